From an optimization exercise on the open Yosys and OpenROAD flow, aimed at small area; shortcuts taken in it are not production practice. Only simulation tests tie the RTL to the original design; equivalence was not proved. Order is by start time. A run may have started before the one above it ended, and the first run may already hold edits. Some runs may be left out. An edit can pass the tests and still lose a function that they never use. In runs 6 to 14 the design's own scripts or RTL, not TritonCTS, make the clock network. The flow treats the clock pin as an ideal source. Dropping or thinning the clock tree relies on that and would not hold on a real chip. Power figures rest on the tool's default switching activity, not on a simulated workload.

==> design/flow/design.v <==
`timescale 1ns/1ps
module alu
#(
    parameter NB_DATA = 8,                                   
    parameter NB_OP = 6                                      
)
(
    input wire signed [NB_DATA-1 : 0] i_data_a,              
    input wire signed [NB_DATA-1 : 0] i_data_b,              
    input wire [NB_OP-1 : 0] i_op,                           
    output reg signed [NB_DATA-1 : 0] o_alu_result           
);
    localparam OP_ADD = 6'b100000;                           
    localparam OP_SUB = 6'b100010;                           
    localparam OP_AND = 6'b100100;                           
    localparam OP_OR  = 6'b100101;                           
    localparam OP_XOR = 6'b100110;                           
    localparam OP_SRA = 6'b000011;                           
    localparam OP_SRL = 6'b000010;                           
    localparam OP_NOR = 6'b100111;                           
    always @(*)
    begin
        case (i_op)
            OP_ADD: o_alu_result = i_data_a + i_data_b;            
            OP_SUB: o_alu_result = i_data_a - i_data_b;            
            OP_AND: o_alu_result = i_data_a & i_data_b;
            OP_OR:  o_alu_result = i_data_a | i_data_b;
            OP_XOR: o_alu_result = i_data_a ^ i_data_b;
            OP_SRA: o_alu_result = i_data_a >>> i_data_b;
            OP_SRL: o_alu_result = i_data_a >> i_data_b;
            OP_NOR: o_alu_result = ~(i_data_a | i_data_b);
            default: o_alu_result = 0;
        endcase
    end
endmodule
`timescale 1ns/1ps
module alu_uart_interface #(
    parameter NB_DATA = 8,                               
    parameter NB_OPCODE = 6                              
)
(
    input wire i_clk,                                    
    input wire i_reset,                                  
    input wire [NB_DATA-1:0] i_alu_result,               
    input wire [NB_DATA-1:0] i_data_to_read,             
    input wire i_fifo_rx_empty,                          
    input wire i_fifo_tx_full,                           
    output wire o_fifo_rx_read,                          
    output wire o_fifo_tx_write,                         
    output wire [NB_DATA-1:0] o_data_to_write,           
    output wire [NB_OPCODE-1:0] o_alu_opcode,            
    output wire [NB_DATA-1:0] o_alu_op_A,                
    output wire [NB_DATA-1:0] o_alu_op_B                
);
localparam [3:0] IDLE = 4'b0000;                         
localparam [3:0] OPCODE = 4'b0001;                       
localparam [3:0] OPERAND_A = 4'b0010;                    
localparam [3:0] OPERAND_B = 4'b0011;                    
localparam [3:0] RESULT = 4'b0100;                       
localparam [3:0] WAIT = 4'b1000;                         
reg [3:0] state, state_next;                             
reg fifo_rx_read, fifo_rx_read_next;                     
reg fifo_tx_write, fifo_tx_write_next;                   
reg [NB_OPCODE-1:0] opcode_sel, opcode_sel_next;         
reg [NB_DATA-1:0] operand_a_sel, operand_a_sel_next;     
reg [NB_DATA-1:0] operand_b_sel, operand_b_sel_next;     
reg [NB_DATA-1:0] result, result_next;                   
reg [3:0] wait_reg, wait_next;                           
always @(posedge i_clk) begin
    if(i_reset) begin
        state           <= IDLE;
        fifo_rx_read    <= 1'b0;
        fifo_tx_write   <= 1'b0;
        opcode_sel      <= {NB_OPCODE{1'b0}};
        operand_a_sel   <= {NB_DATA{1'b0}};
        operand_b_sel   <= {NB_DATA{1'b0}};
        result          <= {NB_DATA{1'b0}};
        wait_reg        <= 4'b0000;
    end
    else begin
        state           <= state_next;
        fifo_rx_read    <= fifo_rx_read_next;
        fifo_tx_write   <= fifo_tx_write_next;
        opcode_sel      <= opcode_sel_next;
        operand_a_sel   <= operand_a_sel_next;
        operand_b_sel   <= operand_b_sel_next;
        result          <= result_next;
        wait_reg        <= wait_next;
    end
end
always @(*) begin
    state_next          = state;
    fifo_rx_read_next   = fifo_rx_read;
    fifo_tx_write_next  = fifo_tx_write;
    opcode_sel_next     = opcode_sel;
    operand_a_sel_next  = operand_a_sel;
    operand_b_sel_next  = operand_b_sel;
    result_next         = result;
    wait_next           = wait_reg;
    case (state)
        IDLE: begin
            fifo_tx_write_next = 1'b0;    
            if (~i_fifo_rx_empty) begin
                state_next          = OPCODE;
                fifo_rx_read_next   = 1'b1;
            end
        end
        WAIT: begin
            if (~i_fifo_rx_empty) begin
                state_next          = wait_reg;      
                fifo_rx_read_next   = 1'b1;
            end
        end
        OPCODE: begin
            if (i_fifo_rx_empty) begin
                fifo_rx_read_next   = 1'b0;
                state_next          = WAIT;
                wait_next           = OPCODE;        
            end
            else begin
                state_next          = OPERAND_A;
                opcode_sel_next     = i_data_to_read[NB_OPCODE-1:0];
                fifo_rx_read_next   = 1'b1;          
            end
        end 
        OPERAND_A: begin
            if (i_fifo_rx_empty) begin
                fifo_rx_read_next   = 1'b0;
                state_next          = WAIT;
                wait_next           = OPERAND_A;     
            end
            else begin
                state_next          = OPERAND_B;
                operand_a_sel_next  = i_data_to_read;
                fifo_rx_read_next   = 1'b1;          
            end
        end
        OPERAND_B: begin
            if (i_fifo_rx_empty) begin
                fifo_rx_read_next   = 1'b0;
                state_next          = WAIT;
                wait_next           = OPERAND_B;     
            end
            else begin
                state_next          = RESULT;
                operand_b_sel_next  = i_data_to_read;
                fifo_rx_read_next   = 1'b0;          
            end
        end
        RESULT: begin
            if (~i_fifo_tx_full) begin
                state_next          = IDLE;          
                result_next         = i_alu_result;  
                fifo_tx_write_next  = 1'b1;          
            end
        end
        default: begin
            state_next          = IDLE;      
            fifo_rx_read_next   = 1'b0;      
            fifo_tx_write_next  = 1'b0;      
        end
    endcase
end
assign o_alu_op_A       = operand_a_sel;      
assign o_alu_op_B       = operand_b_sel;      
assign o_alu_opcode     = opcode_sel;         
assign o_data_to_write  = result;             
assign o_fifo_tx_write  = fifo_tx_write;      
assign o_fifo_rx_read   = fifo_rx_read;       
endmodule
`timescale 1ns/1ps
module baud_rate #
(
    parameter NB_COUNTER = 9,         
    parameter COUNTER_LIMIT = 326      
)
(
    input wire i_clk,
    input wire i_reset,
    output wire o_tick
);
reg [NB_COUNTER-1 : 0] counter;
wire [NB_COUNTER-1 : 0] counter_next;
always @(posedge i_clk) begin
    if (i_reset) begin
        counter <= 0;
    end
    else begin
        counter <= counter_next;
    end
end
assign counter_next = (counter == (COUNTER_LIMIT-1)) ? 0 : counter + 1;
assign o_tick = (counter == (COUNTER_LIMIT-1)) ? 1'b1 : 1'b0;
endmodule
`timescale 1ns/1ps
module fifo #
(
    parameter NB_DATA = 8,                       
    parameter PTR_LEN = 4                        
)
(
    input wire i_clk,                            
    input wire i_reset,                          
    input wire i_read_fifo,                      
    input wire i_write_fifo,                     
    input wire [NB_DATA-1 : 0] i_data_to_write,  
    output wire o_fifo_is_empty,                 
    output wire o_fifo_is_full,                  
    output wire [NB_DATA-1 : 0] o_data_to_read   
);
localparam READ         = 2'b01;
localparam WRITE        = 2'b10;
localparam READWRITE    = 2'b11;
reg [NB_DATA-1 : 0] array [(2**PTR_LEN)-1 : 0];
reg [PTR_LEN-1 : 0] write_ptr, write_ptr_next, write_ptr_ok;
reg [PTR_LEN-1 : 0] read_ptr, read_ptr_next, read_ptr_ok;
reg full, full_next;
reg empty, empty_next;
wire write_enable;
always @(posedge i_clk) begin
    if (write_enable) begin
        array[write_ptr] <= i_data_to_write;
    end
end
assign o_data_to_read = array[read_ptr];
assign write_enable = i_write_fifo & ~full;
always @(posedge i_clk) begin
    if (i_reset) begin
        write_ptr   <= 0;
        read_ptr    <= 0;
        full        <= 0;
        empty       <= 1;
    end
    else begin
        write_ptr   <= write_ptr_next;
        read_ptr    <= read_ptr_next;
        full        <= full_next;
        empty       <= empty_next;
    end
end
always @(*) begin
    write_ptr_ok    = write_ptr + 1;
    read_ptr_ok     = read_ptr + 1;
    write_ptr_next  = write_ptr;
    read_ptr_next   = read_ptr;
    full_next       = full;
    empty_next      = empty;
    case ({i_write_fifo, i_read_fifo})
        READ:   
            if (~empty) begin
                read_ptr_next = read_ptr_ok;     
                full_next = 1'b0;                
                if (read_ptr_ok == write_ptr) begin
                    empty_next = 1'b1;           
                end
            end
        WRITE:   
            if (~full) begin
                write_ptr_next  = write_ptr_ok;          
                empty_next      = 1'b0;                  
                if (write_ptr_ok == read_ptr) begin
                    full_next = 1'b1;                    
                end
            end
        READWRITE:   
            begin
                write_ptr_next  = write_ptr_ok;   
                read_ptr_next   = read_ptr_ok;
            end
        default:   
            begin
                write_ptr_next  = write_ptr_next;
                read_ptr_next   = read_ptr_next;
            end
    endcase
end
assign o_fifo_is_full   = full;
assign o_fifo_is_empty  = empty;
endmodule
`timescale 1ns / 1ps
module uart_rx #(
    parameter NB_DATA = 8,   
    parameter N_TICKS = 16   
)
(
    input wire i_clk,                      
    input wire i_reset,                    
    input wire i_rx,                       
    input wire i_tick,                     
    output reg o_rx_done,                  
    output wire [NB_DATA-1:0] o_dout       
);
localparam [1:0] IDLE = 2'b00, START = 2'b01, DATA = 2'b10, STOP = 2'b11;
reg [1:0] state, state_next;                 
reg [3:0] s, s_next;                         
reg [2:0] n, n_next;                         
reg [NB_DATA-1:0] received_byte, received_byte_next;  
always @(posedge i_clk) begin
    if (i_reset) begin
        state           <= IDLE;
        s               <= 0;
        n               <= 0;
        received_byte   <= 0;
    end
    else begin
        state           <= state_next;
        s               <= s_next;
        n               <= n_next;
        received_byte   <= received_byte_next;
    end
end
always @(*) begin
    state_next          = state;
    o_rx_done           = 1'b0;  
    s_next              = s;
    n_next              = n;
    received_byte_next  = received_byte;
    case (state)
        IDLE: begin
            if (~i_rx) begin
                state_next  = START;
                s_next      = 0;  
            end
        end
        START: begin
            if (i_tick) begin
                if (s == 7) begin
                    state_next  = DATA;
                    s_next      = 0;  
                    n_next      = 0;  
                end
                else begin
                    s_next      = s + 1;  
                end
            end
        end
        DATA: begin
            if (i_tick) begin
                if (s == 15) begin
                    s_next = 0;  
                    received_byte_next = {i_rx, received_byte[NB_DATA-1:1]};  
                    if (n == (NB_DATA - 1)) begin
                        state_next = STOP;
                    end
                    else begin
                        n_next = n + 1;  
                    end
                end
                else begin
                    s_next = s + 1;  
                end
            end
        end
        STOP: begin
            if (i_tick) begin
                if (s == (N_TICKS - 1)) begin
                    state_next = IDLE;
                    if (i_rx) begin
                        o_rx_done = 1'b1;  
                    end
                end
                else begin
                    s_next = s + 1;  
                end
            end
        end
        default: begin
            state_next = IDLE;  
        end
    endcase
end
assign o_dout = received_byte;
endmodule
`timescale 1ns/1ps
module uart_tx #
(
    parameter NB_DATA = 8,   
    parameter N_TICKS = 16   
)
(
    input wire i_clk,                     
    input wire i_reset,                   
    input wire i_tx_ready,                
    input wire i_tick,                    
    input wire [NB_DATA-1 : 0] i_din,     
    output reg o_tx_done,                 
    output wire o_tx                      
);
localparam [1:0] IDLE = 2'b00, START = 2'b01, DATA = 2'b10, STOP = 2'b11;
reg [1:0] state, state_next;                     
reg [3:0] s, s_next;                             
reg [2:0] n, n_next;                             
reg [NB_DATA-1:0] send_byte, send_byte_next;     
reg tx, tx_next;                                 
always @(posedge i_clk) begin
    if (i_reset) begin
        state <= IDLE;
        s <= 0;
        n <= 0;
        send_byte <= 0;
        tx <= 1'b1;                              
    end
    else begin
        state <= state_next;
        s <= s_next;
        n <= n_next;
        send_byte <= send_byte_next;
        tx <= tx_next;
    end
end
always @(*) begin
    state_next = state;
    o_tx_done = 1'b0;
    s_next = s;
    n_next = n;
    send_byte_next = send_byte;
    tx_next = tx;
    case (state)
        IDLE: begin
            tx_next = 1'b1;                              
            if (i_tx_ready) begin
                state_next      = START;
                s_next          = 0;                     
                send_byte_next  = i_din;                 
            end
        end
        START: begin
            tx_next = 1'b0;                              
            if (i_tick) begin
                if (s == 15) begin
                    state_next  = DATA;
                    s_next      = 0;                     
                    n_next      = 0;                     
                end
                else begin
                    s_next      = s + 1;                 
                end
            end
        end
        DATA: begin
            tx_next = send_byte[0];
            if (i_tick) begin
                if (s == 15) begin
                    s_next          = 0;                 
                    send_byte_next  = send_byte >> 1;    
                    if (n == (NB_DATA - 1)) begin
                        state_next  = STOP;
                    end
                    else begin
                        n_next      = n + 1;             
                    end
                end
                else begin
                    s_next = s + 1;                      
                end
            end
        end
        STOP: begin
            tx_next = 1'b1;                  
            if (i_tick) begin
                if (s == (N_TICKS - 1)) begin
                    state_next  = IDLE;
                    o_tx_done   = 1'b1;      
                end
                else begin
                    s_next      = s + 1;     
                end
            end
        end
        default: begin
            state_next = IDLE;               
        end
    endcase
end
assign o_tx = tx;
endmodule
`timescale 1ns/1ps
module uart_interface#
(
    parameter NB_DATA = 8,
    parameter N_TICKS = 16,
    parameter COUNTER_LIMIT = 326,
    parameter NB_COUNTER = 9,
    parameter PTR_LEN = 2        
)
(
    input wire i_clk,
    input wire i_reset,
    input wire i_read_uart,
    input wire i_write_uart,
    input wire i_rx,
    input wire [NB_DATA-1 : 0] i_data_to_write,
    output wire o_tx_full,
    output wire o_rx_empty,
    output wire o_tx,
    output wire [NB_DATA-1 : 0] o_data_to_read
);
wire tick;
wire tx_done;
wire tx_empty;
wire tx_not_empty;
wire rx_done;
wire [NB_DATA-1 : 0] tx_fifo_out;
wire [NB_DATA-1 : 0] rx_data_out;
/*verilator lint_off UNUSED*/
wire rx_fifo_full_unused;
/*verilator lint_on UNUSED*/
baud_rate#
(
    .COUNTER_LIMIT(COUNTER_LIMIT),
    .NB_COUNTER(NB_COUNTER)
) baud_rateUnit
(
    .i_clk(i_clk),
    .i_reset(i_reset),
    .o_tick(tick)
);
uart_rx #
(
    .NB_DATA(NB_DATA),
    .N_TICKS(N_TICKS)
) uartRxUnit
(
    .i_clk(i_clk),
    .i_reset(i_reset),
    .i_rx(i_rx),
    .i_tick(tick),
    .o_rx_done(rx_done),
    .o_dout(rx_data_out)
);
fifo #
(
    .NB_DATA(NB_DATA),
    .PTR_LEN(PTR_LEN)
) fifoRX
(
    .i_clk(i_clk),
    .i_reset(i_reset),
    .i_read_fifo(i_read_uart),
    .i_write_fifo(rx_done),
    .i_data_to_write(rx_data_out),
    .o_fifo_is_empty(o_rx_empty),
    .o_fifo_is_full(rx_fifo_full_unused),  
    .o_data_to_read(o_data_to_read)
);
fifo #
(
    .NB_DATA(NB_DATA),
    .PTR_LEN(PTR_LEN)
) fifoTX
(
    .i_clk(i_clk),
    .i_reset(i_reset),
    .i_read_fifo(tx_done),
    .i_write_fifo(i_write_uart),
    .i_data_to_write(i_data_to_write),
    .o_fifo_is_empty(tx_empty),
    .o_fifo_is_full(o_tx_full),
    .o_data_to_read(tx_fifo_out)
);
uart_tx #
(
    .NB_DATA(NB_DATA),
    .N_TICKS(N_TICKS)
) uartTxUnit
(
    .i_clk(i_clk),
    .i_reset(i_reset),
    .i_tx_ready(tx_not_empty),
    .i_tick(tick),
    .i_din(tx_fifo_out),
    .o_tx_done(tx_done),
    .o_tx(o_tx)
);
assign tx_not_empty = ~tx_empty;
endmodule
`timescale 1ns/1ps
module top#
(
    parameter NB_DATA = 8,
    parameter N_TICKS = 16,
    parameter COUNTER_LIMIT = 20,
    parameter NB_COUNTER = 5,
    parameter PTR_LEN = 2,
    parameter NB_OPCODE = 6     
)
( 
    input wire i_clk,
    input wire i_reset,
    input wire i_uartRx,
    output wire o_uartTx
);
wire tx_full;
wire rx_empty;
wire [NB_DATA-1:0] data_to_read;
wire rx_read;
wire tx_write;
wire [NB_DATA-1:0] data_to_write;
wire [NB_OPCODE-1:0] alu_opcode;
wire [NB_DATA-1:0] alu_op_A;
wire [NB_DATA-1:0] alu_op_B;
wire [NB_DATA-1:0] alu_result;
uart_interface#
(
    .NB_DATA(NB_DATA),
    .N_TICKS(N_TICKS),
    .COUNTER_LIMIT(COUNTER_LIMIT),
    .NB_COUNTER(NB_COUNTER),
    .PTR_LEN(PTR_LEN)        
) uartUnit
(
    .i_clk(i_clk),
    .i_reset(i_reset),
    .i_read_uart(rx_read),
    .i_write_uart(tx_write),
    .i_rx(i_uartRx),
    .i_data_to_write(data_to_write),
    .o_tx_full(tx_full),
    .o_rx_empty(rx_empty),
    .o_tx(o_uartTx),
    .o_data_to_read(data_to_read)
);
alu_uart_interface#
(
    .NB_DATA(NB_DATA),
    .NB_OPCODE(NB_OPCODE)     
) alu_uart_interfaceUnit
(
    .i_clk(i_clk),
    .i_reset(i_reset),
    .i_alu_result(alu_result),
    .i_data_to_read(data_to_read),
    .i_fifo_rx_empty(rx_empty),
    .i_fifo_tx_full(tx_full),
    .o_fifo_rx_read(rx_read),
    .o_fifo_tx_write(tx_write),
    .o_data_to_write(data_to_write),
    .o_alu_opcode(alu_opcode),
    .o_alu_op_A(alu_op_A),
    .o_alu_op_B(alu_op_B)
);
alu#
(
    .NB_DATA(NB_DATA),
    .NB_OP(NB_OPCODE)
) aluUnit
( 
    .i_data_a(alu_op_A),
    .i_data_b(alu_op_B),
    .i_op(alu_opcode),
    .o_alu_result(alu_result)
); 
endmodule
==> design/flow/run.sh <==
#!/bin/bash
# synth_recipe.tcl (not shown) runs the flow's synth.tcl, then flattens the netlist and writes it again
# the make line also repeats each setting of config.mk as NAME=value (left out here)
make -C /OpenROAD-flow-scripts/flow DESIGN_CONFIG=/design/flow/config.mk WORK_HOME=/design/flow/orfs CLKGATE_MAP_FILE= SYNTH_SCRIPT=/design/flow/synth_recipe.tcl finish
==> design/flow/config.mk <==
export PLATFORM = sky130hd
export DESIGN_NAME = top
export DESIGN_NICKNAME = top
export VERILOG_FILES = /design/flow/design.v
export SDC_FILE = /design/flow/constraint.sdc
export NUM_CORES = 4
export LEC_CHECK = 0
export CAP_MARGIN = 20
export CORE_MARGIN = 2
export CORE_UTILIZATION = 40
export SLEW_MARGIN = 20
==> design/flow/constraint.sdc <==
create_clock -name core_clock -period 10.0 [get_ports {i_clk}]
set_input_delay 2.0000 -clock core_clock [delete_from_list [all_inputs] [get_ports {i_clk}]]
set_output_delay 2.0000 -clock core_clock [all_outputs]
set_load 0.01 [all_outputs]
==> metrics.yaml, run 1 <==
setup_path:
  critPathBufInv: 0
  slowest_delay_ns: 0.59
  critPathKind: "flop to flop"
  path_delay_family: "simple AND/OR/NAND/NOR gates"
  crit_path_top_delay_cell: "or3b_2"
  start_kind: "flop"
  crit_chain: "or3b_2 > nor2_1 > mux2_2 > fa_1 > nor2b_1 > o31a_1 > a211oi_1 > a311o_1 > a21oi_1 > o21ai_0"
  critPathArrivalTime_ns: 3.74
  required_ns: 10.30
  end_kind: "flop"
  critPathMaxFanout: 24
sta:
  relSlewSlack: 0.389
  period_needed_ns: 3.44
  rsz0062_at_grt: "false"
  timing.setup.tns_ns: 0
  report.final.slew_viol_count: 0
  finalClockSkew_ns: 0.00664
  max_slew.worst_pin.slew_ns: 0.917
  hold_viol: 0
  timing.final.crit_share: 0.344
  setup_violations: 0
  fmax_ghz: 0.291
die:
  die-area_mm2: 0.0217
  io-pin-count: 4
  coreArea_mm2: 0.0202
  die_h_um: 147
  num_rows: 52
  initial_utilization: 0.407
  die_w_um: 147
global_routing:
  first_global_vias: 5461
  grt_max_degree: 87
  gr-total-overflow: 0
  antenna_found_initial: 0
  grt_pass1_wl_um: 27700
  grtUsageTotal: 0.159
cells_and_area:
  regArea_mm2: 0.00380
  area_growth_pct: 10.8
  num-fill-cells: 1891
  drive_gt1_frac: 0.0955
  multi_input_area_mm2: 0.00413
  final_nets: 826
  n_antenna_cell: 0
  reg.largest.list: "uartUnit.fifoRX.array (32), uartUnit.fifoTX.array (32)"
synthesis:
  yosysWarningCount: 6
  synth_top_area_frac: 0.234
  synthCells: 782
  yosys.area.top_type: "edfxtp_1"
  synth.area.top_cells: "edfxtp_1 (23%), dfxtp_1 (23%), ha_1 (7.6%)"
  ys_seq_area_frac: 0.463
  synth_ff_type: "dfxtp_1"
  syn-cell-area_mm2: 0.00821
  synth.distinct_cells: 74
  synth_nets: 836
  synth_edf_count: 64
  synthArstFlopShare: 0
  synth-seq-cells: 158
  syn_avg_cell_area_um2: 10.5
hold_path:
  hp-class: "flop to flop"
routing:
  postRouteAntennaNets: 0
  wl_per_cell_um: 15.6
  vias: 5613
  vias_per_cell: 5.32
  drc_errors: 0
  drt_wl_total_um: 16500
  drt_iter0_drc: 392
  drt_pass1_iterations: 5
placement:
  io_buffers: 3
  gp_congestion: 0.934
  hpwl_um: 11500
power_and_ir_drop:
  power_density_mw_per_mm2: 176
  peakVddDrop_v: 0.000109
  p_total_mw: 1.60
  p_leak_nw: 3.20
clock_tree:
  hold_buffers: 0
  cts.sinks: 158
  root_buffer: "clkbuf_16"
  post-cts-setup-buffer-count: 0
  clkTransAtPathRegs_ns: 0.06
  cts_resized: 0
  cts_made_buffers: 17
  clockBufferDepth: 2
  tritoncts: "done"
  cts_max_level: 4
  clk_latency_ns: 0.42
status:
  status: "complete, no violations"
flow_run:
  maxCapViolCount: 0
==> kinds of logic (layout without fill, tap and decap cells) <==
| kind of cell | after synthesis | in the layout | share of synthesized area |
|---|---|---|---|
| buffers and inverters | 71 | 74 | 0.0332 |
| AO/OA/AOI/OAI | 155 | 155 | 0.125 |
| AND/OR/NAND/NOR | 244 | 244 | 0.153 |
| adder cells (fa/ha/maj) | 51 | 51 | 0.0787 |
| flip-flops | 158 | 158 | 0.463 |
| multiplexers | 68 | 68 | 0.109 |
| XOR/XNOR | 35 | 35 | 0.0374 |
==> stage by stage <==
stage	utilization	cells	cell area, um2	setup WS (ns)	hold slack (ns)
2_1_floorplan	-	782	8210	7.00	0.433
6_report	0.451	1055	9090	6.56	0.454
3_5_place_dp	0.420	1023	8460	6.17	0.448
3_3_place_gp	0.420	1023	8460	6.22	0.452
4_1_cts	0.451	1055	9090	6.55	0.457
5_1_grt	0.451	1055	9090	6.29	0.496
==> metal layers <==
| layer | up-vias | global-route usage | part of all wire |
|---|---|---|---|
| li1 | 2837 | - | - |
| met1 | 2640 | 0.211 | 0.48 |
| met2 | 108 | 0.255 | 0.46 |
| met3 | 28 | 0.0348 | 0.035 |
| met4 | 0 | 0.0620 | 0.023 |
| met5 | - | 0 | 0 |
==> Yosys cell counts, types with 3 or more instances <==
master    number
ha_1          50
xor2_1        12
buf_2          5
nand2b_1       9
and3_1         3
nand4_1        7
dfxtp_1       94
and2_1        10
a21oi_1       50
nor4_4         3
nor4_1         3
a211oi_1      12
o22ai_1        3
mux2i_1       48
or3b_2         3
a31oi_1        8
xnor2_1       23
nand4b_1       3
clkbuf_1      29
mux4_2        17
o221ai_1       3
o21ai_0       27
mux2_2         3
nor2b_1       11
or2_2          3
nor3_1        21
edfxtp_1      64
inv_1         33
o31a_1         4
a21boi_0       3
o21a_1         5
nor2_1        89
buf_1          3
a221oi_1       9
nand3_1       21
nand2_1       41
==> power breakdown <==
group          internal (mW)  switching (mW)
clock                  0.425           0.255
combinational         0.0822           0.119
sequential             0.694          0.0221
total                   1.20           0.397
==> final timing paths <==
path | from | endpoint | slack, ns | cells after the start
max | alu_uart_interfaceUnit.opcode_sel[0] | alu_uart_interfaceUnit.result[4] | 6.56 | 10
min | uartUnit.uartRxUnit.n[1] | uartUnit.uartRxUnit.n[1] | 0.45 | 2
max reg2reg | alu_uart_interfaceUnit.opcode_sel[0] | alu_uart_interfaceUnit.result[4] | 6.56 | 10
min reg2reg | uartUnit.uartRxUnit.n[1] | uartUnit.uartRxUnit.n[1] | 0.45 | 2
==> worst register-to-register path, stage by stage, from the launching register on <==
cell	delay, ns
dfxtp_1	0.58
or3b_2	0.60
nor2_1	0.33
mux2_2	0.42
fa_1	0.46
nor2b_1	0.17
o31a_1	0.17
a211oi_1	0.07
a311o_1	0.28
a21oi_1	0.15
o21ai_0	0.10
==> placed cells by master, fill, tap and decap left out, drive strengths merged, types with 11 or more instances in the layout <==
cell type and count:
nand2 42, dfxtp 94, ha 50, nand3 21
nor2b 11, edfxtp 64, o21ai 30, mux4 17
a211oi 12, xnor2 23, nor3 21, xor2 12
mux2i 48, a21oi 50, inv 34, clkbuf 19
nor2 89
==> area by class of cell <==
class	count	share of cell area
multi-input cells	553	0.454
flip-flops and latches	158	0.418
clock inverters	13	0.0208
clock buffers	19	0.0487
inverters	34	0.0140
well taps	270	0.0371
repair buffers	8	0.00688
==> run 2, diff against run 1 <==
==> design/flow/design.v (replaced) <==
`timescale 1ns/1ps
module top
(
    input  wire i_clk,
    input  wire i_reset,
    input  wire i_uartRx,
    output wire o_uartTx
);
reg  [4:0] cnt;
wire       tick = (cnt == 5'd19);
wire       cnt0 = (cnt == 5'd0);
always @(posedge i_clk)
    if (i_reset | tick) cnt <= 5'd0;
    else                cnt <= cnt + 5'd1;
reg  [3:0] rm;
reg  [3:0] rs;
wire       r_idle = (rm == 4'd1);
wire       r_bnd  = tick & (rs == 4'd15);
wire       sample = r_bnd & rm[3];
wire       done   = r_bnd & (rm == 4'd0) & i_uartRx;
always @(posedge i_clk) begin
    if (i_reset)
        rm <= 4'd1;
    else if (r_idle) begin
        if (~i_uartRx) rm <= 4'd7;
    end
    else if (r_bnd)
        rm <= rm + 4'd1;
    if (r_idle)     rs <= 4'd8;
    else if (tick)  rs <= rs + 4'd1;
end
reg  [1:0] ph;
reg  [3:0] st;           
reg  [7:0] A;            
reg  [7:0] R;            
reg  [3:0] cls;          
reg        X;            
reg        cy;           
wire ph3   = (ph == 2'd3);
wire txsh  = cnt0 & (st == 4'd0) & ((ph == 2'd0) | (ph3 & ~X));
wire comp  = ph3 & st[3];
wire SH    = cls[3];
wire a = A[0];
wire b = R[0];
reg  f;
always @(*) begin
    case (cls[2:0])
        3'b000, 3'b010: f = a ^ b ^ cy;
        3'b100:         f = a & b;
        3'b101:         f = a | b;
        3'b110:         f = a ^ b;
        3'b111:         f = ~(a | b);
        default:        f = 1'b0;
    endcase
end
wire ai   = a ^ cls[1];
wire cout = (ai & b) | (ai & cy) | (b & cy);
wire [2:0] j = st[2:0];
wire shwin = j[2] | (j[1] & j[0]) |
             (j == 3'd2 & cnt[4:2] == 3'd0) |
             (j == 3'd1 & cnt[4:1] == 4'd0) |
             (j == 3'd0 & cnt0);
wire [5:0] op = R[5:0];
wire op_sh = (op[5:1] == 5'b00001);
wire op_ar = op[5] & ~op[4] & ~op[3] & ~(~op[2] & op[0]);
wire op_ok = op_sh | op_ar;
always @(posedge i_clk) begin
    if (i_reset) begin
        ph <= 2'd0;
        st <= 4'd0;
        A  <= 8'hff;
        X  <= 1'b1;
    end
    else begin
        if (done)
            ph <= ph + 2'd1;
        else if (txsh & ph3)
            ph <= 2'd0;
        if (done & (ph == 2'd2)) st <= 4'd0;
        else if (tick)           st <= st + 4'd1;
        if (sample & (ph == 2'd1))
            A <= {i_uartRx, A[7:1]};
        else if (txsh)
            A <= {1'b1, A[7:1]};
        else if (comp & ~SH & tick)
            A <= {f, A[7:1]};
        else if (comp & SH & b & shwin)
            A <= {cls[0] & A[7], A[7:1]};
        if (ph3 & X & (cnt == 5'd5))
            X <= 1'b0;
        else if (txsh)
            X <= A[0];
    end
    if (sample | (comp & tick))
        R <= {i_uartRx, R[7:1]};
    cy <= comp & (tick ? cout : cy);
    if (done & (ph == 2'd0))
        cls <= {op_sh, op[2] & op_ok, op[1] & op_ok, op[0] | ~op_ok};
end
assign o_uartTx = X;
endmodule
==> run 2 against run 1 <==
Still clean on timing, DRC and antenna. Die area down 73%. Non-clock buffer count down 4. Combinational power down 81%. Fmax up 5.5%. Sequential share of layout area down 0.64 points. Worst hold slack worse by 0.030 ns. Clock skew about the same.
==> metrics.yaml, run 2 <==
status:
  status: "complete, no violations"
global_routing:
  gr-total-overflow: 0  # unchanged
  grt_use_met3: 0.0367  # +0.00195
  grtUsageTotal: 0.147  # -0.0127
  first_global_vias: 1472  # -73%
  use_met1: 0.202  # -0.00964
  grt_pass1_wl_um: 6830  # -75%
  grt_max_degree: 14  # -84%
  top_usage_layer: "met2"
  antenna_found_initial: 0  # unchanged
  grt_use_met2: 0.223  # -0.0321
sta:
  period_needed_ns: 3.26  # -0.180 ns
  hold_viol: 0  # unchanged
  setup_ws_ns: 6.74  # +0.180 ns
  relSlewSlack: 0.457  # +0.0682
  fmax_ghz: 0.307  # +5.5%
  finalClockSkew_ns: 0.00636  # -0.000282 ns
  timing.final.crit_share: 0.326  # -0.0180
  max_slew.worst_pin.slew_ns: 0.815  # -0.102 ns
  setup_violations: 0  # unchanged
  timing.setup.tns_ns: 0  # unchanged
  report.final.slew_viol_count: 0  # unchanged
  rsz0062_at_grt: "false"
setup_path:
  r2r-start: "cnt[0]"
  required_ns: 8.00  # -2.30 ns
  crit_chain: "clkdlybuf4s50_1"
  crit_path_top_delay_cell: "clkdlybuf4s50_1"
  critical_path_depth: 1  # -9
  rrSetupSlack_ns: 7.52  # +0.96 ns
  end_kind: "output pin"
  r2r_cells: 4  # -6
  critPathArrivalTime_ns: 1.26  # -2.48 ns
  crit_path_end: "o_uartTx"
  critPathMaxFanout: 4  # -83%
  slowest_delay_ns: 0.57  # -0.02 ns
  start_kind: "flop"
  crit_path_start: "X"
  critPathBufInv: 1  # +1
  critPathKind: "flop to output pin"
  path_delay_family: "buffers and inverters"
  r2r-end: "R[3]"
die:
  die_w_um: 76.4  # -48%
  die-area_mm2: 0.00583  # -73%
  coreArea_mm2: 0.00507  # -75%
  initial_utilization: 0.413  # +0.00584
  die_h_um: 76.4  # -48%
  io-pin-count: 4  # unchanged
  num_rows: 26  # -50%
routing:
  drt_wl_total_um: 3820  # -77%
  drc_errors: 0  # unchanged
  wl_per_cell_um: 13.1  # -16%
  drt_iter0_drc: 58  # -85%
  vias_per_cell: 5.03  # -5.5%
  drt_pass1_iterations: 4  # -1
  vias: 1468  # -74%
  postRouteAntennaNets: 0  # unchanged
cells_and_area:
  postLayoutCoreUtil: 0.450  # -0.000671
  drive_gt1_frac: 0.0631  # -0.0325
  layout_commonest_cell: "dfxtp_1"
  area_growth_pct: 9.08
  n_antenna_cell: 0  # unchanged
  final_cell_mix: "dfxtp_1 (29), nand3_1 (19), ha_1 (18)"
  num-fill-cells: 524  # -72%
  multi_input_area_mm2: 0.00106  # -74%
  reg.largest.list: "A (8), R (8), cnt (5)"
  final_nets: 242  # -71%
  regArea_um2: 941  # -75%
power_and_ir_drop:
  p_seq_frac: 0.560  # +0.112
  peakVddDrop_v: 0.0000760  # -30%
  internal_power_mw: 0.243  # -80%
  p_sw_mw: 0.0820  # -79%
  p_sw_frac: 0.252  # +0.00400
  pwr-share-comb: 0.114  # -0.012
  p_leak_nw: 0.837  # -74%
  clkPwrFrac: 0.325  # -0.101
  power_density_mw_per_mm2: 142  # -19%
  p_total_mw: 0.325  # -80%
synthesis:
  ys_seq_area_frac: 0.449  # -0.0143
  synth_nets: 235  # -72%
  synth.area.top_cells: "dfxtp_1 (28%), edfxtp_1 (17%), ha_1 (11%)"
  yosys-top-cells-count: "dfxtp_1 (29), nand3_1 (19), ha_1 (18)"
  syn_avg_cell_area_um2: 9.79  # -6.7%
  yosys.area.top_type: "dfxtp_1"
  post-synth-top-count-cell: "dfxtp_1"
  synthArstFlopShare: 0  # unchanged
  syn-cell-area_mm2: 0.00209  # -74%
  synth_edf_count: 12  # -81%
  synth_top_area_frac: 0.277  # +0.0430
  yosysWarningCount: 1  # -5
  synthCells: 214  # -73%
  synth.distinct_cells: 44  # -41%
  synth_ff_type: "dfxtp_1"
  synth-seq-cells: 41  # -74%
placement:
  io_buffers: 3  # unchanged
  hpwl_um: 2820  # -75%
  dp_slack_ns: 6.46  # +0.293 ns
  gp_congestion: 0.812  # -13%
clock_tree:
  cts_max_level: 2  # -2
  tritoncts: "done"
  cts_made_buffers: 5  # -12
  clk_latency_ns: 0.29  # -0.13 ns
  clockBufferDepth: 2  # unchanged
  clkTransAtPathRegs_ns: 0.08  # +0.02 ns
  root_buffer: "clkbuf_8"
  cts_resized: 0  # unchanged
  post-cts-setup-buffer-count: 0  # unchanged
  hold_buffers: 0  # unchanged
  cts.sinks: 41  # -74%
hold_path:
  hp-class: "flop to flop"
flow_run:
  maxCapViolCount: 0  # unchanged
==> run 2: cell count changes in the layout (fill, tap and decap cells not counted), moves of 23 or more <==
cell / previous run / this run
nand2_1: 41 / 17
mux2i_1: 48 / 4
nor2_1: 89 / 11
edfxtp_1: 64 / 12
o21ai_0: 27 / 4
a21oi_1: 50 / 12
dfxtp_1: 94 / 29
ha_1: 50 / 18
==> run 2: layer usage <==
metal  part of all wire  routed length, um  vias up
met5                  0                  0        -
met3              0.040                154        2
met2               0.44               1690       19
met1               0.51               1950      671
met4             0.0058                 22        0
li1                   -                  -      776
==> run 2: worst min-delay path by stage <==
stage / from / endpoint / slack [ns] / cells past startpoint
6_report: R[6] / R[5] / 0.42 / 0
5_1_grt: R[6] / R[5] / 0.43 / 0
4_1_cts: R[6] / R[5] / 0.42 / 0
3_5_place_dp: R[6] / R[5] / 0.41 / 0
3_3_place_gp: R[6] / R[5] / 0.40 / 0
2_1_floorplan: R[6] / R[5] / 0.40 / 0
==> run 2: final cells by class <==
class	instances	area share
Clock inverter	2	0.00657
Tap cell	70	0.0383
Timing Repair Buffer	4	0.0164
Clock buffer	6	0.0318
Multi-Input combinational cell	151	0.465
Sequential cell	41	0.412
Inverter	18	0.0296
==> run 2: stage by stage <==
step                      area (um2)  std cells  hold slack [ns]
after floorplan                 2090        214            0.400
after global placement          2200        284            0.402
after detailed placement        2200        284            0.406
after CTS                       2280        292            0.425
after global routing            2280        292            0.434
final                           2280        292            0.424
==> run 2: power by group through the flow <==
| stage | Clock (mW) | Combinational (mW) | Sequential, mW |
|---|---|---|---|
| after floorplan | 0 | 0.0292 | 0.184 |
| after global placement | 0 | 0.0372 | 0.186 |
| after detailed placement | 0 | 0.0372 | 0.186 |
| after CTS | 0.109 | 0.0375 | 0.182 |
| after global routing | 0.117 | 0.0425 | 0.183 |
| final | 0.106 | 0.0372 | 0.182 |
==> run 2: cell families (layout without fill, tap and decap cells) <==
logic type,count (synthesis),count (layout),synth area share
buffers and inverters,22,30,0.0430
xor gates and xnor gates,10,10,0.0418
adders and majority gates,18,18,0.108
muxes,4,4,0.0191
and+or+nand+nor,78,78,0.192
DFF,41,41,0.449
AOI/OAI and AO/OA,41,41,0.147
==> run 3, diff against run 2 <==
==> design/flow/flow/run.sh (new file) <==
#!/bin/bash
# Own flow: the standard layout, with the synthesis step's ABC mapping done by
# an area-oriented script.  Each tool's output goes to a log file here.
set -euo pipefail
W=$(pwd)
export AREA_ABC_SCRIPT=$W/flow/area.script
# synthesis: standard.sh's make command with our synthesis script
sed "s#$W/synth_recipe.tcl#$W/flow/synth.tcl#" standard.sh > synth_step.sh
grep -q "$W/flow/synth.tcl" synth_step.sh
bash synth_step.sh synth > synth.log 2>&1
# the rest of the standard layout (synthesis results are up to date)
bash standard.sh > layout.log 2>&1
==> design/flow/flow/area.script (new file) <==
&get -n
&st
&deepsyn -T 60
&nf -a -R 1000
&put
==> design/flow/flow/synth.tcl (new file) <==
# synth_recipe.tcl (the standard synthesis) with one change: ABC maps the logic
# with an area-oriented script (flow/area.script) instead of ORFS's speed script.
proc synth {args} { yosys synth -nofsm -noshare {*}$args }
proc abc {args} {
  set i [lsearch -exact $args -script]
  if {$i >= 0} { lset args [expr {$i + 1}] $::env(AREA_ABC_SCRIPT) }
  puts "abc (area script): $args"
  yosys abc {*}$args
}
source $::env(SCRIPTS_DIR)/synth.tcl
# left out here: clear keep_hierarchy, flatten, clean up, hide names made inside functions, write 1_2_yosys.v
==> design/flow/standard.sh (new file) <==
#!/bin/bash
# synth_recipe.tcl (not shown) runs the flow's synth.tcl, then flattens the netlist and writes it again
# the make line also repeats each setting of config.mk as NAME=value (left out here)
make -C /OpenROAD-flow-scripts/flow DESIGN_CONFIG=/design/flow/config.mk WORK_HOME=/design/flow/orfs CLKGATE_MAP_FILE= SYNTH_SCRIPT=/design/flow/synth_recipe.tcl "${@:-finish}"
removed: design/flow/run.sh
==> run 3 against run 2 <==
Still clean. Flip-flop and latch count did not move. Sequential share of layout area rose by 3.5 points. Setup slack improved by 0.022 ns. Critical path depth rose by 2. Synthesized cell count fell by 13%. Highest routed layer unchanged.
==> metrics.yaml, run 3 <==
setup_path:
  required_ns: 10.19  # +2.19 ns
  crit_path_top_delay_cell: "clkdlybuf4s50_1"
  path_delay_family: "buffers and inverters"
  slowest_delay_ns: 0.69  # +0.12 ns
  critPathKind: "primary input to flop"
  end_kind: "flop"
  start_kind: "primary input"
  critPathBufInv: 1  # unchanged
  crit_chain: "clkdlybuf4s50_1 > or2_0 > o22a_1"
  critPathArrivalTime_ns: 3.43  # +2.17 ns
  critPathMaxFanout: 16  # +12
synthesis:
  synth.area.top_cells: "dfxtp_1 (31%), edfxtp_1 (19%), ha_1 (12%)"
  synth-seq-cells: 41  # unchanged
  synthCells: 186  # -13%
  yosys-top-cells-count: "dfxtp_1 (29), ha_1 (18), a21oi_1 (15), clkinv_1 (15), nor2_1 (14)"
  synth_top_area_frac: 0.307  # +0.0295
  syn_avg_cell_area_um2: 10.2  # +4.0%
  syn-cell-area_mm2: 0.00189  # -9.6%
  synth_ff_type: "dfxtp_1"
  synth_edf_count: 12  # unchanged
  yosysWarningCount: 1  # unchanged
  synth.distinct_cells: 35  # -20%
  post-synth-top-count-cell: "dfxtp_1"
  yosys.area.top_type: "dfxtp_1"
  synthArstFlopShare: 0  # unchanged
  synth_nets: 207  # -12%
  ys_seq_area_frac: 0.497  # +0.0478
global_routing:
  first_global_vias: 1357  # -7.8%
  grt_use_met3: 0.0483  # +0.0116
  grtUsageTotal: 0.150  # +0.00374
  top_usage_layer: "met2"
  grt_use_met2: 0.242  # +0.0194
  grt_max_degree: 17  # +3
  antenna_found_initial: 0  # unchanged
  use_met1: 0.179  # -0.0222
  gr-total-overflow: 0  # unchanged
  grt_pass1_wl_um: 6040  # -12%
die:
  die-area_mm2: 0.00530  # -9.1%
  coreArea_mm2: 0.00463  # -8.8%
  die_h_um: 72.8  # -4.7%
  num_rows: 25  # -3.8%
  die_w_um: 72.8  # -4.7%
  io-pin-count: 4  # unchanged
  initial_utilization: 0.409  # -0.00380
cells_and_area:
  fin_area_mm2: 0.00211  # -7.8%
  n_antenna_cell: 0  # unchanged
  layout_commonest_cell: "dfxtp_1"
  reg.largest.list: "A (8), R (8), cnt (5)"
  area_growth_pct: 11.2
  num-fill-cells: 460  # -12%
  drive_gt1_frac: 0.0406  # -0.0225
  final_cell_mix: "dfxtp_1 (29), ha_1 (18), clkinv_1 (15), a21oi_1 (15), nor2_1 (14)"
  final_nets: 217  # -10%
power_and_ir_drop:
  power_density_mw_per_mm2: 155  # +8.5%
  p_sw_mw: 0.0729  # -11%
  p_seq_frac: 0.534  # -0.026
  peakVddDrop_v: 0.0000826  # +8.7%
  pwr-share-comb: 0.052  # -0.062
  internal_power_mw: 0.253  # +3.7%
  p_leak_nw: 0.813  # -2.9%
  p_total_mw: 0.325  # about the same
  p_sw_frac: 0.224  # -0.0281
  clkPwrFrac: 0.414  # +0.089
clock_tree:
  post-cts-setup-buffer-count: 0  # unchanged
  clkTransAtPathRegs_ns: 0.08  # about the same
  cts_resized: 0  # unchanged
  root_buffer: "clkbuf_8"
  tritoncts: "done"
  cts_max_level: 2  # unchanged
  clk_latency_ns: 0.30  # about the same
  hold_buffers: 0  # unchanged
  clockBufferDepth: 2  # unchanged
  cts.sinks: 41  # unchanged
  cts_made_buffers: 5  # unchanged
flow_run:
  maxCapViolCount: 0  # unchanged
placement:
  io_buffers: 3  # unchanged
  gp_congestion: 0.799  # -1.6%
  hpwl_um: 2590  # -8.1%
  dpl_cell_area_mm2: 0.00199  # -9.4%
sta:
  relSlewSlack: 0.574  # +0.117
  timing.setup.tns_ns: 0  # unchanged
  hold_viol: 0  # unchanged
  fmax_ghz: 0.309  # +0.68%
  report.final.slew_viol_count: 0  # unchanged
  rsz0062_at_grt: "false"
  timing.final.crit_share: 0.324  # -0.00221
  period_needed_ns: 3.24  # -0.0221 ns
  setup_violations: 0  # unchanged
  finalClockSkew_ns: 0.00616  # -0.000195 ns
  max_slew.worst_pin.slew_ns: 0.633  # -0.182 ns
hold_path:
  hp-class: "flop to flop"
routing:
  drt_pass1_iterations: 4  # unchanged
  drt_wl_total_um: 3460  # -9.6%
  wl_per_cell_um: 13.8  # +5.1%
  drc_errors: 0  # unchanged
  vias: 1348  # -8.2%
  postRouteAntennaNets: 0  # unchanged
  vias_per_cell: 5.37  # +6.8%
  drt_iter0_drc: 60  # +3.4%
status:
  status: "complete, no violations"
run 3: changes by cell type after synthesis, sizes merged, moves of 4 or more:
cell    delta
a211oi     +5
o22a       +7
mux2i      -4
xor2       -4
nand2      -6
clkinv    +14
nand4      -4
inv       -17
nand3     -17
and3       +4
o21ai      -5
run 3: area by class of cell:
cell class	instances	area [um2]	share of cell area
Clock inverter	3	46.3	0.0220
Tap cell	54	67.6	0.0321
Multi-Input combinational cell	130	896	0.425
Clock buffer	5	68.8	0.0327
Inverter	15	56.3	0.0267
Sequential cell	41	941	0.447
Timing Repair Buffer	3	30.0	0.0143
run 3: kinds of logic after synthesis:
family,Yosys count,synth area share
flip-flops,41,0.497
AO/OA/AOI/OAI,47,0.163
multiplexers,2,0.0119
buffers and inverters,15,0.0297
XOR/XNOR,3,0.0139
adder cells (fa/ha/maj),18,0.119
AND/OR/NAND/NOR,60,0.165
run 3: metal layers:
layer	vias up	wire [um]	share of wire
met5	-	0	0
met4	0	59	0.017
met3	6	106	0.031
met2	12	1680	0.49
met1	637	1610	0.46
li1	693	-	-
run 3: path summary, 6_finish.rpt:
check           from   end  slack, ns  cells after the start
max          i_reset  A[5]       6.76                      3
min             R[7]  R[6]       0.43                      0
max reg2reg   cnt[0]  A[5]       7.24                      9
min reg2reg     R[7]  R[6]       0.43                      0
run 3: per-stage QoR:
step / cells / setup WS [ns] / util / hold WS, ns
2_1_floorplan: 186 / 7.22 / - / 0.400
3_3_place_gp: 243 / 6.49 / 0.430 / 0.407
3_5_place_dp: 243 / 6.44 / 0.430 / 0.407
4_1_cts: 251 / 6.76 / 0.455 / 0.430
5_1_grt: 251 / 6.68 / 0.455 / 0.451
6_report: 251 / 6.76 / 0.455 / 0.427
run 3: power by group through the flow:
stage	registers, mW	logic [mW]	clock network (mW)
floorplan	0.177	0.0117	0
global placement	0.177	0.0158	0
detailed placement	0.178	0.0165	0
CTS	0.174	0.0169	0.137
global route	0.174	0.0190	0.147
finish	0.174	0.0169	0.135
run 3: worst reg2reg max path, cell delays in order (launching register included):
cell and delay [ns]:
dfxtp_1 0.37, ha_1 0.27, and3_1 0.31, and3_1 0.27
and2_0 0.22, and3_1 0.24, nor3_1 0.28, nand2_1 0.11
or2_0 0.34, o22a_1 0.26
==> run 4, diff against run 3 <==
--- a/design/flow/flow/run.sh
+++ b/design/flow/flow/run.sh
@@ -5,3 +5,2 @@
 W=$(pwd)
-export AREA_ABC_SCRIPT=$W/flow/area.script
 # synthesis: standard.sh's make command with our synthesis script
==> design/flow/flow/synth.tcl (replaced) <==
# synth_recipe.tcl (the standard synthesis) with one change: ABC maps the logic
# with an area-oriented script (flow/area.script) instead of ORFS's speed script,
# and adders are not pre-mapped to half/full adder cells.
set area_abc_script [file normalize [file join [file dirname [info script]] area.script]]
proc synth {args} { yosys synth -nofsm -noshare {*}$args }
proc abc {args} {
  set i [lsearch -exact $args -script]
  if {$i >= 0} { lset args [expr {$i + 1}] $::area_abc_script }
  puts "abc (area script): $args"
  yosys abc {*}$args
}
# leave adders to ABC as well (no fixed half/full adder cells)
proc extract_fa {args} { puts "extract_fa skipped" }
source $::env(SCRIPTS_DIR)/synth.tcl
# left out here: clear keep_hierarchy, flatten, clean up, hide names made inside functions, write 1_2_yosys.v
--- a/design/flow/config.mk
+++ b/design/flow/config.mk
@@ -10,2 +10,5 @@
 export CORE_UTILIZATION = 40
+export CTS_BUF_LIST = sky130_fd_sc_hd__clkbuf_8
+export CTS_CLUSTER_DIAMETER = 500
+export CTS_CLUSTER_SIZE = 50
 export SLEW_MARGIN = 20
==> run 4 against run 3 <==
Die area fell by 12%. Clock skew rose by 0.0045 ns. Flip-flop and latch count did not move. Global-route usage fell by 0.48 points. Register-to-register slack got worse by 0.28 ns. Power fell by 11%. Fmax fell by 6.5%. Area after synthesis fell by 13%. Clock power fell by 24%. Sequential power barely moved. Design area fell by 13%. Critical path type unchanged. Highest routed layer unchanged.
==> metrics.yaml, run 4 <==
routing:
  wl_per_cell_um: 12.7  # -7.5%
  drt_pass1_iterations: 4  # unchanged
  vias: 1192  # -12%
  drc_errors: 0  # unchanged
  vias_per_cell: 5.32  # -0.91%
  drt_wl_total_um: 2850  # -17%
  drt_iter0_drc: 72  # +20%
  postRouteAntennaNets: 0  # unchanged
sta:
  timing.final.crit_share: 0.346  # +0.0224
  relSlewSlack: 0.643  # +0.0694
  setup_ws_ns: 6.54  # -0.224 ns
  fmax_ghz: 0.289  # -6.5%
  period_needed_ns: 3.46  # +0.224 ns
  setup_violations: 0  # unchanged
  timing.setup.tns_ns: 0  # unchanged
  report.final.slew_viol_count: 0  # unchanged
  max_slew.worst_pin.slew_ns: 0.531  # -0.102 ns
  finalClockSkew_ns: 0.0107  # +0.00455 ns
  hold_viol: 0  # unchanged
  rsz0062_at_grt: "false"
power_and_ir_drop:
  p_leak_nw: 0.653  # -20%
  peakVddDrop_v: 0.0000727  # -12%
  power_density_mw_per_mm2: 158  # +2.6%
clock_tree:
  cts.sinks: 41  # unchanged
  hold_buffers: 0  # unchanged
  post-cts-setup-buffer-count: 0  # unchanged
  cts_max_level: 2  # unchanged
  tritoncts: "done"
  root_buffer: "clkbuf_8"
  cts_made_buffers: 5  # unchanged
  clk_latency_ns: 0.29  # about the same
  cts_resized: 0  # unchanged
  clockBufferDepth: 2  # unchanged
  clkTransAtPathRegs_ns: 0.07  # about the same
setup_path:
  start_kind: "primary input"
  crit_chain: "clkdlybuf4s50_1 > nor2_1 > nand4b_1 > nand2b_1 > o22a_1"
  crit_path_start: "i_reset"
  required_ns: 10.24  # +0.05 ns
  critPathMaxFanout: 14  # -2
  critPathArrivalTime_ns: 3.70  # +0.27 ns
  rrSetupSlack_ns: 6.96  # -0.28 ns
  r2r_cells: 11  # +2
  slowest_delay_ns: 0.65  # -0.04 ns
  critPathKind: "primary input to flop"
  r2r-end: "A[4]"
  r2r-start: "cnt[0]"
  crit_path_top_delay_cell: "clkdlybuf4s50_1"
  end_kind: "flop"
die:
  die_h_um: 68.3  # -6.2%
  die_w_um: 68.3  # -6.2%
  coreArea_mm2: 0.00400  # -14%
  initial_utilization: 0.413  # +0.00397
  num_rows: 23  # -8.0%
  die-area_mm2: 0.00466  # -12%
  io-pin-count: 4  # unchanged
global_routing:
  grt_pass1_wl_um: 4860  # -20%
  grt_max_degree: 15  # -2
  gr-total-overflow: 0  # unchanged
  antenna_found_initial: 0  # unchanged
  grtUsageTotal: 0.145  # -0.00484
  first_global_vias: 1078  # -21%
flow_run:
  maxCapViolCount: 0  # unchanged
placement:
  gp_congestion: 0.837  # +4.8%
  dp_slack_ns: 6.24  # -0.200 ns
  dp.cells: 216  # -11%
  io_buffers: 3  # unchanged
  hpwl_um: 2050  # -21%
cells_and_area:
  layout_commonest_cell: "dfxtp_1"
  drive_gt1_frac: 0.0460  # +0.00537
  final_nets: 176  # -19%
  area_growth_pct: 11.1
  finalNonFillerCells: 224  # -11%
  final_cell_mix: "dfxtp_1 (29), nor2_1 (21), edfxtp_1 (12), a21oi_1 (12), nand2_1 (11)"
  reg.largest.list: "A (8), R (8), cnt (5)"
  n_antenna_cell: 0  # unchanged
synthesis:
  synth_ff_type: "dfxtp_1"
  synth_edf_count: 12  # unchanged
  synth.distinct_cells: 35  # unchanged
  yosysWarningCount: 1  # unchanged
  synth_top_area_frac: 0.352  # +0.0448
  synth-seq-cells: 41  # unchanged
  post-synth-top-count-cell: "dfxtp_1"
  yosys.area.top_type: "dfxtp_1"
  ys_seq_area_frac: 0.570  # +0.0727
  syn_avg_cell_area_um2: 10.2  # +0.17%
  yosys-top-cells-count: "dfxtp_1 (29), nor2_1 (21), a21oi_1 (12), edfxtp_1 (12), nand2_1 (11)"
  synth.area.top_cells: "dfxtp_1 (35%), edfxtp_1 (22%), nor2_1 (4.8%)"
  synth_nets: 165  # -20%
  synthArstFlopShare: 0  # unchanged
  syn-cell-area_mm2: 0.00165  # -13%
  synthCells: 162  # -13%
status:
  status: "complete, no violations"
hold_path:
  hold_start: "R[7]"
  hold_path_depth: 0  # unchanged
  hp-class: "flop to flop"
  holdPathEnd: "R[6]"
-- run 4: cell count changes after synthesis, sizes merged, moves of 4 or more --
cell,delta
nor2,+7
xor2,+4
clkinv,-12
ha,-18
-- run 4: logic make-up after synthesis --
family / Yosys count / synth area share
AND/OR/NAND/NOR: 68 / 0.209
flip-flops: 41 / 0.570
AO/OA/AOI/OAI: 41 / 0.167
buffers and inverters: 3 / 0.00682
XOR/XNOR: 9 / 0.0477
-- run 4: area by class of cell --
| cell class | instances | area (um2) |
|---|---|---|
| inverter | 3 | 11.3 |
| timing repair buffer | 4 | 37.5 |
| tap | 50 | 62.6 |
| sequential | 41 | 941 |
| fill | 383 | 2170 |
| clock inverter | 3 | 13.8 |
| clock buffer | 5 | 68.8 |
| multi-input combinational | 118 | 699 |
-- run 4: worst max-delay path: cells and delay by family --
kind,cells,cell delay [ns]
compound gates,1,0.18
buf+inv,1,0.65
simple gates,3,0.87
-- run 4: power by group --
part	internal, mW	total (mW)	switching, mW
Clock	0.0473	0.102	0.0544
Combinational	0.00609	0.0150	0.00888
Sequential	0.172	0.174	0.00192
-- run 4: layer usage --
metal / up-vias / share of wire / global-route usage
li1: 620 / - / -
met2: 9 / 0.46 / 0.220
met5: - / 0 / 0
met4: 0 / 0.018 / 0.0600
met3: 7 / 0.029 / 0.0543
met1: 556 / 0.49 / 0.187
-- run 4: worst max-delay path by stage --
stage | to
finish | A[4]
global route | A[5]
floorplan | A[0]
detailed placement | A[4]
global placement | A[3]
CTS | A[4]
-- run 4: metrics by stage --
stage	util	cell area (um2)	hold slack [ns]	power, mW
floorplan	-	1650	0.400	0.189
global placement	0.438	1750	0.415	0.192
detailed placement	0.438	1750	0.411	0.193
CTS	0.459	1830	0.428	0.295
global route	0.459	1830	0.444	0.306
finish	0.459	1830	0.425	0.291
==> run 5, diff against run 4 <==
--- a/design/flow/config.mk
+++ b/design/flow/config.mk
@@ -10,5 +10,2 @@
 export CORE_UTILIZATION = 40
-export CTS_BUF_LIST = sky130_fd_sc_hd__clkbuf_8
-export CTS_CLUSTER_DIAMETER = 500
-export CTS_CLUSTER_SIZE = 50
 export SLEW_MARGIN = 20
==> run 5 against run 4 <==
Via count increased by 0.59%. Flip-flop and latch count unchanged. Count of clock-buffer cells in the layout increased by 1. Largest cell class unchanged. Still clean.
==> metrics.yaml, run 5 <==
status:
  status: "complete, no violations"
power_and_ir_drop:
  peakVddDrop_v: 0.0000732  # +0.81%
  p_leak_nw: 0.649  # -0.63%
  power_density_mw_per_mm2: 159  # +0.20%
  p_total_mw: 0.291  # +0.20%
sta:
  hold_viol: 0  # unchanged
  timing.setup.tns_ns: 0  # unchanged
  rsz0062_at_grt: "false"
  period_needed_ns: 3.46  # -0.00255 ns
  setup_ws_ns: 6.54  # +0.00255 ns
  max_slew.worst_pin.slew_ns: 0.521  # -0.00937 ns
  relSlewSlack: 0.650  # +0.00630
  timing.final.crit_share: 0.346  # about the same
  finalClockSkew_ns: 0.00827  # -0.00244 ns
  fmax_ghz: 0.289  # about the same
  setup_violations: 0  # unchanged
  report.final.slew_viol_count: 0  # unchanged
clock_tree:
  root_buffer: "clkbuf_8"
  cts_made_buffers: 5  # unchanged
  cts_max_level: 2  # unchanged
  post-cts-setup-buffer-count: 0  # unchanged
  clkTransAtPathRegs_ns: 0.07  # about the same
  hold_buffers: 0  # unchanged
  tritoncts: "done"
  clk_latency_ns: 0.29  # about the same
  clockBufferDepth: 2  # unchanged
  cts_resized: 0  # unchanged
  cts.sinks: 41  # unchanged
synthesis:
  syn_avg_cell_area_um2: 10.2  # unchanged
  yosys-top-cells-count: "dfxtp_1 (29), nor2_1 (21), a21oi_1 (12), edfxtp_1 (12), nand2_1 (11)"
  synth_nets: 165  # unchanged
  ys_seq_area_frac: 0.570  # unchanged
  synth.area.top_cells: "dfxtp_1 (35%), edfxtp_1 (22%), nor2_1 (4.8%)"
  synth_ff_type: "dfxtp_1"
  synth_top_area_frac: 0.352  # unchanged
  synthCells: 162  # unchanged
  synth.distinct_cells: 35  # unchanged
  synthArstFlopShare: 0  # unchanged
  synth-seq-cells: 41  # unchanged
  synth_edf_count: 12  # unchanged
  yosysWarningCount: 1  # unchanged
  yosys.area.top_type: "dfxtp_1"
  post-synth-top-count-cell: "dfxtp_1"
  syn-cell-area_mm2: 0.00165  # unchanged
global_routing:
  antenna_found_initial: 0  # unchanged
  grt_pass1_wl_um: 4860  # unchanged
  grtUsageTotal: 0.145  # unchanged
  gr-total-overflow: 0  # unchanged
  grt_max_degree: 15  # unchanged
  first_global_vias: 1078  # unchanged
placement:
  io_buffers: 3  # unchanged
  hpwl_um: 2050  # unchanged
  dp_slack_ns: 6.24  # unchanged
  gp_congestion: 0.837  # unchanged
routing:
  drc_errors: 0  # unchanged
  wl_per_cell_um: 12.7  # -0.21%
  drt_iter0_drc: 71  # -1.4%
  vias: 1199  # +0.59%
  drt_pass1_iterations: 4  # unchanged
  drt_wl_total_um: 2850  # -0.21%
  vias_per_cell: 5.35  # +0.59%
  postRouteAntennaNets: 0  # unchanged
setup_path:
  critPathKind: "primary input to flop"
  critPathArrivalTime_ns: 3.69  # about the same
  required_ns: 10.24  # about the same
  critPathMaxFanout: 14  # unchanged
  start_kind: "primary input"
  end_kind: "flop"
die:
  num_rows: 23  # unchanged
  initial_utilization: 0.413  # unchanged
  die_h_um: 68.3  # unchanged
  die_w_um: 68.3  # unchanged
  die-area_mm2: 0.00466  # unchanged
  coreArea_mm2: 0.00400  # unchanged
  io-pin-count: 4  # unchanged
hold_path:
  hp-class: "flop to flop"
cells_and_area:
  final_cell_mix: "dfxtp_1 (29), nor2_1 (21), edfxtp_1 (12), a21oi_1 (12), nand2_1 (11)"
  postLayoutCoreUtil: 0.459  # unchanged
  layout_commonest_cell: "dfxtp_1"
  n_antenna_cell: 0  # unchanged
  area_growth_pct: 11.1  # unchanged
  final_nets: 176  # unchanged
  reg.largest.list: "A (8), R (8), cnt (5)"
  drive_gt1_frac: 0.0460  # unchanged
flow_run:
  maxCapViolCount: 0  # unchanged
==> run 5: cell counts after synthesis <==
Identical to the previous run, type by type.
==> run 5: logic make-up after synthesis <==
kind of cell	count (synthesis)	share of synthesized area
simple gates	68	0.209
buf+inv	3	0.00682
xor+xnor	9	0.0477
compound gates	41	0.167
flops	41	0.570
==> run 5: path summary, 6_finish.rpt <==
path,end,cells after the start,slack (ns),startpoint
worst max-delay path,A[4],5,6.54,i_reset
worst min-delay path,R[6],0,0.42,R[7]
worst max register to register,A[4],11,6.97,cnt[0]
worst min register to register,R[6],0,0.42,R[7]
==> run 5: through the flow <==
stage                     std cells  area (um2)  hold slack (ns)
after floorplan                 162        1650            0.400
after global placement          216        1750            0.415
after detailed placement        216        1750            0.411
after CTS                       224        1830            0.428
after global routing            224        1830            0.444
final                           224        1830            0.425
==> run 5: layer usage <==
| metal | vias up | track usage | routed length, um | part of all wire |
|---|---|---|---|---|
| met5 | - | 0 | 0 | 0 |
| met2 | 11 | 0.220 | 1330 | 0.47 |
| met4 | 0 | 0.0600 | 52 | 0.018 |
| met1 | 561 | 0.187 | 1370 | 0.48 |
| li1 | 620 | - | - | - |
| met3 | 7 | 0.0543 | 91 | 0.032 |
==> run 5: final cells by class <==
| type | count | area, um2 |
|---|---|---|
| fillers | 383 | 2170 |
| flip-flops and latches | 41 | 941 |
| multi-input cells | 118 | 699 |
| clock buffers | 6 | 72.6 |
| well taps | 50 | 62.6 |
| repair buffers | 4 | 37.5 |
| inverters | 3 | 11.3 |
| clock inverters | 2 | 10.0 |
==> run 5: worst max-delay path: stages <==
cell,delay [ns]
clkdlybuf4s50_1,0.65
nor2_1,0.24
nand4b_1,0.31
nand2b_1,0.32
o22a_1,0.18
==> run 5: where the power goes <==
group	switching, mW	internal (mW)	total, mW
registers	0.00191	0.172	0.174
logic	0.00887	0.00609	0.0150
clock network	0.0540	0.0483	0.102
==> run 6, diff against run 5 <==
--- a/design/flow/flow/run.sh
+++ b/design/flow/flow/run.sh
@@ -1,6 +1,13 @@
 #!/bin/bash
-# Own flow: the standard layout, with the synthesis step's ABC mapping done by
-# an area-oriented script.  Each tool's output goes to a log file here.
+# Own flow: the standard layout with two changes.
+#  - synthesis: ABC maps the logic with an area-oriented script (flow/synth.tcl,
+#    flow/area.script); the registers are those of the standard synthesis.
+#  - clock tree: the clock port drives four clock buffers, each driving the
+#    clock pins of one quarter of the registers (flow/pre_cts.tcl).
+# Each tool's output goes to a log file in this folder.
 set -euo pipefail
 W=$(pwd)
+export PRE_CTS_TCL=$W/flow/pre_cts.tcl
+export CLK_LEAF_BUF=sky130_fd_sc_hd__clkbuf_4
+export CLK_LEAF_SPLITS=2
 # synthesis: standard.sh's make command with our synthesis script
==> design/flow/flow/pre_cts.tcl (new file) <==
# Clock tree: the clock port drives a few clock buffers directly, each placed at
# the centre of one group of registers and driving that group's clock pins
# (in place of the tree that clock_tree_synthesis builds).
proc cf_centre {iterms} {
  set sx 0; set sy 0; set n 0
  foreach it $iterms {
    set box [[$it getInst] getBBox]
    set sx [expr {$sx + ([$box xMin] + [$box xMax]) / 2}]
    set sy [expr {$sy + ([$box yMin] + [$box yMax]) / 2}]
    incr n
  }
  return [list [expr {$sx / $n}] [expr {$sy / $n}]]
}
proc cf_sorted {iterms axis} {
  set keyed {}
  foreach it $iterms {
    set box [[$it getInst] getBBox]
    if {$axis eq "x"} { set k [expr {[$box xMin] + [$box xMax]}] } else { set k [expr {[$box yMin] + [$box yMax]}] }
    lappend keyed [list $k $it]
  }
  set out {}
  foreach p [lsort -integer -index 0 $keyed] { lappend out [lindex $p 1] }
  return $out
}
proc cf_split {iterms axis} {
  set s [cf_sorted $iterms $axis]
  set h [expr {[llength $s] / 2}]
  return [list [lrange $s 0 [expr {$h - 1}]] [lrange $s $h end]]
}
proc clock_tree_synthesis {args} {
  set block [ord::get_db_block]
  set master [[ord::get_db] findMaster $::env(CLK_LEAF_BUF)]
  set clknet [$block findNet i_clk]
  set sinks [$clknet getITerms]
  set groups [list $sinks]
  foreach axis [lrange {x y} 0 [expr {$::env(CLK_LEAF_SPLITS) - 1}]] {
    set next {}
    foreach g $groups { foreach h [cf_split $g $axis] { if {[llength $h]} { lappend next $h } } }
    set groups $next
  }
  set k 0
  foreach g $groups {
    set inst [odb::dbInst_create $block $master clkbuf_leaf_$k]
    set bnet [odb::dbNet_create $block clk_leaf_$k]
    $bnet setSigType CLOCK
    lassign [cf_centre $g] x y
    $inst setLocation $x $y
    $inst setPlacementStatus PLACED
    foreach it $g { $it disconnect; $it connect $bnet }
    [$inst findITerm A] connect $clknet
    [$inst findITerm X] connect $bnet
    puts "clock: clkbuf_leaf_$k ([$master getName]) drives [llength $g] register clock pins"
    incr k
  }
}
==> run 6 against run 5 <==
First-iteration DRC count down 31%. Critical path depth unchanged. Sequential share of layout area up 1.5 points. Via count down 2.1%. Flip-flop and latch count unchanged. Utilization down 1.3 points. Worst hold slack better by 0.0083 ns. Cell count down 1.8%. Largest power group unchanged. Combinational power about the same. Global-route usage down 1.6 points. Critical endpoint is now A[3]. Fmax down 3.5%. Power down 15%.
==> metrics.yaml, run 6 <==
status:
  status: "complete, no violations"
global_routing:
  grt_pass1_wl_um: 4760  # -2.0%
  gr-total-overflow: 0  # unchanged
  first_global_vias: 1078  # unchanged
  grtUsageTotal: 0.129  # -0.0160
  antenna_found_initial: 0  # unchanged
  grt_max_degree: 15  # unchanged
cells_and_area:
  reg.largest.list: "A (8), R (8), cnt (5)"
  fin_area_mm2: 0.00178  # -2.9%
  layout_commonest_cell: "dfxtp_1"
  final_nets: 175  # -0.57%
  final_cell_mix: "dfxtp_1 (29), nor2_1 (21), edfxtp_1 (12), a21oi_1 (12), nand2_1 (11)"
  drive_gt1_frac: 0.0294  # -0.0166
  n_antenna_cell: 0  # unchanged
  num-fill-cells: 389  # +1.6%
  area_growth_pct: 7.88
  multi_input_area_um2: 699  # unchanged
  regArea_um2: 941  # unchanged
die:
  die_h_um: 68.3  # unchanged
  initial_utilization: 0.413  # unchanged
  die_w_um: 68.3  # unchanged
  coreArea_mm2: 0.00400  # unchanged
  io-pin-count: 4  # unchanged
  num_rows: 23  # unchanged
  die-area_mm2: 0.00466  # unchanged
sta:
  report.final.slew_viol_count: 0  # unchanged
  rsz0062_at_grt: "false"
  setup_ws_ns: 6.42  # -0.125 ns
  period_needed_ns: 3.58  # +0.125 ns
  hold_viol: 0  # unchanged
  max_slew.worst_pin.slew_ns: 0.522  # +0.000982 ns
  setup_violations: 0  # unchanged
  relSlewSlack: 0.649  # -0.000660
  timing.setup.tns_ns: 0  # unchanged
  timing.final.crit_share: 0.358  # +0.0125
  timing.hold.ws_ns: 0.433  # +0.00825 ns
  finalClockSkew_ns: 0.0165  # +0.00827 ns
  fmax_ghz: 0.279  # -3.5%
synthesis:
  synth_ff_type: "dfxtp_1"
  yosys.area.top_type: "dfxtp_1"
  syn-cell-area_mm2: 0.00165  # unchanged
  synth_nets: 165  # unchanged
  yosys-top-cells-count: "dfxtp_1 (29), nor2_1 (21), a21oi_1 (12), edfxtp_1 (12), nand2_1 (11)"
  post-synth-top-count-cell: "dfxtp_1"
  synth.distinct_cells: 35  # unchanged
  ys_seq_area_frac: 0.570  # unchanged
  synthCells: 162  # unchanged
  synth.area.top_cells: "dfxtp_1 (35%), edfxtp_1 (22%), nor2_1 (4.8%)"
  synth-seq-cells: 41  # unchanged
  synthArstFlopShare: 0  # unchanged
  synth_edf_count: 12  # unchanged
  syn_avg_cell_area_um2: 10.2  # unchanged
  yosysWarningCount: 1  # unchanged
  synth_top_area_frac: 0.352  # unchanged
clock_tree:
  clkTransAtPathRegs_ns: 0.10  # +0.03 ns
  hold_buffers: 0  # unchanged
  post-cts-setup-buffer-count: 0  # unchanged
  cts_resized: 0  # unchanged
  clk_latency_ns: 0.17  # -0.12 ns
hold_path:
  hold_path_depth: 0  # unchanged
  hp-class: "flop to flop"
  holdPathEnd: "R[6]"
  hold_start: "R[7]"
placement:
  hpwl_um: 2050  # unchanged
  gp_congestion: 0.837  # unchanged
  dp_slack_ns: 6.24  # unchanged
  dpl_cell_area_mm2: 0.00175  # unchanged
  io_buffers: 3  # unchanged
setup_path:
  r2r-end: "A[3]"
  crit_chain: "clkdlybuf4s50_1 > nor2_1 > nand4b_1 > nand2b_1 > o22a_1"
  rrSetupSlack_ns: 6.95  # -0.02 ns
  path_delay_family: "simple AND/OR/NAND/NOR gates"
  critPathBufInv: 1  # unchanged
  critPathMaxFanout: 14  # unchanged
  start_kind: "primary input"
  crit_path_top_delay_cell: "clkdlybuf4s50_1"
  end_kind: "flop"
  critPathArrivalTime_ns: 3.69  # about the same
  critPathKind: "primary input to flop"
  slowest_delay_ns: 0.65  # about the same
  r2r_cells: 11  # unchanged
  required_ns: 10.11  # -0.13 ns
  r2r-start: "cnt[0]"
routing:
  drt_iter0_drc: 49  # -31%
  postRouteAntennaNets: 0  # unchanged
  vias: 1174  # -2.1%
  wl_per_cell_um: 12.5  # -1.6%
  drt_pass1_iterations: 4  # unchanged
  vias_per_cell: 5.34  # -0.30%
  drc_errors: 0  # unchanged
  drt_wl_total_um: 2750  # -3.3%
power_and_ir_drop:
  p_seq_frac: 0.703  # +0.106
  p_total_mw: 0.247  # -15%
  internal_power_mw: 0.197  # -13%
  clkPwrFrac: 0.236  # -0.115
  p_leak_nw: 0.623  # -4.1%
  p_sw_mw: 0.0501  # -23%
  pwr-share-comb: 0.060  # +0.009
  power_density_mw_per_mm2: 139  # -13%
  peakVddDrop_v: 0.0000709  # -3.3%
  p_sw_frac: 0.202  # -0.0201
flow_run:
  maxCapViolCount: 0  # unchanged
## run 6: cell counts after synthesis
Identical to the previous run, type by type.
## run 6: final cells by class
class                      instances  share of cell area
inverter                           3             0.00632
buffer                             4              0.0169
timing repair buffer               4              0.0211
tap                               50              0.0351
sequential                        41               0.528
multi-input combinational        118               0.393
## run 6: per-stage QoR
step	utilization	instances
after global placement	0.438	216
after global routing	0.445	220
after detailed placement	0.438	216
after floorplan	-	162
final	0.445	220
after CTS	0.445	220
## run 6: logic make-up after synthesis
logic type | Yosys count | share of synthesized area
compound gates | 41 | 0.167
xor+xnor | 9 | 0.0477
buf+inv | 3 | 0.00682
flops | 41 | 0.570
simple gates | 68 | 0.209
## run 6: per-layer routing
layer | vias up | track usage | part of all wire | wire (um)
li1 | 614 | - | - | -
met5 | - | 0 | 0 | 0
met2 | 15 | 0.216 | 0.46 | 1270
met3 | 5 | 0.0197 | 0.039 | 106
met1 | 540 | 0.182 | 0.48 | 1320
met4 | 0 | 0.0175 | 0.017 | 48
## run 6: worst max-delay path by stage
| stage | start | end | slack [ns] | cells past startpoint |
|---|---|---|---|---|
| 2_1_floorplan | cnt[0] | A[0] | 6.99 | 10 |
| 4_1_cts | i_reset | A[4] | 6.21 | 5 |
| 5_1_grt | i_reset | A[5] | 6.23 | 5 |
| 3_3_place_gp | i_reset | A[3] | 6.33 | 5 |
| 3_5_place_dp | i_reset | A[4] | 6.24 | 5 |
| 6_report | i_reset | A[3] | 6.42 | 5 |
## run 6: worst reg2reg max path, cell delays in order, from the launching register on
cell      delay [ns]
dfxtp_1         0.40
and2_0          0.35
nand2_1         0.10
nor3_1          0.15
buf_4           0.22
and3_1          0.26
and3_1          0.27
nand2_1         0.11
nor3b_1         0.32
nand4b_1        0.33
nand2b_1        0.23
o22a_1          0.22
## run 6: power by group through the flow
stage	sequential [mW]	clock (mW)	combinational (mW)
detailed placement	0.178	0	0.0150
CTS	0.178	0.0439	0.0151
floorplan	0.177	0	0.0112
global route	0.174	0.0681	0.0173
finish	0.174	0.0585	0.0149
global placement	0.178	0	0.0147
==> run 7, diff against run 6 <==
--- a/design/flow/config.mk
+++ b/design/flow/config.mk
@@ -9,3 +9,3 @@
 export CORE_MARGIN = 2
-export CORE_UTILIZATION = 40
+export CORE_UTILIZATION = 65
 export SLEW_MARGIN = 20
==> run 7 against run 6 <==
Still clean. Synthesized cell count unchanged. Cell count fell by 9.1%. Area after synthesis is the same. Critical path type unchanged. Critical endpoint unchanged. Highest routed layer unchanged.
==> metrics.yaml, run 7 <==
routing:
  wl_per_cell_um: 14.8  # +18%
  vias_per_cell: 6.06  # +13%
  drt_pass1_iterations: 4  # unchanged
  drc_errors: 0  # unchanged
  vias: 1211  # +3.2%
  drt_wl_total_um: 2960  # +7.6%
  postRouteAntennaNets: 0  # unchanged
  drt_iter0_drc: 18  # -63%
synthesis:
  syn_avg_cell_area_um2: 10.2  # unchanged
  yosysWarningCount: 1  # unchanged
  yosys-top-cells-count: "dfxtp_1 (29), nor2_1 (21), a21oi_1 (12), edfxtp_1 (12), nand2_1 (11)"
  syn-cell-area_mm2: 0.00165  # unchanged
  synth.area.top_cells: "dfxtp_1 (35%), edfxtp_1 (22%), nor2_1 (4.8%)"
  synth_ff_type: "dfxtp_1"
  post-synth-top-count-cell: "dfxtp_1"
  synth_top_family_by_area: "simple AND/OR/NAND/NOR gates"
  synthArstFlopShare: 0  # unchanged
  synthCells: 162  # unchanged
  muxShareOfSynthArea: 0  # unchanged
  synth_top_area_frac: 0.352  # unchanged
  synth_compound_area_frac: 0.167  # unchanged
  synthSimpleGateAreaFrac: 0.209  # unchanged
  yosys.area.top_type: "dfxtp_1"
  synth-xor-area-share: 0.0477  # unchanged
  synthAdderAreaFrac: 0  # unchanged
  synth.distinct_cells: 35  # unchanged
  synth_nets: 165  # unchanged
  synth_edf_count: 12  # unchanged
  synth-seq-cells: 41  # unchanged
  ys_seq_area_frac: 0.570  # unchanged
sta:
  relSlewSlack: 0.550  # -0.0993
  timing.final.crit_share: 0.364  # +0.00605
  report.final.slew_viol_count: 0  # unchanged
  hold_viol: 0  # unchanged
  timing.hold.ws_ns: 0.435  # +0.00202 ns
  setup_violations: 0  # unchanged
  rsz0062_at_grt: "false"
  fmax_ghz: 0.275  # -1.7%
  max_slew.worst_pin.slew_ns: 0.670  # +0.148 ns
  timing.setup.tns_ns: 0  # unchanged
  period_needed_ns: 3.64  # +0.0605 ns
  finalClockSkew_ns: 0.00882  # -0.00772 ns
setup_path:
  critPathArrivalTime_ns: 3.76  # +0.07 ns
  path_delay_family: "simple AND/OR/NAND/NOR gates"
  r2r-start: "cnt[0]"
  slowest_delay_ns: 0.65  # about the same
  crit_chain: "clkdlybuf4s50_1 > nor2_1 > nand4b_1 > nand2b_1 > o22a_1"
  critical_path_depth: 5  # unchanged
  critPathMaxFanout: 14  # unchanged
  r2r_cells: 11  # unchanged
  crit_path_top_delay_cell: "clkdlybuf4s50_1"
  critPathKind: "primary input to flop"
  critPathBufInv: 1  # unchanged
  crit_path_start: "i_reset"
  end_kind: "flop"
  start_kind: "primary input"
  rrSetupSlack_ns: 6.90  # -0.05 ns
  required_ns: 10.12  # about the same
  r2r-end: "A[3]"
placement:
  dpl_cell_area_mm2: 0.00173  # -1.4%
  dp.cells: 196  # -9.3%
  gp_congestion: 0.728  # -13%
  io_buffers: 3  # unchanged
  hpwl_um: 2210  # +7.8%
global_routing:
  grtUsageTotal: 0.205  # +0.0753
  grt_pass1_wl_um: 4570  # -4.1%
  grt_max_degree: 15  # unchanged
  antenna_found_initial: 0  # unchanged
  first_global_vias: 1080  # +0.19%
  gr-total-overflow: 0  # unchanged
cells_and_area:
  reg.largest.list: "A (8), R (8), cnt (5)"
  drive_gt1_frac: 0.0294  # unchanged
  area_growth_pct: 6.36
  final_cell_mix: "dfxtp_1 (29), nor2_1 (21), edfxtp_1 (12), a21oi_1 (12), nand2_1 (11)"
  layout_commonest_cell: "dfxtp_1"
  n_antenna_cell: 0  # unchanged
  finalNonFillerCells: 200  # -9.1%
  fin_area_mm2: 0.00176  # -1.4%
  final_nets: 175  # unchanged
die:
  io-pin-count: 4  # unchanged
  die_w_um: 54.4  # -20%
  coreArea_mm2: 0.00243  # -39%
  initial_utilization: 0.679  # +0.266
  die-area_mm2: 0.00296  # -36%
  num_rows: 18  # -22%
  die_h_um: 54.4  # -20%
clock_tree:
  clk_latency_ns: 0.16  # about the same
  post-cts-setup-buffer-count: 0  # unchanged
  clkTransAtPathRegs_ns: 0.10  # about the same
  cts_resized: 0  # unchanged
  hold_buffers: 0  # unchanged
power_and_ir_drop:
  p_total_mw: 0.246  # -0.47%
  peakVddDrop_v: 0.000112  # +58%
  p_leak_nw: 0.623  # unchanged
  power_density_mw_per_mm2: 140  # +0.95%
status:
  status: "complete, no violations"
flow_run:
  maxCapViolCount: 0  # unchanged
hold_path:
  holdPathEnd: "R[5]"
  hp-class: "flop to flop"
  hold_start: "R[6]"
  hold_path_depth: 0  # unchanged
## run 7: cell counts after synthesis
Identical to the previous run, type by type.
## run 7: how the worst max path moves through the flow
stage,to,slack (ns)
floorplan,A[0],6.99
global placement,A[2],6.36
detailed placement,A[3],6.22
CTS,A[3],6.21
global route,A[0],6.17
finish,A[3],6.36
## run 7: report_power, final
| group | internal (mW) | total, mW | switching (mW) |
|---|---|---|---|
| combinational | 0.00610 | 0.0154 | 0.00927 |
| sequential | 0.172 | 0.174 | 0.00201 |
| clock | 0.0192 | 0.0569 | 0.0377 |
| total | 0.197 | 0.246 | 0.0489 |
## run 7: cell type report
type                    instances  area [um2]
multi-input cells             118         699
plain buffers                   4        30.0
well taps                      30        37.5
repair buffers                  4        37.5
flip-flops and latches         41         941
fillers                       190         676
inverters                       3        11.3
## run 7: kinds of logic after synthesis
group                  after synthesis
XOR/XNOR                             9
AND/OR/NAND/NOR                     68
buffers and inverters                3
AO/OA/AOI/OAI                       41
flip-flops                          41
## run 7: routing by layer
| metal | wire [um] | share of wire | GRT usage | vias up |
|---|---|---|---|---|
| met3 | 62 | 0.021 | 0.0137 | 4 |
| met4 | 38 | 0.013 | 0.0333 | 0 |
| li1 | - | - | - | 613 |
| met5 | 0 | 0 | 0 | - |
| met1 | 1320 | 0.45 | 0.236 | 575 |
| met2 | 1540 | 0.52 | 0.412 | 19 |
## run 7: stage by stage
step,setup WS (ns),utilization
2_1_floorplan,6.99,-
3_3_place_gp,6.36,0.710
3_5_place_dp,6.22,0.710
4_1_cts,6.21,0.722
5_1_grt,6.17,0.722
6_report,6.36,0.722
==> run 8, diff against run 7 <==
--- a/design/flow/design.v
+++ b/design/flow/design.v
@@ -9,6 +9,6 @@
 reg  [4:0] cnt;
-wire       tick = (cnt == 5'd19);
-wire       cnt0 = (cnt == 5'd0);
+wire       tick = &cnt;
+wire       cnt0 = ~cnt[4] & ~cnt[1] & ~cnt[0];      
 always @(posedge i_clk)
-    if (i_reset | tick) cnt <= 5'd0;
+    if (i_reset | tick) cnt <= 5'd12;
     else                cnt <= cnt + 5'd1;
@@ -35,5 +35,4 @@
 reg  [7:0] R;            
-reg  [3:0] cls;          
+reg  [2:0] cls;          
 reg        X;            
-reg        cy;           
 wire ph3   = (ph == 2'd3);
@@ -41,14 +40,14 @@
 wire comp  = ph3 & st[3];
-wire SH    = cls[3];
+wire SH    = ~cls[2] & cls[0];
 wire a = A[0];
 wire b = R[0];
+wire cy = R[7] & (st[2:0] != 3'd0);
 reg  f;
 always @(*) begin
-    case (cls[2:0])
-        3'b000, 3'b010: f = a ^ b ^ cy;
-        3'b100:         f = a & b;
-        3'b101:         f = a | b;
-        3'b110:         f = a ^ b;
-        3'b111:         f = ~(a | b);
-        default:        f = 1'b0;
+    case (cls)
+        3'b100:  f = a & b;
+        3'b101:  f = a | b;
+        3'b110:  f = a ^ b;
+        3'b111:  f = ~(a | b);
+        default: f = a ^ b ^ cy;     
     endcase
@@ -59,4 +58,4 @@
 wire shwin = j[2] | (j[1] & j[0]) |
-             (j == 3'd2 & cnt[4:2] == 3'd0) |
-             (j == 3'd1 & cnt[4:1] == 4'd0) |
+             (j == 3'd2 & ~cnt[4]) |
+             (j == 3'd1 & ~cnt[4] & ~cnt[1]) |
              (j == 3'd0 & cnt0);
@@ -66,2 +65,3 @@
 wire op_ok = op_sh | op_ar;
+wire [2:0] op_cls = op_ar ? op[2:0] : {~op_sh, op_sh & op[0], op_sh};
 always @(posedge i_clk) begin
@@ -81,3 +81,3 @@
         if (sample & (ph == 2'd1))
-            A <= {i_uartRx, A[7:1]};
+            A <= {i_uartRx & op_ok, A[7:1]};    
         else if (txsh)
@@ -87,4 +87,4 @@
         else if (comp & SH & b & shwin)
-            A <= {cls[0] & A[7], A[7:1]};
-        if (ph3 & X & (cnt == 5'd5))
+            A <= {cls[1] & A[7], A[7:1]};
+        if (ph3 & X & (cnt == 5'd17))
             X <= 1'b0;
@@ -93,7 +93,6 @@
     end
-    if (sample | (comp & tick))
-        R <= {i_uartRx, R[7:1]};
-    cy <= comp & (tick ? cout : cy);
-    if (done & (ph == 2'd0))
-        cls <= {op_sh, op[2] & op_ok, op[1] & op_ok, op[0] | ~op_ok};
+    if ((sample & (ph != 2'd1)) | (comp & tick))
+        R <= {comp ? cout : i_uartRx, R[7:1]};
+    if (done & (ph == 2'd1))
+        cls <= op_cls;
 end
--- a/design/flow/flow/run.sh
+++ b/design/flow/flow/run.sh
@@ -1,7 +1,9 @@
 #!/bin/bash
-# Own flow: the standard layout with two changes.
-#  - synthesis: ABC maps the logic with an area-oriented script (flow/synth.tcl,
-#    flow/area.script); the registers are those of the standard synthesis.
+# Own flow: the standard layout with these changes.
+#  - synthesis: ABC maps the logic with area-oriented scripts and keeps the
+#    smallest mapping (flow/synth.tcl); the registers are those of the
+#    standard synthesis.
 #  - clock tree: the clock port drives four clock buffers, each driving the
 #    clock pins of one quarter of the registers (flow/pre_cts.tcl).
+#  - port buffers: every input and output port gets a buf_1 buffer.
 # Each tool's output goes to a log file in this folder.
@@ -12,2 +14,3 @@
 export CLK_LEAF_SPLITS=2
+export BUFFER_PORTS_ARGS="-buffer_cell sky130_fd_sc_hd__buf_1"
 # synthesis: standard.sh's make command with our synthesis script
==> design/flow/flow/synth.tcl (replaced) <==
# synth_recipe.tcl (the standard synthesis) with two changes, both in how the
# logic between the registers is mapped (the registers are untouched):
#  - ABC maps the logic with area-oriented scripts instead of ORFS's speed
#    script: each script in cf_abc_scripts maps the same netlist, and the
#    mapping with the smallest cell area is kept;
#  - adders are not pre-mapped to half/full adder cells (ABC maps them too).
set cf_abc_scripts {}
foreach seed {0 1 2 3 4 5} {
  lappend cf_abc_scripts "&get -n; &st; &deepsyn -S $seed -T 50; &nf -a -R 1000; &put"
}
foreach seed {6 7} {
  lappend cf_abc_scripts "&get -n; &st; &deepsyn -S $seed -T 50; &dch -f; &nf -a -R 1000; &put"
}
proc synth {args} { yosys synth -nofsm -noshare {*}$args }
proc cf_area {lib file} {
  yosys tee -q -o $file stat -liberty $lib
  set fh [open $file r]; set text [read $fh]; close $fh
  if {![regexp {Chip area for module '\\top': ([0-9.]+)} $text -> area]} { error "no area in $file" }
  return $area
}
proc abc {args} {
  set lib [lindex $args [expr {[lsearch -exact $args -liberty] + 1}]]
  set i [lsearch -exact $args -script]
  yosys design -save cf_before_abc
  set best_area 1e18
  set k 0
  foreach text $::cf_abc_scripts {
    set script $::env(OBJECTS_DIR)/cf_abc_$k.script
    set fh [open $script w]; puts $fh [join [split $text ";"] "\n"]; close $fh
    yosys design -load cf_before_abc
    lset args [expr {$i + 1}] $script
    yosys abc {*}$args
    set area [cf_area $lib $::env(OBJECTS_DIR)/cf_abc_$k.stat]
    puts "abc mapping $k ($text): area $area"
    if {$area < $best_area} { set best_area $area; set best $k; yosys design -save cf_best }
    incr k
  }
  yosys design -load cf_best
  puts "abc: kept mapping $best, area $best_area"
}
proc extract_fa {args} { puts "extract_fa skipped" }
source $::env(SCRIPTS_DIR)/synth.tcl
# left out here: clear keep_hierarchy, flatten, clean up, hide names made inside functions, write 1_2_yosys.v
--- a/design/flow/config.mk
+++ b/design/flow/config.mk
@@ -9,3 +9,4 @@
 export CORE_MARGIN = 2
-export CORE_UTILIZATION = 65
+export CORE_UTILIZATION = 40
+export GPL_TIMING_DRIVEN = 0
 export SLEW_MARGIN = 20
removed: design/flow/flow/area.script
==> run 8 against run 7 <==
Utilization is 27 points lower. Still clean on timing, DRC and antenna. Flip-flop and latch count fell by 2. Critical path type unchanged. Area after synthesis down 3.1%. Via count decreased by 5.1%. Routed wire length is 11% lower. Cell count is 6.0% higher. Setup slack better by 0.49 ns. Worst hold slack better by 0.0082 ns. First-iteration DRC count rose to 2.9 times the previous value. Critical path depth stayed put.
==> metrics.yaml, run 8 <==
status:
  status: "complete, no violations"
placement:
  dp.cells: 208  # +6.1%
  gp_congestion: 0.779  # +7.0%
  io_buffers: 3  # unchanged
  hpwl_um: 2010  # -9.1%
setup_path:
  crit_path_top_delay_cell: "nor3_1"
  r2r-start: "cnt[0]"
  slowest_delay_ns: 0.51  # -0.14 ns
  start_kind: "primary input"
  r2r-end: "ph[1]"
  end_kind: "flop"
  required_ns: 10.07  # -0.05 ns
  critical_path_depth: 5  # unchanged
  r2r_cells: 8  # -3
  rrSetupSlack_ns: 7.17  # +0.27 ns
  critPathArrivalTime_ns: 3.22  # -0.54 ns
  crit_path_start: "i_uartRx"
  crit_path_end: "ph[1]"
  critPathBufInv: 1  # unchanged
  critPathKind: "primary input to flop"
  critPathMaxFanout: 5  # -9
  crit_chain: "buf_1 > nand4b_1 > nor3_1 > nor2_1 > a311oi_1"
  path_delay_family: "simple AND/OR/NAND/NOR gates"
power_and_ir_drop:
  p_leak_nw: 0.581  # -6.6%
  peakVddDrop_v: 0.0000788  # -30%
  power_density_mw_per_mm2: 139  # -0.53%
flow_run:
  maxCapViolCount: 0  # unchanged
synthesis:
  synth_edf_count: 11  # -1
  yosys.area.top_type: "dfxtp_1"
  synth.area.top_cells: "dfxtp_1 (35%), edfxtp_1 (21%), a21oi_1 (4.4%)"
  yosysWarningCount: 1  # unchanged
  synth_top_area_frac: 0.350  # -0.00124
  syn-cell-area_mm2: 0.00160  # -3.1%
  synth.distinct_cells: 35  # unchanged
  syn_avg_cell_area_um2: 10.2  # about the same
  post-synth-top-count-cell: "dfxtp_1"
  synth_nets: 160  # -3.0%
  synth_ff_type: "dfxtp_1"
  synth-seq-cells: 39  # -4.9%
  yosys-top-cells-count: "dfxtp_1 (28), nor2_1 (18), a21oi_1 (14)"
  synthCells: 157  # -3.1%
  ys_seq_area_frac: 0.557  # -0.0130
  synthArstFlopShare: 0  # unchanged
sta:
  hold_viol: 0  # unchanged
  finalClockSkew_ns: 0.00912  # +0.000304 ns
  timing.final.crit_share: 0.315  # -0.0493
  max_slew.worst_pin.slew_ns: 0.710  # +0.0393 ns
  fmax_ghz: 0.317  # +16%
  rsz0062_at_grt: "false"
  timing.setup.tns_ns: 0  # unchanged
  report.final.slew_viol_count: 0  # unchanged
  setup_violations: 0  # unchanged
  period_needed_ns: 3.15  # -0.493 ns
  relSlewSlack: 0.524  # -0.0259
routing:
  postRouteAntennaNets: 0  # unchanged
  drt_pass1_iterations: 4  # unchanged
  drt_iter0_drc: 53  # +35
  wl_per_cell_um: 12.5  # -16%
  vias_per_cell: 5.42  # -10%
  vias: 1149  # -5.1%
  drt_wl_total_um: 2650  # -11%
  drc_errors: 0  # unchanged
cells_and_area:
  final_cell_mix: "dfxtp_1 (28), nor2_1 (18), a21oi_1 (14)"
  drive_gt1_frac: 0.0244  # -0.00502
  final_nets: 169  # -3.4%
  finalNonFillerCells: 212  # +6.0%
  num-fill-cells: 378  # +99%
  reg.largest.list: "A (8), R (8), cnt (5)"
  area_growth_pct: 6.33  # about the same
  layout_commonest_cell: "dfxtp_1"
  n_antenna_cell: 0  # unchanged
global_routing:
  grt_pass1_wl_um: 4760  # +4.2%
  grtUsageTotal: 0.130  # -0.0744
  gr-total-overflow: 0  # unchanged
  grt_max_degree: 17  # +2
  first_global_vias: 1087  # +0.65%
  antenna_found_initial: 0  # unchanged
die:
  die_h_um: 67.3  # +24%
  initial_utilization: 0.427  # -0.252
  coreArea_mm2: 0.00374  # +54%
  num_rows: 22  # +4
  die-area_mm2: 0.00452  # +53%
  io-pin-count: 4  # unchanged
  die_w_um: 67.3  # +24%
clock_tree:
  clk_latency_ns: 0.16  # about the same
  cts_resized: 0  # unchanged
  post-cts-setup-buffer-count: 0  # unchanged
  hold_buffers: 0  # unchanged
  clkTransAtPathRegs_ns: 0.10  # about the same
hold_path:
  hp-class: "flop to flop"
run 8: cell types whose count changed in the layout (fill, tap and decap cells not counted), sizes merged, moves of 3 or more:
cell / before / now
and3: 5 / 8
or2: 1 / 4
clkdlybuf4s50: 3 / 0
o21ai: 5 / 9
nor2: 21 / 18
nand2: 11 / 5
run 8: kinds of logic (layout without fill, tap and decap cells):
logic type	after synthesis	after routing	synth area share
AND/OR/NAND/NOR	61	61	0.202
flip-flops	39	39	0.557
XOR/XNOR	7	7	0.0383
adder cells (fa/ha/maj)	1	1	0.00626
multiplexers	2	2	0.0133
buffers and inverters	4	11	0.00938
AO/OA/AOI/OAI	43	43	0.174
run 8: through the flow:
stage	cell area (um2)	utilization	hold WS, ns	setup slack (ns)	total power, mW
floorplan	1600	-	0.400	7.15	0.181
global placement	1670	0.447	0.408	6.71	0.184
detailed placement	1670	0.447	0.418	6.66	0.185
CTS	1700	0.455	0.423	6.65	0.228
global route	1700	0.455	0.450	6.64	0.250
finish	1700	0.455	0.443	6.85	0.237
run 8: final cells by class:
class | instances | area, um2 | share of cell area
buffer | 4 | 30.0 | 0.0176
timing repair buffer | 3 | 11.3 | 0.00662
sequential | 39 | 891 | 0.524
inverter | 4 | 15.0 | 0.00882
tap | 48 | 60.1 | 0.0353
multi-input combinational | 114 | 694 | 0.408
run 8: worst min-delay path by stage:
stage	startpoint	to	slack, ns	cells after the start
4_1_cts	R[6]	R[5]	0.42	0
2_1_floorplan	R[6]	R[5]	0.40	0
5_1_grt	R[6]	R[5]	0.45	0
3_5_place_dp	R[6]	R[5]	0.42	0
3_3_place_gp	R[6]	R[5]	0.41	0
6_report	R[6]	R[5]	0.44	0
run 8: layer usage:
| metal | GRT usage | routed length [um] |
|---|---|---|
| met1 | 0.174 | 1230 |
| met4 | 0.0255 | 59 |
| met3 | 0.0133 | 91 |
| met5 | 0 | 0 |
| met2 | 0.230 | 1270 |
run 8: power breakdown:
part	total [mW]	switching [mW]	leakage, nW	internal, mW
clock network	0.0561	0.0369	0.0184	0.0192
registers	0.167	0.00265	0.323	0.164
logic	0.0146	0.00872	0.240	0.00591
total	0.237	0.0483	0.581	0.189
==> run 9, diff against run 8 <==
--- a/design/flow/design.v
+++ b/design/flow/design.v
@@ -28,4 +28,4 @@
         rm <= rm + 4'd1;
-    if (r_idle)     rs <= 4'd8;
-    else if (tick)  rs <= rs + 4'd1;
+    if (r_idle & ~i_uartRx) rs <= 4'd8;
+    else if (tick)          rs <= rs + 4'd1;
 end
@@ -37,4 +37,7 @@
 reg        X;            
-wire ph3   = (ph == 2'd3);
-wire txsh  = cnt0 & (st == 4'd0) & ((ph == 2'd0) | (ph3 & ~X));
+wire ph0   = (ph == 2'b00);
+wire ph1   = (ph == 2'b01);
+wire ph2   = (ph == 2'b11);
+wire ph3   = (ph == 2'b10);
+wire txsh  = cnt0 & (st == 4'd0) & (ph0 | (ph3 & ~X));
 wire comp  = ph3 & st[3];
@@ -69,3 +72,2 @@
         ph <= 2'd0;
-        st <= 4'd0;
         A  <= 8'hff;
@@ -75,8 +77,6 @@
         if (done)
-            ph <= ph + 2'd1;
+            ph <= {ph[0], ~ph[1]};
         else if (txsh & ph3)
             ph <= 2'd0;
-        if (done & (ph == 2'd2)) st <= 4'd0;
-        else if (tick)           st <= st + 4'd1;
-        if (sample & (ph == 2'd1))
+        if (sample & ph1)
             A <= {i_uartRx & op_ok, A[7:1]};    
@@ -88,3 +88,3 @@
             A <= {cls[1] & A[7], A[7:1]};
-        if (ph3 & X & (cnt == 5'd17))
+        if (ph3 & (cnt == 5'd17))          
             X <= 1'b0;
@@ -93,5 +93,7 @@
     end
-    if ((sample & (ph != 2'd1)) | (comp & tick))
+    if (done & ph2)  st <= 4'd0;
+    else if (tick)   st <= st + 4'd1;
+    if ((sample & ~ph1) | (comp & tick))
         R <= {comp ? cout : i_uartRx, R[7:1]};
-    if (done & (ph == 2'd1))
+    if (done & ph1)
         cls <= op_cls;
--- a/design/flow/flow/synth.tcl
+++ b/design/flow/flow/synth.tcl
@@ -7,6 +7,6 @@
 set cf_abc_scripts {}
-foreach seed {0 1 2 3 4 5} {
+foreach seed {0 1 2 3 4 5 6 7 8 9} {
   lappend cf_abc_scripts "&get -n; &st; &deepsyn -S $seed -T 50; &nf -a -R 1000; &put"
 }
-foreach seed {6 7} {
+foreach seed {10 11} {
   lappend cf_abc_scripts "&get -n; &st; &deepsyn -S $seed -T 50; &dch -f; &nf -a -R 1000; &put"
==> run 9 against run 8 <==
Combinational power about the same. Largest power group unchanged. Register-to-register slack improved by 0.13 ns. Sequential power increased by 5%.
==> metrics.yaml, run 9 <==
status:
  status: "complete, no violations"
sta:
  report.final.slew_viol_count: 0  # unchanged
  rsz0062_at_grt: "false"
  timing.final.crit_share: 0.311  # -0.00368
  period_needed_ns: 3.11  # -0.0368 ns
  timing.setup.tns_ns: 0  # unchanged
  hold_viol: 0  # unchanged
  fmax_ghz: 0.321  # +1.2%
  setup_ws_ns: 6.89  # +0.0368 ns
  max_slew.worst_pin.slew_ns: 0.748  # +0.0382 ns
  setup_violations: 0  # unchanged
  relSlewSlack: 0.496  # -0.0276
  finalClockSkew_ns: 0.00964  # +0.000513 ns
synthesis:
  synth_nets: 160  # unchanged
  synth_ff_type: "dfxtp_1"
  synthCells: 157  # unchanged
  yosysWarningCount: 1  # unchanged
  synth_top_area_frac: 0.354  # +0.00332
  yosys.area.top_type: "dfxtp_1"
  synth.area.top_cells: "dfxtp_1 (35%), edfxtp_1 (21%), o21ai_0 (4.1%)"
  synth_edf_count: 11  # unchanged
  syn_avg_cell_area_um2: 10.1  # -0.94%
  synth-seq-cells: 39  # unchanged
  synthArstFlopShare: 0  # unchanged
  ys_seq_area_frac: 0.562  # +0.00527
  yosys-top-cells-count: "dfxtp_1 (28), nor2_1 (16), o21ai_0 (13)"
  post-synth-top-count-cell: "dfxtp_1"
  synth.distinct_cells: 35  # unchanged
  syn-cell-area_mm2: 0.00159  # -0.94%
routing:
  postRouteAntennaNets: 0  # unchanged
  wl_per_cell_um: 13.3  # +6.6%
  vias: 1157  # +0.70%
  drt_pass1_iterations: 4  # unchanged
  drc_errors: 0  # unchanged
  vias_per_cell: 5.46  # +0.70%
  drt_iter0_drc: 65  # +23%
  drt_wl_total_um: 2820  # +6.6%
placement:
  io_buffers: 3  # unchanged
  gp_congestion: 0.744  # -4.5%
  hpwl_um: 2090  # +4.2%
  dp_slack_ns: 6.69  # +0.0375 ns
power_and_ir_drop:
  power_density_mw_per_mm2: 146  # +4.7%
  peakVddDrop_v: 0.0000719  # -8.7%
  p_total_mw: 0.246  # +3.8%
  p_leak_nw: 0.602  # +3.6%
setup_path:
  rrSetupSlack_ns: 7.30  # +0.13 ns
  slowest_delay_ns: 0.36  # -0.15 ns
  r2r-end: "R[0]"
  required_ns: 10.11  # +0.04 ns
  start_kind: "primary input"
  critPathBufInv: 2  # +1
  critPathKind: "primary input to flop"
  r2r_cells: 6  # -2
  crit_path_top_delay_cell: "o21ai_0"
  critPathMaxFanout: 8  # +3
  end_kind: "flop"
  r2r-start: "cnt[0]"
  critPathArrivalTime_ns: 3.22  # about the same
  path_delay_family: "compound AO/OA/AOI/OAI gates"
  crit_chain: "buf_1 > clkinv_1 > o21ai_0 > o22a_1"
die:
  die-area_mm2: 0.00448  # -0.88%
  num_rows: 22  # unchanged
  io-pin-count: 4  # unchanged
  die_w_um: 67.0  # -0.44%
  die_h_um: 67.0  # -0.44%
  coreArea_mm2: 0.00374  # unchanged
  initial_utilization: 0.423  # -0.00401
global_routing:
  grtUsageTotal: 0.143  # +0.0130
  first_global_vias: 1176  # +8.2%
  grt_max_degree: 11  # -6
  antenna_found_initial: 0  # unchanged
  gr-total-overflow: 0  # unchanged
  grt_pass1_wl_um: 5170  # +8.5%
cells_and_area:
  final_cell_mix: "dfxtp_1 (28), nor2_1 (16), o21ai_0 (13)"
  multi_input_area_um2: 676  # -2.7%
  regArea_um2: 891  # unchanged
  layout_commonest_cell: "dfxtp_1"
  n_antenna_cell: 0  # unchanged
  area_growth_pct: 6.39  # about the same
  num-fill-cells: 385  # +1.9%
  drive_gt1_frac: 0.0244  # unchanged
  reg.largest.list: "A (8), R (8), cnt (5)"
  final_nets: 169  # unchanged
hold_path:
  holdPathEnd: "R[5]"
  hold_path_depth: 0  # unchanged
  hp-class: "flop to flop"
  hold_start: "R[6]"
clock_tree:
  clk_latency_ns: 0.16  # about the same
  clkTransAtPathRegs_ns: 0.10  # about the same
  post-cts-setup-buffer-count: 0  # unchanged
  cts_resized: 0  # unchanged
  hold_buffers: 0  # unchanged
flow_run:
  maxCapViolCount: 0  # unchanged
run 9: cell type report:
cell class / count / share of cell area
plain buffers: 4 / 0.0178
repair buffers: 3 / 0.00668
inverters: 5 / 0.0111
multi-input cells: 113 / 0.401
flip-flops and latches: 39 / 0.528
well taps: 48 / 0.0356
run 9: per-layer routing:
layer | share of wire | track usage | up-vias
li1 | - | - | 598
met1 | 0.48 | 0.188 | 536
met4 | 0.0050 | 0.0255 | 0
met2 | 0.46 | 0.249 | 21
met5 | 0 | 0 | -
met3 | 0.055 | 0.0253 | 2
run 9: metrics by stage:
stage,instances,area [um2],hold WS (ns),utilization
after floorplan,157,1590,0.400,-
after detailed placement,208,1660,0.408,0.443
after global routing,212,1690,0.451,0.451
final,212,1690,0.430,0.451
after CTS,212,1690,0.408,0.451
after global placement,208,1660,0.408,0.443
run 9: worst max-delay path by stage:
stage | depth (start not counted) | end | startpoint
after floorplan | 3 | cls[0] | i_uartRx
final | 4 | A[5] | i_reset
after detailed placement | 4 | A[5] | i_reset
after CTS | 4 | A[5] | i_reset
after global placement | 4 | A[6] | i_reset
after global routing | 4 | A[5] | i_reset
run 9: power breakdown:
part           internal [mW]  total [mW]  switching, mW
combinational        0.00691      0.0146        0.00766
clock                 0.0192      0.0561         0.0370
sequential             0.168       0.175        0.00749
run 9: cell families (layout without fill, tap and decap cells):
family,after synthesis,after routing,synth area share
compound gates,46,46,0.191
simple gates,59,59,0.189
flops,39,39,0.562
fa+ha+maj,1,1,0.00631
buf+inv,5,12,0.0118
xor+xnor,6,6,0.0331
mux,1,1,0.00631
==> run 10, diff against run 9 <==
--- a/design/flow/design.v
+++ b/design/flow/design.v
@@ -37,6 +37,6 @@
 reg        X;            
-wire ph0   = (ph == 2'b00);
-wire ph1   = (ph == 2'b01);
-wire ph2   = (ph == 2'b11);
-wire ph3   = (ph == 2'b10);
+wire ph0   = (ph == 2'd0);
+wire ph1   = (ph == 2'd1);
+wire ph2   = (ph == 2'd2);
+wire ph3   = (ph == 2'd3);
 wire txsh  = cnt0 & (st == 4'd0) & (ph0 | (ph3 & ~X));
@@ -77,3 +77,3 @@
         if (done)
-            ph <= {ph[0], ~ph[1]};
+            ph <= ph + 2'd1;
         else if (txsh & ph3)
==> run 10 against run 9 <==
Sequential power barely moved. Highest routed layer is now met5. Worst hold slack improved by 0.0080 ns. Clock skew rose by 0.0013 ns. Area after synthesis fell by 0.63%. Setup slack improved by 0.11 ns. Clock power rose by 2%. Flip-flop and latch count did not move. Global-route usage fell by 1.1 points. Cell count rose by 0.94%. Critical endpoint is now cls[2]. Via count rose by 1.4%. Utilization rose by 0.064 points. Power rose by 0.76%.
==> metrics.yaml, run 10 <==
cells_and_area:
  final_cell_mix: "dfxtp_1 (28), nor2_1 (22), nand2_1 (14)"
  area_growth_pct: 6.43  # about the same
  drive_gt1_frac: 0.0241  # -0.000294
  fin_area_mm2: 0.00168  # -0.59%
  final_nets: 171  # +1.2%
  layout_commonest_cell: "dfxtp_1"
  reg.largest.list: "A (8), R (8), cnt (5)"
  n_antenna_cell: 0  # unchanged
  num-fill-cells: 377  # -2.1%
sta:
  setup_violations: 0  # unchanged
  max_slew.worst_pin.slew_ns: 0.696  # -0.0513 ns
  timing.final.crit_share: 0.300  # -0.0114
  period_needed_ns: 3.00  # -0.114 ns
  fmax_ghz: 0.333  # +3.8%
  report.final.slew_viol_count: 0  # unchanged
  rsz0062_at_grt: "false"
  timing.hold.ws_ns: 0.438  # +0.00797 ns
  timing.setup.tns_ns: 0  # unchanged
  finalClockSkew_ns: 0.0109  # +0.00130 ns
  relSlewSlack: 0.533  # +0.0364
  hold_viol: 0  # unchanged
synthesis:
  muxShareOfSynthArea: 0.00635  # +0.0000401
  post-synth-top-count-cell: "dfxtp_1"
  yosys-top-cells-count: "dfxtp_1 (28), nor2_1 (22), nand2_1 (14)"
  ys_seq_area_frac: 0.566  # +0.00357
  synth.area.top_cells: "dfxtp_1 (36%), edfxtp_1 (21%), nor2_1 (5.2%)"
  yosysWarningCount: 1  # unchanged
  synth-seq-cells: 39  # unchanged
  synthAdderAreaFrac: 0  # -0.00631
  synth_ff_type: "dfxtp_1"
  synthSimpleGateAreaFrac: 0.187  # -0.00197
  synth_compound_area_frac: 0.184  # -0.00673
  synthCells: 159  # +1.3%
  synth.distinct_cells: 31  # -11%
  synth_edf_count: 11  # unchanged
  synth-xor-area-share: 0.0445  # +0.0113
  synth_top_area_frac: 0.356  # +0.00225
  synthArstFlopShare: 0  # unchanged
  syn-cell-area_mm2: 0.00158  # -0.63%
  synth_nets: 162  # +1.3%
  synth_top_family_by_area: "simple AND/OR/NAND/NOR gates"
  syn_avg_cell_area_um2: 9.91  # -1.9%
  yosys.area.top_type: "dfxtp_1"
global_routing:
  first_global_vias: 1078  # -8.3%
  grt_pass1_wl_um: 4690  # -9.2%
  antenna_found_initial: 1  # +1
  gr-total-overflow: 0  # unchanged
  grt_max_degree: 14  # +3
  grtUsageTotal: 0.133  # -0.0108
routing:
  wl_per_cell_um: 12.8  # -4.2%
  vias_per_cell: 5.48  # +0.44%
  drt_iter0_drc: 47  # -28%
  drc_errors: 0  # unchanged
  drt_pass1_iterations: 4  # unchanged
  vias: 1173  # +1.4%
  drt_wl_total_um: 2730  # -3.3%
  postRouteAntennaNets: 0  # unchanged
die:
  die_w_um: 66.8  # -0.30%
  die-area_mm2: 0.00446  # -0.60%
  initial_utilization: 0.424  # +0.000443
  die_h_um: 66.8  # -0.30%
  coreArea_mm2: 0.00372  # -0.74%
  io-pin-count: 4  # unchanged
  num_rows: 22  # unchanged
setup_path:
  start_kind: "primary input"
  critPathMaxFanout: 5  # -3
  crit_path_start: "i_uartRx"
  end_kind: "flop"
  required_ns: 9.82  # -0.29 ns
  critPathArrivalTime_ns: 2.82  # -0.40 ns
  r2r-start: "cnt[0]"
  critPathKind: "primary input to flop"
power_and_ir_drop:
  p_leak_nw: 0.569  # -5.5%
  power_density_mw_per_mm2: 148  # +1.4%
  peakVddDrop_v: 0.0000557  # -23%
  p_total_mw: 0.248  # +0.76%
clock_tree:
  hold_buffers: 0  # unchanged
  clkTransAtPathRegs_ns: 0.10  # about the same
  cts_resized: 0  # unchanged
  clk_latency_ns: 0.16  # about the same
  post-cts-setup-buffer-count: 0  # unchanged
placement:
  hpwl_um: 2040  # -2.4%
  io_buffers: 3  # unchanged
  gp_congestion: 0.733  # -1.4%
  dpl_cell_area_mm2: 0.00165  # -0.60%
hold_path:
  hold_start: "R[6]"
  hp-class: "flop to flop"
status:
  status: "complete, no violations"
flow_run:
  maxCapViolCount: 0  # unchanged
## run 10: metrics by stage
stage / setup WS, ns / utilization / std cells
detailed placement: 6.80 / 0.443 / 210
global route: 6.82 / 0.451 / 214
global placement: 6.82 / 0.443 / 210
finish: 7.00 / 0.451 / 214
CTS: 6.80 / 0.451 / 214
floorplan: 7.22 / - / 159
## run 10: power by group
| group | switching, mW | internal, mW | leakage (nW) | total (mW) |
|---|---|---|---|---|
| clock network | 0.0378 | 0.0192 | 0.0184 | 0.0570 |
| registers | 0.00849 | 0.168 | 0.327 | 0.177 |
| logic | 0.00729 | 0.00694 | 0.223 | 0.0142 |
| total | 0.0536 | 0.194 | 0.569 | 0.248 |
## run 10: cells by family after synthesis
family / count (synthesis)
AND/OR/NAND/NOR: 62
AO/OA/AOI/OAI: 44
flip-flops: 39
XOR/XNOR: 8
buffers and inverters: 5
multiplexers: 1
## run 10: path summary, 6_finish.rpt
check                               to  cells past startpoint  slack, ns
worst min-delay path              R[5]                      0       0.44
worst max register to register    R[1]                      6       7.21
worst max-delay path            cls[2]                      3       7.00
worst min register to register    R[5]                      0       0.44
## run 10: final cells by class
class / count / area (um2) / share of cell area
inverters: 5 / 18.8 / 0.0112
flip-flops and latches: 39 / 891 / 0.531
plain buffers: 4 / 30.0 / 0.0179
repair buffers: 3 / 11.3 / 0.00672
multi-input cells: 115 / 666 / 0.397
well taps: 48 / 60.1 / 0.0358
## run 10: routing by layer
layer,part of all wire,track usage
met3,0.027,0.0186
met2,0.45,0.229
met5,0.0062,0
met4,0.012,0.0153
met1,0.50,0.182
## run 10: worst max-delay path, cell delays in order
cell and delay [ns]:
buf_1 0.18, nand4b_1 0.22, nor3_1 0.42
==> run 11, diff against run 10 <==
--- a/design/flow/design.v
+++ b/design/flow/design.v
@@ -88,3 +88,3 @@
             A <= {cls[1] & A[7], A[7:1]};
-        if (ph3 & (cnt == 5'd17))          
+        if (ph3 & X & (cnt == 5'd17))      
             X <= 1'b0;
--- a/design/flow/flow/synth.tcl
+++ b/design/flow/flow/synth.tcl
@@ -7,6 +7,6 @@
 set cf_abc_scripts {}
-foreach seed {0 1 2 3 4 5 6 7 8 9} {
+foreach seed {0 1 2 3 4 5 6 7 8 9 10 11 12 13 14 15 16 17 18 19} {
   lappend cf_abc_scripts "&get -n; &st; &deepsyn -S $seed -T 50; &nf -a -R 1000; &put"
 }
-foreach seed {10 11} {
+foreach seed {20 21 22 23} {
   lappend cf_abc_scripts "&get -n; &st; &deepsyn -S $seed -T 50; &dch -f; &nf -a -R 1000; &put"
==> run 11 against run 10 <==
Sequential share of layout area did not move. Largest cell class unchanged. Still clean. Setup slack lost 0.26 ns. Critical path type unchanged. Critical endpoint is now A[5]. Global-route usage is 0.16 points higher.
==> metrics.yaml, run 11 <==
status:
  status: "complete, no violations"
placement:
  io_buffers: 3  # unchanged
  gp_congestion: 0.788  # +7.5%
  hpwl_um: 2050  # +0.23%
  dpl_cell_area_mm2: 0.00165  # unchanged
global_routing:
  gr-total-overflow: 0  # unchanged
  first_global_vias: 1112  # +3.2%
  antenna_found_initial: 0  # -1
  grt_max_degree: 14  # unchanged
  grtUsageTotal: 0.134  # +0.00160
  grt_pass1_wl_um: 4810  # +2.5%
routing:
  vias: 1172  # -0.085%
  drt_pass1_iterations: 4  # unchanged
  drt_iter0_drc: 61  # +30%
  vias_per_cell: 5.40  # -1.5%
  drc_errors: 0  # unchanged
  postRouteAntennaNets: 0  # unchanged
  wl_per_cell_um: 12.6  # -0.95%
  drt_wl_total_um: 2740  # +0.44%
power_and_ir_drop:
  power_density_mw_per_mm2: 149  # +0.85%
  p_seq_frac: 0.707  # -0.006
  peakVddDrop_v: 0.0000776  # +39%
  p_sw_mw: 0.0543  # +1.4%
  pwr-share-comb: 0.069  # +0.012
  p_sw_frac: 0.217  # +0.00122
  p_leak_nw: 0.598  # +5.1%
  internal_power_mw: 0.196  # +0.69%
  clkPwrFrac: 0.224  # -0.006
die:
  initial_utilization: 0.424  # unchanged
  num_rows: 22  # unchanged
  io-pin-count: 4  # unchanged
  die_w_um: 66.8  # unchanged
  die-area_mm2: 0.00446  # unchanged
  coreArea_mm2: 0.00372  # unchanged
  die_h_um: 66.8  # unchanged
cells_and_area:
  final_nets: 174  # +1.8%
  n_antenna_cell: 0  # unchanged
  regArea_um2: 891  # unchanged
  num-fill-cells: 372  # -1.3%
  postLayoutCoreUtil: 0.451  # unchanged
  final_cell_mix: "dfxtp_1 (28), nor2_1 (22), a21oi_1 (14)"
  multi_input_area_um2: 666  # unchanged
  area_growth_pct: 6.43  # unchanged
  fin_area_mm2: 0.00168  # unchanged
  drive_gt1_frac: 0.0237  # -0.000428
  reg.largest.list: "A (8), R (8), cnt (5)"
  layout_commonest_cell: "dfxtp_1"
hold_path:
  hp-class: "flop to flop"
sta:
  finalClockSkew_ns: 0.0107  # -0.000237 ns
  period_needed_ns: 3.26  # +0.257 ns
  timing.setup.tns_ns: 0  # unchanged
  timing.hold.ws_ns: 0.439  # +0.00170 ns
  rsz0062_at_grt: "false"
  setup_violations: 0  # unchanged
  hold_viol: 0  # unchanged
  max_slew.worst_pin.slew_ns: 0.705  # +0.00854 ns
  report.final.slew_viol_count: 0  # unchanged
  fmax_ghz: 0.307  # -7.9%
  relSlewSlack: 0.527  # -0.00573
  timing.final.crit_share: 0.326  # +0.0257
synthesis:
  post-synth-top-count-cell: "dfxtp_1"
  yosysWarningCount: 1  # unchanged
  syn_avg_cell_area_um2: 9.72  # -1.9%
  yosys.area.top_type: "dfxtp_1"
  synth_edf_count: 11  # unchanged
  synth_nets: 165  # +1.9%
  synth_top_area_frac: 0.356  # unchanged
  yosys-top-cells-count: "dfxtp_1 (28), nor2_1 (22), a21oi_1 (14)"
  synth.distinct_cells: 29  # -6.5%
  ys_seq_area_frac: 0.566  # unchanged
  synthCells: 162  # +1.9%
  synth.area.top_cells: "dfxtp_1 (36%), edfxtp_1 (21%), nor2_1 (5.2%)"
  syn-cell-area_mm2: 0.00158  # unchanged
  synthArstFlopShare: 0  # unchanged
  synth_ff_type: "dfxtp_1"
  synth-seq-cells: 39  # unchanged
setup_path:
  start_kind: "primary input"
  crit_chain: "buf_1 > nor2_1 > nand3_1 > nand2b_1 > o22a_1"
  critPathMaxFanout: 13  # +8
  critPathArrivalTime_ns: 3.32  # +0.50 ns
  slowest_delay_ns: 0.41  # about the same
  path_delay_family: "simple AND/OR/NAND/NOR gates"
  rrSetupSlack_ns: 7.16  # -0.05 ns
  end_kind: "flop"
  required_ns: 10.06  # +0.24 ns
  critPathKind: "primary input to flop"
  critPathBufInv: 1  # unchanged
  crit_path_top_delay_cell: "buf_1"
clock_tree:
  hold_buffers: 0  # unchanged
  cts_resized: 0  # unchanged
  post-cts-setup-buffer-count: 0  # unchanged
  clk_latency_ns: 0.16  # about the same
  clkTransAtPathRegs_ns: 0.10  # about the same
flow_run:
  maxCapViolCount: 0  # unchanged
[run 11: changes by cell type after synthesis, sizes merged, moves of 2 or more]
cell	change
a21oi	+3
and3	+5
o21a	+2
and4	-2
nand2b	+2
a31oi	-3
o21ai	-4
xor2	-3
a311oi	-2
o21bai	+3
nor3	+5
mux2	+2
[run 11: path summary, 6_finish.rpt]
| path | from | end | cells after the start |
|---|---|---|---|
| worst max-delay path | i_reset | A[5] | 5 |
| worst min register to register | R[6] | R[5] | 0 |
| worst max register to register | cnt[0] | A[5] | 10 |
| worst min-delay path | R[6] | R[5] | 0 |
[run 11: kinds of logic (layout without fill, tap and decap cells)]
| kind of cell | Yosys count | after routing | share of synthesized area |
|---|---|---|---|
| adders and majority gates | 1 | 1 | 0.00635 |
| xor gates and xnor gates | 4 | 4 | 0.0222 |
| and+or+nand+nor | 69 | 69 | 0.209 |
| DFF | 39 | 39 | 0.566 |
| buffers and inverters | 5 | 12 | 0.0119 |
| muxes | 2 | 2 | 0.0143 |
| AOI/OAI and AO/OA | 42 | 42 | 0.171 |
[run 11: routing by layer]
metal / GRT usage / wire, um / vias up
met3: 0.0169 / 74 / 3
met5: 0 / 0 / -
met1: 0.178 / 1330 / 546
met4: 0.0128 / 31 / 0
met2: 0.241 / 1310 / 15
li1: - / - / 608
[run 11: layout make-up]
cell class,instances,area share
Sequential cell,39,0.531
Multi-Input combinational cell,118,0.397
Tap cell,48,0.0358
Buffer,4,0.0179
Inverter,5,0.0112
Timing Repair Buffer,3,0.00672
[run 11: power by group through the flow]
| stage | sequential [mW] | combinational, mW | clock, mW |
|---|---|---|---|
| floorplan | 0.179 | 0.0138 | 0 |
| global placement | 0.180 | 0.0165 | 0 |
| detailed placement | 0.180 | 0.0173 | 0 |
| CTS | 0.180 | 0.0175 | 0.0426 |
| global route | 0.179 | 0.0206 | 0.0642 |
| finish | 0.177 | 0.0173 | 0.0560 |
[run 11: worst reg2reg max path: cells and delay by family (launching register included)]
kind,cells,cell delay (ns)
flip-flops,1,0.44
AO/OA/AOI/OAI,1,0.22
AND/OR/NAND/NOR,9,2.06
[run 11: through the flow]
stage               power, mW  std cells  worst slack [ns]
finish                  0.250        217              6.74
floorplan               0.192        162              7.22
global placement        0.196        213              6.63
CTS                     0.241        217              6.55
global route            0.263        217              6.59
detailed placement      0.198        213              6.56
==> run 12, diff against run 11 <==
--- a/design/flow/design.v
+++ b/design/flow/design.v
@@ -88,3 +88,3 @@
             A <= {cls[1] & A[7], A[7:1]};
-        if (ph3 & X & (cnt == 5'd17))      
+        if (ph3 & (cnt == 5'd17))          
             X <= 1'b0;
--- a/design/flow/flow/run.sh
+++ b/design/flow/flow/run.sh
@@ -14,2 +14,3 @@
 export CLK_LEAF_SPLITS=2
+export CLK_LEAF_STRIPS=3
 export BUFFER_PORTS_ARGS="-buffer_cell sky130_fd_sc_hd__buf_1"
--- a/design/flow/flow/pre_cts.tcl
+++ b/design/flow/flow/pre_cts.tcl
@@ -35,6 +35,14 @@
   set groups [list $sinks]
-  foreach axis [lrange {x y} 0 [expr {$::env(CLK_LEAF_SPLITS) - 1}]] {
-    set next {}
-    foreach g $groups { foreach h [cf_split $g $axis] { if {[llength $h]} { lappend next $h } } }
-    set groups $next
+  if {[info exists ::env(CLK_LEAF_STRIPS)]} {
+    # three groups: a third of the registers by x, then the rest halved by y
+    set s [cf_sorted $sinks x]
+    set k [expr {[llength $s] / 3}]
+    set groups [list [lrange $s 0 [expr {$k - 1}]]]
+    foreach h [cf_split [lrange $s $k end] y] { lappend groups $h }
+  } else {
+    foreach axis [lrange {x y} 0 [expr {$::env(CLK_LEAF_SPLITS) - 1}]] {
+      set next {}
+      foreach g $groups { foreach h [cf_split $g $axis] { if {[llength $h]} { lappend next $h } } }
+      set groups $next
+    }
   }
--- a/design/flow/flow/synth.tcl
+++ b/design/flow/flow/synth.tcl
@@ -7,6 +7,6 @@
 set cf_abc_scripts {}
-foreach seed {0 1 2 3 4 5 6 7 8 9 10 11 12 13 14 15 16 17 18 19} {
+foreach seed {10} {
   lappend cf_abc_scripts "&get -n; &st; &deepsyn -S $seed -T 50; &nf -a -R 1000; &put"
 }
-foreach seed {20 21 22 23} {
+foreach seed {} {
   lappend cf_abc_scripts "&get -n; &st; &deepsyn -S $seed -T 50; &dch -f; &nf -a -R 1000; &put"
--- a/design/flow/config.mk
+++ b/design/flow/config.mk
@@ -11,2 +11,3 @@
 export GPL_TIMING_DRIVEN = 0
+export PLACE_DENSITY = 0.9
 export SLEW_MARGIN = 20
==> run 12 against run 11 <==
Synthesized cell count is 3.1% lower. Area after synthesis is 0.71% higher. Combinational power is 8% lower. Power is 3.0% lower. Sequential power hardly changed. Setup slack better by 0.26 ns.
==> metrics.yaml, run 12 <==
cells_and_area:
  regArea_um2: 891  # unchanged
  n_antenna_cell: 0  # unchanged
  drive_gt1_frac: 0.0184  # -0.00526
  finalNonFillerCells: 211  # -2.8%
  final_nets: 168  # -3.4%
  reg.largest.list: "A (8), R (8), cnt (5)"
  multi_input_area_um2: 673  # +1.1%
  area_growth_pct: 5.91
  layout_commonest_cell: "dfxtp_1"
  num-fill-cells: 385  # +3.5%
  final_cell_mix: "dfxtp_1 (28), nor2_1 (15), o21ai_0 (12), a21oi_1 (12), edfxtp_1 (11)"
synthesis:
  synth_ff_type: "dfxtp_1"
  synth_nets: 160  # -3.0%
  synth_compound_area_frac: 0.188  # +0.0177
  yosys-top-cells-count: "dfxtp_1 (28), nor2_1 (15), a21oi_1 (12), o21ai_0 (12), edfxtp_1 (11)"
  synthSimpleGateAreaFrac: 0.190  # -0.0188
  syn_avg_cell_area_um2: 10.1  # +3.9%
  yosys.area.top_type: "dfxtp_1"
  synth_edf_count: 11  # unchanged
  synthArstFlopShare: 0  # unchanged
  synthAdderAreaFrac: 0.00631  # -0.0000451
  muxShareOfSynthArea: 0.00631  # -0.00799
  synth-seq-cells: 39  # unchanged
  syn-cell-area_mm2: 0.00159  # +0.71%
  synth.distinct_cells: 37  # +28%
  synth_top_family_by_area: "simple AND/OR/NAND/NOR gates"
  post-synth-top-count-cell: "dfxtp_1"
  synth.area.top_cells: "dfxtp_1 (35%), edfxtp_1 (21%), o22a_1 (3.9%)"
  synthCells: 157  # -3.1%
  synth_top_area_frac: 0.353  # -0.00253
  ys_seq_area_frac: 0.562  # -0.00401
  synth-xor-area-share: 0.0331  # +0.0109
  yosysWarningCount: 1  # unchanged
die:
  die-area_mm2: 0.00449  # +0.68%
  num_rows: 22  # unchanged
  io-pin-count: 4  # unchanged
  die_h_um: 67.0  # +0.34%
  die_w_um: 67.0  # +0.34%
  initial_utilization: 0.424  # about the same
  coreArea_mm2: 0.00374  # +0.74%
routing:
  drt_wl_total_um: 2630  # -4.1%
  postRouteAntennaNets: 0  # unchanged
  drt_iter0_drc: 68  # +11%
  drt_pass1_iterations: 4  # unchanged
  vias_per_cell: 5.44  # +0.65%
  drc_errors: 0  # unchanged
  wl_per_cell_um: 12.5  # -1.4%
  vias: 1147  # -2.1%
hold_path:
  hold_path_depth: 0  # unchanged
  holdPathEnd: "R[5]"
  hold_start: "R[6]"
  hp-class: "flop to flop"
sta:
  hold_viol: 0  # unchanged
  timing.final.crit_share: 0.299  # -0.0263
  period_needed_ns: 2.99  # -0.263 ns
  rsz0062_at_grt: "false"
  fmax_ghz: 0.334  # +8.8%
  setup_violations: 0  # unchanged
  setup_ws_ns: 7.01  # +0.263 ns
  relSlewSlack: 0.520  # -0.00686
  finalClockSkew_ns: 0.00690  # -0.00379 ns
  max_slew.worst_pin.slew_ns: 0.720  # +0.0150 ns
  timing.setup.tns_ns: 0  # unchanged
  report.final.slew_viol_count: 0  # unchanged
placement:
  gp_congestion: 0.824  # +4.6%
  io_buffers: 3  # unchanged
  dp.cells: 208  # -2.3%
  dp_slack_ns: 6.83  # +0.269 ns
  hpwl_um: 1970  # -3.9%
setup_path:
  required_ns: 9.85  # -0.21 ns
  r2r-start: "cnt[0]"
  start_kind: "primary input"
  crit_path_start: "i_uartRx"
  end_kind: "flop"
  r2r_cells: 6  # -4
  rrSetupSlack_ns: 7.27  # +0.11 ns
  critPathKind: "primary input to flop"
  critPathMaxFanout: 5  # -8
  critPathArrivalTime_ns: 2.84  # -0.48 ns
  r2r-end: "R[2]"
clock_tree:
  cts_resized: 0  # unchanged
  clkTransAtPathRegs_ns: 0.12  # +0.02 ns
  post-cts-setup-buffer-count: 0  # unchanged
  hold_buffers: 0  # unchanged
  clk_latency_ns: 0.18  # +0.02 ns
global_routing:
  grt_pass1_wl_um: 4530  # -5.9%
  antenna_found_initial: 0  # unchanged
  grt_max_degree: 14  # unchanged
  first_global_vias: 1066  # -4.1%
  gr-total-overflow: 0  # unchanged
  grtUsageTotal: 0.125  # -0.00943
status:
  status: "complete, no violations"
power_and_ir_drop:
  p_leak_nw: 0.592  # -0.89%
  peakVddDrop_v: 0.0000797  # +2.7%
  power_density_mw_per_mm2: 144  # -3.2%
flow_run:
  maxCapViolCount: 0  # unchanged
run 12: cell families (layout without fill, tap and decap cells):
kind of cell | count (synthesis) | count (layout)
buf+inv | 6 | 12
mux | 1 | 1
fa+ha+maj | 1 | 1
flops | 39 | 39
compound gates | 46 | 46
xor+xnor | 6 | 6
simple gates | 58 | 58
run 12: worst max-delay path, stage by stage:
cell and delay [ns]:
buf_1 0.18, nand4b_1 0.23, nor3_1 0.42
run 12: power breakdown:
group	internal, mW	switching [mW]	total [mW]
registers	0.168	0.00794	0.176
clock network	0.0145	0.0360	0.0505
logic	0.00780	0.00810	0.0159
total	0.191	0.0521	0.243
run 12: worst max-delay path by stage:
stage	to	slack, ns	cells past startpoint
3_5_place_dp	st[3]	6.83	4
4_1_cts	st[3]	6.82	4
5_1_grt	A[6]	6.92	4
2_1_floorplan	cls[0]	7.22	2
3_3_place_gp	cls[1]	6.86	3
6_report	cls[0]	7.01	3
run 12: cell type report:
type | instances | share of cell area
flip-flops and latches | 39 | 0.530
multi-input cells | 112 | 0.401
well taps | 48 | 0.0357
plain buffers | 3 | 0.0134
inverters | 6 | 0.0134
repair buffers | 3 | 0.00670
run 12: metal layers:
metal  wire (um)  track usage
met1        1260        0.168
met2        1210        0.218
met3         114       0.0118
met4          46       0.0255
met5           0            0
run 12: metrics by stage:
| step | hold WS (ns) | area [um2] | util | power [mW] |
|---|---|---|---|---|
| finish | 0.447 | 1680 | 0.449 | 0.243 |
| global placement | 0.409 | 1660 | 0.443 | 0.195 |
| global route | 0.456 | 1680 | 0.449 | 0.254 |
| detailed placement | 0.407 | 1660 | 0.443 | 0.196 |
| floorplan | 0.400 | 1590 | - | 0.191 |
| CTS | 0.418 | 1680 | 0.449 | 0.234 |
==> run 13, diff against run 12 <==
--- a/design/flow/config.mk
+++ b/design/flow/config.mk
@@ -11,3 +11,3 @@
 export GPL_TIMING_DRIVEN = 0
-export PLACE_DENSITY = 0.9
+export PLACE_DENSITY = 0.95
 export SLEW_MARGIN = 20
==> run 13 against run 12 <==
Area after synthesis is the same. Worst hold slack improved by 0.0033 ns. Cell count unchanged. Largest cell class unchanged. Global-route usage increased by 0.71 points. Critical path type unchanged.
==> metrics.yaml, run 13 <==
power_and_ir_drop:
  peakVddDrop_v: 0.000115  # +45%
  power_density_mw_per_mm2: 145  # +0.57%
  p_seq_frac: 0.722  # -0.004
  clkPwrFrac: 0.211  # +0.003
  p_leak_nw: 0.592  # unchanged
  internal_power_mw: 0.191  # about the same
  p_sw_mw: 0.0534  # +2.6%
  p_sw_frac: 0.219  # +0.00435
  pwr-share-comb: 0.067  # about the same
cells_and_area:
  area_growth_pct: 5.91  # unchanged
  reg.largest.list: "A (8), R (8), cnt (5)"
  num-fill-cells: 370  # -3.9%
  drive_gt1_frac: 0.0184  # unchanged
  n_antenna_cell: 0  # unchanged
  layout_commonest_cell: "dfxtp_1"
  final_cell_mix: "dfxtp_1 (28), nor2_1 (15), o21ai_0 (12), a21oi_1 (12), edfxtp_1 (11)"
  final_nets: 168  # unchanged
clock_tree:
  clkTransAtPathRegs_ns: 0.12  # about the same
  post-cts-setup-buffer-count: 0  # unchanged
  cts_resized: 0  # unchanged
  hold_buffers: 0  # unchanged
  clk_latency_ns: 0.18  # about the same
sta:
  hold_viol: 0  # unchanged
  fmax_ghz: 0.335  # +0.26%
  setup_violations: 0  # unchanged
  rsz0062_at_grt: "false"
  period_needed_ns: 2.99  # -0.00766 ns
  timing.final.crit_share: 0.299  # -0.000766
  max_slew.worst_pin.slew_ns: 0.791  # +0.0714 ns
  setup_ws_ns: 7.01  # +0.00766 ns
  relSlewSlack: 0.472  # -0.0476
  timing.setup.tns_ns: 0  # unchanged
  report.final.slew_viol_count: 0  # unchanged
  finalClockSkew_ns: 0.00299  # -0.00391 ns
setup_path:
  required_ns: 10.06  # +0.21 ns
  r2r-start: "cnt[0]"
  critPathMaxFanout: 5  # unchanged
  critPathArrivalTime_ns: 3.05  # +0.21 ns
  slowest_delay_ns: 0.51  # +0.09 ns
  crit_chain: "buf_1 > nand4b_1 > nor3b_1 > nor2_1"
  start_kind: "primary input"
  crit_path_top_delay_cell: "nor3b_1"
  critPathKind: "primary input to flop"
  rrSetupSlack_ns: 7.22  # -0.05 ns
  crit_path_start: "i_uartRx"
  end_kind: "flop"
global_routing:
  first_global_vias: 1124  # +5.4%
  antenna_found_initial: 0  # unchanged
  grt_pass1_wl_um: 4800  # +6.1%
  grt_max_degree: 14  # unchanged
  gr-total-overflow: 0  # unchanged
  grtUsageTotal: 0.132  # +0.00710
synthesis:
  post-synth-top-count-cell: "dfxtp_1"
  synth_edf_count: 11  # unchanged
  synth_nets: 160  # unchanged
  synth_top_family_by_area: "simple AND/OR/NAND/NOR gates"
  synthSimpleGateAreaFrac: 0.190  # unchanged
  yosysWarningCount: 1  # unchanged
  yosys.area.top_type: "dfxtp_1"
  synth_compound_area_frac: 0.188  # unchanged
  yosys-top-cells-count: "dfxtp_1 (28), nor2_1 (15), a21oi_1 (12), o21ai_0 (12), edfxtp_1 (11)"
  synth.distinct_cells: 37  # unchanged
  syn-cell-area_mm2: 0.00159  # unchanged
  syn_avg_cell_area_um2: 10.1  # unchanged
  synthCells: 157  # unchanged
  synth.area.top_cells: "dfxtp_1 (35%), edfxtp_1 (21%), o22a_1 (3.9%)"
  synth_top_area_frac: 0.353  # unchanged
  synth-xor-area-share: 0.0331  # unchanged
  synthArstFlopShare: 0  # unchanged
  muxShareOfSynthArea: 0.00631  # unchanged
  synth_ff_type: "dfxtp_1"
  synthAdderAreaFrac: 0.00631  # unchanged
  ys_seq_area_frac: 0.562  # unchanged
  synth-seq-cells: 39  # unchanged
die:
  initial_utilization: 0.424  # unchanged
  io-pin-count: 4  # unchanged
  die_w_um: 67.0  # unchanged
  num_rows: 22  # unchanged
  die_h_um: 67.0  # unchanged
  die-area_mm2: 0.00449  # unchanged
  coreArea_mm2: 0.00374  # unchanged
hold_path:
  hold_start: "R[6]"
  hp-class: "flop to flop"
routing:
  drt_iter0_drc: 53  # -22%
  vias_per_cell: 5.56  # +2.4%
  vias: 1174  # +2.4%
  postRouteAntennaNets: 0  # unchanged
  drc_errors: 0  # unchanged
  wl_per_cell_um: 12.8  # +3.0%
  drt_pass1_iterations: 4  # unchanged
  drt_wl_total_um: 2710  # +3.0%
placement:
  dp_slack_ns: 6.83  # -0.00517 ns
  gp_congestion: 0.802  # -2.7%
  hpwl_um: 1980  # +0.81%
  io_buffers: 3  # unchanged
flow_run:
  maxCapViolCount: 0  # unchanged
status:
  status: "complete, no violations"
## run 13: kinds of logic (layout without fill, tap and decap cells)
family	Yosys count	after routing
and+or+nand+nor	58	58
AOI/OAI and AO/OA	46	46
DFF	39	39
xor gates and xnor gates	6	6
buffers and inverters	6	12
adders and majority gates	1	1
muxes	1	1
## run 13: area by class of cell
type | count | area [um2] | share of cell area
multi-input combinational | 112 | 673 | 0.401
buffer | 3 | 22.5 | 0.0134
timing repair buffer | 3 | 11.3 | 0.00670
inverter | 6 | 22.5 | 0.0134
sequential | 39 | 891 | 0.530
tap | 48 | 60.1 | 0.0357
## run 13: critical path: cells and delay by family
| family | cells | cell delay, ns |
|---|---|---|
| simple gates | 3 | 0.86 |
| buf+inv | 1 | 0.19 |
## run 13: path summary, 6_finish.rpt
kind                              end  depth (start not counted)
worst min-delay path             R[5]                          0
worst max-delay path            st[1]                          4
worst min register to register   R[5]                          0
worst max register to register   R[2]                          6
## run 13: per-stage QoR
stage | total power, mW | cells | util | hold WS, ns | cell area (um2)
2_1_floorplan | 0.191 | 157 | - | 0.400 | 1590
3_3_place_gp | 0.195 | 208 | 0.443 | 0.409 | 1660
3_5_place_dp | 0.196 | 208 | 0.443 | 0.413 | 1660
4_1_cts | 0.234 | 211 | 0.449 | 0.426 | 1680
5_1_grt | 0.256 | 211 | 0.449 | 0.468 | 1680
6_report | 0.244 | 211 | 0.449 | 0.450 | 1680
## run 13: power by group through the flow
stage | Sequential [mW] | Clock (mW) | Combinational (mW)
2_1_floorplan | 0.178 | 0 | 0.0132
3_3_place_gp | 0.179 | 0 | 0.0155
3_5_place_dp | 0.180 | 0 | 0.0162
4_1_cts | 0.180 | 0.0379 | 0.0165
5_1_grt | 0.177 | 0.0590 | 0.0193
6_report | 0.176 | 0.0515 | 0.0163
## run 13: per-layer routing
layer	GRT usage	routed length, um	share of wire	up-vias
met5	0	0	0	-
met4	0.0204	15	0.0055	0
met3	0.0203	94	0.035	4
met2	0.234	1280	0.47	13
met1	0.172	1320	0.49	554
li1	-	-	-	603
==> run 14, diff against run 13 <==
--- a/design/flow/design.v
+++ b/design/flow/design.v
@@ -9,6 +9,6 @@
 reg  [4:0] cnt;
-wire       tick = &cnt;
-wire       cnt0 = ~cnt[4] & ~cnt[1] & ~cnt[0];      
+wire       tick = cnt[4] & cnt[1] & cnt[0];        
+wire       cnt0 = (cnt == 5'd0);
 always @(posedge i_clk)
-    if (i_reset | tick) cnt <= 5'd12;
+    if (i_reset | tick) cnt <= 5'd0;
     else                cnt <= cnt + 5'd1;
@@ -61,4 +61,4 @@
 wire shwin = j[2] | (j[1] & j[0]) |
-             (j == 3'd2 & ~cnt[4]) |
-             (j == 3'd1 & ~cnt[4] & ~cnt[1]) |
+             (j == 3'd2 & cnt[4:2] == 3'd0) |
+             (j == 3'd1 & cnt[4:1] == 4'd0) |
              (j == 3'd0 & cnt0);
@@ -88,3 +88,3 @@
             A <= {cls[1] & A[7], A[7:1]};
-        if (ph3 & (cnt == 5'd17))          
+        if (ph3 & X & (cnt[3:0] == 4'd5))      
             X <= 1'b0;
--- a/design/flow/flow/run.sh
+++ b/design/flow/flow/run.sh
@@ -14,3 +14,2 @@
 export CLK_LEAF_SPLITS=2
-export CLK_LEAF_STRIPS=3
 export BUFFER_PORTS_ARGS="-buffer_cell sky130_fd_sc_hd__buf_1"
--- a/design/flow/flow/pre_cts.tcl
+++ b/design/flow/flow/pre_cts.tcl
@@ -35,14 +35,6 @@
   set groups [list $sinks]
-  if {[info exists ::env(CLK_LEAF_STRIPS)]} {
-    # three groups: a third of the registers by x, then the rest halved by y
-    set s [cf_sorted $sinks x]
-    set k [expr {[llength $s] / 3}]
-    set groups [list [lrange $s 0 [expr {$k - 1}]]]
-    foreach h [cf_split [lrange $s $k end] y] { lappend groups $h }
-  } else {
-    foreach axis [lrange {x y} 0 [expr {$::env(CLK_LEAF_SPLITS) - 1}]] {
-      set next {}
-      foreach g $groups { foreach h [cf_split $g $axis] { if {[llength $h]} { lappend next $h } } }
-      set groups $next
-    }
+  foreach axis [lrange {x y} 0 [expr {$::env(CLK_LEAF_SPLITS) - 1}]] {
+    set next {}
+    foreach g $groups { foreach h [cf_split $g $axis] { if {[llength $h]} { lappend next $h } } }
+    set groups $next
   }
--- a/design/flow/flow/synth.tcl
+++ b/design/flow/flow/synth.tcl
@@ -7,6 +7,6 @@
 set cf_abc_scripts {}
-foreach seed {10} {
+foreach seed {0 1 2 3 4 5 6 7 8 9 10 11 12 13 14 15 16 17 18 19} {
   lappend cf_abc_scripts "&get -n; &st; &deepsyn -S $seed -T 50; &nf -a -R 1000; &put"
 }
-foreach seed {} {
+foreach seed {20 21 22 23} {
   lappend cf_abc_scripts "&get -n; &st; &deepsyn -S $seed -T 50; &dch -f; &nf -a -R 1000; &put"
--- a/design/flow/config.mk
+++ b/design/flow/config.mk
@@ -11,3 +11,2 @@
 export GPL_TIMING_DRIVEN = 0
-export PLACE_DENSITY = 0.95
 export SLEW_MARGIN = 20
==> run 14 against run 13 <==
Global-route usage fell by 0.24 points. First-iteration DRC count fell by 38%. Cell count grew 0.47%. Clock power is 7.2% higher. Flip-flop and latch count stayed put. Register-to-register slack better by 0.16 ns. Highest routed layer unchanged.
==> metrics.yaml, run 14 <==
status:
  status: "complete, no violations"
sta:
  period_needed_ns: 3.50  # +0.515 ns
  setup_violations: 0  # unchanged
  setup_ws_ns: 6.50  # -0.515 ns
  report.final.slew_viol_count: 0  # unchanged
  relSlewSlack: 0.545  # +0.0725
  timing.setup.tns_ns: 0  # unchanged
  timing.final.crit_share: 0.350  # +0.0515
  fmax_ghz: 0.286  # -15%
  hold_viol: 0  # unchanged
  rsz0062_at_grt: "false"
  max_slew.worst_pin.slew_ns: 0.678  # -0.113 ns
  finalClockSkew_ns: 0.0141  # +0.0111 ns
cells_and_area:
  area_growth_pct: 6.47
  n_antenna_cell: 0  # unchanged
  final_nets: 169  # +0.60%
  drive_gt1_frac: 0.0244  # +0.00599
  layout_commonest_cell: "dfxtp_1"
  final_cell_mix: "dfxtp_1 (28), nor2_1 (19), nand2_1 (14)"
  num-fill-cells: 363  # -1.9%
  reg.largest.list: "A (8), R (8), cnt (5)"
setup_path:
  end_kind: "flop"
  start_kind: "primary input"
  critPathKind: "primary input to flop"
  crit_path_top_delay_cell: "buf_1"
  slowest_delay_ns: 0.30  # -0.21 ns
  critPathArrivalTime_ns: 3.56  # +0.51 ns
  critPathMaxFanout: 8  # +3
  crit_path_start: "i_reset"
  required_ns: 10.06  # about the same
  crit_path_end: "A[4]"
  rrSetupSlack_ns: 7.38  # +0.16 ns
  r2r-start: "cnt[0]"
  r2r_cells: 9  # +3
  crit_chain: "buf_1 > clkinv_1 > nand2_1 > clkinv_1 > nand3_1 > nand2_1 > o22a_1"
  r2r-end: "A[4]"
synthesis:
  syn_avg_cell_area_um2: 9.98  # -1.3%
  synth_nets: 160  # unchanged
  yosysWarningCount: 1  # unchanged
  post-synth-top-count-cell: "dfxtp_1"
  yosys.area.top_type: "dfxtp_1"
  ys_seq_area_frac: 0.569  # +0.00718
  synth-seq-cells: 39  # unchanged
  yosys-top-cells-count: "dfxtp_1 (28), nor2_1 (19), nand2_1 (14)"
  synth.area.top_cells: "dfxtp_1 (36%), edfxtp_1 (21%), nor2_1 (4.6%)"
  synthCells: 157  # unchanged
  synth_ff_type: "dfxtp_1"
  syn-cell-area_mm2: 0.00157  # -1.3%
  synth.distinct_cells: 31  # -16%
  synth_top_area_frac: 0.358  # +0.00452
  synthArstFlopShare: 0  # unchanged
  synth_edf_count: 11  # unchanged
die:
  die-area_mm2: 0.00443  # -1.2%
  io-pin-count: 4  # unchanged
  initial_utilization: 0.422  # -0.00225
  num_rows: 22  # unchanged
  coreArea_mm2: 0.00372  # -0.74%
  die_w_um: 66.6  # -0.60%
  die_h_um: 66.6  # -0.60%
routing:
  drt_wl_total_um: 2660  # -1.7%
  postRouteAntennaNets: 0  # unchanged
  vias: 1174  # unchanged
  drc_errors: 0  # unchanged
  wl_per_cell_um: 12.6  # -2.1%
  drt_pass1_iterations: 4  # unchanged
  drt_iter0_drc: 33  # -38%
  vias_per_cell: 5.54  # -0.47%
clock_tree:
  hold_buffers: 0  # unchanged
  clk_latency_ns: 0.16  # -0.02 ns
  cts_resized: 0  # unchanged
  post-cts-setup-buffer-count: 0  # unchanged
  clkTransAtPathRegs_ns: 0.10  # -0.02 ns
power_and_ir_drop:
  power_density_mw_per_mm2: 139  # -4.2%
  peakVddDrop_v: 0.0000707  # -39%
  p_total_mw: 0.232  # -4.9%
  p_leak_nw: 0.566  # -4.4%
global_routing:
  grtUsageTotal: 0.129  # -0.00240
  grt_pass1_wl_um: 4660  # -3.0%
  antenna_found_initial: 0  # unchanged
  gr-total-overflow: 0  # unchanged
  grt_max_degree: 12  # -2
  first_global_vias: 1124  # unchanged
flow_run:
  maxCapViolCount: 0  # unchanged
placement:
  hpwl_um: 2030  # +2.5%
  dp_slack_ns: 6.31  # -0.523 ns
  io_buffers: 3  # unchanged
  gp_congestion: 0.797  # -0.66%
hold_path:
  hp-class: "flop to flop"
-- run 14: worst max-delay path, delay by kind of cell --
kind                   cells  cell delay (ns)
AO/OA/AOI/OAI              1             0.23
buffers and inverters      3             0.67
AND/OR/NAND/NOR            3             0.67
-- run 14: layout make-up --
| class | instances | area [um2] | share of cell area |
|---|---|---|---|
| Sequential cell | 39 | 891 | 0.534 |
| Multi-Input combinational cell | 113 | 657 | 0.394 |
| Tap cell | 48 | 60.1 | 0.0360 |
| Buffer | 4 | 30.0 | 0.0180 |
| Inverter | 5 | 18.8 | 0.0113 |
| Timing Repair Buffer | 3 | 11.3 | 0.00675 |
-- run 14: worst min-delay path by stage --
stage                     from    to  slack [ns]  cells past startpoint
final                     R[6]  R[5]        0.43                      0
after global routing      R[6]  R[5]        0.47                      0
after CTS                 R[6]  R[5]        0.42                      0
after detailed placement  R[6]  R[5]        0.41                      0
after global placement    R[6]  R[5]        0.42                      0
after floorplan           R[6]  R[5]        0.40                      0
-- run 14: power by group --
group          leakage, nW  internal [mW]  switching (mW)
Clock               0.0184         0.0192          0.0360
Sequential           0.326          0.164         0.00319
Combinational        0.222        0.00372         0.00593
Total                0.566          0.187          0.0451
-- run 14: metal layers --
layer	up-vias	wire length [um]	share of wire	GRT usage
met5	-	0	0	0
met4	0	29	0.011	0.0102
met3	4	82	0.031	0.0169
met2	10	1290	0.48	0.241
met1	569	1260	0.47	0.165
li1	591	-	-	-
-- run 14: metrics by stage --
step / hold slack, ns / std cells / utilization / cell area [um2]
detailed placement: 0.414 / 208 / 0.441 / 1640
global route: 0.466 / 212 / 0.449 / 1670
floorplan: 0.400 / 157 / - / 1570
CTS: 0.417 / 212 / 0.449 / 1670
finish: 0.431 / 212 / 0.449 / 1670
global placement: 0.415 / 208 / 0.441 / 1640
-- run 14: logic make-up after synthesis --
logic type,share of synthesized area
and+or+nand+nor,0.216
muxes,0.00639
xor gates and xnor gates,0.0503
DFF,0.569
AOI/OAI and AO/OA,0.146
buffers and inverters,0.0120

==> separate check: timing with driven ports <==
Ports are ideal in the flow. The routed layouts listed here were re-timed in OpenROAD. Step 1, drivers: a clkbuf_16 drives i_clk and a buf_2 each remaining input, both assumed. Step 2, shift: input delay + t, output delay - t, t = (earliest + latest rising clock arrival at the registers) / 2. This alone moves slack from input paths to output paths. a / b / c = ideal ports / drivers / drivers and shift; a / b = the first two.
| run | shift t [ns] | slack for setup (ns) | hold slack, ns | slew at the worst register clock pin (ns) |
|---|---|---|---|---|
| run 1 | 0.467 | 6.563 / 6.563 / 6.145 | 0.454 / 0.454 / 0.454 | 0.06 / 0.06 |
| run 2 | 0.318 | 6.742 / 6.716 / 6.452 | 0.424 / 0.424 / 0.424 | 0.08 / 0.08 |
| run 3 | 0.321 | 6.764 / 6.753 / 6.448 | 0.427 / 0.427 / 0.427 | 0.08 / 0.08 |
| run 4 | 0.315 | 6.540 / 6.544 / 6.230 | 0.425 / 0.425 / 0.425 | 0.08 / 0.08 |
| run 5 | 0.314 | 6.543 / 6.547 / 6.233 | 0.425 / 0.425 / 0.425 | 0.08 / 0.08 |
| run 6 | 0.209 | 6.418 / 6.439 / 6.231 | 0.433 / 0.433 / 0.433 | 0.12 / 0.12 |
| run 7 | 0.202 | 6.357 / 6.379 / 6.177 | 0.435 / 0.435 / 0.435 | 0.10 / 0.10 |
| run 8 | 0.203 | 6.850 / 6.865 / 6.663 | 0.443 / 0.443 / 0.443 | 0.10 / 0.10 |
| run 9 | 0.199 | 6.887 / 6.906 / 6.707 | 0.430 / 0.430 / 0.430 | 0.10 / 0.10 |
| run 10 | 0.205 | 7.001 / 7.027 / 6.823 | 0.438 / 0.438 / 0.438 | 0.10 / 0.10 |
| run 11 | 0.198 | 6.744 / 6.765 / 6.567 | 0.439 / 0.439 / 0.439 | 0.10 / 0.10 |
| run 12 | 0.217 | 7.007 / 7.027 / 6.809 | 0.447 / 0.447 / 0.447 | 0.12 / 0.12 |
| run 13 | 0.215 | 7.015 / 7.028 / 6.813 | 0.450 / 0.450 / 0.450 | 0.12 / 0.12 |
| run 14 | 0.196 | 6.500 / 6.518 / 6.322 | 0.431 / 0.431 / 0.431 | 0.10 / 0.10 |
After both steps every run listed still meets setup and hold. For run 1, which loses most, drivers alone change the setup slack by 0.000 ns; drivers and shift together by -0.418 ns.
